Background: an optimization exercise with open tools, aiming at small area and a short achievable clock period. Do not read the settings as production practice.
In this exercise RTL edits were held to simulation tests only and were not proved equivalent to the original.
The runs stand in the order in which they began. Some may have run side by side, so a run need not build on the results above it, and the first need not be the original design.
Not every run is shown, and edits may drop behaviour that the tests do not exercise.

==> design/flow/design.v <==
module cnn(clk,rst,data_valid,data,
				data_b,
				data_w,
				result_en,
				result1);
input clk;
input rst;
input data_valid;
input [32-1 :0]data;
input [32-1 :0] data_b;
input [32*9 -1 :0] data_w;
output result_en;
output [32-1:0] result1;
reg [287:0] w_r;
reg [31:0] b_r;
always @(posedge clk) begin
	w_r <= data_w;
	b_r <= data_b;
end
reg [4:0] col, row;
always @(posedge clk) begin
	if (rst) begin
		col <= 5'd0;
		row <= 5'd0;
	end
	else if (data_valid) begin
		if (col == 5'd27) begin
			col <= 5'd0;
			row <= (row == 5'd27) ? 5'd0 : row + 5'd1;
		end
		else
			col <= col + 5'd1;
	end
end
reg v0, v1, v2, v3, v4, v5, en;
reg c0, c1, c2;
reg r0, r1, r2, r3, r4, r5;
always @(posedge clk) begin
	if (rst) begin
		v0 <= 1'b0; v1 <= 1'b0; v2 <= 1'b0; v3 <= 1'b0; v4 <= 1'b0; v5 <= 1'b0;
		en <= 1'b0;
	end
	else begin
		v0 <= data_valid;
		v1 <= v0;
		v2 <= v1;
		v3 <= v2 & c2;
		v4 <= v3;
		v5 <= v4;
		en <= v5 & r5;
	end
	c0 <= (col >= 5'd2);
	r0 <= (row >= 5'd2);
	c1 <= c0; c2 <= c1;
	r1 <= r0; r2 <= r1; r3 <= r2; r4 <= r3; r5 <= r4;
end
reg [31:0] x_r;
always @(posedge clk)
	x_r <= data;
reg xs, xz;
reg [7:0] xe;
reg [22:0] xf;
reg [25:0] x3;
always @(posedge clk) begin
	xs <= x_r[31];
	xe <= x_r[30:23];
	xf <= x_r[22:0];
	xz <= (x_r[22:0] == 23'd0);
	x3 <= {2'b01, x_r[22:0]} + {1'b1, x_r[22:0], 1'b0};
end
wire [31:0] pw [0:8];
reg  [31:0] p_r [0:8];
genvar k;
generate
	for (k = 0; k < 9; k = k + 1) begin : m
		mul mk(.xs(xs), .xe(xe), .xz(xz), .X({1'b1, xf}), .X3(x3),
			.w(w_r[32*k +: 32]), .p(pw[k]));
		always @(posedge clk)
			p_r[k] <= pw[k];
	end
endgenerate
reg [31:0] ha_r [0:2];
reg [31:0] hb_r [0:2];
reg [31:0] t_r  [0:2];
wire [31:0] hbw [0:2];
wire [31:0] tw  [0:2];
genvar i;
generate
	for (i = 0; i < 3; i = i + 1) begin : h
		add ab(.a(ha_r[i]), .b(p_r[3*i+1]), .ab(hbw[i]));
		add at(.a(hb_r[i]), .b(p_r[3*i+2]), .ab(tw[i]));
		always @(posedge clk) begin
			if (v2) begin
				ha_r[i] <= p_r[3*i];
				hb_r[i] <= hbw[i];
			end
			t_r[i] <= tw[i];
		end
	end
endgenerate
wire [31:0] d0_out, uw;
reg  [31:0] u_r, t2_r;
line_delay d0(.clk(clk), .en(v3), .din(t_r[0]), .dout(d0_out));
add au(.a(d0_out), .b(t_r[1]), .ab(uw));
always @(posedge clk) begin
	u_r <= uw;
	t2_r <= t_r[2];
end
wire [31:0] d1_out, vw;
reg  [31:0] v_r;
line_delay d1(.clk(clk), .en(v4), .din(u_r), .dout(d1_out));
add av(.a(t2_r), .b(d1_out), .ab(vw));
always @(posedge clk)
	v_r <= vw;
wire [31:0] rw;
reg  [31:0] res_r;
add ar(.a(v_r), .b(b_r), .ab(rw));
always @(posedge clk)
	res_r <= rw;
assign result_en = en;
assign result1 = res_r;
endmodule
module line_delay(clk, en, din, dout);
parameter W = 32;
parameter N = 26;
input clk;
input en;
input [W-1:0] din;
output [W-1:0] dout;
reg [W*N-1:0] q;
always @(posedge clk)
	if (en)
		q <= {q[W*(N-1)-1:0], din};
assign dout = q[W*N-1 -: W];
endmodule
module mul(xs, xe, xz, X, X3, w, p);
input xs;            
input [7:0] xe;      
input xz;            
input [23:0] X;      
input [25:0] X3;     
input [31:0] w;      
output [31:0] p;
wire [24:0] m;
mant_mul u(.X(X), .X3(X3), .W(w[22:0]), .P(m));
wire n = m[24];
wire [22:0] f = n ? m[23:1] : m[22:0];
wire z = xz | (w[22:0] == 23'd0) | (f == 23'd0);
wire [7:0] e = xe + w[30:23] + 8'd129 + {7'd0, n};
assign p = z ? 32'd0 : {xs ^ w[31], e, f};
endmodule
module mant_mul(X, X3, W, P);
input [23:0] X;     
input [25:0] X3;    
input [22:0] W;     
output [24:0] P;    
wire [24:0] Wx = {1'b1, W, 1'b0};
wire [3:0] g0 = Wx[3:0];
wire n0 = g0[3] & ~(g0[2] & g0[1] & g0[0]);
wire a01 = g0[1] ^ g0[0];
wire a02 = (g0 == 4'b0011) | (g0 == 4'b0100) | (g0 == 4'b1011) | (g0 == 4'b1100);
wire a03 = (g0 == 4'b0101) | (g0 == 4'b0110) | (g0 == 4'b1001) | (g0 == 4'b1010);
wire a04 = (g0 == 4'b0111) | (g0 == 4'b1000);
wire s01 = a01 & ~a03;
wire [25:0] M0 = ({26{s01}} & {2'b0,X}) | ({26{a02}} & {1'b0,X,1'b0}) | ({26{a03}} & X3) | ({26{a04}} & {X,2'b0});
wire [25:0] R0 = M0 ^ {26{n0}};
wire [3:0] g1 = Wx[6:3];
wire n1 = g1[3] & ~(g1[2] & g1[1] & g1[0]);
wire a11 = g1[1] ^ g1[0];
wire a12 = (g1 == 4'b0011) | (g1 == 4'b0100) | (g1 == 4'b1011) | (g1 == 4'b1100);
wire a13 = (g1 == 4'b0101) | (g1 == 4'b0110) | (g1 == 4'b1001) | (g1 == 4'b1010);
wire a14 = (g1 == 4'b0111) | (g1 == 4'b1000);
wire s11 = a11 & ~a13;
wire [25:0] M1 = ({26{s11}} & {2'b0,X}) | ({26{a12}} & {1'b0,X,1'b0}) | ({26{a13}} & X3) | ({26{a14}} & {X,2'b0});
wire [25:0] R1 = M1 ^ {26{n1}};
wire [3:0] g2 = Wx[9:6];
wire n2 = g2[3] & ~(g2[2] & g2[1] & g2[0]);
wire a21 = g2[1] ^ g2[0];
wire a22 = (g2 == 4'b0011) | (g2 == 4'b0100) | (g2 == 4'b1011) | (g2 == 4'b1100);
wire a23 = (g2 == 4'b0101) | (g2 == 4'b0110) | (g2 == 4'b1001) | (g2 == 4'b1010);
wire a24 = (g2 == 4'b0111) | (g2 == 4'b1000);
wire s21 = a21 & ~a23;
wire [25:0] M2 = ({26{s21}} & {2'b0,X}) | ({26{a22}} & {1'b0,X,1'b0}) | ({26{a23}} & X3) | ({26{a24}} & {X,2'b0});
wire [25:0] R2 = M2 ^ {26{n2}};
wire [3:0] g3 = Wx[12:9];
wire n3 = g3[3] & ~(g3[2] & g3[1] & g3[0]);
wire a31 = g3[1] ^ g3[0];
wire a32 = (g3 == 4'b0011) | (g3 == 4'b0100) | (g3 == 4'b1011) | (g3 == 4'b1100);
wire a33 = (g3 == 4'b0101) | (g3 == 4'b0110) | (g3 == 4'b1001) | (g3 == 4'b1010);
wire a34 = (g3 == 4'b0111) | (g3 == 4'b1000);
wire s31 = a31 & ~a33;
wire [25:0] M3 = ({26{s31}} & {2'b0,X}) | ({26{a32}} & {1'b0,X,1'b0}) | ({26{a33}} & X3) | ({26{a34}} & {X,2'b0});
wire [25:0] R3 = M3 ^ {26{n3}};
wire [3:0] g4 = Wx[15:12];
wire n4 = g4[3] & ~(g4[2] & g4[1] & g4[0]);
wire a41 = g4[1] ^ g4[0];
wire a42 = (g4 == 4'b0011) | (g4 == 4'b0100) | (g4 == 4'b1011) | (g4 == 4'b1100);
wire a43 = (g4 == 4'b0101) | (g4 == 4'b0110) | (g4 == 4'b1001) | (g4 == 4'b1010);
wire a44 = (g4 == 4'b0111) | (g4 == 4'b1000);
wire s41 = a41 & ~a43;
wire [25:0] M4 = ({26{s41}} & {2'b0,X}) | ({26{a42}} & {1'b0,X,1'b0}) | ({26{a43}} & X3) | ({26{a44}} & {X,2'b0});
wire [25:0] R4 = M4 ^ {26{n4}};
wire [3:0] g5 = Wx[18:15];
wire n5 = g5[3] & ~(g5[2] & g5[1] & g5[0]);
wire a51 = g5[1] ^ g5[0];
wire a52 = (g5 == 4'b0011) | (g5 == 4'b0100) | (g5 == 4'b1011) | (g5 == 4'b1100);
wire a53 = (g5 == 4'b0101) | (g5 == 4'b0110) | (g5 == 4'b1001) | (g5 == 4'b1010);
wire a54 = (g5 == 4'b0111) | (g5 == 4'b1000);
wire s51 = a51 & ~a53;
wire [25:0] M5 = ({26{s51}} & {2'b0,X}) | ({26{a52}} & {1'b0,X,1'b0}) | ({26{a53}} & X3) | ({26{a54}} & {X,2'b0});
wire [25:0] R5 = M5 ^ {26{n5}};
wire [3:0] g6 = Wx[21:18];
wire n6 = g6[3] & ~(g6[2] & g6[1] & g6[0]);
wire a61 = g6[1] ^ g6[0];
wire a62 = (g6 == 4'b0011) | (g6 == 4'b0100) | (g6 == 4'b1011) | (g6 == 4'b1100);
wire a63 = (g6 == 4'b0101) | (g6 == 4'b0110) | (g6 == 4'b1001) | (g6 == 4'b1010);
wire a64 = (g6 == 4'b0111) | (g6 == 4'b1000);
wire s61 = a61 & ~a63;
wire [25:0] M6 = ({26{s61}} & {2'b0,X}) | ({26{a62}} & {1'b0,X,1'b0}) | ({26{a63}} & X3) | ({26{a64}} & {X,2'b0});
wire [25:0] R6 = M6 ^ {26{n6}};
wire [3:0] g7 = Wx[24:21];
wire n7 = g7[3] & ~(g7[2] & g7[1] & g7[0]);
wire a71 = g7[1] ^ g7[0];
wire a72 = (g7 == 4'b0011) | (g7 == 4'b0100) | (g7 == 4'b1011) | (g7 == 4'b1100);
wire a73 = (g7 == 4'b0101) | (g7 == 4'b0110) | (g7 == 4'b1001) | (g7 == 4'b1010);
wire a74 = (g7 == 4'b0111) | (g7 == 4'b1000);
wire s71 = a71 & ~a73;
wire [25:0] M7 = ({26{s71}} & {2'b0,X}) | ({26{a72}} & {1'b0,X,1'b0}) | ({26{a73}} & X3) | ({26{a74}} & {X,2'b0});
wire [25:0] R7 = M7 ^ {26{n7}};
wire fs0 = ~n0 ^ R1[23];
wire fc0 = ~n0 & R1[23];
wire fs1 = R1[24] ^ R2[21];
wire fc1 = R1[24] & R2[21];
wire fs2 = R1[25] ^ R2[22];
wire fc2 = R1[25] & R2[22];
wire fs3 = R0[15] ^ R1[12];
wire fc3 = R0[15] & R1[12];
wire fs4 = R0[16] ^ R1[13];
wire fc4 = R0[16] & R1[13];
wire fs5 = R0[17] ^ R1[14];
wire fc5 = R0[17] & R1[14];
wire fs6 = R0[18] ^ R1[15] ^ R2[12];
wire fc6 = (R0[18] & R1[15]) | (R0[18] & R2[12]) | (R1[15] & R2[12]);
wire fs7 = R3[9] ^ R4[6];
wire fc7 = R3[9] & R4[6];
wire fs8 = R0[19] ^ R1[16] ^ R2[13];
wire fc8 = (R0[19] & R1[16]) | (R0[19] & R2[13]) | (R1[16] & R2[13]);
wire fs9 = R3[10] ^ R4[7];
wire fc9 = R3[10] & R4[7];
wire fs10 = R0[20] ^ R1[17] ^ R2[14];
wire fc10 = (R0[20] & R1[17]) | (R0[20] & R2[14]) | (R1[17] & R2[14]);
wire fs11 = R3[11] ^ R4[8];
wire fc11 = R3[11] & R4[8];
wire fs12 = R0[21] ^ R1[18] ^ R2[15];
wire fc12 = (R0[21] & R1[18]) | (R0[21] & R2[15]) | (R1[18] & R2[15]);
wire fs13 = R3[12] ^ R4[9] ^ R5[6];
wire fc13 = (R3[12] & R4[9]) | (R3[12] & R5[6]) | (R4[9] & R5[6]);
wire fs14 = R6[3] ^ R7[0];
wire fc14 = R6[3] & R7[0];
wire fs15 = R0[22] ^ R1[19] ^ R2[16];
wire fc15 = (R0[22] & R1[19]) | (R0[22] & R2[16]) | (R1[19] & R2[16]);
wire fs16 = R3[13] ^ R4[10] ^ R5[7];
wire fc16 = (R3[13] & R4[10]) | (R3[13] & R5[7]) | (R4[10] & R5[7]);
wire fs17 = R6[4] ^ R7[1];
wire fc17 = R6[4] & R7[1];
wire fs18 = R0[23] ^ R1[20] ^ R2[17];
wire fc18 = (R0[23] & R1[20]) | (R0[23] & R2[17]) | (R1[20] & R2[17]);
wire fs19 = R3[14] ^ R4[11] ^ R5[8];
wire fc19 = (R3[14] & R4[11]) | (R3[14] & R5[8]) | (R4[11] & R5[8]);
wire fs20 = R6[5] ^ R7[2];
wire fc20 = R6[5] & R7[2];
wire fs21 = R0[24] ^ R1[21] ^ R2[18];
wire fc21 = (R0[24] & R1[21]) | (R0[24] & R2[18]) | (R1[21] & R2[18]);
wire fs22 = R3[15] ^ R4[12] ^ R5[9];
wire fc22 = (R3[15] & R4[12]) | (R3[15] & R5[9]) | (R4[12] & R5[9]);
wire fs23 = R6[6] ^ R7[3] ^ X[0];
wire fc23 = (R6[6] & R7[3]) | (R6[6] & X[0]) | (R7[3] & X[0]);
wire fs24 = R0[25] ^ R1[22] ^ R2[19];
wire fc24 = (R0[25] & R1[22]) | (R0[25] & R2[19]) | (R1[22] & R2[19]);
wire fs25 = R3[16] ^ R4[13] ^ R5[10];
wire fc25 = (R3[16] & R4[13]) | (R3[16] & R5[10]) | (R4[13] & R5[10]);
wire fs26 = R6[7] ^ R7[4] ^ X[1];
wire fc26 = (R6[7] & R7[4]) | (R6[7] & X[1]) | (R7[4] & X[1]);
wire fs27 = fs0 ^ R2[20] ^ R3[17];
wire fc27 = (fs0 & R2[20]) | (fs0 & R3[17]) | (R2[20] & R3[17]);
wire fs28 = R4[14] ^ R5[11] ^ R6[8];
wire fc28 = (R4[14] & R5[11]) | (R4[14] & R6[8]) | (R5[11] & R6[8]);
wire fs29 = R7[5] ^ X[2] ^ 1'b1;
wire fc29 = (R7[5] & X[2]) | (R7[5] & 1'b1) | (X[2] & 1'b1);
wire fs30 = fc0 ^ fs1 ^ R3[18];
wire fc30 = (fc0 & fs1) | (fc0 & R3[18]) | (fs1 & R3[18]);
wire fs31 = R4[15] ^ R5[12] ^ R6[9];
wire fc31 = (R4[15] & R5[12]) | (R4[15] & R6[9]) | (R5[12] & R6[9]);
wire fs32 = R7[6] ^ X[3] ^ 1'b1;
wire fc32 = (R7[6] & X[3]) | (R7[6] & 1'b1) | (X[3] & 1'b1);
wire fs33 = fc1 ^ fs2 ^ R3[19];
wire fc33 = (fc1 & fs2) | (fc1 & R3[19]) | (fs2 & R3[19]);
wire fs34 = R4[16] ^ R5[13] ^ R6[10];
wire fc34 = (R4[16] & R5[13]) | (R4[16] & R6[10]) | (R5[13] & R6[10]);
wire fs35 = R7[7] ^ X[4] ^ 1'b1;
wire fc35 = (R7[7] & X[4]) | (R7[7] & 1'b1) | (X[4] & 1'b1);
wire fs36 = fc2 ^ ~n1 ^ R2[23];
wire fc36 = (fc2 & ~n1) | (fc2 & R2[23]) | (~n1 & R2[23]);
wire fs37 = R3[20] ^ R4[17] ^ R5[14];
wire fc37 = (R3[20] & R4[17]) | (R3[20] & R5[14]) | (R4[17] & R5[14]);
wire fs38 = R6[11] ^ R7[8] ^ X[5];
wire fc38 = (R6[11] & R7[8]) | (R6[11] & X[5]) | (R7[8] & X[5]);
wire fs39 = R2[24] ^ R3[21] ^ R4[18];
wire fc39 = (R2[24] & R3[21]) | (R2[24] & R4[18]) | (R3[21] & R4[18]);
wire fs40 = R5[15] ^ R6[12] ^ R7[9];
wire fc40 = (R5[15] & R6[12]) | (R5[15] & R7[9]) | (R6[12] & R7[9]);
wire fs41 = X[6] ^ 1'b1;
wire fc41 = X[6] & 1'b1;
wire fs42 = R2[25] ^ R3[22] ^ R4[19];
wire fc42 = (R2[25] & R3[22]) | (R2[25] & R4[19]) | (R3[22] & R4[19]);
wire fs43 = R5[16] ^ R6[13] ^ R7[10];
wire fc43 = (R5[16] & R6[13]) | (R5[16] & R7[10]) | (R6[13] & R7[10]);
wire fs44 = X[7] ^ 1'b1;
wire fc44 = X[7] & 1'b1;
wire fs45 = ~n2 ^ R3[23] ^ R4[20];
wire fc45 = (~n2 & R3[23]) | (~n2 & R4[20]) | (R3[23] & R4[20]);
wire fs46 = R5[17] ^ R6[14] ^ R7[11];
wire fc46 = (R5[17] & R6[14]) | (R5[17] & R7[11]) | (R6[14] & R7[11]);
wire fs47 = R3[24] ^ R4[21] ^ R5[18];
wire fc47 = (R3[24] & R4[21]) | (R3[24] & R5[18]) | (R4[21] & R5[18]);
wire fs48 = R6[15] ^ R7[12];
wire fc48 = R6[15] & R7[12];
wire fs49 = R3[25] ^ R4[22] ^ R5[19];
wire fc49 = (R3[25] & R4[22]) | (R3[25] & R5[19]) | (R4[22] & R5[19]);
wire fs50 = R6[16] ^ R7[13];
wire fc50 = R6[16] & R7[13];
wire fs51 = ~n3 ^ R4[23] ^ R5[20];
wire fc51 = (~n3 & R4[23]) | (~n3 & R5[20]) | (R4[23] & R5[20]);
wire fs52 = R4[24] ^ R5[21];
wire fc52 = R4[24] & R5[21];
wire fs53 = R4[25] ^ R5[22];
wire fc53 = R4[25] & R5[22];
wire fs54 = R0[9] ^ R1[6];
wire fc54 = R0[9] & R1[6];
wire fs55 = R0[10] ^ R1[7];
wire fc55 = R0[10] & R1[7];
wire fs56 = R0[11] ^ R1[8];
wire fc56 = R0[11] & R1[8];
wire fs57 = R0[12] ^ R1[9] ^ R2[6];
wire fc57 = (R0[12] & R1[9]) | (R0[12] & R2[6]) | (R1[9] & R2[6]);
wire fs58 = R3[3] ^ R4[0];
wire fc58 = R3[3] & R4[0];
wire fs59 = R0[13] ^ R1[10] ^ R2[7];
wire fc59 = (R0[13] & R1[10]) | (R0[13] & R2[7]) | (R1[10] & R2[7]);
wire fs60 = R3[4] ^ R4[1];
wire fc60 = R3[4] & R4[1];
wire fs61 = R0[14] ^ R1[11] ^ R2[8];
wire fc61 = (R0[14] & R1[11]) | (R0[14] & R2[8]) | (R1[11] & R2[8]);
wire fs62 = R3[5] ^ R4[2];
wire fc62 = R3[5] & R4[2];
wire fs63 = fs3 ^ R2[9] ^ R3[6];
wire fc63 = (fs3 & R2[9]) | (fs3 & R3[6]) | (R2[9] & R3[6]);
wire fs64 = R4[3] ^ R5[0] ^ n5;
wire fc64 = (R4[3] & R5[0]) | (R4[3] & n5) | (R5[0] & n5);
wire fs65 = fc3 ^ fs4 ^ R2[10];
wire fc65 = (fc3 & fs4) | (fc3 & R2[10]) | (fs4 & R2[10]);
wire fs66 = R3[7] ^ R4[4] ^ R5[1];
wire fc66 = (R3[7] & R4[4]) | (R3[7] & R5[1]) | (R4[4] & R5[1]);
wire fs67 = fc4 ^ fs5 ^ R2[11];
wire fc67 = (fc4 & fs5) | (fc4 & R2[11]) | (fs5 & R2[11]);
wire fs68 = R3[8] ^ R4[5] ^ R5[2];
wire fc68 = (R3[8] & R4[5]) | (R3[8] & R5[2]) | (R4[5] & R5[2]);
wire fs69 = fc5 ^ fs6 ^ fs7;
wire fc69 = (fc5 & fs6) | (fc5 & fs7) | (fs6 & fs7);
wire fs70 = R5[3] ^ R6[0] ^ n6;
wire fc70 = (R5[3] & R6[0]) | (R5[3] & n6) | (R6[0] & n6);
wire fs71 = fc6 ^ fc7 ^ fs8;
wire fc71 = (fc6 & fc7) | (fc6 & fs8) | (fc7 & fs8);
wire fs72 = fs9 ^ R5[4] ^ R6[1];
wire fc72 = (fs9 & R5[4]) | (fs9 & R6[1]) | (R5[4] & R6[1]);
wire fs73 = fc8 ^ fc9 ^ fs10;
wire fc73 = (fc8 & fc9) | (fc8 & fs10) | (fc9 & fs10);
wire fs74 = fs11 ^ R5[5] ^ R6[2];
wire fc74 = (fs11 & R5[5]) | (fs11 & R6[2]) | (R5[5] & R6[2]);
wire fs75 = fc10 ^ fc11 ^ fs12;
wire fc75 = (fc10 & fc11) | (fc10 & fs12) | (fc11 & fs12);
wire fs76 = fs13 ^ fs14 ^ n7;
wire fc76 = (fs13 & fs14) | (fs13 & n7) | (fs14 & n7);
wire fs77 = fc12 ^ fc13 ^ fc14;
wire fc77 = (fc12 & fc13) | (fc12 & fc14) | (fc13 & fc14);
wire fs78 = fs15 ^ fs16 ^ fs17;
wire fc78 = (fs15 & fs16) | (fs15 & fs17) | (fs16 & fs17);
wire fs79 = fc15 ^ fc16 ^ fc17;
wire fc79 = (fc15 & fc16) | (fc15 & fc17) | (fc16 & fc17);
wire fs80 = fs18 ^ fs19 ^ fs20;
wire fc80 = (fs18 & fs19) | (fs18 & fs20) | (fs19 & fs20);
wire fs81 = fc18 ^ fc19 ^ fc20;
wire fc81 = (fc18 & fc19) | (fc18 & fc20) | (fc19 & fc20);
wire fs82 = fs21 ^ fs22 ^ fs23;
wire fc82 = (fs21 & fs22) | (fs21 & fs23) | (fs22 & fs23);
wire fs83 = fc21 ^ fc22 ^ fc23;
wire fc83 = (fc21 & fc22) | (fc21 & fc23) | (fc22 & fc23);
wire fs84 = fs24 ^ fs25 ^ fs26;
wire fc84 = (fs24 & fs25) | (fs24 & fs26) | (fs25 & fs26);
wire fs85 = fc24 ^ fc25 ^ fc26;
wire fc85 = (fc24 & fc25) | (fc24 & fc26) | (fc25 & fc26);
wire fs86 = fs27 ^ fs28 ^ fs29;
wire fc86 = (fs27 & fs28) | (fs27 & fs29) | (fs28 & fs29);
wire fs87 = fc27 ^ fc28 ^ fc29;
wire fc87 = (fc27 & fc28) | (fc27 & fc29) | (fc28 & fc29);
wire fs88 = fs30 ^ fs31 ^ fs32;
wire fc88 = (fs30 & fs31) | (fs30 & fs32) | (fs31 & fs32);
wire fs89 = fc30 ^ fc31 ^ fc32;
wire fc89 = (fc30 & fc31) | (fc30 & fc32) | (fc31 & fc32);
wire fs90 = fs33 ^ fs34 ^ fs35;
wire fc90 = (fs33 & fs34) | (fs33 & fs35) | (fs34 & fs35);
wire fs91 = fc33 ^ fc34 ^ fc35;
wire fc91 = (fc33 & fc34) | (fc33 & fc35) | (fc34 & fc35);
wire fs92 = fs36 ^ fs37 ^ fs38;
wire fc92 = (fs36 & fs37) | (fs36 & fs38) | (fs37 & fs38);
wire fs93 = fc36 ^ fc37 ^ fc38;
wire fc93 = (fc36 & fc37) | (fc36 & fc38) | (fc37 & fc38);
wire fs94 = fs39 ^ fs40 ^ fs41;
wire fc94 = (fs39 & fs40) | (fs39 & fs41) | (fs40 & fs41);
wire fs95 = fc39 ^ fc40 ^ fc41;
wire fc95 = (fc39 & fc40) | (fc39 & fc41) | (fc40 & fc41);
wire fs96 = fs42 ^ fs43 ^ fs44;
wire fc96 = (fs42 & fs43) | (fs42 & fs44) | (fs43 & fs44);
wire fs97 = fc42 ^ fc43 ^ fc44;
wire fc97 = (fc42 & fc43) | (fc42 & fc44) | (fc43 & fc44);
wire fs98 = fs45 ^ fs46 ^ X[8];
wire fc98 = (fs45 & fs46) | (fs45 & X[8]) | (fs46 & X[8]);
wire fs99 = fc45 ^ fc46 ^ fs47;
wire fc99 = (fc45 & fc46) | (fc45 & fs47) | (fc46 & fs47);
wire fs100 = fs48 ^ X[9] ^ 1'b1;
wire fc100 = (fs48 & X[9]) | (fs48 & 1'b1) | (X[9] & 1'b1);
wire fs101 = fc47 ^ fc48 ^ fs49;
wire fc101 = (fc47 & fc48) | (fc47 & fs49) | (fc48 & fs49);
wire fs102 = fs50 ^ X[10] ^ 1'b1;
wire fc102 = (fs50 & X[10]) | (fs50 & 1'b1) | (X[10] & 1'b1);
wire fs103 = fc49 ^ fc50 ^ fs51;
wire fc103 = (fc49 & fc50) | (fc49 & fs51) | (fc50 & fs51);
wire fs104 = R6[17] ^ R7[14] ^ X[11];
wire fc104 = (R6[17] & R7[14]) | (R6[17] & X[11]) | (R7[14] & X[11]);
wire fs105 = fc51 ^ fs52 ^ R6[18];
wire fc105 = (fc51 & fs52) | (fc51 & R6[18]) | (fs52 & R6[18]);
wire fs106 = R7[15] ^ X[12] ^ 1'b1;
wire fc106 = (R7[15] & X[12]) | (R7[15] & 1'b1) | (X[12] & 1'b1);
wire fs107 = fc52 ^ fs53 ^ R6[19];
wire fc107 = (fc52 & fs53) | (fc52 & R6[19]) | (fs53 & R6[19]);
wire fs108 = R7[16] ^ X[13] ^ 1'b1;
wire fc108 = (R7[16] & X[13]) | (R7[16] & 1'b1) | (X[13] & 1'b1);
wire fs109 = fc53 ^ ~n4 ^ R5[23];
wire fc109 = (fc53 & ~n4) | (fc53 & R5[23]) | (~n4 & R5[23]);
wire fs110 = R6[20] ^ R7[17] ^ X[14];
wire fc110 = (R6[20] & R7[17]) | (R6[20] & X[14]) | (R7[17] & X[14]);
wire fs111 = R5[24] ^ R6[21] ^ R7[18];
wire fc111 = (R5[24] & R6[21]) | (R5[24] & R7[18]) | (R6[21] & R7[18]);
wire fs112 = X[15] ^ 1'b1;
wire fc112 = X[15] & 1'b1;
wire fs113 = R5[25] ^ R6[22] ^ R7[19];
wire fc113 = (R5[25] & R6[22]) | (R5[25] & R7[19]) | (R6[22] & R7[19]);
wire fs114 = X[16] ^ 1'b1;
wire fc114 = X[16] & 1'b1;
wire fs115 = ~n5 ^ R6[23] ^ R7[20];
wire fc115 = (~n5 & R6[23]) | (~n5 & R7[20]) | (R6[23] & R7[20]);
wire fs116 = R6[24] ^ R7[21];
wire fc116 = R6[24] & R7[21];
wire fs117 = R6[25] ^ R7[22];
wire fc117 = R6[25] & R7[22];
wire fs118 = R0[6] ^ R1[3];
wire fc118 = R0[6] & R1[3];
wire fs119 = R0[7] ^ R1[4];
wire fc119 = R0[7] & R1[4];
wire fs120 = R0[8] ^ R1[5];
wire fc120 = R0[8] & R1[5];
wire fs121 = fs54 ^ R2[3] ^ R3[0];
wire fc121 = (fs54 & R2[3]) | (fs54 & R3[0]) | (R2[3] & R3[0]);
wire fs122 = fc54 ^ fs55 ^ R2[4];
wire fc122 = (fc54 & fs55) | (fc54 & R2[4]) | (fs55 & R2[4]);
wire fs123 = fc55 ^ fs56 ^ R2[5];
wire fc123 = (fc55 & fs56) | (fc55 & R2[5]) | (fs56 & R2[5]);
wire fs124 = fc56 ^ fs57 ^ fs58;
wire fc124 = (fc56 & fs57) | (fc56 & fs58) | (fs57 & fs58);
wire fs125 = fc57 ^ fc58 ^ fs59;
wire fc125 = (fc57 & fc58) | (fc57 & fs59) | (fc58 & fs59);
wire fs126 = fc59 ^ fc60 ^ fs61;
wire fc126 = (fc59 & fc60) | (fc59 & fs61) | (fc60 & fs61);
wire fs127 = fc61 ^ fc62 ^ fs63;
wire fc127 = (fc61 & fc62) | (fc61 & fs63) | (fc62 & fs63);
wire fs128 = fc63 ^ fc64 ^ fs65;
wire fc128 = (fc63 & fc64) | (fc63 & fs65) | (fc64 & fs65);
wire fs129 = fc65 ^ fc66 ^ fs67;
wire fc129 = (fc65 & fc66) | (fc65 & fs67) | (fc66 & fs67);
wire fs130 = fc67 ^ fc68 ^ fs69;
wire fc130 = (fc67 & fc68) | (fc67 & fs69) | (fc68 & fs69);
wire fs131 = fc69 ^ fc70 ^ fs71;
wire fc131 = (fc69 & fc70) | (fc69 & fs71) | (fc70 & fs71);
wire fs132 = fc71 ^ fc72 ^ fs73;
wire fc132 = (fc71 & fc72) | (fc71 & fs73) | (fc72 & fs73);
wire fs133 = fc73 ^ fc74 ^ fs75;
wire fc133 = (fc73 & fc74) | (fc73 & fs75) | (fc74 & fs75);
wire fs134 = fc75 ^ fc76 ^ fs77;
wire fc134 = (fc75 & fc76) | (fc75 & fs77) | (fc76 & fs77);
wire fs135 = fc77 ^ fc78 ^ fs79;
wire fc135 = (fc77 & fc78) | (fc77 & fs79) | (fc78 & fs79);
wire fs136 = fc79 ^ fc80 ^ fs81;
wire fc136 = (fc79 & fc80) | (fc79 & fs81) | (fc80 & fs81);
wire fs137 = fc81 ^ fc82 ^ fs83;
wire fc137 = (fc81 & fc82) | (fc81 & fs83) | (fc82 & fs83);
wire fs138 = fc83 ^ fc84 ^ fs85;
wire fc138 = (fc83 & fc84) | (fc83 & fs85) | (fc84 & fs85);
wire fs139 = fc85 ^ fc86 ^ fs87;
wire fc139 = (fc85 & fc86) | (fc85 & fs87) | (fc86 & fs87);
wire fs140 = fc87 ^ fc88 ^ fs89;
wire fc140 = (fc87 & fc88) | (fc87 & fs89) | (fc88 & fs89);
wire fs141 = fc89 ^ fc90 ^ fs91;
wire fc141 = (fc89 & fc90) | (fc89 & fs91) | (fc90 & fs91);
wire fs142 = fc91 ^ fc92 ^ fs93;
wire fc142 = (fc91 & fc92) | (fc91 & fs93) | (fc92 & fs93);
wire fs143 = fc93 ^ fc94 ^ fs95;
wire fc143 = (fc93 & fc94) | (fc93 & fs95) | (fc94 & fs95);
wire fs144 = fc95 ^ fc96 ^ fs97;
wire fc144 = (fc95 & fc96) | (fc95 & fs97) | (fc96 & fs97);
wire fs145 = fc97 ^ fc98 ^ fs99;
wire fc145 = (fc97 & fc98) | (fc97 & fs99) | (fc98 & fs99);
wire fs146 = fc99 ^ fc100 ^ fs101;
wire fc146 = (fc99 & fc100) | (fc99 & fs101) | (fc100 & fs101);
wire fs147 = fc101 ^ fc102 ^ fs103;
wire fc147 = (fc101 & fc102) | (fc101 & fs103) | (fc102 & fs103);
wire fs148 = fc103 ^ fc104 ^ fs105;
wire fc148 = (fc103 & fc104) | (fc103 & fs105) | (fc104 & fs105);
wire fs149 = fc105 ^ fc106 ^ fs107;
wire fc149 = (fc105 & fc106) | (fc105 & fs107) | (fc106 & fs107);
wire fs150 = fc107 ^ fc108 ^ fs109;
wire fc150 = (fc107 & fc108) | (fc107 & fs109) | (fc108 & fs109);
wire fs151 = fc109 ^ fc110 ^ fs111;
wire fc151 = (fc109 & fc110) | (fc109 & fs111) | (fc110 & fs111);
wire fs152 = fc111 ^ fc112 ^ fs113;
wire fc152 = (fc111 & fc112) | (fc111 & fs113) | (fc112 & fs113);
wire fs153 = fc113 ^ fc114 ^ fs115;
wire fc153 = (fc113 & fc114) | (fc113 & fs115) | (fc114 & fs115);
wire fs154 = fc115 ^ fs116 ^ X[18];
wire fc154 = (fc115 & fs116) | (fc115 & X[18]) | (fs116 & X[18]);
wire fs155 = fc116 ^ fs117 ^ X[19];
wire fc155 = (fc116 & fs117) | (fc116 & X[19]) | (fs117 & X[19]);
wire fs156 = fc117 ^ ~n6 ^ R7[23];
wire fc156 = (fc117 & ~n6) | (fc117 & R7[23]) | (~n6 & R7[23]);
wire fs157 = R7[24] ^ X[21];
wire fc157 = R7[24] & X[21];
wire fs158 = R7[25] ^ X[22];
wire fc158 = R7[25] & X[22];
wire fs159 = R0[3] ^ R1[0];
wire fc159 = R0[3] & R1[0];
wire fs160 = R0[4] ^ R1[1];
wire fc160 = R0[4] & R1[1];
wire fs161 = R0[5] ^ R1[2];
wire fc161 = R0[5] & R1[2];
wire fs162 = fs118 ^ R2[0] ^ n2;
wire fc162 = (fs118 & R2[0]) | (fs118 & n2) | (R2[0] & n2);
wire fs163 = fc118 ^ fs119 ^ R2[1];
wire fc163 = (fc118 & fs119) | (fc118 & R2[1]) | (fs119 & R2[1]);
wire fs164 = fc119 ^ fs120 ^ R2[2];
wire fc164 = (fc119 & fs120) | (fc119 & R2[2]) | (fs120 & R2[2]);
wire fs165 = fc120 ^ fs121 ^ n3;
wire fc165 = (fc120 & fs121) | (fc120 & n3) | (fs121 & n3);
wire fs166 = fc121 ^ fs122 ^ R3[1];
wire fc166 = (fc121 & fs122) | (fc121 & R3[1]) | (fs122 & R3[1]);
wire fs167 = fc122 ^ fs123 ^ R3[2];
wire fc167 = (fc122 & fs123) | (fc122 & R3[2]) | (fs123 & R3[2]);
wire fs168 = fc123 ^ fs124 ^ n4;
wire fc168 = (fc123 & fs124) | (fc123 & n4) | (fs124 & n4);
wire fs169 = fc124 ^ fs125 ^ fs60;
wire fc169 = (fc124 & fs125) | (fc124 & fs60) | (fs125 & fs60);
wire fs170 = fc125 ^ fs126 ^ fs62;
wire fc170 = (fc125 & fs126) | (fc125 & fs62) | (fs126 & fs62);
wire fs171 = fc126 ^ fs127 ^ fs64;
wire fc171 = (fc126 & fs127) | (fc126 & fs64) | (fs127 & fs64);
wire fs172 = fc127 ^ fs128 ^ fs66;
wire fc172 = (fc127 & fs128) | (fc127 & fs66) | (fs128 & fs66);
wire fs173 = fc128 ^ fs129 ^ fs68;
wire fc173 = (fc128 & fs129) | (fc128 & fs68) | (fs129 & fs68);
wire fs174 = fc129 ^ fs130 ^ fs70;
wire fc174 = (fc129 & fs130) | (fc129 & fs70) | (fs130 & fs70);
wire fs175 = fc130 ^ fs131 ^ fs72;
wire fc175 = (fc130 & fs131) | (fc130 & fs72) | (fs131 & fs72);
wire fs176 = fc131 ^ fs132 ^ fs74;
wire fc176 = (fc131 & fs132) | (fc131 & fs74) | (fs132 & fs74);
wire fs177 = fc132 ^ fs133 ^ fs76;
wire fc177 = (fc132 & fs133) | (fc132 & fs76) | (fs133 & fs76);
wire fs178 = fc133 ^ fs134 ^ fs78;
wire fc178 = (fc133 & fs134) | (fc133 & fs78) | (fs134 & fs78);
wire fs179 = fc134 ^ fs135 ^ fs80;
wire fc179 = (fc134 & fs135) | (fc134 & fs80) | (fs135 & fs80);
wire fs180 = fc135 ^ fs136 ^ fs82;
wire fc180 = (fc135 & fs136) | (fc135 & fs82) | (fs136 & fs82);
wire fs181 = fc136 ^ fs137 ^ fs84;
wire fc181 = (fc136 & fs137) | (fc136 & fs84) | (fs137 & fs84);
wire fs182 = fc137 ^ fs138 ^ fs86;
wire fc182 = (fc137 & fs138) | (fc137 & fs86) | (fs138 & fs86);
wire fs183 = fc138 ^ fs139 ^ fs88;
wire fc183 = (fc138 & fs139) | (fc138 & fs88) | (fs139 & fs88);
wire fs184 = fc139 ^ fs140 ^ fs90;
wire fc184 = (fc139 & fs140) | (fc139 & fs90) | (fs140 & fs90);
wire fs185 = fc140 ^ fs141 ^ fs92;
wire fc185 = (fc140 & fs141) | (fc140 & fs92) | (fs141 & fs92);
wire fs186 = fc141 ^ fs142 ^ fs94;
wire fc186 = (fc141 & fs142) | (fc141 & fs94) | (fs142 & fs94);
wire fs187 = fc142 ^ fs143 ^ fs96;
wire fc187 = (fc142 & fs143) | (fc142 & fs96) | (fs143 & fs96);
wire fs188 = fc143 ^ fs144 ^ fs98;
wire fc188 = (fc143 & fs144) | (fc143 & fs98) | (fs144 & fs98);
wire fs189 = fc144 ^ fs145 ^ fs100;
wire fc189 = (fc144 & fs145) | (fc144 & fs100) | (fs145 & fs100);
wire fs190 = fc145 ^ fs146 ^ fs102;
wire fc190 = (fc145 & fs146) | (fc145 & fs102) | (fs146 & fs102);
wire fs191 = fc146 ^ fs147 ^ fs104;
wire fc191 = (fc146 & fs147) | (fc146 & fs104) | (fs147 & fs104);
wire fs192 = fc147 ^ fs148 ^ fs106;
wire fc192 = (fc147 & fs148) | (fc147 & fs106) | (fs148 & fs106);
wire fs193 = fc148 ^ fs149 ^ fs108;
wire fc193 = (fc148 & fs149) | (fc148 & fs108) | (fs149 & fs108);
wire fs194 = fc149 ^ fs150 ^ fs110;
wire fc194 = (fc149 & fs150) | (fc149 & fs110) | (fs150 & fs110);
wire fs195 = fc150 ^ fs151 ^ fs112;
wire fc195 = (fc150 & fs151) | (fc150 & fs112) | (fs151 & fs112);
wire fs196 = fc151 ^ fs152 ^ fs114;
wire fc196 = (fc151 & fs152) | (fc151 & fs114) | (fs152 & fs114);
wire fs197 = fc152 ^ fs153 ^ X[17];
wire fc197 = (fc152 & fs153) | (fc152 & X[17]) | (fs153 & X[17]);
wire fs198 = fc153 ^ fs154 ^ 1'b1;
wire fc198 = (fc153 & fs154) | (fc153 & 1'b1) | (fs154 & 1'b1);
wire fs199 = fc154 ^ fs155 ^ 1'b1;
wire fc199 = (fc154 & fs155) | (fc154 & 1'b1) | (fs155 & 1'b1);
wire fs200 = fc155 ^ fs156 ^ X[20];
wire fc200 = (fc155 & fs156) | (fc155 & X[20]) | (fs156 & X[20]);
wire fs201 = fc156 ^ fs157 ^ 1'b1;
wire fc201 = (fc156 & fs157) | (fc156 & 1'b1) | (fs157 & 1'b1);
wire fs202 = fc157 ^ fs158 ^ 1'b1;
wire fc202 = (fc157 & fs158) | (fc157 & 1'b1) | (fs158 & 1'b1);
wire fs203 = fc158 ^ ~n7 ^ 1'b1;
wire fc203 = (fc158 & ~n7) | (fc158 & 1'b1) | (~n7 & 1'b1);
wire [47:0] ra = {fc202, fc201, fc200, fc199, fc198, fc197, fc196, fc195, fc194, fc193, fc192, fc191, fc190, fc189, fc188, fc187, fc186, fc185, fc184, fc183, fc182, fc181, fc180, fc179, fc178, fc177, fc176, fc175, fc174, fc173, fc172, fc171, fc170, fc169, fc168, fc167, fc166, fc165, fc164, fc163, fc162, fc161, fc160, fc159, fs159, R0[2], R0[1], R0[0]};
wire [47:0] rb = {fs203, fs202, fs201, fs200, fs199, fs198, fs197, fs196, fs195, fs194, fs193, fs192, fs191, fs190, fs189, fs188, fs187, fs186, fs185, fs184, fs183, fs182, fs181, fs180, fs179, fs178, fs177, fs176, fs175, fs174, fs173, fs172, fs171, fs170, fs169, fs168, fs167, fs166, fs165, fs164, fs163, fs162, fs161, fs160, n1, 1'b0, 1'b0, n0};
wire [47:0] sum = ra + rb;
assign P = sum[47:23];
endmodule
module add(a, b, ab);
input  [31:0] a;
input  [31:0] b;
output [31:0] ab;
wire sa = a[31], sb = b[31];
wire [7:0] ea = a[30:23], eb = b[30:23];
wire [22:0] fa = a[22:0], fb = b[22:0];
wire sub = sa ^ sb;
wire gt = a[30:0] > b[30:0];
wire [7:0] emax = gt ? ea : eb;
wire [7:0] diff = gt ? (ea - eb) : (eb - ea);
wire [22:0] fmax = gt ? fa : fb;
wire [22:0] fmin = gt ? fb : fa;
wire sign = sub ? (gt ? sa : sb) : sa;
wire [23:0] mmin = {1'b1, fmin} >> diff[3:0];
wire [23:0] msh = (diff > 8'd14) ? 24'd0 : mmin;
wire [24:0] mmax = {2'b01, fmax};
wire [24:0] val = sub ? (mmax - {1'b0, msh}) : (mmax + {1'b0, msh});
reg [3:0] k;
reg found;
integer i;
always @* begin
	k = 4'd0;
	found = 1'b0;
	for (i = 13; i >= 0; i = i - 1)
		if (val[23-i]) begin
			k = i[3:0];
			found = 1'b1;
		end
end
wire [23:0] nsh = val[23:0] << k;
wire [8:0] esub = {1'b0, emax} - {5'd0, k};
reg [31:0] r;
always @* begin
	if (sub) begin
		if (!found) r = {sign, 31'd0};
		else if (esub[8]) r = 32'd0;
		else r = {sign, esub[7:0], nsh[22:0]};
	end
	else begin
		if (val[24]) r = {sign, emax + 8'd1, val[23:1]};
		else r = {sign, emax, val[22:0]};
	end
end
assign ab = r;
endmodule
==> design/flow/run.sh <==
#!/bin/bash
# synth_recipe.tcl (not shown) runs the flow's synth.tcl, then flattens the netlist and writes it again
# the make line also repeats each setting of config.mk as NAME=value (left out here)
make -C /OpenROAD-flow-scripts/flow DESIGN_CONFIG=/design/flow/config.mk WORK_HOME=/design/flow/orfs CLKGATE_MAP_FILE= SYNTH_SCRIPT=/design/flow/synth_recipe.tcl finish
==> design/flow/config.mk <==
export PLATFORM = sky130hd
export DESIGN_NAME = cnn
export DESIGN_NICKNAME = cnn
export VERILOG_FILES = /design/flow/design.v
export SDC_FILE = /design/flow/constraint.sdc
export NUM_CORES = 4
export LEC_CHECK = 0
export CAP_MARGIN = 20
export CORE_MARGIN = 2
export CORE_UTILIZATION = 45
export PLACE_DENSITY = 0.6
export SLEW_MARGIN = 20
==> design/flow/constraint.sdc <==
create_clock -name core_clock -period 64.0 [get_ports {clk}]
set_input_delay 12.8000 -clock core_clock [delete_from_list [all_inputs] [get_ports {clk}]]
set_output_delay 12.8000 -clock core_clock [all_outputs]
set_load 0.01 [all_outputs]
==> results.py, run 1 <==
metrics = {
    "run_status": {
        "status": "complete, no violations",
    },
    "timing": {
        "max_clock_freq_ghz": 0.06795,
        "clock_skew_ns": 0.1500,
        "post-route-min-period_ns": 14.72,
        "slew-limit-headroom_pct": 15.64,
        "tightest_slew_ns": 1.261,
        "drv_slew": 0,
        "hold_violations": 0,
        "setup_viol": 0,
        "period_share_pct": 23.00,
        "fin_tns_setup_ns": 0,
        "rsz0062_at_grt": "no",
    },
    "routing": {
        "routedWlPerCell_um": 25.88,
        "drt_iter0_drc": 28050,
        "routed-via-count": 242400,
        "routed_via_density": 6.125,
        "dr.pass1.iters": 8,
        "remaining_drc_errors": 0,
        "antenna_left": 0,
        "drt_wl_total_mm": 1024,
    },
    "global_routing": {
        "grtUsageMet3_pct": 7.767,
        "grt_use_met1_pct": 41.29,
        "grt.busiest_layer": "met2",
        "grt_util_met2_pct": 48.44,
        "grt_antenna_before_repair": 42,
        "overflow": 0,
        "grt_pass1_vias": 232100,
        "grt_pass1_wl_mm": 1517,
        "track_usage_pct": 31.76,
        "grt_max_degree": 194,
    },
    "synthesis": {
        "synth_cell_types": 123,
        "synth_cells": 32330,
        "synth-xor-area-share_pct": 7.769,
        "synth_top_area_share_pct": 20.20,
        "muxShareOfSynthArea_pct": 6.423,
        "synth_edf_count": 1856,
        "synthArstFlopShare_pct": 0,
        "synth_fa_ha_area_share_pct": 18.50,
        "synth_top_family_by_area": "compound AO/OA/AOI/OAI gates",
        "synth_seq_cells": 2804,
        "synth_area_um2": 275900,
        "yosysSeqAreaShare_pct": 27.08,
        "synth_area_leader_cell": "edfxtp_1",
        "yosysWarnings": 11,
        "synthSimpleGateAreaFrac_pct": 13.46,
        "synth_compound_area_share_pct": 18.75,
        "synth_ff_type": "edfxtp_1",
        "synth_area_leaders": "edfxtp_1 20%, fa_1 10%, ha_1 8.2%",
        "avgSynthCellArea_um2": 8.533,
    },
    "worst_setup_path": {
        "arrival_ns": 1.92,
        "slowest_delay_ns": 0.58,
        "reg2reg_slack_ns": 49.71,
        "crit_path_end_kind": "output pin",
        "slowest_stage": "clkdlybuf4s50_1",
        "cp-start-kind": "flop",
        "worstPathCellList": "clkdlybuf4s50_1",
        "critPathBufInv": 1,
        "crit_required_ns": 51.20,
        "crit_family": "buffers and inverters",
        "critical_path_class": "reg2out",
        "worst-path-max-fanout": 1,
    },
    "die": {
        "die_y_um": 787.0,
        "num_io_pins": 388,
        "fp.dieW_um": 787.0,
        "core_um2": 610800,
        "num_rows": 287,
        "dieArea_um2": 619400,
        "start_util_pct": 45.17,
    },
    "cells_and_area": {
        "nets": 34780,
        "final_layout_size_suffix_gt1_share_pct": 6.398,
        "utilization_pct": 48.64,
        "syn2layout_area_growth_pct": 7.680,
        "mostFrequentLayoutCells": "4296 x nand2_1, 3284 x inv_1, 2294 x o21ai_0",
        "final_common_cell": "nand2_1",
    },
    "clock_network": {
        "cts_resized": 0,
        "cts_tree": "yes",
        "cts_max_level": 5,
        "clkLatencyLatePin_ns": 1.05,
        "cts-root-buf": "clkbuf_16",
        "cts_hold_buf": 0,
        "cts_setup_buffers": 0,
        "cts_buffers": 299,
        "cts.sinks": 2804,
        "clk_pin_slew_ns": 0.06,
        "cts_max_path_buffers": 4,
    },
    "placement": {
        "dp_hpwl_mm": 716.7,
        "routabilityCongestion": 0.9791,
        "portBuffers": 387,
    },
    "min_path": {
        "hold_path_class": "reg2reg",
    },
    "run": {
        "drv_cap": 0,
    },
}
[layer usage]
layer	vias up	wire [um]
met5	-	231
met4	34	70250
met3	3146	107200
met2	12970	437900
met1	116200	408500
li1	110000	-
[path summary, 6_finish.rpt]
path / start / endpoint / depth (start not counted)
max reg2reg: ha_r[0][25]$_DFFE_PP_ / hb_r[0][11]$_DFFE_PP_ / 51
min reg2reg: t_r[2][6]$_DFF_P_ / t2_r[6]$_DFF_P_ / 0
max: res_r[3]$_DFF_P_ / result1[3] / 1
min: t_r[2][6]$_DFF_P_ / t2_r[6]$_DFF_P_ / 0
[Yosys cell counts (242+ instances only)]
cell type / count
edfxtp_1: 1856
xor2_1: 427
ha_1: 1811
o21ai_0: 2296
nor2b_1: 332
nand3_1: 751
o22ai_1: 262
a211oi_1: 309
nand2_1: 4298
a21oi_1: 1781
a22oi_1: 242
buf_1: 327
clkbuf_1: 2063
inv_1: 3291
xnor2_1: 2011
nor2_1: 1748
mux2_2: 305
a21o_1: 356
a221oi_1: 1426
dfxtp_1: 948
mux2i_1: 1096
nor3_1: 337
fa_1: 1414
[state kept, by name, summed over array words and instances, names as in the netlist, 96 cells and up]
register  cells
d0.q        832
d1.q        832
ha_r         96
hb_r         96
p_r         288
t_r          96
w_r         288
[stage by stage]
stage | cell area (um^2) | worst slack, ns | cells | hold slack [ns]
global placement | 286800 | 49.79 | 38980 | 0.3111
floorplan | 275900 | 44.17 | 32330 | 0.3096
finish | 297100 | 49.28 | 39570 | 0.3221
detailed placement | 286800 | 49.83 | 38980 | 0.3121
CTS | 296900 | 49.19 | 39540 | 0.3240
global route | 297000 | 48.49 | 39550 | 0.3275
[final cells by class]
| class | count | area, um^2 |
|---|---|---|
| Tap cell | 8092 | 10120 |
| Fill cell | 57960 | 313700 |
| Multi-Input combinational cell | 23690 | 180100 |
| Antenna cell | 28 | 70.07 |
| Clock inverter | 159 | 1832 |
| Sequential cell | 2804 | 74940 |
| Inverter | 3342 | 12550 |
| Timing Repair Buffer | 1065 | 9164 |
| Clock buffer | 392 | 8287 |
[cells by family after synthesis]
kind of cell	count (synthesis)
muxes	1549
AOI/OAI and AO/OA	7966
adders and majority gates	3234
buffers and inverters	5844
xor gates and xnor gates	2443
and+or+nand+nor	8494
DFF	2804
Power of run 1 is left out: the tool's default activity adds up to more than one toggle a clock period on the data nets, which glitch-free logic cannot reach.
==> run 2, diff against run 1 <==
==> design/flow/design.v (replaced) <==
module cnn(clk,rst,data_valid,data,
				data_b,
				data_w,
				result_en,
				result1);
input clk;
input rst;
input data_valid;
input [32-1 :0]data;
input [32-1 :0] data_b;
input [32*9 -1 :0] data_w;
output result_en;
output [32-1:0] result1;
reg [287:0] w_r;
reg [31:0] b_r;
always @(posedge clk) begin
	w_r <= data_w;
	b_r <= data_b;
end
reg [4:0] col, row;
always @(posedge clk) begin
	if (rst) begin
		col <= 5'd0;
		row <= 5'd0;
	end
	else if (data_valid) begin
		if (col == 5'd27) begin
			col <= 5'd0;
			row <= (row == 5'd27) ? 5'd0 : row + 5'd1;
		end
		else
			col <= col + 5'd1;
	end
end
reg v0, v2, v3, v4, en;
reg c0, c2;
reg r0, r2, r3, r4;
always @(posedge clk) begin
	if (rst) begin
		v0 <= 1'b0; v2 <= 1'b0; v3 <= 1'b0; v4 <= 1'b0;
		en <= 1'b0;
	end
	else begin
		v0 <= data_valid;
		v2 <= v0;
		v3 <= v2 & c2;
		v4 <= v3;
		en <= v4 & r4;
	end
	c0 <= (col >= 5'd2);
	r0 <= (row >= 5'd2);
	c2 <= c0;
	r2 <= r0; r3 <= r2; r4 <= r3;
end
reg [31:0] x_r;
always @(posedge clk)
	x_r <= data;
wire xs = x_r[31];
wire [7:0] xe = x_r[30:23];
wire [22:0] xf = x_r[22:0];
wire xz = (xf == 23'd0);
wire [25:0] x3 = {2'b01, xf} + {1'b1, xf, 1'b0};
wire [31:0] pw [0:8];
reg  [31:0] p_r [0:8];
genvar k;
generate
	for (k = 0; k < 9; k = k + 1) begin : m
		mul mk(.xs(xs), .xe(xe), .xz(xz), .X({1'b1, xf}), .X3(x3),
			.w(w_r[32*k +: 32]), .p(pw[k]));
		always @(posedge clk)
			p_r[k] <= pw[k];
	end
endgenerate
reg [31:0] ha_r [0:2];
reg [31:0] hb_r [0:2];
reg [31:0] t_r  [0:2];
wire [31:0] hbw [0:2];
wire [31:0] tw  [0:2];
genvar i;
generate
	for (i = 0; i < 3; i = i + 1) begin : h
		add ab(.a(ha_r[i]), .b(p_r[3*i+1]), .ab(hbw[i]));
		add at(.a(hb_r[i]), .b(p_r[3*i+2]), .ab(tw[i]));
		always @(posedge clk) begin
			if (v2) begin
				ha_r[i] <= p_r[3*i];
				hb_r[i] <= hbw[i];
			end
			t_r[i] <= tw[i];
		end
	end
endgenerate
reg [32*26-1:0] d0, d1;
wire [31:0] d0_out = d0[32*26-1 -: 32];
wire [31:0] d1_out = d1[32*26-1 -: 32];
wire [31:0] uw, vw;
reg  [31:0] v_r;
add au(.a(d0_out), .b(t_r[1]), .ab(uw));
add av(.a(t_r[2]), .b(d1_out), .ab(vw));
always @(posedge clk) begin
	if (v3) begin
		d0 <= {d0[32*25-1:0], t_r[0]};
		d1 <= {d1[32*25-1:0], uw};
	end
	v_r <= vw;
end
wire [31:0] rw;
reg  [31:0] res_r;
add ar(.a(v_r), .b(b_r), .ab(rw));
always @(posedge clk)
	res_r <= rw;
assign result_en = en;
assign result1 = res_r;
endmodule
module mul(xs, xe, xz, X, X3, w, p);
input xs;            
input [7:0] xe;      
input xz;            
input [23:0] X;      
input [25:0] X3;     
input [31:0] w;      
output [31:0] p;
wire [24:0] m;
mant_mul u(.X(X), .X3(X3), .W(w[22:0]), .P(m));
wire n = m[24];
wire [22:0] f = n ? m[23:1] : m[22:0];
wire z = xz | (w[22:0] == 23'd0) | (f == 23'd0);
wire [7:0] e = xe + w[30:23] + 8'd129 + {7'd0, n};
assign p = z ? 32'd0 : {xs ^ w[31], e, f};
endmodule
module pp_sel(s1, s2, s3, a, b, c, rn);
input s1, s2, s3, a, b, c;
output rn;
assign rn = ~((s1 & a) | (s2 & b) | (s3 & c));
endmodule
module pp_sel_0(s1, s3, a, c, rn);
input s1, s3, a, c;
output rn;
assign rn = ~((s1 & a) | (s3 & c));
endmodule
module pp_sel_24(s2, s3, c, rn);
input s2, s3, c;
output rn;
assign rn = ~(s2 | (s3 & c));
endmodule
module pp_sel_25(s3, c, rn);
input s3, c;
output rn;
assign rn = ~(s3 & c);
endmodule
module csa_fa(a, b, c, s, co);
input a, b, c;
output s, co;
assign s = a ^ b ^ c;
assign co = (a & b) | (a & c) | (b & c);
endmodule
module mant_mul(X, X3, W, P);
input [23:0] X;     
input [25:0] X3;    
input [22:0] W;     
output [24:0] P;    
wire [23:0] Wf = {1'b1, W};
wire s0_1 = ~Wf[1] & Wf[0];
wire s0_2 = Wf[1] & ~Wf[0];
wire s0_3 = Wf[1] & Wf[0];
wire s1_1 = ~Wf[3] & Wf[2];
wire s1_2 = Wf[3] & ~Wf[2];
wire s1_3 = Wf[3] & Wf[2];
wire s2_1 = ~Wf[5] & Wf[4];
wire s2_2 = Wf[5] & ~Wf[4];
wire s2_3 = Wf[5] & Wf[4];
wire s3_1 = ~Wf[7] & Wf[6];
wire s3_2 = Wf[7] & ~Wf[6];
wire s3_3 = Wf[7] & Wf[6];
wire s4_1 = ~Wf[9] & Wf[8];
wire s4_2 = Wf[9] & ~Wf[8];
wire s4_3 = Wf[9] & Wf[8];
wire s5_1 = ~Wf[11] & Wf[10];
wire s5_2 = Wf[11] & ~Wf[10];
wire s5_3 = Wf[11] & Wf[10];
wire s6_1 = ~Wf[13] & Wf[12];
wire s6_2 = Wf[13] & ~Wf[12];
wire s6_3 = Wf[13] & Wf[12];
wire s7_1 = ~Wf[15] & Wf[14];
wire s7_2 = Wf[15] & ~Wf[14];
wire s7_3 = Wf[15] & Wf[14];
wire s8_1 = ~Wf[17] & Wf[16];
wire s8_2 = Wf[17] & ~Wf[16];
wire s8_3 = Wf[17] & Wf[16];
wire s9_1 = ~Wf[19] & Wf[18];
wire s9_2 = Wf[19] & ~Wf[18];
wire s9_3 = Wf[19] & Wf[18];
wire s10_1 = ~Wf[21] & Wf[20];
wire s10_2 = Wf[21] & ~Wf[20];
wire s10_3 = Wf[21] & Wf[20];
wire s11_1 = ~Wf[23] & Wf[22];
wire s11_2 = Wf[23] & ~Wf[22];
wire s11_3 = Wf[23] & Wf[22];
wire r0_0;
pp_sel_0 ps1(.s1(s0_1), .s3(s0_3), .a(X[0]), .c(X3[0]), .rn(r0_0));
wire r0_1;
pp_sel ps2(.s1(s0_1), .s2(s0_2), .s3(s0_3), .a(X[1]), .b(X[0]), .c(X3[1]), .rn(r0_1));
wire r0_2;
pp_sel ps3(.s1(s0_1), .s2(s0_2), .s3(s0_3), .a(X[2]), .b(X[1]), .c(X3[2]), .rn(r0_2));
wire r0_3;
pp_sel ps4(.s1(s0_1), .s2(s0_2), .s3(s0_3), .a(X[3]), .b(X[2]), .c(X3[3]), .rn(r0_3));
wire r0_4;
pp_sel ps5(.s1(s0_1), .s2(s0_2), .s3(s0_3), .a(X[4]), .b(X[3]), .c(X3[4]), .rn(r0_4));
wire r0_5;
pp_sel ps6(.s1(s0_1), .s2(s0_2), .s3(s0_3), .a(X[5]), .b(X[4]), .c(X3[5]), .rn(r0_5));
wire r0_6;
pp_sel ps7(.s1(s0_1), .s2(s0_2), .s3(s0_3), .a(X[6]), .b(X[5]), .c(X3[6]), .rn(r0_6));
wire r0_7;
pp_sel ps8(.s1(s0_1), .s2(s0_2), .s3(s0_3), .a(X[7]), .b(X[6]), .c(X3[7]), .rn(r0_7));
wire r0_8;
pp_sel ps9(.s1(s0_1), .s2(s0_2), .s3(s0_3), .a(X[8]), .b(X[7]), .c(X3[8]), .rn(r0_8));
wire r0_9;
pp_sel ps10(.s1(s0_1), .s2(s0_2), .s3(s0_3), .a(X[9]), .b(X[8]), .c(X3[9]), .rn(r0_9));
wire r0_10;
pp_sel ps11(.s1(s0_1), .s2(s0_2), .s3(s0_3), .a(X[10]), .b(X[9]), .c(X3[10]), .rn(r0_10));
wire r0_11;
pp_sel ps12(.s1(s0_1), .s2(s0_2), .s3(s0_3), .a(X[11]), .b(X[10]), .c(X3[11]), .rn(r0_11));
wire r0_12;
pp_sel ps13(.s1(s0_1), .s2(s0_2), .s3(s0_3), .a(X[12]), .b(X[11]), .c(X3[12]), .rn(r0_12));
wire r0_13;
pp_sel ps14(.s1(s0_1), .s2(s0_2), .s3(s0_3), .a(X[13]), .b(X[12]), .c(X3[13]), .rn(r0_13));
wire r0_14;
pp_sel ps15(.s1(s0_1), .s2(s0_2), .s3(s0_3), .a(X[14]), .b(X[13]), .c(X3[14]), .rn(r0_14));
wire r0_15;
pp_sel ps16(.s1(s0_1), .s2(s0_2), .s3(s0_3), .a(X[15]), .b(X[14]), .c(X3[15]), .rn(r0_15));
wire r0_16;
pp_sel ps17(.s1(s0_1), .s2(s0_2), .s3(s0_3), .a(X[16]), .b(X[15]), .c(X3[16]), .rn(r0_16));
wire r0_17;
pp_sel ps18(.s1(s0_1), .s2(s0_2), .s3(s0_3), .a(X[17]), .b(X[16]), .c(X3[17]), .rn(r0_17));
wire r0_18;
pp_sel ps19(.s1(s0_1), .s2(s0_2), .s3(s0_3), .a(X[18]), .b(X[17]), .c(X3[18]), .rn(r0_18));
wire r0_19;
pp_sel ps20(.s1(s0_1), .s2(s0_2), .s3(s0_3), .a(X[19]), .b(X[18]), .c(X3[19]), .rn(r0_19));
wire r0_20;
pp_sel ps21(.s1(s0_1), .s2(s0_2), .s3(s0_3), .a(X[20]), .b(X[19]), .c(X3[20]), .rn(r0_20));
wire r0_21;
pp_sel ps22(.s1(s0_1), .s2(s0_2), .s3(s0_3), .a(X[21]), .b(X[20]), .c(X3[21]), .rn(r0_21));
wire r0_22;
pp_sel ps23(.s1(s0_1), .s2(s0_2), .s3(s0_3), .a(X[22]), .b(X[21]), .c(X3[22]), .rn(r0_22));
wire r0_23;
pp_sel ps24(.s1(s0_1), .s2(s0_2), .s3(s0_3), .a(1'b1), .b(X[22]), .c(X3[23]), .rn(r0_23));
wire r0_24;
pp_sel_24 ps25(.s2(s0_2), .s3(s0_3), .c(X3[24]), .rn(r0_24));
wire r0_25;
pp_sel_25 ps26(.s3(s0_3), .c(X3[25]), .rn(r0_25));
wire r1_0;
pp_sel_0 ps27(.s1(s1_1), .s3(s1_3), .a(X[0]), .c(X3[0]), .rn(r1_0));
wire r1_1;
pp_sel ps28(.s1(s1_1), .s2(s1_2), .s3(s1_3), .a(X[1]), .b(X[0]), .c(X3[1]), .rn(r1_1));
wire r1_2;
pp_sel ps29(.s1(s1_1), .s2(s1_2), .s3(s1_3), .a(X[2]), .b(X[1]), .c(X3[2]), .rn(r1_2));
wire r1_3;
pp_sel ps30(.s1(s1_1), .s2(s1_2), .s3(s1_3), .a(X[3]), .b(X[2]), .c(X3[3]), .rn(r1_3));
wire r1_4;
pp_sel ps31(.s1(s1_1), .s2(s1_2), .s3(s1_3), .a(X[4]), .b(X[3]), .c(X3[4]), .rn(r1_4));
wire r1_5;
pp_sel ps32(.s1(s1_1), .s2(s1_2), .s3(s1_3), .a(X[5]), .b(X[4]), .c(X3[5]), .rn(r1_5));
wire r1_6;
pp_sel ps33(.s1(s1_1), .s2(s1_2), .s3(s1_3), .a(X[6]), .b(X[5]), .c(X3[6]), .rn(r1_6));
wire r1_7;
pp_sel ps34(.s1(s1_1), .s2(s1_2), .s3(s1_3), .a(X[7]), .b(X[6]), .c(X3[7]), .rn(r1_7));
wire r1_8;
pp_sel ps35(.s1(s1_1), .s2(s1_2), .s3(s1_3), .a(X[8]), .b(X[7]), .c(X3[8]), .rn(r1_8));
wire r1_9;
pp_sel ps36(.s1(s1_1), .s2(s1_2), .s3(s1_3), .a(X[9]), .b(X[8]), .c(X3[9]), .rn(r1_9));
wire r1_10;
pp_sel ps37(.s1(s1_1), .s2(s1_2), .s3(s1_3), .a(X[10]), .b(X[9]), .c(X3[10]), .rn(r1_10));
wire r1_11;
pp_sel ps38(.s1(s1_1), .s2(s1_2), .s3(s1_3), .a(X[11]), .b(X[10]), .c(X3[11]), .rn(r1_11));
wire r1_12;
pp_sel ps39(.s1(s1_1), .s2(s1_2), .s3(s1_3), .a(X[12]), .b(X[11]), .c(X3[12]), .rn(r1_12));
wire r1_13;
pp_sel ps40(.s1(s1_1), .s2(s1_2), .s3(s1_3), .a(X[13]), .b(X[12]), .c(X3[13]), .rn(r1_13));
wire r1_14;
pp_sel ps41(.s1(s1_1), .s2(s1_2), .s3(s1_3), .a(X[14]), .b(X[13]), .c(X3[14]), .rn(r1_14));
wire r1_15;
pp_sel ps42(.s1(s1_1), .s2(s1_2), .s3(s1_3), .a(X[15]), .b(X[14]), .c(X3[15]), .rn(r1_15));
wire r1_16;
pp_sel ps43(.s1(s1_1), .s2(s1_2), .s3(s1_3), .a(X[16]), .b(X[15]), .c(X3[16]), .rn(r1_16));
wire r1_17;
pp_sel ps44(.s1(s1_1), .s2(s1_2), .s3(s1_3), .a(X[17]), .b(X[16]), .c(X3[17]), .rn(r1_17));
wire r1_18;
pp_sel ps45(.s1(s1_1), .s2(s1_2), .s3(s1_3), .a(X[18]), .b(X[17]), .c(X3[18]), .rn(r1_18));
wire r1_19;
pp_sel ps46(.s1(s1_1), .s2(s1_2), .s3(s1_3), .a(X[19]), .b(X[18]), .c(X3[19]), .rn(r1_19));
wire r1_20;
pp_sel ps47(.s1(s1_1), .s2(s1_2), .s3(s1_3), .a(X[20]), .b(X[19]), .c(X3[20]), .rn(r1_20));
wire r1_21;
pp_sel ps48(.s1(s1_1), .s2(s1_2), .s3(s1_3), .a(X[21]), .b(X[20]), .c(X3[21]), .rn(r1_21));
wire r1_22;
pp_sel ps49(.s1(s1_1), .s2(s1_2), .s3(s1_3), .a(X[22]), .b(X[21]), .c(X3[22]), .rn(r1_22));
wire r1_23;
pp_sel ps50(.s1(s1_1), .s2(s1_2), .s3(s1_3), .a(1'b1), .b(X[22]), .c(X3[23]), .rn(r1_23));
wire r1_24;
pp_sel_24 ps51(.s2(s1_2), .s3(s1_3), .c(X3[24]), .rn(r1_24));
wire r1_25;
pp_sel_25 ps52(.s3(s1_3), .c(X3[25]), .rn(r1_25));
wire r2_0;
pp_sel_0 ps53(.s1(s2_1), .s3(s2_3), .a(X[0]), .c(X3[0]), .rn(r2_0));
wire r2_1;
pp_sel ps54(.s1(s2_1), .s2(s2_2), .s3(s2_3), .a(X[1]), .b(X[0]), .c(X3[1]), .rn(r2_1));
wire r2_2;
pp_sel ps55(.s1(s2_1), .s2(s2_2), .s3(s2_3), .a(X[2]), .b(X[1]), .c(X3[2]), .rn(r2_2));
wire r2_3;
pp_sel ps56(.s1(s2_1), .s2(s2_2), .s3(s2_3), .a(X[3]), .b(X[2]), .c(X3[3]), .rn(r2_3));
wire r2_4;
pp_sel ps57(.s1(s2_1), .s2(s2_2), .s3(s2_3), .a(X[4]), .b(X[3]), .c(X3[4]), .rn(r2_4));
wire r2_5;
pp_sel ps58(.s1(s2_1), .s2(s2_2), .s3(s2_3), .a(X[5]), .b(X[4]), .c(X3[5]), .rn(r2_5));
wire r2_6;
pp_sel ps59(.s1(s2_1), .s2(s2_2), .s3(s2_3), .a(X[6]), .b(X[5]), .c(X3[6]), .rn(r2_6));
wire r2_7;
pp_sel ps60(.s1(s2_1), .s2(s2_2), .s3(s2_3), .a(X[7]), .b(X[6]), .c(X3[7]), .rn(r2_7));
wire r2_8;
pp_sel ps61(.s1(s2_1), .s2(s2_2), .s3(s2_3), .a(X[8]), .b(X[7]), .c(X3[8]), .rn(r2_8));
wire r2_9;
pp_sel ps62(.s1(s2_1), .s2(s2_2), .s3(s2_3), .a(X[9]), .b(X[8]), .c(X3[9]), .rn(r2_9));
wire r2_10;
pp_sel ps63(.s1(s2_1), .s2(s2_2), .s3(s2_3), .a(X[10]), .b(X[9]), .c(X3[10]), .rn(r2_10));
wire r2_11;
pp_sel ps64(.s1(s2_1), .s2(s2_2), .s3(s2_3), .a(X[11]), .b(X[10]), .c(X3[11]), .rn(r2_11));
wire r2_12;
pp_sel ps65(.s1(s2_1), .s2(s2_2), .s3(s2_3), .a(X[12]), .b(X[11]), .c(X3[12]), .rn(r2_12));
wire r2_13;
pp_sel ps66(.s1(s2_1), .s2(s2_2), .s3(s2_3), .a(X[13]), .b(X[12]), .c(X3[13]), .rn(r2_13));
wire r2_14;
pp_sel ps67(.s1(s2_1), .s2(s2_2), .s3(s2_3), .a(X[14]), .b(X[13]), .c(X3[14]), .rn(r2_14));
wire r2_15;
pp_sel ps68(.s1(s2_1), .s2(s2_2), .s3(s2_3), .a(X[15]), .b(X[14]), .c(X3[15]), .rn(r2_15));
wire r2_16;
pp_sel ps69(.s1(s2_1), .s2(s2_2), .s3(s2_3), .a(X[16]), .b(X[15]), .c(X3[16]), .rn(r2_16));
wire r2_17;
pp_sel ps70(.s1(s2_1), .s2(s2_2), .s3(s2_3), .a(X[17]), .b(X[16]), .c(X3[17]), .rn(r2_17));
wire r2_18;
pp_sel ps71(.s1(s2_1), .s2(s2_2), .s3(s2_3), .a(X[18]), .b(X[17]), .c(X3[18]), .rn(r2_18));
wire r2_19;
pp_sel ps72(.s1(s2_1), .s2(s2_2), .s3(s2_3), .a(X[19]), .b(X[18]), .c(X3[19]), .rn(r2_19));
wire r2_20;
pp_sel ps73(.s1(s2_1), .s2(s2_2), .s3(s2_3), .a(X[20]), .b(X[19]), .c(X3[20]), .rn(r2_20));
wire r2_21;
pp_sel ps74(.s1(s2_1), .s2(s2_2), .s3(s2_3), .a(X[21]), .b(X[20]), .c(X3[21]), .rn(r2_21));
wire r2_22;
pp_sel ps75(.s1(s2_1), .s2(s2_2), .s3(s2_3), .a(X[22]), .b(X[21]), .c(X3[22]), .rn(r2_22));
wire r2_23;
pp_sel ps76(.s1(s2_1), .s2(s2_2), .s3(s2_3), .a(1'b1), .b(X[22]), .c(X3[23]), .rn(r2_23));
wire r2_24;
pp_sel_24 ps77(.s2(s2_2), .s3(s2_3), .c(X3[24]), .rn(r2_24));
wire r2_25;
pp_sel_25 ps78(.s3(s2_3), .c(X3[25]), .rn(r2_25));
wire r3_0;
pp_sel_0 ps79(.s1(s3_1), .s3(s3_3), .a(X[0]), .c(X3[0]), .rn(r3_0));
wire r3_1;
pp_sel ps80(.s1(s3_1), .s2(s3_2), .s3(s3_3), .a(X[1]), .b(X[0]), .c(X3[1]), .rn(r3_1));
wire r3_2;
pp_sel ps81(.s1(s3_1), .s2(s3_2), .s3(s3_3), .a(X[2]), .b(X[1]), .c(X3[2]), .rn(r3_2));
wire r3_3;
pp_sel ps82(.s1(s3_1), .s2(s3_2), .s3(s3_3), .a(X[3]), .b(X[2]), .c(X3[3]), .rn(r3_3));
wire r3_4;
pp_sel ps83(.s1(s3_1), .s2(s3_2), .s3(s3_3), .a(X[4]), .b(X[3]), .c(X3[4]), .rn(r3_4));
wire r3_5;
pp_sel ps84(.s1(s3_1), .s2(s3_2), .s3(s3_3), .a(X[5]), .b(X[4]), .c(X3[5]), .rn(r3_5));
wire r3_6;
pp_sel ps85(.s1(s3_1), .s2(s3_2), .s3(s3_3), .a(X[6]), .b(X[5]), .c(X3[6]), .rn(r3_6));
wire r3_7;
pp_sel ps86(.s1(s3_1), .s2(s3_2), .s3(s3_3), .a(X[7]), .b(X[6]), .c(X3[7]), .rn(r3_7));
wire r3_8;
pp_sel ps87(.s1(s3_1), .s2(s3_2), .s3(s3_3), .a(X[8]), .b(X[7]), .c(X3[8]), .rn(r3_8));
wire r3_9;
pp_sel ps88(.s1(s3_1), .s2(s3_2), .s3(s3_3), .a(X[9]), .b(X[8]), .c(X3[9]), .rn(r3_9));
wire r3_10;
pp_sel ps89(.s1(s3_1), .s2(s3_2), .s3(s3_3), .a(X[10]), .b(X[9]), .c(X3[10]), .rn(r3_10));
wire r3_11;
pp_sel ps90(.s1(s3_1), .s2(s3_2), .s3(s3_3), .a(X[11]), .b(X[10]), .c(X3[11]), .rn(r3_11));
wire r3_12;
pp_sel ps91(.s1(s3_1), .s2(s3_2), .s3(s3_3), .a(X[12]), .b(X[11]), .c(X3[12]), .rn(r3_12));
wire r3_13;
pp_sel ps92(.s1(s3_1), .s2(s3_2), .s3(s3_3), .a(X[13]), .b(X[12]), .c(X3[13]), .rn(r3_13));
wire r3_14;
pp_sel ps93(.s1(s3_1), .s2(s3_2), .s3(s3_3), .a(X[14]), .b(X[13]), .c(X3[14]), .rn(r3_14));
wire r3_15;
pp_sel ps94(.s1(s3_1), .s2(s3_2), .s3(s3_3), .a(X[15]), .b(X[14]), .c(X3[15]), .rn(r3_15));
wire r3_16;
pp_sel ps95(.s1(s3_1), .s2(s3_2), .s3(s3_3), .a(X[16]), .b(X[15]), .c(X3[16]), .rn(r3_16));
wire r3_17;
pp_sel ps96(.s1(s3_1), .s2(s3_2), .s3(s3_3), .a(X[17]), .b(X[16]), .c(X3[17]), .rn(r3_17));
wire r3_18;
pp_sel ps97(.s1(s3_1), .s2(s3_2), .s3(s3_3), .a(X[18]), .b(X[17]), .c(X3[18]), .rn(r3_18));
wire r3_19;
pp_sel ps98(.s1(s3_1), .s2(s3_2), .s3(s3_3), .a(X[19]), .b(X[18]), .c(X3[19]), .rn(r3_19));
wire r3_20;
pp_sel ps99(.s1(s3_1), .s2(s3_2), .s3(s3_3), .a(X[20]), .b(X[19]), .c(X3[20]), .rn(r3_20));
wire r3_21;
pp_sel ps100(.s1(s3_1), .s2(s3_2), .s3(s3_3), .a(X[21]), .b(X[20]), .c(X3[21]), .rn(r3_21));
wire r3_22;
pp_sel ps101(.s1(s3_1), .s2(s3_2), .s3(s3_3), .a(X[22]), .b(X[21]), .c(X3[22]), .rn(r3_22));
wire r3_23;
pp_sel ps102(.s1(s3_1), .s2(s3_2), .s3(s3_3), .a(1'b1), .b(X[22]), .c(X3[23]), .rn(r3_23));
wire r3_24;
pp_sel_24 ps103(.s2(s3_2), .s3(s3_3), .c(X3[24]), .rn(r3_24));
wire r3_25;
pp_sel_25 ps104(.s3(s3_3), .c(X3[25]), .rn(r3_25));
wire r4_0;
pp_sel_0 ps105(.s1(s4_1), .s3(s4_3), .a(X[0]), .c(X3[0]), .rn(r4_0));
wire r4_1;
pp_sel ps106(.s1(s4_1), .s2(s4_2), .s3(s4_3), .a(X[1]), .b(X[0]), .c(X3[1]), .rn(r4_1));
wire r4_2;
pp_sel ps107(.s1(s4_1), .s2(s4_2), .s3(s4_3), .a(X[2]), .b(X[1]), .c(X3[2]), .rn(r4_2));
wire r4_3;
pp_sel ps108(.s1(s4_1), .s2(s4_2), .s3(s4_3), .a(X[3]), .b(X[2]), .c(X3[3]), .rn(r4_3));
wire r4_4;
pp_sel ps109(.s1(s4_1), .s2(s4_2), .s3(s4_3), .a(X[4]), .b(X[3]), .c(X3[4]), .rn(r4_4));
wire r4_5;
pp_sel ps110(.s1(s4_1), .s2(s4_2), .s3(s4_3), .a(X[5]), .b(X[4]), .c(X3[5]), .rn(r4_5));
wire r4_6;
pp_sel ps111(.s1(s4_1), .s2(s4_2), .s3(s4_3), .a(X[6]), .b(X[5]), .c(X3[6]), .rn(r4_6));
wire r4_7;
pp_sel ps112(.s1(s4_1), .s2(s4_2), .s3(s4_3), .a(X[7]), .b(X[6]), .c(X3[7]), .rn(r4_7));
wire r4_8;
pp_sel ps113(.s1(s4_1), .s2(s4_2), .s3(s4_3), .a(X[8]), .b(X[7]), .c(X3[8]), .rn(r4_8));
wire r4_9;
pp_sel ps114(.s1(s4_1), .s2(s4_2), .s3(s4_3), .a(X[9]), .b(X[8]), .c(X3[9]), .rn(r4_9));
wire r4_10;
pp_sel ps115(.s1(s4_1), .s2(s4_2), .s3(s4_3), .a(X[10]), .b(X[9]), .c(X3[10]), .rn(r4_10));
wire r4_11;
pp_sel ps116(.s1(s4_1), .s2(s4_2), .s3(s4_3), .a(X[11]), .b(X[10]), .c(X3[11]), .rn(r4_11));
wire r4_12;
pp_sel ps117(.s1(s4_1), .s2(s4_2), .s3(s4_3), .a(X[12]), .b(X[11]), .c(X3[12]), .rn(r4_12));
wire r4_13;
pp_sel ps118(.s1(s4_1), .s2(s4_2), .s3(s4_3), .a(X[13]), .b(X[12]), .c(X3[13]), .rn(r4_13));
wire r4_14;
pp_sel ps119(.s1(s4_1), .s2(s4_2), .s3(s4_3), .a(X[14]), .b(X[13]), .c(X3[14]), .rn(r4_14));
wire r4_15;
pp_sel ps120(.s1(s4_1), .s2(s4_2), .s3(s4_3), .a(X[15]), .b(X[14]), .c(X3[15]), .rn(r4_15));
wire r4_16;
pp_sel ps121(.s1(s4_1), .s2(s4_2), .s3(s4_3), .a(X[16]), .b(X[15]), .c(X3[16]), .rn(r4_16));
wire r4_17;
pp_sel ps122(.s1(s4_1), .s2(s4_2), .s3(s4_3), .a(X[17]), .b(X[16]), .c(X3[17]), .rn(r4_17));
wire r4_18;
pp_sel ps123(.s1(s4_1), .s2(s4_2), .s3(s4_3), .a(X[18]), .b(X[17]), .c(X3[18]), .rn(r4_18));
wire r4_19;
pp_sel ps124(.s1(s4_1), .s2(s4_2), .s3(s4_3), .a(X[19]), .b(X[18]), .c(X3[19]), .rn(r4_19));
wire r4_20;
pp_sel ps125(.s1(s4_1), .s2(s4_2), .s3(s4_3), .a(X[20]), .b(X[19]), .c(X3[20]), .rn(r4_20));
wire r4_21;
pp_sel ps126(.s1(s4_1), .s2(s4_2), .s3(s4_3), .a(X[21]), .b(X[20]), .c(X3[21]), .rn(r4_21));
wire r4_22;
pp_sel ps127(.s1(s4_1), .s2(s4_2), .s3(s4_3), .a(X[22]), .b(X[21]), .c(X3[22]), .rn(r4_22));
wire r4_23;
pp_sel ps128(.s1(s4_1), .s2(s4_2), .s3(s4_3), .a(1'b1), .b(X[22]), .c(X3[23]), .rn(r4_23));
wire r4_24;
pp_sel_24 ps129(.s2(s4_2), .s3(s4_3), .c(X3[24]), .rn(r4_24));
wire r4_25;
pp_sel_25 ps130(.s3(s4_3), .c(X3[25]), .rn(r4_25));
wire r5_0;
pp_sel_0 ps131(.s1(s5_1), .s3(s5_3), .a(X[0]), .c(X3[0]), .rn(r5_0));
wire r5_1;
pp_sel ps132(.s1(s5_1), .s2(s5_2), .s3(s5_3), .a(X[1]), .b(X[0]), .c(X3[1]), .rn(r5_1));
wire r5_2;
pp_sel ps133(.s1(s5_1), .s2(s5_2), .s3(s5_3), .a(X[2]), .b(X[1]), .c(X3[2]), .rn(r5_2));
wire r5_3;
pp_sel ps134(.s1(s5_1), .s2(s5_2), .s3(s5_3), .a(X[3]), .b(X[2]), .c(X3[3]), .rn(r5_3));
wire r5_4;
pp_sel ps135(.s1(s5_1), .s2(s5_2), .s3(s5_3), .a(X[4]), .b(X[3]), .c(X3[4]), .rn(r5_4));
wire r5_5;
pp_sel ps136(.s1(s5_1), .s2(s5_2), .s3(s5_3), .a(X[5]), .b(X[4]), .c(X3[5]), .rn(r5_5));
wire r5_6;
pp_sel ps137(.s1(s5_1), .s2(s5_2), .s3(s5_3), .a(X[6]), .b(X[5]), .c(X3[6]), .rn(r5_6));
wire r5_7;
pp_sel ps138(.s1(s5_1), .s2(s5_2), .s3(s5_3), .a(X[7]), .b(X[6]), .c(X3[7]), .rn(r5_7));
wire r5_8;
pp_sel ps139(.s1(s5_1), .s2(s5_2), .s3(s5_3), .a(X[8]), .b(X[7]), .c(X3[8]), .rn(r5_8));
wire r5_9;
pp_sel ps140(.s1(s5_1), .s2(s5_2), .s3(s5_3), .a(X[9]), .b(X[8]), .c(X3[9]), .rn(r5_9));
wire r5_10;
pp_sel ps141(.s1(s5_1), .s2(s5_2), .s3(s5_3), .a(X[10]), .b(X[9]), .c(X3[10]), .rn(r5_10));
wire r5_11;
pp_sel ps142(.s1(s5_1), .s2(s5_2), .s3(s5_3), .a(X[11]), .b(X[10]), .c(X3[11]), .rn(r5_11));
wire r5_12;
pp_sel ps143(.s1(s5_1), .s2(s5_2), .s3(s5_3), .a(X[12]), .b(X[11]), .c(X3[12]), .rn(r5_12));
wire r5_13;
pp_sel ps144(.s1(s5_1), .s2(s5_2), .s3(s5_3), .a(X[13]), .b(X[12]), .c(X3[13]), .rn(r5_13));
wire r5_14;
pp_sel ps145(.s1(s5_1), .s2(s5_2), .s3(s5_3), .a(X[14]), .b(X[13]), .c(X3[14]), .rn(r5_14));
wire r5_15;
pp_sel ps146(.s1(s5_1), .s2(s5_2), .s3(s5_3), .a(X[15]), .b(X[14]), .c(X3[15]), .rn(r5_15));
wire r5_16;
pp_sel ps147(.s1(s5_1), .s2(s5_2), .s3(s5_3), .a(X[16]), .b(X[15]), .c(X3[16]), .rn(r5_16));
wire r5_17;
pp_sel ps148(.s1(s5_1), .s2(s5_2), .s3(s5_3), .a(X[17]), .b(X[16]), .c(X3[17]), .rn(r5_17));
wire r5_18;
pp_sel ps149(.s1(s5_1), .s2(s5_2), .s3(s5_3), .a(X[18]), .b(X[17]), .c(X3[18]), .rn(r5_18));
wire r5_19;
pp_sel ps150(.s1(s5_1), .s2(s5_2), .s3(s5_3), .a(X[19]), .b(X[18]), .c(X3[19]), .rn(r5_19));
wire r5_20;
pp_sel ps151(.s1(s5_1), .s2(s5_2), .s3(s5_3), .a(X[20]), .b(X[19]), .c(X3[20]), .rn(r5_20));
wire r5_21;
pp_sel ps152(.s1(s5_1), .s2(s5_2), .s3(s5_3), .a(X[21]), .b(X[20]), .c(X3[21]), .rn(r5_21));
wire r5_22;
pp_sel ps153(.s1(s5_1), .s2(s5_2), .s3(s5_3), .a(X[22]), .b(X[21]), .c(X3[22]), .rn(r5_22));
wire r5_23;
pp_sel ps154(.s1(s5_1), .s2(s5_2), .s3(s5_3), .a(1'b1), .b(X[22]), .c(X3[23]), .rn(r5_23));
wire r5_24;
pp_sel_24 ps155(.s2(s5_2), .s3(s5_3), .c(X3[24]), .rn(r5_24));
wire r5_25;
pp_sel_25 ps156(.s3(s5_3), .c(X3[25]), .rn(r5_25));
wire r6_0;
pp_sel_0 ps157(.s1(s6_1), .s3(s6_3), .a(X[0]), .c(X3[0]), .rn(r6_0));
wire r6_1;
pp_sel ps158(.s1(s6_1), .s2(s6_2), .s3(s6_3), .a(X[1]), .b(X[0]), .c(X3[1]), .rn(r6_1));
wire r6_2;
pp_sel ps159(.s1(s6_1), .s2(s6_2), .s3(s6_3), .a(X[2]), .b(X[1]), .c(X3[2]), .rn(r6_2));
wire r6_3;
pp_sel ps160(.s1(s6_1), .s2(s6_2), .s3(s6_3), .a(X[3]), .b(X[2]), .c(X3[3]), .rn(r6_3));
wire r6_4;
pp_sel ps161(.s1(s6_1), .s2(s6_2), .s3(s6_3), .a(X[4]), .b(X[3]), .c(X3[4]), .rn(r6_4));
wire r6_5;
pp_sel ps162(.s1(s6_1), .s2(s6_2), .s3(s6_3), .a(X[5]), .b(X[4]), .c(X3[5]), .rn(r6_5));
wire r6_6;
pp_sel ps163(.s1(s6_1), .s2(s6_2), .s3(s6_3), .a(X[6]), .b(X[5]), .c(X3[6]), .rn(r6_6));
wire r6_7;
pp_sel ps164(.s1(s6_1), .s2(s6_2), .s3(s6_3), .a(X[7]), .b(X[6]), .c(X3[7]), .rn(r6_7));
wire r6_8;
pp_sel ps165(.s1(s6_1), .s2(s6_2), .s3(s6_3), .a(X[8]), .b(X[7]), .c(X3[8]), .rn(r6_8));
wire r6_9;
pp_sel ps166(.s1(s6_1), .s2(s6_2), .s3(s6_3), .a(X[9]), .b(X[8]), .c(X3[9]), .rn(r6_9));
wire r6_10;
pp_sel ps167(.s1(s6_1), .s2(s6_2), .s3(s6_3), .a(X[10]), .b(X[9]), .c(X3[10]), .rn(r6_10));
wire r6_11;
pp_sel ps168(.s1(s6_1), .s2(s6_2), .s3(s6_3), .a(X[11]), .b(X[10]), .c(X3[11]), .rn(r6_11));
wire r6_12;
pp_sel ps169(.s1(s6_1), .s2(s6_2), .s3(s6_3), .a(X[12]), .b(X[11]), .c(X3[12]), .rn(r6_12));
wire r6_13;
pp_sel ps170(.s1(s6_1), .s2(s6_2), .s3(s6_3), .a(X[13]), .b(X[12]), .c(X3[13]), .rn(r6_13));
wire r6_14;
pp_sel ps171(.s1(s6_1), .s2(s6_2), .s3(s6_3), .a(X[14]), .b(X[13]), .c(X3[14]), .rn(r6_14));
wire r6_15;
pp_sel ps172(.s1(s6_1), .s2(s6_2), .s3(s6_3), .a(X[15]), .b(X[14]), .c(X3[15]), .rn(r6_15));
wire r6_16;
pp_sel ps173(.s1(s6_1), .s2(s6_2), .s3(s6_3), .a(X[16]), .b(X[15]), .c(X3[16]), .rn(r6_16));
wire r6_17;
pp_sel ps174(.s1(s6_1), .s2(s6_2), .s3(s6_3), .a(X[17]), .b(X[16]), .c(X3[17]), .rn(r6_17));
wire r6_18;
pp_sel ps175(.s1(s6_1), .s2(s6_2), .s3(s6_3), .a(X[18]), .b(X[17]), .c(X3[18]), .rn(r6_18));
wire r6_19;
pp_sel ps176(.s1(s6_1), .s2(s6_2), .s3(s6_3), .a(X[19]), .b(X[18]), .c(X3[19]), .rn(r6_19));
wire r6_20;
pp_sel ps177(.s1(s6_1), .s2(s6_2), .s3(s6_3), .a(X[20]), .b(X[19]), .c(X3[20]), .rn(r6_20));
wire r6_21;
pp_sel ps178(.s1(s6_1), .s2(s6_2), .s3(s6_3), .a(X[21]), .b(X[20]), .c(X3[21]), .rn(r6_21));
wire r6_22;
pp_sel ps179(.s1(s6_1), .s2(s6_2), .s3(s6_3), .a(X[22]), .b(X[21]), .c(X3[22]), .rn(r6_22));
wire r6_23;
pp_sel ps180(.s1(s6_1), .s2(s6_2), .s3(s6_3), .a(1'b1), .b(X[22]), .c(X3[23]), .rn(r6_23));
wire r6_24;
pp_sel_24 ps181(.s2(s6_2), .s3(s6_3), .c(X3[24]), .rn(r6_24));
wire r6_25;
pp_sel_25 ps182(.s3(s6_3), .c(X3[25]), .rn(r6_25));
wire r7_0;
pp_sel_0 ps183(.s1(s7_1), .s3(s7_3), .a(X[0]), .c(X3[0]), .rn(r7_0));
wire r7_1;
pp_sel ps184(.s1(s7_1), .s2(s7_2), .s3(s7_3), .a(X[1]), .b(X[0]), .c(X3[1]), .rn(r7_1));
wire r7_2;
pp_sel ps185(.s1(s7_1), .s2(s7_2), .s3(s7_3), .a(X[2]), .b(X[1]), .c(X3[2]), .rn(r7_2));
wire r7_3;
pp_sel ps186(.s1(s7_1), .s2(s7_2), .s3(s7_3), .a(X[3]), .b(X[2]), .c(X3[3]), .rn(r7_3));
wire r7_4;
pp_sel ps187(.s1(s7_1), .s2(s7_2), .s3(s7_3), .a(X[4]), .b(X[3]), .c(X3[4]), .rn(r7_4));
wire r7_5;
pp_sel ps188(.s1(s7_1), .s2(s7_2), .s3(s7_3), .a(X[5]), .b(X[4]), .c(X3[5]), .rn(r7_5));
wire r7_6;
pp_sel ps189(.s1(s7_1), .s2(s7_2), .s3(s7_3), .a(X[6]), .b(X[5]), .c(X3[6]), .rn(r7_6));
wire r7_7;
pp_sel ps190(.s1(s7_1), .s2(s7_2), .s3(s7_3), .a(X[7]), .b(X[6]), .c(X3[7]), .rn(r7_7));
wire r7_8;
pp_sel ps191(.s1(s7_1), .s2(s7_2), .s3(s7_3), .a(X[8]), .b(X[7]), .c(X3[8]), .rn(r7_8));
wire r7_9;
pp_sel ps192(.s1(s7_1), .s2(s7_2), .s3(s7_3), .a(X[9]), .b(X[8]), .c(X3[9]), .rn(r7_9));
wire r7_10;
pp_sel ps193(.s1(s7_1), .s2(s7_2), .s3(s7_3), .a(X[10]), .b(X[9]), .c(X3[10]), .rn(r7_10));
wire r7_11;
pp_sel ps194(.s1(s7_1), .s2(s7_2), .s3(s7_3), .a(X[11]), .b(X[10]), .c(X3[11]), .rn(r7_11));
wire r7_12;
pp_sel ps195(.s1(s7_1), .s2(s7_2), .s3(s7_3), .a(X[12]), .b(X[11]), .c(X3[12]), .rn(r7_12));
wire r7_13;
pp_sel ps196(.s1(s7_1), .s2(s7_2), .s3(s7_3), .a(X[13]), .b(X[12]), .c(X3[13]), .rn(r7_13));
wire r7_14;
pp_sel ps197(.s1(s7_1), .s2(s7_2), .s3(s7_3), .a(X[14]), .b(X[13]), .c(X3[14]), .rn(r7_14));
wire r7_15;
pp_sel ps198(.s1(s7_1), .s2(s7_2), .s3(s7_3), .a(X[15]), .b(X[14]), .c(X3[15]), .rn(r7_15));
wire r7_16;
pp_sel ps199(.s1(s7_1), .s2(s7_2), .s3(s7_3), .a(X[16]), .b(X[15]), .c(X3[16]), .rn(r7_16));
wire r7_17;
pp_sel ps200(.s1(s7_1), .s2(s7_2), .s3(s7_3), .a(X[17]), .b(X[16]), .c(X3[17]), .rn(r7_17));
wire r7_18;
pp_sel ps201(.s1(s7_1), .s2(s7_2), .s3(s7_3), .a(X[18]), .b(X[17]), .c(X3[18]), .rn(r7_18));
wire r7_19;
pp_sel ps202(.s1(s7_1), .s2(s7_2), .s3(s7_3), .a(X[19]), .b(X[18]), .c(X3[19]), .rn(r7_19));
wire r7_20;
pp_sel ps203(.s1(s7_1), .s2(s7_2), .s3(s7_3), .a(X[20]), .b(X[19]), .c(X3[20]), .rn(r7_20));
wire r7_21;
pp_sel ps204(.s1(s7_1), .s2(s7_2), .s3(s7_3), .a(X[21]), .b(X[20]), .c(X3[21]), .rn(r7_21));
wire r7_22;
pp_sel ps205(.s1(s7_1), .s2(s7_2), .s3(s7_3), .a(X[22]), .b(X[21]), .c(X3[22]), .rn(r7_22));
wire r7_23;
pp_sel ps206(.s1(s7_1), .s2(s7_2), .s3(s7_3), .a(1'b1), .b(X[22]), .c(X3[23]), .rn(r7_23));
wire r7_24;
pp_sel_24 ps207(.s2(s7_2), .s3(s7_3), .c(X3[24]), .rn(r7_24));
wire r7_25;
pp_sel_25 ps208(.s3(s7_3), .c(X3[25]), .rn(r7_25));
wire r8_0;
pp_sel_0 ps209(.s1(s8_1), .s3(s8_3), .a(X[0]), .c(X3[0]), .rn(r8_0));
wire r8_1;
pp_sel ps210(.s1(s8_1), .s2(s8_2), .s3(s8_3), .a(X[1]), .b(X[0]), .c(X3[1]), .rn(r8_1));
wire r8_2;
pp_sel ps211(.s1(s8_1), .s2(s8_2), .s3(s8_3), .a(X[2]), .b(X[1]), .c(X3[2]), .rn(r8_2));
wire r8_3;
pp_sel ps212(.s1(s8_1), .s2(s8_2), .s3(s8_3), .a(X[3]), .b(X[2]), .c(X3[3]), .rn(r8_3));
wire r8_4;
pp_sel ps213(.s1(s8_1), .s2(s8_2), .s3(s8_3), .a(X[4]), .b(X[3]), .c(X3[4]), .rn(r8_4));
wire r8_5;
pp_sel ps214(.s1(s8_1), .s2(s8_2), .s3(s8_3), .a(X[5]), .b(X[4]), .c(X3[5]), .rn(r8_5));
wire r8_6;
pp_sel ps215(.s1(s8_1), .s2(s8_2), .s3(s8_3), .a(X[6]), .b(X[5]), .c(X3[6]), .rn(r8_6));
wire r8_7;
pp_sel ps216(.s1(s8_1), .s2(s8_2), .s3(s8_3), .a(X[7]), .b(X[6]), .c(X3[7]), .rn(r8_7));
wire r8_8;
pp_sel ps217(.s1(s8_1), .s2(s8_2), .s3(s8_3), .a(X[8]), .b(X[7]), .c(X3[8]), .rn(r8_8));
wire r8_9;
pp_sel ps218(.s1(s8_1), .s2(s8_2), .s3(s8_3), .a(X[9]), .b(X[8]), .c(X3[9]), .rn(r8_9));
wire r8_10;
pp_sel ps219(.s1(s8_1), .s2(s8_2), .s3(s8_3), .a(X[10]), .b(X[9]), .c(X3[10]), .rn(r8_10));
wire r8_11;
pp_sel ps220(.s1(s8_1), .s2(s8_2), .s3(s8_3), .a(X[11]), .b(X[10]), .c(X3[11]), .rn(r8_11));
wire r8_12;
pp_sel ps221(.s1(s8_1), .s2(s8_2), .s3(s8_3), .a(X[12]), .b(X[11]), .c(X3[12]), .rn(r8_12));
wire r8_13;
pp_sel ps222(.s1(s8_1), .s2(s8_2), .s3(s8_3), .a(X[13]), .b(X[12]), .c(X3[13]), .rn(r8_13));
wire r8_14;
pp_sel ps223(.s1(s8_1), .s2(s8_2), .s3(s8_3), .a(X[14]), .b(X[13]), .c(X3[14]), .rn(r8_14));
wire r8_15;
pp_sel ps224(.s1(s8_1), .s2(s8_2), .s3(s8_3), .a(X[15]), .b(X[14]), .c(X3[15]), .rn(r8_15));
wire r8_16;
pp_sel ps225(.s1(s8_1), .s2(s8_2), .s3(s8_3), .a(X[16]), .b(X[15]), .c(X3[16]), .rn(r8_16));
wire r8_17;
pp_sel ps226(.s1(s8_1), .s2(s8_2), .s3(s8_3), .a(X[17]), .b(X[16]), .c(X3[17]), .rn(r8_17));
wire r8_18;
pp_sel ps227(.s1(s8_1), .s2(s8_2), .s3(s8_3), .a(X[18]), .b(X[17]), .c(X3[18]), .rn(r8_18));
wire r8_19;
pp_sel ps228(.s1(s8_1), .s2(s8_2), .s3(s8_3), .a(X[19]), .b(X[18]), .c(X3[19]), .rn(r8_19));
wire r8_20;
pp_sel ps229(.s1(s8_1), .s2(s8_2), .s3(s8_3), .a(X[20]), .b(X[19]), .c(X3[20]), .rn(r8_20));
wire r8_21;
pp_sel ps230(.s1(s8_1), .s2(s8_2), .s3(s8_3), .a(X[21]), .b(X[20]), .c(X3[21]), .rn(r8_21));
wire r8_22;
pp_sel ps231(.s1(s8_1), .s2(s8_2), .s3(s8_3), .a(X[22]), .b(X[21]), .c(X3[22]), .rn(r8_22));
wire r8_23;
pp_sel ps232(.s1(s8_1), .s2(s8_2), .s3(s8_3), .a(1'b1), .b(X[22]), .c(X3[23]), .rn(r8_23));
wire r8_24;
pp_sel_24 ps233(.s2(s8_2), .s3(s8_3), .c(X3[24]), .rn(r8_24));
wire r8_25;
pp_sel_25 ps234(.s3(s8_3), .c(X3[25]), .rn(r8_25));
wire r9_0;
pp_sel_0 ps235(.s1(s9_1), .s3(s9_3), .a(X[0]), .c(X3[0]), .rn(r9_0));
wire r9_1;
pp_sel ps236(.s1(s9_1), .s2(s9_2), .s3(s9_3), .a(X[1]), .b(X[0]), .c(X3[1]), .rn(r9_1));
wire r9_2;
pp_sel ps237(.s1(s9_1), .s2(s9_2), .s3(s9_3), .a(X[2]), .b(X[1]), .c(X3[2]), .rn(r9_2));
wire r9_3;
pp_sel ps238(.s1(s9_1), .s2(s9_2), .s3(s9_3), .a(X[3]), .b(X[2]), .c(X3[3]), .rn(r9_3));
wire r9_4;
pp_sel ps239(.s1(s9_1), .s2(s9_2), .s3(s9_3), .a(X[4]), .b(X[3]), .c(X3[4]), .rn(r9_4));
wire r9_5;
pp_sel ps240(.s1(s9_1), .s2(s9_2), .s3(s9_3), .a(X[5]), .b(X[4]), .c(X3[5]), .rn(r9_5));
wire r9_6;
pp_sel ps241(.s1(s9_1), .s2(s9_2), .s3(s9_3), .a(X[6]), .b(X[5]), .c(X3[6]), .rn(r9_6));
wire r9_7;
pp_sel ps242(.s1(s9_1), .s2(s9_2), .s3(s9_3), .a(X[7]), .b(X[6]), .c(X3[7]), .rn(r9_7));
wire r9_8;
pp_sel ps243(.s1(s9_1), .s2(s9_2), .s3(s9_3), .a(X[8]), .b(X[7]), .c(X3[8]), .rn(r9_8));
wire r9_9;
pp_sel ps244(.s1(s9_1), .s2(s9_2), .s3(s9_3), .a(X[9]), .b(X[8]), .c(X3[9]), .rn(r9_9));
wire r9_10;
pp_sel ps245(.s1(s9_1), .s2(s9_2), .s3(s9_3), .a(X[10]), .b(X[9]), .c(X3[10]), .rn(r9_10));
wire r9_11;
pp_sel ps246(.s1(s9_1), .s2(s9_2), .s3(s9_3), .a(X[11]), .b(X[10]), .c(X3[11]), .rn(r9_11));
wire r9_12;
pp_sel ps247(.s1(s9_1), .s2(s9_2), .s3(s9_3), .a(X[12]), .b(X[11]), .c(X3[12]), .rn(r9_12));
wire r9_13;
pp_sel ps248(.s1(s9_1), .s2(s9_2), .s3(s9_3), .a(X[13]), .b(X[12]), .c(X3[13]), .rn(r9_13));
wire r9_14;
pp_sel ps249(.s1(s9_1), .s2(s9_2), .s3(s9_3), .a(X[14]), .b(X[13]), .c(X3[14]), .rn(r9_14));
wire r9_15;
pp_sel ps250(.s1(s9_1), .s2(s9_2), .s3(s9_3), .a(X[15]), .b(X[14]), .c(X3[15]), .rn(r9_15));
wire r9_16;
pp_sel ps251(.s1(s9_1), .s2(s9_2), .s3(s9_3), .a(X[16]), .b(X[15]), .c(X3[16]), .rn(r9_16));
wire r9_17;
pp_sel ps252(.s1(s9_1), .s2(s9_2), .s3(s9_3), .a(X[17]), .b(X[16]), .c(X3[17]), .rn(r9_17));
wire r9_18;
pp_sel ps253(.s1(s9_1), .s2(s9_2), .s3(s9_3), .a(X[18]), .b(X[17]), .c(X3[18]), .rn(r9_18));
wire r9_19;
pp_sel ps254(.s1(s9_1), .s2(s9_2), .s3(s9_3), .a(X[19]), .b(X[18]), .c(X3[19]), .rn(r9_19));
wire r9_20;
pp_sel ps255(.s1(s9_1), .s2(s9_2), .s3(s9_3), .a(X[20]), .b(X[19]), .c(X3[20]), .rn(r9_20));
wire r9_21;
pp_sel ps256(.s1(s9_1), .s2(s9_2), .s3(s9_3), .a(X[21]), .b(X[20]), .c(X3[21]), .rn(r9_21));
wire r9_22;
pp_sel ps257(.s1(s9_1), .s2(s9_2), .s3(s9_3), .a(X[22]), .b(X[21]), .c(X3[22]), .rn(r9_22));
wire r9_23;
pp_sel ps258(.s1(s9_1), .s2(s9_2), .s3(s9_3), .a(1'b1), .b(X[22]), .c(X3[23]), .rn(r9_23));
wire r9_24;
pp_sel_24 ps259(.s2(s9_2), .s3(s9_3), .c(X3[24]), .rn(r9_24));
wire r9_25;
pp_sel_25 ps260(.s3(s9_3), .c(X3[25]), .rn(r9_25));
wire r10_0;
pp_sel_0 ps261(.s1(s10_1), .s3(s10_3), .a(X[0]), .c(X3[0]), .rn(r10_0));
wire r10_1;
pp_sel ps262(.s1(s10_1), .s2(s10_2), .s3(s10_3), .a(X[1]), .b(X[0]), .c(X3[1]), .rn(r10_1));
wire r10_2;
pp_sel ps263(.s1(s10_1), .s2(s10_2), .s3(s10_3), .a(X[2]), .b(X[1]), .c(X3[2]), .rn(r10_2));
wire r10_3;
pp_sel ps264(.s1(s10_1), .s2(s10_2), .s3(s10_3), .a(X[3]), .b(X[2]), .c(X3[3]), .rn(r10_3));
wire r10_4;
pp_sel ps265(.s1(s10_1), .s2(s10_2), .s3(s10_3), .a(X[4]), .b(X[3]), .c(X3[4]), .rn(r10_4));
wire r10_5;
pp_sel ps266(.s1(s10_1), .s2(s10_2), .s3(s10_3), .a(X[5]), .b(X[4]), .c(X3[5]), .rn(r10_5));
wire r10_6;
pp_sel ps267(.s1(s10_1), .s2(s10_2), .s3(s10_3), .a(X[6]), .b(X[5]), .c(X3[6]), .rn(r10_6));
wire r10_7;
pp_sel ps268(.s1(s10_1), .s2(s10_2), .s3(s10_3), .a(X[7]), .b(X[6]), .c(X3[7]), .rn(r10_7));
wire r10_8;
pp_sel ps269(.s1(s10_1), .s2(s10_2), .s3(s10_3), .a(X[8]), .b(X[7]), .c(X3[8]), .rn(r10_8));
wire r10_9;
pp_sel ps270(.s1(s10_1), .s2(s10_2), .s3(s10_3), .a(X[9]), .b(X[8]), .c(X3[9]), .rn(r10_9));
wire r10_10;
pp_sel ps271(.s1(s10_1), .s2(s10_2), .s3(s10_3), .a(X[10]), .b(X[9]), .c(X3[10]), .rn(r10_10));
wire r10_11;
pp_sel ps272(.s1(s10_1), .s2(s10_2), .s3(s10_3), .a(X[11]), .b(X[10]), .c(X3[11]), .rn(r10_11));
wire r10_12;
pp_sel ps273(.s1(s10_1), .s2(s10_2), .s3(s10_3), .a(X[12]), .b(X[11]), .c(X3[12]), .rn(r10_12));
wire r10_13;
pp_sel ps274(.s1(s10_1), .s2(s10_2), .s3(s10_3), .a(X[13]), .b(X[12]), .c(X3[13]), .rn(r10_13));
wire r10_14;
pp_sel ps275(.s1(s10_1), .s2(s10_2), .s3(s10_3), .a(X[14]), .b(X[13]), .c(X3[14]), .rn(r10_14));
wire r10_15;
pp_sel ps276(.s1(s10_1), .s2(s10_2), .s3(s10_3), .a(X[15]), .b(X[14]), .c(X3[15]), .rn(r10_15));
wire r10_16;
pp_sel ps277(.s1(s10_1), .s2(s10_2), .s3(s10_3), .a(X[16]), .b(X[15]), .c(X3[16]), .rn(r10_16));
wire r10_17;
pp_sel ps278(.s1(s10_1), .s2(s10_2), .s3(s10_3), .a(X[17]), .b(X[16]), .c(X3[17]), .rn(r10_17));
wire r10_18;
pp_sel ps279(.s1(s10_1), .s2(s10_2), .s3(s10_3), .a(X[18]), .b(X[17]), .c(X3[18]), .rn(r10_18));
wire r10_19;
pp_sel ps280(.s1(s10_1), .s2(s10_2), .s3(s10_3), .a(X[19]), .b(X[18]), .c(X3[19]), .rn(r10_19));
wire r10_20;
pp_sel ps281(.s1(s10_1), .s2(s10_2), .s3(s10_3), .a(X[20]), .b(X[19]), .c(X3[20]), .rn(r10_20));
wire r10_21;
pp_sel ps282(.s1(s10_1), .s2(s10_2), .s3(s10_3), .a(X[21]), .b(X[20]), .c(X3[21]), .rn(r10_21));
wire r10_22;
pp_sel ps283(.s1(s10_1), .s2(s10_2), .s3(s10_3), .a(X[22]), .b(X[21]), .c(X3[22]), .rn(r10_22));
wire r10_23;
pp_sel ps284(.s1(s10_1), .s2(s10_2), .s3(s10_3), .a(1'b1), .b(X[22]), .c(X3[23]), .rn(r10_23));
wire r10_24;
pp_sel_24 ps285(.s2(s10_2), .s3(s10_3), .c(X3[24]), .rn(r10_24));
wire r10_25;
pp_sel_25 ps286(.s3(s10_3), .c(X3[25]), .rn(r10_25));
wire r11_0;
pp_sel_0 ps287(.s1(s11_1), .s3(s11_3), .a(X[0]), .c(X3[0]), .rn(r11_0));
wire r11_1;
pp_sel ps288(.s1(s11_1), .s2(s11_2), .s3(s11_3), .a(X[1]), .b(X[0]), .c(X3[1]), .rn(r11_1));
wire r11_2;
pp_sel ps289(.s1(s11_1), .s2(s11_2), .s3(s11_3), .a(X[2]), .b(X[1]), .c(X3[2]), .rn(r11_2));
wire r11_3;
pp_sel ps290(.s1(s11_1), .s2(s11_2), .s3(s11_3), .a(X[3]), .b(X[2]), .c(X3[3]), .rn(r11_3));
wire r11_4;
pp_sel ps291(.s1(s11_1), .s2(s11_2), .s3(s11_3), .a(X[4]), .b(X[3]), .c(X3[4]), .rn(r11_4));
wire r11_5;
pp_sel ps292(.s1(s11_1), .s2(s11_2), .s3(s11_3), .a(X[5]), .b(X[4]), .c(X3[5]), .rn(r11_5));
wire r11_6;
pp_sel ps293(.s1(s11_1), .s2(s11_2), .s3(s11_3), .a(X[6]), .b(X[5]), .c(X3[6]), .rn(r11_6));
wire r11_7;
pp_sel ps294(.s1(s11_1), .s2(s11_2), .s3(s11_3), .a(X[7]), .b(X[6]), .c(X3[7]), .rn(r11_7));
wire r11_8;
pp_sel ps295(.s1(s11_1), .s2(s11_2), .s3(s11_3), .a(X[8]), .b(X[7]), .c(X3[8]), .rn(r11_8));
wire r11_9;
pp_sel ps296(.s1(s11_1), .s2(s11_2), .s3(s11_3), .a(X[9]), .b(X[8]), .c(X3[9]), .rn(r11_9));
wire r11_10;
pp_sel ps297(.s1(s11_1), .s2(s11_2), .s3(s11_3), .a(X[10]), .b(X[9]), .c(X3[10]), .rn(r11_10));
wire r11_11;
pp_sel ps298(.s1(s11_1), .s2(s11_2), .s3(s11_3), .a(X[11]), .b(X[10]), .c(X3[11]), .rn(r11_11));
wire r11_12;
pp_sel ps299(.s1(s11_1), .s2(s11_2), .s3(s11_3), .a(X[12]), .b(X[11]), .c(X3[12]), .rn(r11_12));
wire r11_13;
pp_sel ps300(.s1(s11_1), .s2(s11_2), .s3(s11_3), .a(X[13]), .b(X[12]), .c(X3[13]), .rn(r11_13));
wire r11_14;
pp_sel ps301(.s1(s11_1), .s2(s11_2), .s3(s11_3), .a(X[14]), .b(X[13]), .c(X3[14]), .rn(r11_14));
wire r11_15;
pp_sel ps302(.s1(s11_1), .s2(s11_2), .s3(s11_3), .a(X[15]), .b(X[14]), .c(X3[15]), .rn(r11_15));
wire r11_16;
pp_sel ps303(.s1(s11_1), .s2(s11_2), .s3(s11_3), .a(X[16]), .b(X[15]), .c(X3[16]), .rn(r11_16));
wire r11_17;
pp_sel ps304(.s1(s11_1), .s2(s11_2), .s3(s11_3), .a(X[17]), .b(X[16]), .c(X3[17]), .rn(r11_17));
wire r11_18;
pp_sel ps305(.s1(s11_1), .s2(s11_2), .s3(s11_3), .a(X[18]), .b(X[17]), .c(X3[18]), .rn(r11_18));
wire r11_19;
pp_sel ps306(.s1(s11_1), .s2(s11_2), .s3(s11_3), .a(X[19]), .b(X[18]), .c(X3[19]), .rn(r11_19));
wire r11_20;
pp_sel ps307(.s1(s11_1), .s2(s11_2), .s3(s11_3), .a(X[20]), .b(X[19]), .c(X3[20]), .rn(r11_20));
wire r11_21;
pp_sel ps308(.s1(s11_1), .s2(s11_2), .s3(s11_3), .a(X[21]), .b(X[20]), .c(X3[21]), .rn(r11_21));
wire r11_22;
pp_sel ps309(.s1(s11_1), .s2(s11_2), .s3(s11_3), .a(X[22]), .b(X[21]), .c(X3[22]), .rn(r11_22));
wire r11_23;
pp_sel ps310(.s1(s11_1), .s2(s11_2), .s3(s11_3), .a(1'b1), .b(X[22]), .c(X3[23]), .rn(r11_23));
wire r11_24;
pp_sel_24 ps311(.s2(s11_2), .s3(s11_3), .c(X3[24]), .rn(r11_24));
wire r11_25;
pp_sel_25 ps312(.s3(s11_3), .c(X3[25]), .rn(r11_25));
wire t313s, t313c;
csa_fa f314(.a(r0_18), .b(r1_16), .c(1'b1), .s(t313s), .co(t313c));
wire t315s, t315c;
csa_fa f316(.a(r0_19), .b(r1_17), .c(r2_15), .s(t315s), .co(t315c));
wire t317s, t317c;
csa_fa f318(.a(r0_20), .b(r1_18), .c(r2_16), .s(t317s), .co(t317c));
wire t319s, t319c;
csa_fa f320(.a(r3_14), .b(r4_12), .c(1'b1), .s(t319s), .co(t319c));
wire t321s, t321c;
csa_fa f322(.a(r0_21), .b(r1_19), .c(r2_17), .s(t321s), .co(t321c));
wire t323s, t323c;
csa_fa f324(.a(r3_15), .b(r4_13), .c(r5_11), .s(t323s), .co(t323c));
wire t325s, t325c;
csa_fa f326(.a(r0_22), .b(r1_20), .c(r2_18), .s(t325s), .co(t325c));
wire t327s, t327c;
csa_fa f328(.a(r3_16), .b(r4_14), .c(r5_12), .s(t327s), .co(t327c));
wire t329s, t329c;
csa_fa f330(.a(r6_10), .b(r7_8), .c(1'b1), .s(t329s), .co(t329c));
wire t331s, t331c;
csa_fa f332(.a(r0_23), .b(r1_21), .c(r2_19), .s(t331s), .co(t331c));
wire t333s, t333c;
csa_fa f334(.a(r3_17), .b(r4_15), .c(r5_13), .s(t333s), .co(t333c));
wire t335s, t335c;
csa_fa f336(.a(r6_11), .b(r7_9), .c(r8_7), .s(t335s), .co(t335c));
wire t337s, t337c;
csa_fa f338(.a(r0_24), .b(r1_22), .c(r2_20), .s(t337s), .co(t337c));
wire t339s, t339c;
csa_fa f340(.a(r3_18), .b(r4_16), .c(r5_14), .s(t339s), .co(t339c));
wire t341s, t341c;
csa_fa f342(.a(r6_12), .b(r7_10), .c(r8_8), .s(t341s), .co(t341c));
wire t343s, t343c;
csa_fa f344(.a(r0_25), .b(r1_23), .c(r2_21), .s(t343s), .co(t343c));
wire t345s, t345c;
csa_fa f346(.a(r3_19), .b(r4_17), .c(r5_15), .s(t345s), .co(t345c));
wire t347s, t347c;
csa_fa f348(.a(r6_13), .b(r7_11), .c(r8_9), .s(t347s), .co(t347c));
wire t349s, t349c;
csa_fa f350(.a(r1_24), .b(r2_22), .c(r3_20), .s(t349s), .co(t349c));
wire t351s, t351c;
csa_fa f352(.a(r4_18), .b(r5_16), .c(r6_14), .s(t351s), .co(t351c));
wire t353s, t353c;
csa_fa f354(.a(r7_12), .b(r8_10), .c(1'b1), .s(t353s), .co(t353c));
wire t355s, t355c;
csa_fa f356(.a(r1_25), .b(r2_23), .c(r3_21), .s(t355s), .co(t355c));
wire t357s, t357c;
csa_fa f358(.a(r4_19), .b(r5_17), .c(r6_15), .s(t357s), .co(t357c));
wire t359s, t359c;
csa_fa f360(.a(r7_13), .b(r8_11), .c(1'b1), .s(t359s), .co(t359c));
wire t361s, t361c;
csa_fa f362(.a(r2_24), .b(r3_22), .c(r4_20), .s(t361s), .co(t361c));
wire t363s, t363c;
csa_fa f364(.a(r5_18), .b(r6_16), .c(r7_14), .s(t363s), .co(t363c));
wire t365s, t365c;
csa_fa f366(.a(r2_25), .b(r3_23), .c(r4_21), .s(t365s), .co(t365c));
wire t367s, t367c;
csa_fa f368(.a(r5_19), .b(r6_17), .c(1'b1), .s(t367s), .co(t367c));
wire t369s, t369c;
csa_fa f370(.a(r3_24), .b(r4_22), .c(r5_20), .s(t369s), .co(t369c));
wire t371s, t371c;
csa_fa f372(.a(r3_25), .b(r4_23), .c(1'b1), .s(t371s), .co(t371c));
wire t373s, t373c;
csa_fa f374(.a(r0_12), .b(r1_10), .c(1'b1), .s(t373s), .co(t373c));
wire t375s, t375c;
csa_fa f376(.a(r0_13), .b(r1_11), .c(r2_9), .s(t375s), .co(t375c));
wire t377s, t377c;
csa_fa f378(.a(r0_14), .b(r1_12), .c(r2_10), .s(t377s), .co(t377c));
wire t379s, t379c;
csa_fa f380(.a(r3_8), .b(r4_6), .c(1'b1), .s(t379s), .co(t379c));
wire t381s, t381c;
csa_fa f382(.a(r0_15), .b(r1_13), .c(r2_11), .s(t381s), .co(t381c));
wire t383s, t383c;
csa_fa f384(.a(r3_9), .b(r4_7), .c(r5_5), .s(t383s), .co(t383c));
wire t385s, t385c;
csa_fa f386(.a(r0_16), .b(r1_14), .c(r2_12), .s(t385s), .co(t385c));
wire t387s, t387c;
csa_fa f388(.a(r3_10), .b(r4_8), .c(r5_6), .s(t387s), .co(t387c));
wire t389s, t389c;
csa_fa f390(.a(r6_4), .b(r7_2), .c(1'b1), .s(t389s), .co(t389c));
wire t391s, t391c;
csa_fa f392(.a(r0_17), .b(r1_15), .c(r2_13), .s(t391s), .co(t391c));
wire t393s, t393c;
csa_fa f394(.a(r3_11), .b(r4_9), .c(r5_7), .s(t393s), .co(t393c));
wire t395s, t395c;
csa_fa f396(.a(r6_5), .b(r7_3), .c(r8_1), .s(t395s), .co(t395c));
wire t397s, t397c;
csa_fa f398(.a(t313s), .b(r2_14), .c(r3_12), .s(t397s), .co(t397c));
wire t399s, t399c;
csa_fa f400(.a(r4_10), .b(r5_8), .c(r6_6), .s(t399s), .co(t399c));
wire t401s, t401c;
csa_fa f402(.a(r7_4), .b(r8_2), .c(r9_0), .s(t401s), .co(t401c));
wire t403s, t403c;
csa_fa f404(.a(t313c), .b(t315s), .c(r3_13), .s(t403s), .co(t403c));
wire t405s, t405c;
csa_fa f406(.a(r4_11), .b(r5_9), .c(r6_7), .s(t405s), .co(t405c));
wire t407s, t407c;
csa_fa f408(.a(r7_5), .b(r8_3), .c(r9_1), .s(t407s), .co(t407c));
wire t409s, t409c;
csa_fa f410(.a(t315c), .b(t317s), .c(t319s), .s(t409s), .co(t409c));
wire t411s, t411c;
csa_fa f412(.a(r5_10), .b(r6_8), .c(r7_6), .s(t411s), .co(t411c));
wire t413s, t413c;
csa_fa f414(.a(r8_4), .b(r9_2), .c(r10_0), .s(t413s), .co(t413c));
wire t415s, t415c;
csa_fa f416(.a(t317c), .b(t319c), .c(t321s), .s(t415s), .co(t415c));
wire t417s, t417c;
csa_fa f418(.a(t323s), .b(r6_9), .c(r7_7), .s(t417s), .co(t417c));
wire t419s, t419c;
csa_fa f420(.a(r8_5), .b(r9_3), .c(r10_1), .s(t419s), .co(t419c));
wire t421s, t421c;
csa_fa f422(.a(t321c), .b(t323c), .c(t325s), .s(t421s), .co(t421c));
wire t423s, t423c;
csa_fa f424(.a(t327s), .b(t329s), .c(r8_6), .s(t423s), .co(t423c));
wire t425s, t425c;
csa_fa f426(.a(r9_4), .b(r10_2), .c(r11_0), .s(t425s), .co(t425c));
wire t427s, t427c;
csa_fa f428(.a(t325c), .b(t327c), .c(t329c), .s(t427s), .co(t427c));
wire t429s, t429c;
csa_fa f430(.a(t331s), .b(t333s), .c(t335s), .s(t429s), .co(t429c));
wire t431s, t431c;
csa_fa f432(.a(r9_5), .b(r10_3), .c(r11_1), .s(t431s), .co(t431c));
wire t433s, t433c;
csa_fa f434(.a(t331c), .b(t333c), .c(t335c), .s(t433s), .co(t433c));
wire t435s, t435c;
csa_fa f436(.a(t337s), .b(t339s), .c(t341s), .s(t435s), .co(t435c));
wire t437s, t437c;
csa_fa f438(.a(r9_6), .b(r10_4), .c(r11_2), .s(t437s), .co(t437c));
wire t439s, t439c;
csa_fa f440(.a(t337c), .b(t339c), .c(t341c), .s(t439s), .co(t439c));
wire t441s, t441c;
csa_fa f442(.a(t343s), .b(t345s), .c(t347s), .s(t441s), .co(t441c));
wire t443s, t443c;
csa_fa f444(.a(r9_7), .b(r10_5), .c(r11_3), .s(t443s), .co(t443c));
wire t445s, t445c;
csa_fa f446(.a(t343c), .b(t345c), .c(t347c), .s(t445s), .co(t445c));
wire t447s, t447c;
csa_fa f448(.a(t349s), .b(t351s), .c(t353s), .s(t447s), .co(t447c));
wire t449s, t449c;
csa_fa f450(.a(r9_8), .b(r10_6), .c(r11_4), .s(t449s), .co(t449c));
wire t451s, t451c;
csa_fa f452(.a(t349c), .b(t351c), .c(t353c), .s(t451s), .co(t451c));
wire t453s, t453c;
csa_fa f454(.a(t355s), .b(t357s), .c(t359s), .s(t453s), .co(t453c));
wire t455s, t455c;
csa_fa f456(.a(r9_9), .b(r10_7), .c(r11_5), .s(t455s), .co(t455c));
wire t457s, t457c;
csa_fa f458(.a(t355c), .b(t357c), .c(t359c), .s(t457s), .co(t457c));
wire t459s, t459c;
csa_fa f460(.a(t361s), .b(t363s), .c(r8_12), .s(t459s), .co(t459c));
wire t461s, t461c;
csa_fa f462(.a(r9_10), .b(r10_8), .c(r11_6), .s(t461s), .co(t461c));
wire t463s, t463c;
csa_fa f464(.a(t361c), .b(t363c), .c(t365s), .s(t463s), .co(t463c));
wire t465s, t465c;
csa_fa f466(.a(t367s), .b(r7_15), .c(r8_13), .s(t465s), .co(t465c));
wire t467s, t467c;
csa_fa f468(.a(r9_11), .b(r10_9), .c(r11_7), .s(t467s), .co(t467c));
wire t469s, t469c;
csa_fa f470(.a(t365c), .b(t367c), .c(t369s), .s(t469s), .co(t469c));
wire t471s, t471c;
csa_fa f472(.a(r6_18), .b(r7_16), .c(r8_14), .s(t471s), .co(t471c));
wire t473s, t473c;
csa_fa f474(.a(r9_12), .b(r10_10), .c(r11_8), .s(t473s), .co(t473c));
wire t475s, t475c;
csa_fa f476(.a(t369c), .b(t371s), .c(r5_21), .s(t475s), .co(t475c));
wire t477s, t477c;
csa_fa f478(.a(r6_19), .b(r7_17), .c(r8_15), .s(t477s), .co(t477c));
wire t479s, t479c;
csa_fa f480(.a(r9_13), .b(r10_11), .c(r11_9), .s(t479s), .co(t479c));
wire t481s, t481c;
csa_fa f482(.a(t371c), .b(r4_24), .c(r5_22), .s(t481s), .co(t481c));
wire t483s, t483c;
csa_fa f484(.a(r6_20), .b(r7_18), .c(r8_16), .s(t483s), .co(t483c));
wire t485s, t485c;
csa_fa f486(.a(r9_14), .b(r10_12), .c(r11_10), .s(t485s), .co(t485c));
wire t487s, t487c;
csa_fa f488(.a(r4_25), .b(r5_23), .c(r6_21), .s(t487s), .co(t487c));
wire t489s, t489c;
csa_fa f490(.a(r7_19), .b(r8_17), .c(r9_15), .s(t489s), .co(t489c));
wire t491s, t491c;
csa_fa f492(.a(r10_13), .b(r11_11), .c(1'b1), .s(t491s), .co(t491c));
wire t493s, t493c;
csa_fa f494(.a(r5_24), .b(r6_22), .c(r7_20), .s(t493s), .co(t493c));
wire t495s, t495c;
csa_fa f496(.a(r8_18), .b(r9_16), .c(r10_14), .s(t495s), .co(t495c));
wire t497s, t497c;
csa_fa f498(.a(r5_25), .b(r6_23), .c(r7_21), .s(t497s), .co(t497c));
wire t499s, t499c;
csa_fa f500(.a(r8_19), .b(r9_17), .c(1'b1), .s(t499s), .co(t499c));
wire t501s, t501c;
csa_fa f502(.a(r6_24), .b(r7_22), .c(r8_20), .s(t501s), .co(t501c));
wire t503s, t503c;
csa_fa f504(.a(r6_25), .b(r7_23), .c(1'b1), .s(t503s), .co(t503c));
wire t505s, t505c;
csa_fa f506(.a(r0_8), .b(r1_6), .c(1'b1), .s(t505s), .co(t505c));
wire t507s, t507c;
csa_fa f508(.a(r0_9), .b(r1_7), .c(r2_5), .s(t507s), .co(t507c));
wire t509s, t509c;
csa_fa f510(.a(r0_10), .b(r1_8), .c(r2_6), .s(t509s), .co(t509c));
wire t511s, t511c;
csa_fa f512(.a(r3_4), .b(r4_2), .c(1'b1), .s(t511s), .co(t511c));
wire t513s, t513c;
csa_fa f514(.a(r0_11), .b(r1_9), .c(r2_7), .s(t513s), .co(t513c));
wire t515s, t515c;
csa_fa f516(.a(r3_5), .b(r4_3), .c(r5_1), .s(t515s), .co(t515c));
wire t517s, t517c;
csa_fa f518(.a(t373s), .b(r2_8), .c(r3_6), .s(t517s), .co(t517c));
wire t519s, t519c;
csa_fa f520(.a(r4_4), .b(r5_2), .c(r6_0), .s(t519s), .co(t519c));
wire t521s, t521c;
csa_fa f522(.a(t373c), .b(t375s), .c(r3_7), .s(t521s), .co(t521c));
wire t523s, t523c;
csa_fa f524(.a(r4_5), .b(r5_3), .c(r6_1), .s(t523s), .co(t523c));
wire t525s, t525c;
csa_fa f526(.a(t375c), .b(t377s), .c(t379s), .s(t525s), .co(t525c));
wire t527s, t527c;
csa_fa f528(.a(r5_4), .b(r6_2), .c(r7_0), .s(t527s), .co(t527c));
wire t529s, t529c;
csa_fa f530(.a(t377c), .b(t379c), .c(t381s), .s(t529s), .co(t529c));
wire t531s, t531c;
csa_fa f532(.a(t383s), .b(r6_3), .c(r7_1), .s(t531s), .co(t531c));
wire t533s, t533c;
csa_fa f534(.a(t381c), .b(t383c), .c(t385s), .s(t533s), .co(t533c));
wire t535s, t535c;
csa_fa f536(.a(t387s), .b(t389s), .c(r8_0), .s(t535s), .co(t535c));
wire t537s, t537c;
csa_fa f538(.a(t385c), .b(t387c), .c(t389c), .s(t537s), .co(t537c));
wire t539s, t539c;
csa_fa f540(.a(t391s), .b(t393s), .c(t395s), .s(t539s), .co(t539c));
wire t541s, t541c;
csa_fa f542(.a(t391c), .b(t393c), .c(t395c), .s(t541s), .co(t541c));
wire t543s, t543c;
csa_fa f544(.a(t397s), .b(t399s), .c(t401s), .s(t543s), .co(t543c));
wire t545s, t545c;
csa_fa f546(.a(t397c), .b(t399c), .c(t401c), .s(t545s), .co(t545c));
wire t547s, t547c;
csa_fa f548(.a(t403s), .b(t405s), .c(t407s), .s(t547s), .co(t547c));
wire t549s, t549c;
csa_fa f550(.a(t403c), .b(t405c), .c(t407c), .s(t549s), .co(t549c));
wire t551s, t551c;
csa_fa f552(.a(t409s), .b(t411s), .c(t413s), .s(t551s), .co(t551c));
wire t553s, t553c;
csa_fa f554(.a(t409c), .b(t411c), .c(t413c), .s(t553s), .co(t553c));
wire t555s, t555c;
csa_fa f556(.a(t415s), .b(t417s), .c(t419s), .s(t555s), .co(t555c));
wire t557s, t557c;
csa_fa f558(.a(t415c), .b(t417c), .c(t419c), .s(t557s), .co(t557c));
wire t559s, t559c;
csa_fa f560(.a(t421s), .b(t423s), .c(t425s), .s(t559s), .co(t559c));
wire t561s, t561c;
csa_fa f562(.a(t421c), .b(t423c), .c(t425c), .s(t561s), .co(t561c));
wire t563s, t563c;
csa_fa f564(.a(t427s), .b(t429s), .c(t431s), .s(t563s), .co(t563c));
wire t565s, t565c;
csa_fa f566(.a(t427c), .b(t429c), .c(t431c), .s(t565s), .co(t565c));
wire t567s, t567c;
csa_fa f568(.a(t433s), .b(t435s), .c(t437s), .s(t567s), .co(t567c));
wire t569s, t569c;
csa_fa f570(.a(t433c), .b(t435c), .c(t437c), .s(t569s), .co(t569c));
wire t571s, t571c;
csa_fa f572(.a(t439s), .b(t441s), .c(t443s), .s(t571s), .co(t571c));
wire t573s, t573c;
csa_fa f574(.a(t439c), .b(t441c), .c(t443c), .s(t573s), .co(t573c));
wire t575s, t575c;
csa_fa f576(.a(t445s), .b(t447s), .c(t449s), .s(t575s), .co(t575c));
wire t577s, t577c;
csa_fa f578(.a(t445c), .b(t447c), .c(t449c), .s(t577s), .co(t577c));
wire t579s, t579c;
csa_fa f580(.a(t451s), .b(t453s), .c(t455s), .s(t579s), .co(t579c));
wire t581s, t581c;
csa_fa f582(.a(t451c), .b(t453c), .c(t455c), .s(t581s), .co(t581c));
wire t583s, t583c;
csa_fa f584(.a(t457s), .b(t459s), .c(t461s), .s(t583s), .co(t583c));
wire t585s, t585c;
csa_fa f586(.a(t457c), .b(t459c), .c(t461c), .s(t585s), .co(t585c));
wire t587s, t587c;
csa_fa f588(.a(t463s), .b(t465s), .c(t467s), .s(t587s), .co(t587c));
wire t589s, t589c;
csa_fa f590(.a(t463c), .b(t465c), .c(t467c), .s(t589s), .co(t589c));
wire t591s, t591c;
csa_fa f592(.a(t469s), .b(t471s), .c(t473s), .s(t591s), .co(t591c));
wire t593s, t593c;
csa_fa f594(.a(t469c), .b(t471c), .c(t473c), .s(t593s), .co(t593c));
wire t595s, t595c;
csa_fa f596(.a(t475s), .b(t477s), .c(t479s), .s(t595s), .co(t595c));
wire t597s, t597c;
csa_fa f598(.a(t475c), .b(t477c), .c(t479c), .s(t597s), .co(t597c));
wire t599s, t599c;
csa_fa f600(.a(t481s), .b(t483s), .c(t485s), .s(t599s), .co(t599c));
wire t601s, t601c;
csa_fa f602(.a(t481c), .b(t483c), .c(t485c), .s(t601s), .co(t601c));
wire t603s, t603c;
csa_fa f604(.a(t487s), .b(t489s), .c(t491s), .s(t603s), .co(t603c));
wire t605s, t605c;
csa_fa f606(.a(t487c), .b(t489c), .c(t491c), .s(t605s), .co(t605c));
wire t607s, t607c;
csa_fa f608(.a(t493s), .b(t495s), .c(r11_12), .s(t607s), .co(t607c));
wire t609s, t609c;
csa_fa f610(.a(t493c), .b(t495c), .c(t497s), .s(t609s), .co(t609c));
wire t611s, t611c;
csa_fa f612(.a(t499s), .b(r10_15), .c(r11_13), .s(t611s), .co(t611c));
wire t613s, t613c;
csa_fa f614(.a(t497c), .b(t499c), .c(t501s), .s(t613s), .co(t613c));
wire t615s, t615c;
csa_fa f616(.a(r9_18), .b(r10_16), .c(r11_14), .s(t615s), .co(t615c));
wire t617s, t617c;
csa_fa f618(.a(t501c), .b(t503s), .c(r8_21), .s(t617s), .co(t617c));
wire t619s, t619c;
csa_fa f620(.a(r9_19), .b(r10_17), .c(r11_15), .s(t619s), .co(t619c));
wire t621s, t621c;
csa_fa f622(.a(t503c), .b(r7_24), .c(r8_22), .s(t621s), .co(t621c));
wire t623s, t623c;
csa_fa f624(.a(r9_20), .b(r10_18), .c(r11_16), .s(t623s), .co(t623c));
wire t625s, t625c;
csa_fa f626(.a(r7_25), .b(r8_23), .c(r9_21), .s(t625s), .co(t625c));
wire t627s, t627c;
csa_fa f628(.a(r10_19), .b(r11_17), .c(1'b1), .s(t627s), .co(t627c));
wire t629s, t629c;
csa_fa f630(.a(r8_24), .b(r9_22), .c(r10_20), .s(t629s), .co(t629c));
wire t631s, t631c;
csa_fa f632(.a(r8_25), .b(r9_23), .c(1'b1), .s(t631s), .co(t631c));
wire t633s, t633c;
csa_fa f634(.a(r0_6), .b(r1_4), .c(1'b1), .s(t633s), .co(t633c));
wire t635s, t635c;
csa_fa f636(.a(r0_7), .b(r1_5), .c(r2_3), .s(t635s), .co(t635c));
wire t637s, t637c;
csa_fa f638(.a(t505s), .b(r2_4), .c(r3_2), .s(t637s), .co(t637c));
wire t639s, t639c;
csa_fa f640(.a(t505c), .b(t507s), .c(r3_3), .s(t639s), .co(t639c));
wire t641s, t641c;
csa_fa f642(.a(t507c), .b(t509s), .c(t511s), .s(t641s), .co(t641c));
wire t643s, t643c;
csa_fa f644(.a(t509c), .b(t511c), .c(t513s), .s(t643s), .co(t643c));
wire t645s, t645c;
csa_fa f646(.a(t513c), .b(t515c), .c(t517s), .s(t645s), .co(t645c));
wire t647s, t647c;
csa_fa f648(.a(t517c), .b(t519c), .c(t521s), .s(t647s), .co(t647c));
wire t649s, t649c;
csa_fa f650(.a(t521c), .b(t523c), .c(t525s), .s(t649s), .co(t649c));
wire t651s, t651c;
csa_fa f652(.a(t525c), .b(t527c), .c(t529s), .s(t651s), .co(t651c));
wire t653s, t653c;
csa_fa f654(.a(t529c), .b(t531c), .c(t533s), .s(t653s), .co(t653c));
wire t655s, t655c;
csa_fa f656(.a(t533c), .b(t535c), .c(t537s), .s(t655s), .co(t655c));
wire t657s, t657c;
csa_fa f658(.a(t537c), .b(t539c), .c(t541s), .s(t657s), .co(t657c));
wire t659s, t659c;
csa_fa f660(.a(t541c), .b(t543c), .c(t545s), .s(t659s), .co(t659c));
wire t661s, t661c;
csa_fa f662(.a(t545c), .b(t547c), .c(t549s), .s(t661s), .co(t661c));
wire t663s, t663c;
csa_fa f664(.a(t549c), .b(t551c), .c(t553s), .s(t663s), .co(t663c));
wire t665s, t665c;
csa_fa f666(.a(t553c), .b(t555c), .c(t557s), .s(t665s), .co(t665c));
wire t667s, t667c;
csa_fa f668(.a(t557c), .b(t559c), .c(t561s), .s(t667s), .co(t667c));
wire t669s, t669c;
csa_fa f670(.a(t561c), .b(t563c), .c(t565s), .s(t669s), .co(t669c));
wire t671s, t671c;
csa_fa f672(.a(t565c), .b(t567c), .c(t569s), .s(t671s), .co(t671c));
wire t673s, t673c;
csa_fa f674(.a(t569c), .b(t571c), .c(t573s), .s(t673s), .co(t673c));
wire t675s, t675c;
csa_fa f676(.a(t573c), .b(t575c), .c(t577s), .s(t675s), .co(t675c));
wire t677s, t677c;
csa_fa f678(.a(t577c), .b(t579c), .c(t581s), .s(t677s), .co(t677c));
wire t679s, t679c;
csa_fa f680(.a(t581c), .b(t583c), .c(t585s), .s(t679s), .co(t679c));
wire t681s, t681c;
csa_fa f682(.a(t585c), .b(t587c), .c(t589s), .s(t681s), .co(t681c));
wire t683s, t683c;
csa_fa f684(.a(t589c), .b(t591c), .c(t593s), .s(t683s), .co(t683c));
wire t685s, t685c;
csa_fa f686(.a(t593c), .b(t595c), .c(t597s), .s(t685s), .co(t685c));
wire t687s, t687c;
csa_fa f688(.a(t597c), .b(t599c), .c(t601s), .s(t687s), .co(t687c));
wire t689s, t689c;
csa_fa f690(.a(t601c), .b(t603c), .c(t605s), .s(t689s), .co(t689c));
wire t691s, t691c;
csa_fa f692(.a(t605c), .b(t607c), .c(t609s), .s(t691s), .co(t691c));
wire t693s, t693c;
csa_fa f694(.a(t609c), .b(t611c), .c(t613s), .s(t693s), .co(t693c));
wire t695s, t695c;
csa_fa f696(.a(t613c), .b(t615c), .c(t617s), .s(t695s), .co(t695c));
wire t697s, t697c;
csa_fa f698(.a(t617c), .b(t619c), .c(t621s), .s(t697s), .co(t697c));
wire t699s, t699c;
csa_fa f700(.a(t621c), .b(t623c), .c(t625s), .s(t699s), .co(t699c));
wire t701s, t701c;
csa_fa f702(.a(t625c), .b(t627c), .c(t629s), .s(t701s), .co(t701c));
wire t703s, t703c;
csa_fa f704(.a(t629c), .b(t631s), .c(r10_21), .s(t703s), .co(t703c));
wire t705s, t705c;
csa_fa f706(.a(t631c), .b(r9_24), .c(r10_22), .s(t705s), .co(t705c));
wire t707s, t707c;
csa_fa f708(.a(r9_25), .b(r10_23), .c(1'b1), .s(t707s), .co(t707c));
wire t709s, t709c;
csa_fa f710(.a(r0_4), .b(r1_2), .c(1'b1), .s(t709s), .co(t709c));
wire t711s, t711c;
csa_fa f712(.a(r0_5), .b(r1_3), .c(r2_1), .s(t711s), .co(t711c));
wire t713s, t713c;
csa_fa f714(.a(t633s), .b(r2_2), .c(r3_0), .s(t713s), .co(t713c));
wire t715s, t715c;
csa_fa f716(.a(t633c), .b(t635s), .c(r3_1), .s(t715s), .co(t715c));
wire t717s, t717c;
csa_fa f718(.a(t635c), .b(t637s), .c(r4_0), .s(t717s), .co(t717c));
wire t719s, t719c;
csa_fa f720(.a(t637c), .b(t639s), .c(r4_1), .s(t719s), .co(t719c));
wire t721s, t721c;
csa_fa f722(.a(t639c), .b(t641s), .c(r5_0), .s(t721s), .co(t721c));
wire t723s, t723c;
csa_fa f724(.a(t641c), .b(t643s), .c(t515s), .s(t723s), .co(t723c));
wire t725s, t725c;
csa_fa f726(.a(t643c), .b(t645s), .c(t519s), .s(t725s), .co(t725c));
wire t727s, t727c;
csa_fa f728(.a(t645c), .b(t647s), .c(t523s), .s(t727s), .co(t727c));
wire t729s, t729c;
csa_fa f730(.a(t647c), .b(t649s), .c(t527s), .s(t729s), .co(t729c));
wire t731s, t731c;
csa_fa f732(.a(t649c), .b(t651s), .c(t531s), .s(t731s), .co(t731c));
wire t733s, t733c;
csa_fa f734(.a(t651c), .b(t653s), .c(t535s), .s(t733s), .co(t733c));
wire t735s, t735c;
csa_fa f736(.a(t653c), .b(t655s), .c(t539s), .s(t735s), .co(t735c));
wire t737s, t737c;
csa_fa f738(.a(t655c), .b(t657s), .c(t543s), .s(t737s), .co(t737c));
wire t739s, t739c;
csa_fa f740(.a(t657c), .b(t659s), .c(t547s), .s(t739s), .co(t739c));
wire t741s, t741c;
csa_fa f742(.a(t659c), .b(t661s), .c(t551s), .s(t741s), .co(t741c));
wire t743s, t743c;
csa_fa f744(.a(t661c), .b(t663s), .c(t555s), .s(t743s), .co(t743c));
wire t745s, t745c;
csa_fa f746(.a(t663c), .b(t665s), .c(t559s), .s(t745s), .co(t745c));
wire t747s, t747c;
csa_fa f748(.a(t665c), .b(t667s), .c(t563s), .s(t747s), .co(t747c));
wire t749s, t749c;
csa_fa f750(.a(t667c), .b(t669s), .c(t567s), .s(t749s), .co(t749c));
wire t751s, t751c;
csa_fa f752(.a(t669c), .b(t671s), .c(t571s), .s(t751s), .co(t751c));
wire t753s, t753c;
csa_fa f754(.a(t671c), .b(t673s), .c(t575s), .s(t753s), .co(t753c));
wire t755s, t755c;
csa_fa f756(.a(t673c), .b(t675s), .c(t579s), .s(t755s), .co(t755c));
wire t757s, t757c;
csa_fa f758(.a(t675c), .b(t677s), .c(t583s), .s(t757s), .co(t757c));
wire t759s, t759c;
csa_fa f760(.a(t677c), .b(t679s), .c(t587s), .s(t759s), .co(t759c));
wire t761s, t761c;
csa_fa f762(.a(t679c), .b(t681s), .c(t591s), .s(t761s), .co(t761c));
wire t763s, t763c;
csa_fa f764(.a(t681c), .b(t683s), .c(t595s), .s(t763s), .co(t763c));
wire t765s, t765c;
csa_fa f766(.a(t683c), .b(t685s), .c(t599s), .s(t765s), .co(t765c));
wire t767s, t767c;
csa_fa f768(.a(t685c), .b(t687s), .c(t603s), .s(t767s), .co(t767c));
wire t769s, t769c;
csa_fa f770(.a(t687c), .b(t689s), .c(t607s), .s(t769s), .co(t769c));
wire t771s, t771c;
csa_fa f772(.a(t689c), .b(t691s), .c(t611s), .s(t771s), .co(t771c));
wire t773s, t773c;
csa_fa f774(.a(t691c), .b(t693s), .c(t615s), .s(t773s), .co(t773c));
wire t775s, t775c;
csa_fa f776(.a(t693c), .b(t695s), .c(t619s), .s(t775s), .co(t775c));
wire t777s, t777c;
csa_fa f778(.a(t695c), .b(t697s), .c(t623s), .s(t777s), .co(t777c));
wire t779s, t779c;
csa_fa f780(.a(t697c), .b(t699s), .c(t627s), .s(t779s), .co(t779c));
wire t781s, t781c;
csa_fa f782(.a(t699c), .b(t701s), .c(r11_18), .s(t781s), .co(t781c));
wire t783s, t783c;
csa_fa f784(.a(t701c), .b(t703s), .c(r11_19), .s(t783s), .co(t783c));
wire t785s, t785c;
csa_fa f786(.a(t703c), .b(t705s), .c(r11_20), .s(t785s), .co(t785c));
wire t787s, t787c;
csa_fa f788(.a(t705c), .b(t707s), .c(r11_21), .s(t787s), .co(t787c));
wire t789s, t789c;
csa_fa f790(.a(t707c), .b(r10_24), .c(r11_22), .s(t789s), .co(t789c));
wire t791s, t791c;
csa_fa f792(.a(r10_25), .b(r11_23), .c(1'b1), .s(t791s), .co(t791c));
wire [47:0] an = {r11_25, t791c, t789c, t787c, t785c, t783c, t781c, t779c, t777c, t775c, t773c, t771c, t769c, t767c, t765c, t763c, t761c, t759c, t757c, t755c, t753c, t751c, t749c, t747c, t745c, t743c, t741c, t739c, t737c, t735c, t733c, t731c, t729c, t727c, t725c, t723c, t721c, t719c, t717c, t715c, t713c, t711c, t709c, t709s, r0_3, r0_2, r0_1, r0_0};
wire [47:0] bn = {1'b1, r11_24, t791s, t789s, t787s, t785s, t783s, t781s, t779s, t777s, t775s, t773s, t771s, t769s, t767s, t765s, t763s, t761s, t759s, t757s, t755s, t753s, t751s, t749s, t747s, t745s, t743s, t741s, t739s, t737s, t735s, t733s, t731s, t729s, t727s, t725s, t723s, t721s, t719s, t717s, t715s, t713s, t711s, r2_0, r1_1, r1_0, 1'b1, 1'b1};
wire [47:0] sn = an + bn + 48'd1;
assign P = ~sn[47:23];
endmodule
module add(a, b, ab);
input  [31:0] a;
input  [31:0] b;
output [31:0] ab;
wire sa = a[31], sb = b[31];
wire sub = sa ^ sb;
wire gt = a[30:0] > b[30:0];
wire [30:0] mx = gt ? a[30:0] : b[30:0];
wire [30:0] mn = gt ? b[30:0] : a[30:0];
wire [7:0] emax = mx[30:23];
wire [7:0] diff = mx[30:23] - mn[30:23];
wire sign = sub ? (gt ? sa : sb) : sa;
wire [23:0] mmin = {1'b1, mn[22:0]} >> diff[3:0];
wire far = (diff[7:4] != 4'd0) | (diff[3:0] == 4'd15);
wire [23:0] msh = far ? 24'd0 : mmin;
wire [25:0] t = {2'b01, mx[22:0], 1'b1} + {1'b0, {1'b0, msh} ^ {25{sub}}, sub};
wire [24:0] val = t[25:1];
reg [3:0] k;
reg found;
integer i;
always @* begin
	k = 4'd0;
	found = 1'b0;
	for (i = 13; i >= 0; i = i - 1)
		if (val[23-i]) begin
			k = i[3:0];
			found = 1'b1;
		end
end
wire [23:0] nsh = val[23:0] << k;
wire [8:0] esub = {1'b0, emax} - {5'd0, k};
reg [31:0] r;
always @* begin
	if (sub) begin
		if (!found) r = {sign, 31'd0};
		else if (esub[8]) r = 32'd0;
		else r = {sign, esub[7:0], nsh[22:0]};
	end
	else begin
		if (val[24]) r = {sign, emax + 8'd1, val[23:1]};
		else r = {sign, emax, val[22:0]};
	end
end
assign ab = r;
endmodule
==> design/flow/flow/run.sh (new file) <==
#!/bin/bash
# Standard layout, with two changes to how it is made:
# - port buffers are buf_2 cells (every input and output port still gets one);
# - the timing repairs (floorplan, CTS, global route) aim for a setup slack
#   close to what the input/output delays allow, instead of the default 0.
set -euo pipefail
bash standard.sh SETUP_SLACK_MARGIN=49.7 "BUFFER_PORTS_ARGS=-buffer_cell sky130_fd_sc_hd__buf_2" finish > make_finish.log 2>&1
==> design/flow/standard.sh (new file) <==
#!/bin/bash
# synth_recipe.tcl (not shown) runs the flow's synth.tcl, then flattens the netlist and writes it again
# the make line also repeats each setting of config.mk as NAME=value (left out here)
make -C /OpenROAD-flow-scripts/flow DESIGN_CONFIG=/design/flow/config.mk WORK_HOME=/design/flow/orfs CLKGATE_MAP_FILE= SYNTH_SCRIPT=/design/flow/synth_recipe.tcl "${@:-finish}"
--- a/design/flow/config.mk
+++ b/design/flow/config.mk
@@ -8,5 +8,9 @@
 export CAP_MARGIN = 20
+export CELL_PAD_IN_SITES_DETAIL_PLACEMENT = 1
+export CELL_PAD_IN_SITES_GLOBAL_PLACEMENT = 1
 export CORE_MARGIN = 2
-export CORE_UTILIZATION = 45
+export CORE_UTILIZATION = 40
 export PLACE_DENSITY = 0.6
 export SLEW_MARGIN = 20
+export SYNTH_HIERARCHICAL = 1
+export SYNTH_MINIMUM_KEEP_SIZE = 0
removed: design/flow/run.sh
==> results.py, run 2 <==
metrics = {
    "cells_and_area": {
        "instances_no_fill": 31240,
        "nets": 26610,
        "final_layout_size_suffix_gt1_share_pct": 11.57,
        "fillers": 64960,
        "mostFrequentLayoutCells": "2475 x a222oi_1, 2178 x fa_1, 1856 x edfxtp_1",
        "syn2layout_area_growth_pct": 11.04,
        "top_regs": "d0 x832, d1 x832",
        "final_common_cell": "a222oi_1",
    },
    "routing": {
        "drt_wl_total_mm": 1015,
        "drt_iter0_drc": 38120,
        "dr.pass1.iters": 17,
        "routedWlPerCell_um": 32.48,
        "remaining_drc_errors": 0,
        "routed_via_density": 6.904,
        "antenna_left": 0,
        "routed-via-count": 215700,
    },
    "global_routing": {
        "track_usage_pct": 32.06,
        "grt_max_degree": 192,
        "grt_antenna_before_repair": 23,
        "grt_pass1_wl_mm": 1503,
        "overflow": 0,
        "grt_pass1_vias": 224200,
    },
    "placement": {
        "routabilityCongestion": 0.9255,
        "portBuffers": 387,
        "dp_hpwl_mm": 676.9,
        "numPlacedInstances": 30690,
    },
    "die": {
        "start_util_pct": 40.20,
        "num_io_pins": 388,
        "dieArea_um2": 608300,
        "die_y_um": 779.9,
        "fp.dieW_um": 779.9,
        "num_rows": 284,
        "core_um2": 599100,
    },
    "timing": {
        "drv_slew": 0,
        "rsz0062_at_grt": "no",
        "slew-limit-headroom_pct": 8.680,
        "whs_ns": 0.3270,
        "clock_skew_ns": 0.09229,
        "max_clock_freq_ghz": 0.07029,
        "hold_violations": 0,
        "period_share_pct": 22.23,
        "fin_tns_setup_ns": 0,
        "setup_viol": 0,
        "tightest_slew_ns": 1.370,
        "post-route-min-period_ns": 14.23,
    },
    "synthesis": {
        "synth_cells": 21880,
        "yosysWarnings": 16,
        "avgSynthCellArea_um2": 11.01,
        "synth_area_um2": 240800,
    },
    "run": {
        "drv_cap": 0,
    },
    "worst_setup_path": {
        "cp-start-kind": "flop",
        "worstSetupStartpoint": "res_r[20]$_DFF_P_",
        "critPathBufInv": 1,
        "crit_required_ns": 51.20,
        "slowest_stage": "dfxtp_1",
        "critical_path_class": "reg2out",
        "arrival_ns": 1.43,
        "r2r_cells": 46,
        "crit_path_end": "result1[20]",
        "r2r_end": "hb_r[0][10]$_DFFE_PP_",
        "worstPathCellList": "buf_2",
        "worst-path-max-fanout": 1,
        "crit_path_end_kind": "output pin",
        "r2r_start": "ha_r[0][26]$_DFFE_PP_",
        "crit_family": "flip-flops",
        "slowest_delay_ns": 0.31,
        "reg2reg_slack_ns": 50.31,
        "path_depth": 1,
    },
    "clock_network": {
        "cts.sinks": 2677,
        "cts_resized": 6,
        "clkLatencyLatePin_ns": 1.05,
        "clk_pin_slew_ns": 0.06,
        "cts_hold_buf": 0,
        "cts_tree": "yes",
        "cts_buffers": 297,
        "cts-root-buf": "clkbuf_16",
        "cts_setup_buffers": 0,
        "cts_max_path_buffers": 4,
        "cts_max_level": 5,
    },
    "min_path": {
        "hold_path_class": "reg2reg",
    },
    "run_status": {
        "status": "complete, no violations",
    },
}
==> run 2: stage by stage <==
stage / util, % / worst slack (ns) / instance area (um^2)
floorplan: - / 49.84 / 242800
global placement: 42.96 / 49.71 / 257400
detailed placement: 42.97 / 49.72 / 257400
CTS: 44.61 / 49.70 / 267200
global route: 44.63 / 49.68 / 267400
finish: 44.63 / 49.77 / 267400
==> run 2: how the worst min path moves through the flow <==
stage / startpoint / endpoint / cells past startpoint
floorplan: c0$_DFF_P_ / c2$_DFF_P_ / 0
global placement: c0$_DFF_P_ / c2$_DFF_P_ / 0
detailed placement: r3$_DFF_P_ / r4$_DFF_P_ / 0
CTS: r3$_DFF_P_ / r4$_DFF_P_ / 0
global route: r3$_DFF_P_ / r4$_DFF_P_ / 0
finish: r3$_DFF_P_ / r4$_DFF_P_ / 0
==> run 2: final cells by class <==
cell class	instances	area [um^2]	share of cell area, %
timing repair buffer	1011	6947	2.598
clock inverter	141	1712	0.6401
multi-input combinational	18390	166000	62.07
inverter	605	2316	0.8661
antenna	20	50.05	0.01872
tap	8008	10020	3.747
sequential	2677	72280	27.03
clock buffer	395	8089	3.025
==> run 2: metal layers <==
layer / wire [um] / global-route usage, % / up-vias
met5: 180 / 0.1331 / -
li1: - / - / 90300
met1: 407300 / 42.75 / 108800
met2: 437300 / 48.74 / 13600
met3: 114200 / 8.453 / 2962
met4: 55800 / 14.82 / 16
Power of run 2 is left out for the same reason.
==> run 3, diff against run 2 <==
--- a/design/flow/design.v
+++ b/design/flow/design.v
@@ -62,2 +62,10 @@
 wire [25:0] x3 = {2'b01, xf} + {1'b1, xf, 1'b0};
+reg [31:0] xp_r;
+reg [25:0] xp3_r;
+always @(posedge clk)
+	if (v0) begin
+		xp_r <= x_r;
+		xp3_r <= x3;
+	end
+wire xpz = (xp_r[22:0] == 23'd0);
 wire [31:0] pw [0:8];
@@ -67,4 +75,10 @@
 	for (k = 0; k < 9; k = k + 1) begin : m
-		mul mk(.xs(xs), .xe(xe), .xz(xz), .X({1'b1, xf}), .X3(x3),
-			.w(w_r[32*k +: 32]), .p(pw[k]));
+		if (k % 3 == 0) begin : prev
+			mul mk(.xs(xp_r[31]), .xe(xp_r[30:23]), .xz(xpz), .X({1'b1, xp_r[22:0]}),
+				.X3(xp3_r), .w(w_r[32*k +: 32]), .p(pw[k]));
+		end
+		else begin : cur
+			mul mk(.xs(xs), .xe(xe), .xz(xz), .X({1'b1, xf}), .X3(x3),
+				.w(w_r[32*k +: 32]), .p(pw[k]));
+		end
 		always @(posedge clk)
@@ -73,3 +87,2 @@
 endgenerate
-reg [31:0] ha_r [0:2];
 reg [31:0] hb_r [0:2];
@@ -81,9 +94,7 @@
 	for (i = 0; i < 3; i = i + 1) begin : h
-		add ab(.a(ha_r[i]), .b(p_r[3*i+1]), .ab(hbw[i]));
+		add ab(.a(p_r[3*i]), .b(p_r[3*i+1]), .ab(hbw[i]));
 		add at(.a(hb_r[i]), .b(p_r[3*i+2]), .ab(tw[i]));
 		always @(posedge clk) begin
-			if (v2) begin
-				ha_r[i] <= p_r[3*i];
+			if (v2)
 				hb_r[i] <= hbw[i];
-			end
 			t_r[i] <= tw[i];
@@ -135,7 +146,2 @@
 endmodule
-module pp_sel_0(s1, s3, a, c, rn);
-input s1, s3, a, c;
-output rn;
-assign rn = ~((s1 & a) | (s3 & c));
-endmodule
 module pp_sel_24(s2, s3, c, rn);
@@ -199,3 +205,3 @@
 wire r0_0;
-pp_sel_0 ps1(.s1(s0_1), .s3(s0_3), .a(X[0]), .c(X3[0]), .rn(r0_0));
+pp_sel ps1(.s1(s0_1), .s2(s0_2), .s3(s0_3), .a(X[0]), .b(1'b0), .c(X3[0]), .rn(r0_0));
 wire r0_1;
@@ -251,3 +257,3 @@
 wire r1_0;
-pp_sel_0 ps27(.s1(s1_1), .s3(s1_3), .a(X[0]), .c(X3[0]), .rn(r1_0));
+pp_sel ps27(.s1(s1_1), .s2(s1_2), .s3(s1_3), .a(X[0]), .b(1'b0), .c(X3[0]), .rn(r1_0));
 wire r1_1;
@@ -303,3 +309,3 @@
 wire r2_0;
-pp_sel_0 ps53(.s1(s2_1), .s3(s2_3), .a(X[0]), .c(X3[0]), .rn(r2_0));
+pp_sel ps53(.s1(s2_1), .s2(s2_2), .s3(s2_3), .a(X[0]), .b(1'b0), .c(X3[0]), .rn(r2_0));
 wire r2_1;
@@ -355,3 +361,3 @@
 wire r3_0;
-pp_sel_0 ps79(.s1(s3_1), .s3(s3_3), .a(X[0]), .c(X3[0]), .rn(r3_0));
+pp_sel ps79(.s1(s3_1), .s2(s3_2), .s3(s3_3), .a(X[0]), .b(1'b0), .c(X3[0]), .rn(r3_0));
 wire r3_1;
@@ -407,3 +413,3 @@
 wire r4_0;
-pp_sel_0 ps105(.s1(s4_1), .s3(s4_3), .a(X[0]), .c(X3[0]), .rn(r4_0));
+pp_sel ps105(.s1(s4_1), .s2(s4_2), .s3(s4_3), .a(X[0]), .b(1'b0), .c(X3[0]), .rn(r4_0));
 wire r4_1;
@@ -459,3 +465,3 @@
 wire r5_0;
-pp_sel_0 ps131(.s1(s5_1), .s3(s5_3), .a(X[0]), .c(X3[0]), .rn(r5_0));
+pp_sel ps131(.s1(s5_1), .s2(s5_2), .s3(s5_3), .a(X[0]), .b(1'b0), .c(X3[0]), .rn(r5_0));
 wire r5_1;
@@ -511,3 +517,3 @@
 wire r6_0;
-pp_sel_0 ps157(.s1(s6_1), .s3(s6_3), .a(X[0]), .c(X3[0]), .rn(r6_0));
+pp_sel ps157(.s1(s6_1), .s2(s6_2), .s3(s6_3), .a(X[0]), .b(1'b0), .c(X3[0]), .rn(r6_0));
 wire r6_1;
@@ -563,3 +569,3 @@
 wire r7_0;
-pp_sel_0 ps183(.s1(s7_1), .s3(s7_3), .a(X[0]), .c(X3[0]), .rn(r7_0));
+pp_sel ps183(.s1(s7_1), .s2(s7_2), .s3(s7_3), .a(X[0]), .b(1'b0), .c(X3[0]), .rn(r7_0));
 wire r7_1;
@@ -615,3 +621,3 @@
 wire r8_0;
-pp_sel_0 ps209(.s1(s8_1), .s3(s8_3), .a(X[0]), .c(X3[0]), .rn(r8_0));
+pp_sel ps209(.s1(s8_1), .s2(s8_2), .s3(s8_3), .a(X[0]), .b(1'b0), .c(X3[0]), .rn(r8_0));
 wire r8_1;
@@ -667,3 +673,3 @@
 wire r9_0;
-pp_sel_0 ps235(.s1(s9_1), .s3(s9_3), .a(X[0]), .c(X3[0]), .rn(r9_0));
+pp_sel ps235(.s1(s9_1), .s2(s9_2), .s3(s9_3), .a(X[0]), .b(1'b0), .c(X3[0]), .rn(r9_0));
 wire r9_1;
@@ -719,3 +725,3 @@
 wire r10_0;
-pp_sel_0 ps261(.s1(s10_1), .s3(s10_3), .a(X[0]), .c(X3[0]), .rn(r10_0));
+pp_sel ps261(.s1(s10_1), .s2(s10_2), .s3(s10_3), .a(X[0]), .b(1'b0), .c(X3[0]), .rn(r10_0));
 wire r10_1;
@@ -771,3 +777,3 @@
 wire r11_0;
-pp_sel_0 ps287(.s1(s11_1), .s3(s11_3), .a(X[0]), .c(X3[0]), .rn(r11_0));
+pp_sel ps287(.s1(s11_1), .s2(s11_2), .s3(s11_3), .a(X[0]), .b(1'b0), .c(X3[0]), .rn(r11_0));
 wire r11_1;
==> design/flow/flow/run.sh (replaced) <==
#!/bin/bash
# Standard layout (standard.sh), with these changes to how it is made:
# - synthesis runs flow/synth_mix.tcl: the standard flow's synthesis script with the fp
#   adder module mapped by ABC's area script (registers are unchanged);
# - port buffers are buf_2 cells (every input and output port still gets one);
# - the timing repairs (floorplan, CTS, global route) aim for a setup slack
#   close to what the input/output delays allow, instead of the default 0.
# Each ORFS step writes its full log under orfs/logs/; make's own output goes
# to make_finish.log.
set -euo pipefail
bash standard.sh "SYNTH_SCRIPT=$PWD/flow/synth_mix.tcl" SETUP_SLACK_MARGIN=49.7 \
  "BUFFER_PORTS_ARGS=-buffer_cell sky130_fd_sc_hd__buf_2" finish > make_finish.log 2>&1
==> design/flow/flow/synth_mix.tcl (new file) <==
# The standard synthesis script (synth_recipe.tcl), with one change: the
# fp adder module `add` is mapped by ABC's area script, every other module by
# the standard (speed) script. The adder holds no registers, so the registers
# and their names are those of the standard synthesis.
proc synth {args} { yosys synth -nofsm -noshare {*}$args }
set f [open $::env(SCRIPTS_DIR)/synth.tcl]
set src [read $f]
close $f
set old "  log_cmd abc {*}\$abc_args\n"
set new "  log_cmd abc {*}\[lreplace \$abc_args 1 1 \$::env(SCRIPTS_DIR)/abc_area.script\] add\n  log_cmd abc {*}\$abc_args\n"
set n [string first $old $src]
if { $n < 0 } { error "synth_mix.tcl: abc call not found in synth.tcl" }
set src [string replace $src $n [expr { $n + [string length $old] - 1 }] $new]
eval $src
# left out here: clear keep_hierarchy, flatten, clean up, hide names made inside functions, write 1_2_yosys.v
--- a/design/flow/config.mk
+++ b/design/flow/config.mk
@@ -11,4 +11,6 @@
 export CORE_MARGIN = 2
-export CORE_UTILIZATION = 40
-export PLACE_DENSITY = 0.6
+export CORE_UTILIZATION = 35
+export CTS_CLUSTER_DIAMETER = 100
+export CTS_CLUSTER_SIZE = 25
+export PLACE_DENSITY = 0.5
 export SLEW_MARGIN = 20
==> results.py, run 3 <==
metrics = {
    "clock_network": {
        "cts_max_level": 4,
        "cts_hold_buf": 0,
        "cts_buffers": 158,
        "cts_max_path_buffers": 4,
        "cts-root-buf": "clkbuf_16",
        "cts.sinks": 2638,
        "clk_pin_slew_ns": 0.09,
        "cts_tree": "yes",
        "clkLatencyLatePin_ns": 0.98,
    },
    "routing": {
        "routed-via-count": 210500,
        "dr.pass1.iters": 15,
        "drt_wl_total_mm": 1055,
        "antenna_left": 0,
        "drt_iter0_drc": 35140,
        "routed_via_density": 6.265,
        "remaining_drc_errors": 0,
        "routedWlPerCell_um": 31.40,
    },
    "global_routing": {
        "grt_util_met2_pct": 47.09,
        "grt_use_met1_pct": 40.11,
        "grt.busiest_layer": "met2",
        "grt_antenna_before_repair": 23,
        "grt_pass1_vias": 219000,
        "grtUsageMet3_pct": 8.763,
        "grt_max_degree": 134,
        "overflow": 0,
        "grt_pass1_wl_mm": 1535,
        "track_usage_pct": 30.34,
    },
    "placement": {
        "portBuffers": 387,
        "routabilityCongestion": 0.8980,
        "dpl-instance-area_um2": 251100,
        "dp_hpwl_mm": 721.0,
    },
    "timing": {
        "rsz0062_at_grt": "no",
        "clock_skew_ns": 0.09350,
        "setup_viol": 0,
        "slew-limit-headroom_pct": 13.82,
        "period_share_pct": 22.20,
        "hold_violations": 0,
        "max_clock_freq_ghz": 0.07038,
        "post-route-min-period_ns": 14.21,
        "drv_slew": 0,
        "tightest_slew_ns": 1.284,
        "fin_tns_setup_ns": 0,
    },
    "synthesis": {
        "yosysWarnings": 14,
        "synth_cells": 23420,
        "synth_area_um2": 232900,
        "avgSynthCellArea_um2": 9.945,
    },
    "cells_and_area": {
        "syn2layout_area_growth_pct": 10.16,
        "nets": 28200,
        "fillers": 74940,
        "final_common_cell": "nand2_1",
        "mostFrequentLayoutCells": "3859 x nand2_1, 2574 x a222oi_1, 2178 x fa_1",
        "top_regs": "d0 x832, d1 x832",
        "final_layout_size_suffix_gt1_share_pct": 9.687,
        "utilization_pct": 38.71,
        "final_area_um2": 256600,
    },
    "die": {
        "num_rows": 299,
        "fp.dieW_um": 819.8,
        "core_um2": 662900,
        "die_y_um": 819.8,
        "dieArea_um2": 672100,
        "num_io_pins": 388,
        "start_util_pct": 35.14,
    },
    "worst_setup_path": {
        "crit_required_ns": 51.20,
        "r2r_cells": 37,
        "reg2reg_slack_ns": 50.93,
        "crit_path_end_kind": "output pin",
        "critical_path_class": "reg2out",
        "slowest_delay_ns": 0.30,
        "slowest_stage": "dfxtp_1",
        "cp-start-kind": "flop",
        "arrival_ns": 1.41,
        "worst-path-max-fanout": 1,
        "crit_family": "flip-flops",
        "critPathBufInv": 1,
        "r2r_end": "p_r[5][29]$_DFF_P_",
        "worstPathCellList": "buf_2",
        "r2r_start": "x_r[7]$_DFF_P_",
    },
    "min_path": {
        "holdPathStages": 0,
        "holdPathEnd": "c2$_DFF_P_",
        "hold_start": "c0$_DFF_P_",
        "hold_path_class": "reg2reg",
    },
    "run": {
        "drv_cap": 0,
    },
    "run_status": {
        "status": "complete, no violations",
    },
}
## run 3: final cells by class
class | count | area, um^2 | area share, %
antenna | 29 | 72.57 | 0.02828
clock buffer | 221 | 4264 | 1.662
clock inverter | 67 | 1149 | 0.4476
inverter | 1586 | 6021 | 2.346
multi-input combinational | 19220 | 156500 | 60.98
sequential | 2638 | 71110 | 27.71
tap | 8879 | 11110 | 4.329
timing repair buffer | 957 | 6409 | 2.498
## run 3: timing repair
item | in CTS | in global routing
gates resized for setup | 5 | 0
buffers inserted | 0 | 0
endpoints found under the setup margin | 5 | 0
## run 3: worst max path at each step
stage,start,to,slack [ns],cells after the start
global route,res_r[30]$_DFF_P_,result1[30],49.72,1
detailed placement,data_valid,row[4]$_SDFFE_PP0P_,49.66,6
global placement,data_valid,row[4]$_SDFFE_PP0P_,49.60,6
CTS,en$_SDFF_PP0_,result_en,49.69,1
floorplan,x_r[2]$_DFF_P_,p_r[1][29]$_DFF_P_,49.77,34
finish,en$_SDFF_PP0_,result_en,49.79,1
## run 3: routing by layer
| layer | vias to the layer above | wire length, um |
|---|---|---|
| met5 | - | 108 |
| met4 | 10 | 46940 |
| met3 | 2308 | 113400 |
| met2 | 11170 | 459600 |
| met1 | 106100 | 435100 |
| li1 | 90970 | - |
## run 3: per-stage QoR
stage          setup WS [ns]  cells  hold WS, ns
4_1_cts                49.69  33570       0.3366
5_1_grt                49.72  33580       0.3453
3_3_place_gp           49.60  33280       0.3122
3_5_place_dp           49.66  33280       0.3132
2_1_floorplan          49.77  24020       0.3096
6_report               49.79  33600       0.3322
Power of run 3 is left out for the same reason.
==> run 4, diff against run 3 <==
--- a/design/flow/design.v
+++ b/design/flow/design.v
@@ -146,2 +146,7 @@
 endmodule
+module pp_sel_0(s1, s3, a, c, rn);
+input s1, s3, a, c;
+output rn;
+assign rn = ~((s1 & a) | (s3 & c));
+endmodule
 module pp_sel_24(s2, s3, c, rn);
@@ -205,3 +210,3 @@
 wire r0_0;
-pp_sel ps1(.s1(s0_1), .s2(s0_2), .s3(s0_3), .a(X[0]), .b(1'b0), .c(X3[0]), .rn(r0_0));
+pp_sel_0 ps1(.s1(s0_1), .s3(s0_3), .a(X[0]), .c(X3[0]), .rn(r0_0));
 wire r0_1;
@@ -257,3 +262,3 @@
 wire r1_0;
-pp_sel ps27(.s1(s1_1), .s2(s1_2), .s3(s1_3), .a(X[0]), .b(1'b0), .c(X3[0]), .rn(r1_0));
+pp_sel_0 ps27(.s1(s1_1), .s3(s1_3), .a(X[0]), .c(X3[0]), .rn(r1_0));
 wire r1_1;
@@ -309,3 +314,3 @@
 wire r2_0;
-pp_sel ps53(.s1(s2_1), .s2(s2_2), .s3(s2_3), .a(X[0]), .b(1'b0), .c(X3[0]), .rn(r2_0));
+pp_sel_0 ps53(.s1(s2_1), .s3(s2_3), .a(X[0]), .c(X3[0]), .rn(r2_0));
 wire r2_1;
@@ -361,3 +366,3 @@
 wire r3_0;
-pp_sel ps79(.s1(s3_1), .s2(s3_2), .s3(s3_3), .a(X[0]), .b(1'b0), .c(X3[0]), .rn(r3_0));
+pp_sel_0 ps79(.s1(s3_1), .s3(s3_3), .a(X[0]), .c(X3[0]), .rn(r3_0));
 wire r3_1;
@@ -413,3 +418,3 @@
 wire r4_0;
-pp_sel ps105(.s1(s4_1), .s2(s4_2), .s3(s4_3), .a(X[0]), .b(1'b0), .c(X3[0]), .rn(r4_0));
+pp_sel_0 ps105(.s1(s4_1), .s3(s4_3), .a(X[0]), .c(X3[0]), .rn(r4_0));
 wire r4_1;
@@ -465,3 +470,3 @@
 wire r5_0;
-pp_sel ps131(.s1(s5_1), .s2(s5_2), .s3(s5_3), .a(X[0]), .b(1'b0), .c(X3[0]), .rn(r5_0));
+pp_sel_0 ps131(.s1(s5_1), .s3(s5_3), .a(X[0]), .c(X3[0]), .rn(r5_0));
 wire r5_1;
@@ -517,3 +522,3 @@
 wire r6_0;
-pp_sel ps157(.s1(s6_1), .s2(s6_2), .s3(s6_3), .a(X[0]), .b(1'b0), .c(X3[0]), .rn(r6_0));
+pp_sel_0 ps157(.s1(s6_1), .s3(s6_3), .a(X[0]), .c(X3[0]), .rn(r6_0));
 wire r6_1;
@@ -569,3 +574,3 @@
 wire r7_0;
-pp_sel ps183(.s1(s7_1), .s2(s7_2), .s3(s7_3), .a(X[0]), .b(1'b0), .c(X3[0]), .rn(r7_0));
+pp_sel_0 ps183(.s1(s7_1), .s3(s7_3), .a(X[0]), .c(X3[0]), .rn(r7_0));
 wire r7_1;
@@ -621,3 +626,3 @@
 wire r8_0;
-pp_sel ps209(.s1(s8_1), .s2(s8_2), .s3(s8_3), .a(X[0]), .b(1'b0), .c(X3[0]), .rn(r8_0));
+pp_sel_0 ps209(.s1(s8_1), .s3(s8_3), .a(X[0]), .c(X3[0]), .rn(r8_0));
 wire r8_1;
@@ -673,3 +678,3 @@
 wire r9_0;
-pp_sel ps235(.s1(s9_1), .s2(s9_2), .s3(s9_3), .a(X[0]), .b(1'b0), .c(X3[0]), .rn(r9_0));
+pp_sel_0 ps235(.s1(s9_1), .s3(s9_3), .a(X[0]), .c(X3[0]), .rn(r9_0));
 wire r9_1;
@@ -725,3 +730,3 @@
 wire r10_0;
-pp_sel ps261(.s1(s10_1), .s2(s10_2), .s3(s10_3), .a(X[0]), .b(1'b0), .c(X3[0]), .rn(r10_0));
+pp_sel_0 ps261(.s1(s10_1), .s3(s10_3), .a(X[0]), .c(X3[0]), .rn(r10_0));
 wire r10_1;
@@ -777,3 +782,3 @@
 wire r11_0;
-pp_sel ps287(.s1(s11_1), .s2(s11_2), .s3(s11_3), .a(X[0]), .b(1'b0), .c(X3[0]), .rn(r11_0));
+pp_sel_0 ps287(.s1(s11_1), .s3(s11_3), .a(X[0]), .c(X3[0]), .rn(r11_0));
 wire r11_1;
@@ -1310,4 +1315,184 @@
 wire [47:0] bn = {1'b1, r11_24, t791s, t789s, t787s, t785s, t783s, t781s, t779s, t777s, t775s, t773s, t771s, t769s, t767s, t765s, t763s, t761s, t759s, t757s, t755s, t753s, t751s, t749s, t747s, t745s, t743s, t741s, t739s, t737s, t735s, t733s, t731s, t729s, t727s, t725s, t723s, t721s, t719s, t717s, t715s, t713s, t711s, r2_0, r1_1, r1_0, 1'b1, 1'b1};
-wire [47:0] sn = an + bn + 48'd1;
-assign P = ~sn[47:23];
+wire [47:0] pp = an ^ bn;
+wire [47:0] gg = an & bn;
+wire cg0 = gg[0] | (pp[0] & 1'b1);
+wire cp0 = pp[0] & 1'b0;
+wire cg1 = gg[2] | (pp[2] & gg[1]);
+wire cp1 = pp[2] & pp[1];
+wire cg2 = gg[4] | (pp[4] & gg[3]);
+wire cp2 = pp[4] & pp[3];
+wire cg3 = gg[6] | (pp[6] & gg[5]);
+wire cp3 = pp[6] & pp[5];
+wire cg4 = gg[8] | (pp[8] & gg[7]);
+wire cp4 = pp[8] & pp[7];
+wire cg5 = gg[10] | (pp[10] & gg[9]);
+wire cp5 = pp[10] & pp[9];
+wire cg6 = gg[12] | (pp[12] & gg[11]);
+wire cp6 = pp[12] & pp[11];
+wire cg7 = gg[14] | (pp[14] & gg[13]);
+wire cp7 = pp[14] & pp[13];
+wire cg8 = gg[16] | (pp[16] & gg[15]);
+wire cp8 = pp[16] & pp[15];
+wire cg9 = gg[18] | (pp[18] & gg[17]);
+wire cp9 = pp[18] & pp[17];
+wire cg10 = gg[20] | (pp[20] & gg[19]);
+wire cp10 = pp[20] & pp[19];
+wire cg11 = gg[22] | (pp[22] & gg[21]);
+wire cp11 = pp[22] & pp[21];
+wire cg12 = gg[24] | (pp[24] & gg[23]);
+wire cp12 = pp[24] & pp[23];
+wire cg13 = gg[26] | (pp[26] & gg[25]);
+wire cp13 = pp[26] & pp[25];
+wire cg14 = gg[28] | (pp[28] & gg[27]);
+wire cp14 = pp[28] & pp[27];
+wire cg15 = gg[30] | (pp[30] & gg[29]);
+wire cp15 = pp[30] & pp[29];
+wire cg16 = gg[32] | (pp[32] & gg[31]);
+wire cp16 = pp[32] & pp[31];
+wire cg17 = gg[34] | (pp[34] & gg[33]);
+wire cp17 = pp[34] & pp[33];
+wire cg18 = gg[36] | (pp[36] & gg[35]);
+wire cp18 = pp[36] & pp[35];
+wire cg19 = gg[38] | (pp[38] & gg[37]);
+wire cp19 = pp[38] & pp[37];
+wire cg20 = gg[40] | (pp[40] & gg[39]);
+wire cp20 = pp[40] & pp[39];
+wire cg21 = gg[42] | (pp[42] & gg[41]);
+wire cp21 = pp[42] & pp[41];
+wire cg22 = gg[44] | (pp[44] & gg[43]);
+wire cp22 = pp[44] & pp[43];
+wire cg23 = gg[46] | (pp[46] & gg[45]);
+wire cp23 = pp[46] & pp[45];
+wire cg24 = cg1 | (cp1 & cg0);
+wire cp24 = cp1 & cp0;
+wire cg25 = cg3 | (cp3 & cg2);
+wire cp25 = cp3 & cp2;
+wire cg26 = cg5 | (cp5 & cg4);
+wire cp26 = cp5 & cp4;
+wire cg27 = cg7 | (cp7 & cg6);
+wire cp27 = cp7 & cp6;
+wire cg28 = cg9 | (cp9 & cg8);
+wire cp28 = cp9 & cp8;
+wire cg29 = cg11 | (cp11 & cg10);
+wire cp29 = cp11 & cp10;
+wire cg30 = cg13 | (cp13 & cg12);
+wire cp30 = cp13 & cp12;
+wire cg31 = cg15 | (cp15 & cg14);
+wire cp31 = cp15 & cp14;
+wire cg32 = cg17 | (cp17 & cg16);
+wire cp32 = cp17 & cp16;
+wire cg33 = cg19 | (cp19 & cg18);
+wire cp33 = cp19 & cp18;
+wire cg34 = cg21 | (cp21 & cg20);
+wire cp34 = cp21 & cp20;
+wire cg35 = cg23 | (cp23 & cg22);
+wire cp35 = cp23 & cp22;
+wire cg36 = cg25 | (cp25 & cg24);
+wire cp36 = cp25 & cp24;
+wire cg37 = cg27 | (cp27 & cg26);
+wire cp37 = cp27 & cp26;
+wire cg38 = cg29 | (cp29 & cg28);
+wire cp38 = cp29 & cp28;
+wire cg39 = cg31 | (cp31 & cg30);
+wire cp39 = cp31 & cp30;
+wire cg40 = cg33 | (cp33 & cg32);
+wire cp40 = cp33 & cp32;
+wire cg41 = cg35 | (cp35 & cg34);
+wire cp41 = cp35 & cp34;
+wire cg42 = cg37 | (cp37 & cg36);
+wire cp42 = cp37 & cp36;
+wire cg43 = cg39 | (cp39 & cg38);
+wire cp43 = cp39 & cp38;
+wire cg44 = cg41 | (cp41 & cg40);
+wire cp44 = cp41 & cp40;
+wire cg45 = cg43 | (cp43 & cg42);
+wire cp45 = cp43 & cp42;
+wire cg46 = cg44 | (cp44 & cg45);
+wire cp46 = cp44 & cp45;
+wire cg47 = cg38 | (cp38 & cg42);
+wire cp47 = cp38 & cp42;
+wire cg48 = cg40 | (cp40 & cg45);
+wire cp48 = cp40 & cp45;
+wire cg49 = cg26 | (cp26 & cg36);
+wire cp49 = cp26 & cp36;
+wire cg50 = cg28 | (cp28 & cg42);
+wire cp50 = cp28 & cp42;
+wire cg51 = cg30 | (cp30 & cg47);
+wire cp51 = cp30 & cp47;
+wire cg52 = cg32 | (cp32 & cg45);
+wire cp52 = cp32 & cp45;
+wire cg53 = cg34 | (cp34 & cg48);
+wire cp53 = cp34 & cp48;
+wire cg54 = cg2 | (cp2 & cg24);
+wire cp54 = cp2 & cp24;
+wire cg55 = cg4 | (cp4 & cg36);
+wire cp55 = cp4 & cp36;
+wire cg56 = cg6 | (cp6 & cg49);
+wire cp56 = cp6 & cp49;
+wire cg57 = cg8 | (cp8 & cg42);
+wire cp57 = cp8 & cp42;
+wire cg58 = cg10 | (cp10 & cg50);
+wire cp58 = cp10 & cp50;
+wire cg59 = cg12 | (cp12 & cg47);
+wire cp59 = cp12 & cp47;
+wire cg60 = cg14 | (cp14 & cg51);
+wire cp60 = cp14 & cp51;
+wire cg61 = cg16 | (cp16 & cg45);
+wire cp61 = cp16 & cp45;
+wire cg62 = cg18 | (cp18 & cg52);
+wire cp62 = cp18 & cp52;
+wire cg63 = cg20 | (cp20 & cg48);
+wire cp63 = cp20 & cp48;
+wire cg64 = cg22 | (cp22 & cg53);
+wire cp64 = cp22 & cp53;
+wire cg65 = gg[1] | (pp[1] & cg0);
+wire cp65 = pp[1] & cp0;
+wire cg66 = gg[3] | (pp[3] & cg24);
+wire cp66 = pp[3] & cp24;
+wire cg67 = gg[5] | (pp[5] & cg54);
+wire cp67 = pp[5] & cp54;
+wire cg68 = gg[7] | (pp[7] & cg36);
+wire cp68 = pp[7] & cp36;
+wire cg69 = gg[9] | (pp[9] & cg55);
+wire cp69 = pp[9] & cp55;
+wire cg70 = gg[11] | (pp[11] & cg49);
+wire cp70 = pp[11] & cp49;
+wire cg71 = gg[13] | (pp[13] & cg56);
+wire cp71 = pp[13] & cp56;
+wire cg72 = gg[15] | (pp[15] & cg42);
+wire cp72 = pp[15] & cp42;
+wire cg73 = gg[17] | (pp[17] & cg57);
+wire cp73 = pp[17] & cp57;
+wire cg74 = gg[19] | (pp[19] & cg50);
+wire cp74 = pp[19] & cp50;
+wire cg75 = gg[21] | (pp[21] & cg58);
+wire cp75 = pp[21] & cp58;
+wire cg76 = gg[23] | (pp[23] & cg47);
+wire cp76 = pp[23] & cp47;
+wire cg77 = gg[25] | (pp[25] & cg59);
+wire cp77 = pp[25] & cp59;
+wire cg78 = gg[27] | (pp[27] & cg51);
+wire cp78 = pp[27] & cp51;
+wire cg79 = gg[29] | (pp[29] & cg60);
+wire cp79 = pp[29] & cp60;
+wire cg80 = gg[31] | (pp[31] & cg45);
+wire cp80 = pp[31] & cp45;
+wire cg81 = gg[33] | (pp[33] & cg61);
+wire cp81 = pp[33] & cp61;
+wire cg82 = gg[35] | (pp[35] & cg52);
+wire cp82 = pp[35] & cp52;
+wire cg83 = gg[37] | (pp[37] & cg62);
+wire cp83 = pp[37] & cp62;
+wire cg84 = gg[39] | (pp[39] & cg48);
+wire cp84 = pp[39] & cp48;
+wire cg85 = gg[41] | (pp[41] & cg63);
+wire cp85 = pp[41] & cp63;
+wire cg86 = gg[43] | (pp[43] & cg53);
+wire cp86 = pp[43] & cp53;
+wire cg87 = gg[45] | (pp[45] & cg64);
+wire cp87 = pp[45] & cp64;
+wire cg88 = gg[47] | (pp[47] & cg46);
+wire cp88 = pp[47] & cp46;
+wire [24:0] sn = {pp[47] ^ cg46, pp[46] ^ cg87, pp[45] ^ cg64, pp[44] ^ cg86, pp[43] ^ cg53, pp[42] ^ cg85, pp[41] ^ cg63, pp[40] ^ cg84, pp[39] ^ cg48, pp[38] ^ cg83, pp[37] ^ cg62, pp[36] ^ cg82, pp[35] ^ cg52, pp[34] ^ cg81, pp[33] ^ cg61, pp[32] ^ cg80, pp[31] ^ cg45, pp[30] ^ cg79, pp[29] ^ cg60, pp[28] ^ cg78, pp[27] ^ cg51, pp[26] ^ cg77, pp[25] ^ cg59, pp[24] ^ cg76, pp[23] ^ cg47};
+assign P = ~sn;
 endmodule
==> results.py, run 4 <==
metrics = {
    "timing": {
        "drv_slew": 0,
        "clock_skew_ns": 0.04571,
        "period_share_pct": 22.19,
        "max_clock_freq_ghz": 0.07040,
        "rsz0062_at_grt": "no",
        "worst_slack_ns": 49.80,
        "tightest_slew_ns": 1.213,
        "hold_violations": 0,
        "setup_viol": 0,
        "fin_tns_setup_ns": 0,
        "slew-limit-headroom_pct": 18.39,
        "post-route-min-period_ns": 14.20,
    },
    "placement": {
        "place_ws_ns": 49.64,
        "portBuffers": 387,
        "routabilityCongestion": 0.8780,
        "dp_hpwl_mm": 686.9,
    },
    "worst_setup_path": {
        "critical_path_class": "reg2out",
        "crit_required_ns": 51.20,
        "arrival_ns": 1.40,
        "slowest_delay_ns": 0.33,
        "cp-start-kind": "flop",
        "slowest_stage": "dfxtp_1",
        "crit_path_end_kind": "output pin",
        "worst-path-max-fanout": 1,
        "crit_family": "flip-flops",
        "worstPathCellList": "buf_2",
        "critPathBufInv": 1,
        "reg2reg_slack_ns": 50.86,
    },
    "clock_network": {
        "cts_resized": 0,
        "cts-root-buf": "clkbuf_16",
        "cts_setup_buffers": 0,
        "cts_max_level": 4,
        "clkLatencyLatePin_ns": 0.96,
        "cts_buffers": 155,
        "cts.sinks": 2638,
        "cts_hold_buf": 0,
        "cts_max_path_buffers": 4,
        "cts_tree": "yes",
        "clk_pin_slew_ns": 0.09,
    },
    "synthesis": {
        "synth_area_um2": 226800,
        "avgSynthCellArea_um2": 10.26,
        "yosysWarnings": 14,
        "synth_cells": 22100,
    },
    "routing": {
        "antenna_left": 0,
        "remaining_drc_errors": 0,
        "routed_via_density": 6.196,
        "drt_wl_total_mm": 999.0,
        "drt_iter0_drc": 31880,
        "dr.pass1.iters": 15,
        "routed-via-count": 198000,
        "routedWlPerCell_um": 31.26,
    },
    "die": {
        "start_util_pct": 35.14,
        "num_rows": 295,
        "core_um2": 645600,
        "num_io_pins": 388,
        "fp.dieW_um": 809.0,
        "dieArea_um2": 654500,
        "die_y_um": 809.0,
    },
    "run": {
        "drv_cap": 0,
    },
    "min_path": {
        "hold_path_class": "reg2reg",
    },
    "cells_and_area": {
        "top_regs": "d0 x832, d1 x832",
        "final_common_cell": "nand2_1",
        "mostFrequentLayoutCells": "3686 x nand2_1, 2475 x a222oi_1, 2190 x fa_1",
        "syn2layout_area_growth_pct": 10.36,
        "final_layout_size_suffix_gt1_share_pct": 11.17,
        "nets": 26950,
        "fillers": 71950,
    },
    "global_routing": {
        "grt_pass1_vias": 207000,
        "grt_max_degree": 195,
        "grt_pass1_wl_mm": 1453,
        "grt_antenna_before_repair": 36,
        "track_usage_pct": 29.47,
        "overflow": 0,
    },
    "run_status": {
        "status": "complete, no violations",
    },
}
run 4: area by class of cell:
type / count / area [um^2] / share of cell area [%]
inverter: 1666 / 6254 / 2.498
antenna: 19 / 47.55 / 0.01899
clock inverter: 57 / 969.7 / 0.3874
timing repair buffer: 984 / 6623 / 2.646
sequential: 2638 / 71100 / 28.41
clock buffer: 216 / 4244 / 1.696
tap: 8613 / 10780 / 4.305
multi-input combinational: 17760 / 150300 / 60.04
run 4: final timing paths:
kind                startpoint                  to  depth (start not counted)
max          res_r[23]$_DFF_P_         result1[23]                          1
min                 r3$_DFF_P_          r4$_DFF_P_                          0
max reg2reg     x_r[3]$_DFF_P_  p_r[5][25]$_DFF_P_                         29
min reg2reg         r3$_DFF_P_          r4$_DFF_P_                          0
run 4: metal layers:
metal  share of wire, %  GRT usage [%]
met5              0.029         0.1826
met1                 41          39.28
met2                 45          47.10
met3                 10          7.352
met4                3.4          9.171
run 4: stage by stage:
| stage | instances | instance area (um^2) | hold slack [ns] | utilization (%) |
|---|---|---|---|---|
| 6_report | 31950 | 250300 | 0.3349 | 38.77 |
| 5_1_grt | 31950 | 250300 | 0.3445 | 38.77 |
| 4_1_cts | 31930 | 250200 | 0.3366 | 38.75 |
| 3_5_place_dp | 31660 | 245000 | 0.3136 | 37.94 |
| 3_3_place_gp | 31660 | 244900 | 0.3109 | 37.94 |
| 2_1_floorplan | 22600 | 229600 | 0.3096 | - |
Power of run 4 is left out for the same reason.

==> separate check: timing with driven ports <==
Ports are ideal in the flow. The routed layouts listed here were re-timed in OpenROAD.
Step 1 (the two cells are an assumption about what drives the block):
set clk [get_ports {clk}]
set_driving_cell -lib_cell sky130_fd_sc_hd__clkbuf_16 $clk
set_driving_cell -lib_cell sky130_fd_sc_hd__buf_2 [delete_from_list [all_inputs] $clk]
Step 2 times the ports against the registers' clock, not the clock port: input delays grow and output delays shrink by t, the midpoint of the rising clock arrivals with the driver on.
Three values: no drivers, after step 1, after step 2; two values: the first two.
| run | shift t [ns] | setup WS [ns] | worst register clock-pin slew, ns |
|---|---|---|---|
| run 1 | 1.118 | 49.283 / 49.138 / 49.707 | 0.11 / 0.11 |
| run 2 | 1.131 | 49.774 / 49.644 / 49.712 | 0.07 / 0.07 |
| run 3 | 1.075 | 49.791 / 49.654 / 49.689 | 0.10 / 0.10 |
| run 4 | 1.083 | 49.795 / 49.655 / 49.658 | 0.11 / 0.11 |
After both steps setup and hold are still met in every run listed. The setup slack of run 4, which loses most, moves by -0.140 ns with the drivers and by -0.137 ns with both steps.
